What follows belongs to an exercise in optimizing a design on an open flow for small area; a production flow would make more cautious choices.
RTL that was checked went through simulation tests only; none was proved equivalent to the original.
The runs stand in the order in which they began. Some may have run side by side, so a run need not build on the results above it, and the first need not be the original design.
The series may have gaps, and a smaller design here may also do less where the tests do not look.
Function not checked in run 5: the RTL went through the layout flow alone.
The clock port is modelled as an ideal driver; clocking choices that lean on that would not hold on a real chip.
Power is estimated from default activity; no workload was simulated.

**flow/design.v**
```verilog
`timescale 1ns / 1ps
module CLA (
    input [3:0] a,         
    input [3:0] b,         
    input ci,              
    output [3:0] sum,      
    output co              
);
    wire [3:0] p, g;
    wire [4:0] c;  
    assign c[0] = ci;
    assign g[0] = a[0] & b[0];
    assign g[1] = a[1] & b[1];
    assign g[2] = a[2] & b[2];
    assign g[3] = a[3] & b[3];
    assign p[0] = a[0] ^ b[0];
    assign p[1] = a[1] ^ b[1];
    assign p[2] = a[2] ^ b[2];
    assign p[3] = a[3] ^ b[3];
    assign c[1] = g[0] | (p[0] & c[0]);
    assign c[2] = g[1] | (p[1] & c[1]);
    assign c[3] = g[2] | (p[2] & c[2]);
    assign c[4] = g[3] | (p[3] & c[3]);
    assign sum[0] = p[0] ^ c[0];
    assign sum[1] = p[1] ^ c[1];
    assign sum[2] = p[2] ^ c[2];
    assign sum[3] = p[3] ^ c[3];
    assign co = c[4];
endmodule
`timescale 1ns / 1ps
module Subtraction(a, b, result);
input [3:0] a, b;
output [3:0] result;
wire [3:0] b_complement;
wire co;
assign b_complement = ~b + 1;
CLA minus(a, b_complement, 1'b0, result, co);
endmodule
`timescale 1ns / 1ps
module Combine_Multiplier(
input [3:0] a,
input [3:0] b,
output [7:0] p
);
wire [3:0] m0;
wire [4:0] m1;
wire [5:0] m2;
wire [6:0] m3;
wire [7:0] s1,s2,s3;
assign m0 = a & {4{b[0]}};
    assign m1 = (a & {4{b[1]}}) << 1;
    assign m2 = (a & {4{b[2]}}) << 2;
    assign m3 = (a & {4{b[3]}}) << 3;
    assign s1 = m1 + {4'b0000, m0};
    assign s2 = m2 + s1;
    assign s3 = m3 + s2;
    assign p = s3;
endmodule
`timescale 1ns / 1ps
module Division (
    input [3:0] a,          
    input [3:0] b,          
    output reg [3:0] quotient,  
    output reg [3:0] remainder  
);
    integer i;  
    always @(*) begin
        quotient = 4'b0000;
        remainder = 4'b0000;
        if (b == 0) begin
            quotient = 4'b1111;  
            remainder = 4'b0000;
        end else begin
            for (i = 3; i >= 0; i = i - 1) begin
                remainder = (remainder << 1) | a[i];
                if (remainder >= b) begin
                    remainder = remainder - b;  
                    quotient[i] = 1;            
                end
            end
        end
    end
endmodule
`timescale 1ns / 1ps
module operation(a, b, op, result);
input [3:0] a, b;
input [2:0] op;
output reg [7:0] result;
wire [3:0] add_out;
wire co;
wire [7:0] p;
wire [3:0] sub_out;
wire [3:0] div_out;
CLA add(a, b, 1'b0, add_out, co);
Subtraction sub(a, b, sub_out);
Combine_Multiplier multi(a, b, p);
Division div(a, b, div_out);
always @(*) begin
        case (op)
            3'b000: result <= {3'b0, co, add_out};  
            3'b001: result <= {4'b0, sub_out};   
            3'b010: result <= p;                 
            3'b011: result <= {4'b0, div_out};   
            3'b100: result <= a & b;         
            3'b101: result <= a | b;         
            3'b110: result <= a ^ b;         
            3'b111: result <= ~a;            
            default: result <= 8'b00000000;           
        endcase
    end
endmodule
`timescale 1ns / 1ps
module Bin2BCD_converter(   
    input           clk,
    input           reset,
    input           en,
    input   [11:0]  bin_d_in,
    output  [15:0]  bcd_d_out,
    output          rdy
    );
    parameter IDLE      = 3'b000;
    parameter SETUP     = 3'b001;
    parameter ADD      = 3'b010;
    parameter SHIFT     = 3'b011;
    parameter DONE     = 3'b100;
	reg [11:0]  bin_data;
	reg [27:0] bcd_data;
	reg [2:0] state;
	reg busy;
	reg [3:0]   sh_counter;
    reg [1:0]   add_counter;
    reg result_rdy;
    always @(posedge clk)
        begin
        if(reset)
            begin
            bcd_data    <= 0;
            state       <= IDLE;
            busy        <= 0;
            sh_counter  <= 0;
            add_counter <= 0;
            result_rdy  <= 0;
            end
        else
        begin
        if(en)
            begin
                if(~busy)
                    begin
                    bcd_data    <= {16'b0, bin_d_in};
                    state       <= SETUP;
                    end
            end
        case(state)
            IDLE:
                begin
                    result_rdy  <= 0;
                    busy        <= 0;
                end
            SETUP:
                begin
                busy        <= 1;
                state       <= ADD;
                end
            ADD:
                begin
                case(add_counter)
                0: begin
				if (bcd_data[15:12] > 4)
				    bcd_data[27:12] <= bcd_data[27:12] + 3;
				    add_counter <= add_counter +1;
				end
				1:begin
				if (bcd_data[19:16] > 4)
				    bcd_data[27:16] <= bcd_data[27:16] + 3;
				    add_counter <= add_counter +1;
				end
				2:begin
				 if((add_counter == 2) && (bcd_data[23:20] > 4))
                 begin
				    bcd_data[27:20] <= bcd_data[27:20] + 3;
				 end
				    add_counter <= add_counter +1;
				end
				3:begin
				 if((add_counter == 3) && (bcd_data[27:24] > 4))
                 begin
				    bcd_data[27:24] <= bcd_data[27:24] + 3;
				 end
				    add_counter <= 0;
				    state <= SHIFT;
				end
            endcase
				end 
            SHIFT:
                begin
                sh_counter  <= sh_counter + 1;
                bcd_data    <= bcd_data << 1;
                if(sh_counter == 11)
                    begin
                    sh_counter  <= 0;
                    state       <= DONE;
                    end
                else
                    begin
                    state   <= ADD;
                    end
                end
            DONE:
                begin
                    result_rdy <= 1;
                    state <= IDLE;
                end
            default:
                begin
                state <= IDLE;
                end
            endcase
        end
        end
        assign bcd_d_out = bcd_data[27:12];
        assign rdy = result_rdy;
endmodule
`timescale 1ns / 1ps
module ss_decode(clk, reset, bcd,seg);
    input clk;
    input reset;
    input [3:0] bcd;
    output reg[6:0] seg;
always @(posedge clk)
    if (reset)
        seg <= 7'b1000000;
    else
    begin
        case (bcd)  
            0 : seg <= 7'b1000000;
            1 : seg <= 7'b1111001;
            2 : seg <= 7'b0100100;
            3 : seg <= 7'b0110000;
            4 : seg <= 7'b0011001;
            5 : seg <= 7'b0010010;
            6 : seg <= 7'b0000010;
            7 : seg <= 7'b1111000;
            8 : seg <= 7'b0000000;
            9 : seg <= 7'b0010000;
            default : seg <= 7'b1111111; 
        endcase
        end 
endmodule
`timescale 1ns / 1ps
module multi_seg_drive(
    input clk,
    input reset,
    input [15:0] bcd_in,
    output [3:0] sseg_a_o,
    output [6:0] sseg_c_o);
parameter g_s = 5;
parameter gt = 4;
wire [6:0] sseg_o;
reg [3:0] anode;
reg [3:0] bcd_seg;
reg [g_s-1:0] g_count;
ss_decode ss_dec(clk, reset, bcd_seg,sseg_o);
always @(posedge clk)
    if (reset)
    begin
        g_count = 0;
        anode = 4'b0001;
        bcd_seg <= 4'b0000;
    end
    else
    begin
        g_count =g_count+1;
        if(g_count == 0)
            begin
            if(anode == 4'b0001)
                begin
                anode = 4'b1000;
                end   
            else 
                begin
                anode = anode >>1;
                end
             end
         if(&g_count[g_s-1:gt])
            begin
            case (anode)  
            4'b1000 : bcd_seg <= bcd_in[15:12];
            4'b0100 : bcd_seg <= bcd_in[11:8];
            4'b0010 : bcd_seg <= bcd_in[7:4];
            4'b0001 : bcd_seg <= bcd_in[3:0];
            default : bcd_seg <= 4'b1111; 
            endcase
         end 
         else 
            begin
            bcd_seg <= 4'b1111; 
            end 
          end
assign  sseg_a_o = ~anode;   
assign  sseg_c_o =  sseg_o;    
endmodule
`timescale 1ns / 1ps
module calculator(clk, reset, rst, a, b, op, seg, an);
input clk, reset, rst;
input [3:0] a, b;
input [2:0] op;
output [6:0] seg;
output [3:0] an;
wire [7:0] result;
wire [11:0] bin_d_in;
wire [15:0] bcd_d_out;
wire rdy;
assign bin_d_in = {4'b0, result};
operation ops(a, b, op, result);
Bin2BCD_converter Bin2BCD(clk, reset, rst, bin_d_in, bcd_d_out, rdy);
multi_seg_drive msd(clk, reset, bcd_d_out, an, seg);
endmodule
```
**flow/run.sh**
```bash
#!/bin/bash
# synth_recipe.tcl (not shown) runs the flow's synth.tcl, then flattens the netlist and writes it again
# the make line also repeats each setting of config.mk as NAME=value (left out here)
make -C /OpenROAD-flow-scripts/flow DESIGN_CONFIG=/design/flow/config.mk WORK_HOME=/design/flow/orfs CLKGATE_MAP_FILE= SYNTH_SCRIPT=/design/flow/synth_recipe.tcl finish
```
**flow/config.mk**
```make
export PLATFORM = sky130hd
export DESIGN_NAME = calculator
export DESIGN_NICKNAME = calculator
export VERILOG_FILES = /design/flow/design.v
export SDC_FILE = /design/flow/constraint.sdc
export NUM_CORES = 4
export LEC_CHECK = 0
export CAP_MARGIN = 20
export CORE_MARGIN = 2
export CORE_UTILIZATION = 40
export SLEW_MARGIN = 20
```
**flow/constraint.sdc**
```tcl
create_clock -name core_clock -period 6.0 [get_ports {clk}]
set_input_delay 1.2000 -clock core_clock [delete_from_list [all_inputs] [get_ports {clk}]]
set_output_delay 1.2000 -clock core_clock [all_outputs]
set_load 0.01 [all_outputs]
```
==> summary.txt, run 1 <==
largest family of logic cells by synthesized area=compound AO/OA/AOI/OAI gates; starting density of the core=41.2%; total setup buffers inserted after CTS=0; LEAKAGE=2.43 nW; largest cells by area after synthesis=dfxtp_1 21%, ha_1 12%, a21oi_1 6.3%, nor2_1 4.7%, fa_1 4.4%; status=complete, no violations; RSZ-0062 raised after global routing=false; Synth Area in Compound Gates=27.3%; drt wl/cell=16.5 microns; number of synthesized flops with an enable pin=0; ys flop type=dfxtp_1; clk sinks=58; maximum vdd drop=0.000142 V; post-synthesis mux area share=2.61%; antenna violations before repair=0; Finished Core Util=47.6%; top post-synthesis cells by count=69 x a21oi_1, 69 x nor2_1, 63 x nand2_1, 58 x dfxtp_1, 53 x ha_1; DR vias/cell=5.92; Power Density=203 nW/um^2; I/O pins=25; DP Worst Slack=-0.368 ns; CTS Buffer Depth=2; Clock Pin Slew Worst Setup and Hold Paths=0.06 ns; Synth Area per Inst=7.57 sq um; synth unique cells=77; global-route wire length before repair=25700 microns; f_max=177 MHz; largest fanout on the critical path=4; Cells after Synth=727; area leader, netlist=dfxtp_1; hpwl dp=10800 microns; fin nets=820; Filler cells=1330; CORE AREA=13300 sq um; post-route insts no fill=922; Hold Path Class=reg2reg; Yosys Warn Count=5; setup violators final=0; RD Place Congestion=0.899; Post-Synth Simple-Gate Area=22.2%; DRC viols=0; maxcap violations=0; area delta synth->final=15.3%; antenna viol nets, final=0; Critical Path End Type=flop; Post-synth ARST share=0%; CTS tree=built; slew at the pin with the worst max-slew slack=1.08 ns; gr usage total=21.4%; Tcrit/Tclk final=94.1%; Fin Clk Skew=0.00927 ns; worst rel slew slack=27.8%; max incr delay on CP=0.49 ns; Die W=121 microns; Setup crit start kind=input port; placed cell area=5950 sq um; Total Wirelength=15200 microns; highest routed metal layer=met4; XOR/XNOR Fraction of Synth Area=3.59%; routed length on met2=7100 microns; CTS root buf=clkbuf_16; vias in the first global route=5246; slowest CP cell=clkdlybuf4s50_1; min cycle time layout=5.64 ns; worst-skew pair later-pin latency=0.33 ns; synthesized-area fraction occupied by adder cells=16.4%; Critical Path AT=5.83 ns; WL met1=7090 microns; Buffers on Ports=24; largest net degree at the start of global routing=61; Slew Limit Fails=0; die height=121 microns; post-synthesis sequential area ratio=21.1%; cell area after synthesis=5510 sq um; final hold vios=0; DRT iter0 DRCs=595; fin area=6350 sq um; met3 wire length=773 microns; H-tree depth=3; DRT Pass-1 Iters=6; total CTS buffers=9; FF+latch count, synth=58; crit path kind=in2reg; syn_nets=806; n_diodes=0; via count=5461; Sum Neg Setup Slack=0 ns; setup ws final=0.355 ns; top-area cell type share of the netlist area=21.1%; Congestion Overflow GR=0; Die ar.=14700 sq um; hold slack=0.448 ns; floorplan row count=42; placed cell count=906; Power, Total=1.29 mW; Critical Path RT=6.18 ns; layout cell share with drive strength beyond 1=9.92%
critical path: cells and delay by family:
family                   cells  cell delay [ns]
adder cells (fa/ha/maj)      4             1.09
buffers and inverters        5             1.00
AO/OA/AOI/OAI               13             1.77
multiplexers                 1             0.24
AND/OR/NAND/NOR              4             0.51
worst paths after layout:
kind	start	to	slack, ns	cells after the start
worst max-delay path	a[3]	Bin2BCD.bcd_data[0]$_SDFFE_PP0P_	0.36	27
worst min-delay path	Bin2BCD.bcd_data[3]$_SDFFE_PP0P_	Bin2BCD.bcd_data[4]$_SDFFE_PP0P_	0.45	2
worst max register to register	Bin2BCD.bcd_data[12]$_SDFF_PP0_	Bin2BCD.bcd_data[24]$_SDFF_PP0_	3.15	7
worst min register to register	Bin2BCD.bcd_data[3]$_SDFFE_PP0P_	Bin2BCD.bcd_data[4]$_SDFFE_PP0P_	0.45	2
power breakdown:
group / internal (mW) / switching, mW / total [mW] / leakage, nW
registers: 0.399 / 0.0140 / 0.413 / 0.473
clock network: 0.410 / 0.200 / 0.610 / 0.171
logic: 0.120 / 0.147 / 0.267 / 1.79
cell families (layout without fill, tap and decap cells):
family,Yosys count,after routing
buf+inv,92,111
simple gates,256,256
mux,13,13
xor+xnor,21,21
compound gates,222,222
fa+ha+maj,65,65
flops,58,58
cell type report:
class | instances | area, sq um | area share (%)
timing repair buffer | 48 | 415 | 6.54
clock buffer | 9 | 225 | 3.55
inverter | 47 | 176 | 2.78
tap | 176 | 220 | 3.47
multi-input combinational | 577 | 4030 | 63.4
sequential | 58 | 1160 | 18.3
clock inverter | 7 | 125 | 1.97
per-layer routing:
layer / up-vias / track usage [%]
met5: - / 0
met4: 0 / 6.39
met3: 29 / 2.91
met2: 173 / 34.7
met1: 2597 / 29.5
li1: 2662 / -
layout by cell type, fill, tap and decap left out, types with 6 or more instances in the layout:
cell / n
nand3_1: 40
fa_1: 12
mux2i_1: 8
xor2_1: 7
xnor2_1: 13
or2_2: 7
buf_4: 24
nor2_1: 69
or3_1: 6
a21o_1: 6
clkbuf_16: 9
nor2b_1: 14
a21oi_1: 65
a22oi_1: 6
o211ai_1: 6
a211oi_1: 9
nand2_1: 63
nand2b_1: 11
ha_1: 52
nor3_1: 19
a31oi_1: 13
o21ai_0: 40
inv_1: 46
clkdlybuf4s50_1: 23
dfxtp_1: 58
what timing repair did:
action / 4_1_cts / 5_1_grt
endpoints found under the setup margin: 1 / 1
resized for setup: 1 / 11
cloned: 0 / 0
pin swaps: 0 / 3
hold buffers: 0 / 0
registers in the layout (all words and copies together) (netlist names):
signal and count:
msd.g_count 5, Bin2BCD.add_counter 2, msd.anode 4, Bin2BCD.state 3, Bin2BCD.busy 1, Bin2BCD.sh_counter 4
msd.ss_dec.seg 7, msd.bcd_seg 4, Bin2BCD.bcd_data 28
==> run 2: changes to the inputs <==
==> flow/design.v (replaced) <==
`timescale 1ns / 1ps
module calculator(clk, reset, rst, a, b, op, seg, an);
input clk, reset, rst;
input [3:0] a, b;
input [2:0] op;
output [6:0] seg;
output [3:0] an;
reg [7:0] res;
reg [3:0] quo;
reg [4:0] rem;
integer i;
always @* begin
    rem = 5'd0;
    for (i = 3; i >= 0; i = i - 1) begin
        rem = {rem[3:0], a[i]};
        quo[i] = (rem >= {1'b0, b});
        if (quo[i]) rem = rem - {1'b0, b};
    end
    case (op)
        3'd0: res = a + b;
        3'd1: res = {4'b0, a - b};
        3'd2: res = a * b;
        3'd3: res = {4'b0, quo};
        3'd4: res = {4'b0, a & b};
        3'd5: res = {4'b0, a | b};
        3'd6: res = {4'b0, a ^ b};
        default: res = {4'b1111, ~a};
    endcase
end
reg [5:0] t;
reg [7:0] rr;
reg [3:0] ones, tens;
reg [1:0] hund;
wire free = (t == 6'd0) | (t == 6'd63);
wire load = rst & free;
reg sh, a0, a1, bi;
integer k;
always @* begin
    sh = 1'b0; a0 = 1'b0; a1 = 1'b0; bi = 1'b0;
    for (k = 0; k < 8; k = k + 1) begin
        if (t == 25 + 5 * k) begin sh = 1'b1; bi = rr[7 - k]; end
        if (k < 7 && t == 26 + 5 * k) a0 = 1'b1;
        if (k < 7 && t == 27 + 5 * k) a1 = 1'b1;
    end
end
always @(posedge clk) begin
    if (reset)
        t <= 6'd63;
    else if (rst | (t != 6'd63))
        t <= t + 6'd1;
    if (load)
        rr <= res;
    if (reset | load)
        {hund, tens, ones} <= 10'd0;
    else if (sh)
        {hund, tens, ones} <= {hund[0], tens, ones, bi};
    else if (a0 & (ones > 4'd4))
        ones <= ones + 4'd3;
    else if (a1 & (tens > 4'd4))
        tens <= tens + 4'd3;
end
reg [6:0] cnt;
reg [3:0] dig, dig2;
always @(posedge clk) begin
    if (reset) begin
        cnt  <= 7'd0;
        dig  <= 4'd0;
        dig2 <= 4'd0;
    end else begin
        cnt  <= cnt + 7'd1;
        dig2 <= dig;
        if (cnt[4:0] >= 5'd15 && cnt[4:0] != 5'd31)
            case (cnt[6:5])
                2'd0: dig <= ones;
                2'd1: dig <= 4'd0;
                2'd2: dig <= {2'b00, hund};
                default: dig <= tens;
            endcase
        else
            dig <= 4'd15;
    end
end
assign an = {cnt[6:5] != 2'd1, cnt[6:5] != 2'd2, cnt[6:5] != 2'd3, cnt[6:5] != 2'd0};
reg [6:0] pat;
always @* begin
    case (dig2)
        4'd0: pat = 7'b1000000;
        4'd1: pat = 7'b1111001;
        4'd2: pat = 7'b0100100;
        4'd3: pat = 7'b0110000;
        4'd4: pat = 7'b0011001;
        4'd5: pat = 7'b0010010;
        4'd6: pat = 7'b0000010;
        4'd7: pat = 7'b1111000;
        4'd8: pat = 7'b0000000;
        4'd9: pat = 7'b0010000;
        default: pat = 7'b1111111;
    endcase
end
assign seg = pat;
endmodule
--- a/flow/config.mk
+++ b/flow/config.mk
@@ -5,7 +5,8 @@
 export SDC_FILE = /design/flow/constraint.sdc
 export NUM_CORES = 4
 export LEC_CHECK = 0
+export ABC_AREA = 1
 export CAP_MARGIN = 20
 export CORE_MARGIN = 2
-export CORE_UTILIZATION = 40
+export CORE_UTILIZATION = 60
 export SLEW_MARGIN = 20
==> run 2 against run 1 <==
  * Sequential cell count is 16 lower
  * Global-route usage is 2.1 points higher
  * Synthesized cell count is 29% lower
  * Sequential power is 4.8% lower
  * Synthesized area is 32% lower
  * Clock skew is 0.0027 ns lower
  * First-iteration DRC count is 76% lower
==> summary.txt, run 2 <==
CORE AREA=5990 sq um (was 13300 sq um); post-synthesis mux area share=0% (was 2.61%); Die ar.=6900 sq um (was 14700 sq um); hold buffers post-CTS=0 (unchanged); crit path kind=in2reg (unchanged); Finished Core Util=70.9% (was 47.6%); Largest register FFs=8 (was 28); largest cells by area after synthesis=dfxtp_1 18%, ha_1 18%, nand2_1 10%, inv_1 8.9%, edfxtp_1 6.4% (was dfxtp_1 21%, ha_1 12%, a21oi_1 6.3%, nor2_1 4.7%, fa_1 4.4%); Total Wirelength=8050 microns (was 15200 microns); RSZ-0062 raised after global routing=false (unchanged); largest family of logic cells by synthesized area=simple AND/OR/NAND/NOR gates (was compound AO/OA/AOI/OAI gates); reg-to-reg setup timing slack=3.85 ns (was 3.15 ns); I/O pins=25 (unchanged); drt wl/cell=12.8 microns (was 16.5 microns); routed length on met2=4160 microns (was 7100 microns); Fin Clk Skew=0.00653 ns (was 0.00927 ns); Die W=83.1 microns (was 121 microns); antenna viol nets, final=0 (unchanged); setup violators final=0 (unchanged); Hold Path Class=reg2reg (unchanged); syn_nets=592 (was 806); number of synthesized flops with an enable pin=8 (was 0); worst rel slew slack=59.2% (was 27.8%); Power Density=280 nW/um^2 (was 203 nW/um^2); hold slack=0.450 ns (was 0.448 ns); ys flop type=dfxtp_1 (unchanged); area leader, netlist=dfxtp_1 (unchanged); Slew Limit Fails=0 (unchanged); Post-Synth Simple-Gate Area=24.6% (was 22.2%); layout cell share with drive strength beyond 1=10.1% (was 9.92%); WL met1=3530 microns (was 7090 microns); XOR/XNOR Fraction of Synth Area=2.57% (was 3.59%); placed cell area=4110 sq um (was 5950 sq um); Buffers on Ports=24 (unchanged); min cycle time layout=5.51 ns (was 5.64 ns); synth unique cells=53 (was 77); Critical Path End Type=flop (unchanged); largest fanout on the critical path=7 (was 4); largest net degree at the start of global routing=19 (was 61); Clock Pin Slew Worst Setup and Hold Paths=0.08 ns (was 0.06 ns); synthesized-area fraction occupied by adder cells=22.0% (was 16.4%); Cells after Synth=517 (was 727); FF+latch count, synth=42 (was 58); maxcap violations=0 (unchanged); vias in the first global route=3243 (was 5246); H-tree depth=2 (was 3); clk sinks=42 (was 58); via count=3437 (was 5461); final hold vios=0 (unchanged); global-route wire length before repair=13600 microns (was 25700 microns); status=complete, no violations (unchanged); floorplan row count=28 (was 42); Sum Neg Setup Slack=0 ns (unchanged); post-synthesis sequential area ratio=24.6% (was 21.1%); Synth Area per Inst=7.25 sq um (was 7.57 sq um); most frequent cells in the layout=101 x nand2_1, 89 x inv_1, 53 x ha_1, 42 x nor2_1, 34 x dfxtp_1 (was 69 x nor2_1, 65 x a21oi_1, 63 x nand2_1, 58 x dfxtp_1, 52 x ha_1); fin area=4250 sq um (was 6350 sq um); LEAKAGE=2.06 nW (was 2.43 nW); n_diodes=0 (unchanged); CTS Buffer Depth=2 (unchanged); cell area after synthesis=3750 sq um (was 5510 sq um); maximum vdd drop=0.000230 V (was 0.000142 V); f_max=182 MHz (was 177 MHz); Reg with most FFs=rr (was Bin2BCD.bcd_data); hpwl dp=6610 microns (was 10800 microns); DRC viols=0 (unchanged); CP most frequent cell=nand2_1; Post-synth ARST share=0% (unchanged); Tcrit/Tclk final=91.8% (was 94.1%); top-area cell type share of the netlist area=18.2% (was 21.1%); fin nets=627 (was 820); Synth Area in Compound Gates=15.6% (was 27.3%); highest routed metal layer=met4 (unchanged); slowest CP cell=clkdlybuf4s50_1 (unchanged); area delta synth->final=13.3% (was 15.3%); Congestion Overflow GR=0 (unchanged); Critical Path AT=5.56 ns (was 5.83 ns); worst-skew pair later-pin latency=0.30 ns (was 0.33 ns); gr usage total=23.5% (was 21.4%); DR vias/cell=5.47 (was 5.92); max incr delay on CP=0.47 ns (was 0.49 ns); CTS root buf=clkbuf_8 (was clkbuf_16); DRT Pass-1 Iters=5 (was 6); RD Place Congestion=0.909 (was 0.899); starting density of the core=62.6% (was 41.2%); top post-synthesis cells by count=101 x nand2_1, 89 x inv_1, 53 x ha_1, 42 x nor2_1, 34 x dfxtp_1 (was 69 x a21oi_1, 69 x nor2_1, 63 x nand2_1, 58 x dfxtp_1, 53 x ha_1); count leader, synth=nand2_1; Yosys Warn Count=1 (was 5); Critical Path RT=6.05 ns (was 6.18 ns); antenna violations before repair=0 (unchanged); met3 wire length=241 microns (was 773 microns); CTS tree=built (unchanged); total CTS buffers=5 (was 9); Setup crit start kind=input port (unchanged); DRT iter0 DRCs=145 (was 595); most common cell after layout, fill and taps aside=nand2_1 (was nor2_1); slew at the pin with the worst max-slew slack=0.611 ns (was 1.08 ns); die height=83.1 microns (was 121 microns)
-- run 2: cell count changes after synthesis, sizes merged, moves of 15 or more --
cell | before | now
inv | 46 | 102
nand2 | 65 | 108
a21oi | 69 | 28
clkbuf | 30 | 1
nor2 | 69 | 44
dfxtp | 58 | 34
nand3 | 40 | 20
nor2b | 15 | 0
-- run 2: cells by family after synthesis --
kind of cell | Yosys count
AOI/OAI and AO/OA | 94
xor gates and xnor gates | 11
adders and majority gates | 61
buffers and inverters | 104
DFF | 42
and+or+nand+nor | 205
-- run 2: final timing paths --
kind | depth (start not counted) | end | start
max | 36 | rr[0]$_DFFE_PP_ | a[3]
min | 1 | cnt[0]$_SDFF_PP0_ | cnt[0]$_SDFF_PP0_
max reg2reg | 10 | tens[2]$_SDFFE_PP0P_ | t[0]$_SDFFE_PP1P_
min reg2reg | 1 | cnt[0]$_SDFF_PP0_ | cnt[0]$_SDFF_PP0_
-- run 2: layout make-up --
type                       count  area, sq um
multi-input combinational    371         2450
fill                         520         1740
sequential                    42          921
inverter                     102          385
timing repair buffer          30          285
tap                           75         93.8
clock buffer                   5         68.8
clock inverter                 3         40.0
-- run 2: power breakdown --
| group | internal, mW | leakage (nW) | switching, mW |
|---|---|---|---|
| sequential | 0.345 | 0.355 | 0.0480 |
| combinational | 0.204 | 1.65 | 0.370 |
| clock | 0.123 | 0.0579 | 0.100 |
| total | 0.672 | 2.06 | 0.518 |
-- run 2: stage by stage --
stage / std cells / setup WS (ns) / total power, mW
after global placement: 619 / 0.0342 / 0.942
after CTS: 627 / 0.116 / 1.18
after floorplan: 517 / 0.751 / 0.829
final: 628 / 0.494 / 1.19
after detailed placement: 619 / -0.179 / 0.960
after global routing: 628 / 0.0482 / 1.29
-- run 2: per-layer routing --
layer / up-vias / global-route usage (%)
li1: 1761 / -
met1: 1594 / 26.1
met2: 70 / 45.0
met3: 12 / 3.28
met4: 0 / 8.35
met5: - / 0
-- run 2: repair_timing --
item,in CTS,in global routing
setup buffers,0,1
setup endpoints to repair,0,1
gates resized for setup,0,8
-- run 2: worst max-delay path, delay by kind of cell --
| family | cells | cell delay (ns) |
|---|---|---|
| simple gates | 18 | 1.69 |
| fa+ha+maj | 5 | 1.04 |
| buf+inv | 7 | 0.85 |
| compound gates | 6 | 0.79 |
==> run 3: changes to the inputs <==
==> flow/design.v (replaced) <==
`timescale 1ns / 1ps
module calculator(clk, reset, rst, a, b, op, seg, an);
input clk, reset, rst;
input [3:0] a, b;
input [2:0] op;
output [6:0] seg;
output [3:0] an;
reg [2:0] p;
reg [3:0] r;
wire idle  = (p == 3'd7);
wire setup = (p == 3'd4) & (r == 4'd15);
wire load  = rst & (idle | setup);
wire sh    = (p == 3'd4);
wire a0    = (p == 3'd0);
wire a1    = (p == 3'd1);
wire step  = sh & (r[3:2] == 2'b00);         
wire oshf  = sh & (r[3] ^ r[2]);             
wire last  = (r == 4'd11);
always @(posedge clk) begin
    if (reset) begin
        p <= 3'd7;
        r <= 4'd11;
    end else if (idle) begin
        if (rst) begin
            p <= 3'd4;
            r <= 4'd15;
        end
    end else if (sh & ~last) begin
        p <= 3'd0;
        r <= r + 4'd1;
    end else
        p <= p + 3'd1;
end
reg [3:0] A, P, Q;
reg mmul, mmsk;    
reg mdiv;
wire [4:0] msum = {1'b0, P} + {1'b0, A & {4{Q[0]}}};
wire [4:0] dx   = {P, Q[3]};
wire [5:0] ddif = {1'b0, dx} - {2'b00, A};
wire dge  = ~ddif[5];
always @(posedge clk) begin
    if (load) begin
        mmul <= (op == 3'd0) | (op == 3'd1) | (op == 3'd2);
        mdiv <= (op == 3'd3);
        mmsk <= (op == 3'd1) | (op == 3'd3);
        case (op)
            3'd0: begin A <= a;     Q <= 4'd1;  P <= b;     end
            3'd1: begin A <= 4'd15; Q <= b;     P <= a;     end
            3'd2: begin A <= a;     Q <= b;     P <= 4'd0;  end
            3'd3: begin A <= b;     Q <= a;     P <= 4'd0;  end
            3'd4: begin A <= a;     Q <= a & b; P <= 4'd0;  end
            3'd5: begin A <= a;     Q <= a | b; P <= 4'd0;  end
            3'd6: begin A <= a;     Q <= a ^ b; P <= 4'd0;  end
            default: begin A <= a;  Q <= ~a;    P <= 4'd15; end
        endcase
    end else if (step & mmul) begin
        {P, Q} <= {msum, Q[3:1]};
    end else if (step & mdiv) begin
        P <= dge ? ddif[3:0] : dx[3:0];
        Q <= {Q[2:0], dge};
    end else if (oshf) begin
        {P, Q} <= {P[2:0], Q, 1'b0};
    end
end
wire bi = P[3] & ~(mmsk & ~r[3]) & oshf;
reg [3:0] ones, tens;
reg [1:0] hund;
function [3:0] adj(input [3:0] o);
    adj = (o > 4'd4) ? o + 4'd3 : o;
endfunction
always @(posedge clk) begin
    if (reset | load)
        {hund, tens, ones} <= 10'd0;
    else if (sh)
        {hund, tens, ones} <= {hund[0], tens, ones, bi};
    else if (a0)
        ones <= adj(ones);
    else if (a1)
        tens <= adj(tens);
end
reg [6:0] cnt;
reg [3:0] dig, dig2;
wire show = (cnt[4] | (cnt[3:0] == 4'd15)) & (cnt[4:0] != 5'd31);
always @(posedge clk) begin
    if (reset) begin
        cnt  <= 7'd0;
        dig  <= 4'd0;
        dig2 <= 4'd0;
    end else begin
        cnt  <= cnt + 7'd1;
        dig2 <= dig;
        if (show)
            case (cnt[6:5])
                2'd0: dig <= ones;
                2'd1: dig <= 4'd0;
                2'd2: dig <= {2'b00, hund};
                default: dig <= tens;
            endcase
        else
            dig <= 4'd15;
    end
end
assign an = {cnt[6:5] != 2'd1, cnt[6:5] != 2'd2, cnt[6:5] != 2'd3, cnt[6:5] != 2'd0};
wire [3:0] x = dig2;
wire blank = x[3] & (x[2] | x[1]);
assign seg[0] = (x == 4'd1) | (x == 4'd4) | blank;
assign seg[1] = (x == 4'd5) | (x == 4'd6) | blank;
assign seg[2] = (x == 4'd2) | blank;
assign seg[3] = (x == 4'd1) | (x == 4'd4) | (x == 4'd7) | blank;
assign seg[4] = (x == 4'd1) | (x == 4'd3) | (x == 4'd4) | (x == 4'd5) | (x == 4'd7) | (x == 4'd9) | blank;
assign seg[5] = (x == 4'd1) | (x == 4'd2) | (x == 4'd3) | (x == 4'd7) | blank;
assign seg[6] = (x == 4'd0) | (x == 4'd1) | (x == 4'd7) | blank;
endmodule
==> run 3 against run 2 <==
  * First-iteration DRC count is 1.4% higher
  * Final area is 17% lower
  * Cell count is 16% lower
  * Global-route usage is 0.72 points lower
  * Die area is 16% lower
  * Largest power group unchanged
  * Highest routed layer unchanged
==> summary.txt, run 3 <==
status=complete, no violations (unchanged); drt wl/cell=11.9 microns (was 12.8 microns); area leader, netlist=dfxtp_1 (unchanged); Synth Area per Inst=7.17 sq um (was 7.25 sq um); RD Place Congestion=0.873 (was 0.909); fin nets=500 (was 627); placed cell area=3400 sq um (was 4110 sq um); Critical Path AT=1.73 ns (was 5.56 ns); maximum vdd drop=0.000167 V (was 0.000230 V); total CTS buffers=5 (unchanged); Crit path max-delay family=buffers and inverters (was simple AND/OR/NAND/NOR gates); Congestion Overflow GR=0 (unchanged); ys flop type=dfxtp_1 (unchanged); Fin Clk Skew=0.00723 ns (was 0.00653 ns); CTS resizes=0 (unchanged); H-tree depth=2 (unchanged); Tcrit/Tclk final=48.9% (was 91.8%); CORE AREA=5040 sq um (was 5990 sq um); number of synthesized flops with an enable pin=15 (was 8); f_max=341 MHz (was 182 MHz); largest fanout on the critical path=5 (was 7); maxcap violations=0 (unchanged); via count=2774 (was 3437); layout cell share with drive strength beyond 1=3.49% (was 10.1%); Critical Path End Type=output port (was flop); DRT Pass-1 Iters=5 (unchanged); min cycle time layout=2.93 ns (was 5.51 ns); Reg with most FFs=cnt (was rr); Hold Path Class=reg2reg (unchanged); Buffers on Ports=24 (unchanged); Clock Pin Slew Worst Setup and Hold Paths=0.09 ns (was 0.08 ns); slew at the pin with the worst max-slew slack=0.668 ns (was 0.611 ns); syn_nets=476 (was 592); gr usage total=22.8% (was 23.5%); Cells after Synth=433 (was 517); Setup crit start kind=flop (was input port); area delta synth->final=13.1% (was 13.3%); most frequent cells in the layout=79 x inv_1, 79 x nand2_1, 48 x nor2_1, 33 x nand3_1, 33 x a21oi_1 (was 101 x nand2_1, 89 x inv_1, 53 x ha_1, 42 x nor2_1, 34 x dfxtp_1); setup violators final=0 (unchanged); CTS root buf=clkbuf_8 (unchanged); top post-synthesis cells by count=79 x inv_1, 79 x nand2_1, 48 x nor2_1, 33 x a21oi_1, 33 x nand3_1 (was 101 x nand2_1, 89 x inv_1, 53 x ha_1, 42 x nor2_1, 34 x dfxtp_1); hold buffers post-CTS=0 (unchanged); DRT iter0 DRCs=147 (was 145); n_diodes=0 (unchanged); Critical Path RT=4.80 ns (was 6.05 ns); cell area after synthesis=3110 sq um (was 3750 sq um); WP buf/inv=1 (was 7); Power Density=331 nW/um^2 (was 280 nW/um^2); antenna violations before repair=0 (unchanged); Post-synth ARST share=0% (unchanged); antenna viol nets, final=0 (unchanged); floorplan row count=26 (was 28); Largest register FFs=7 (was 8); Slew Limit Fails=0 (unchanged); LEAKAGE=1.66 nW (was 2.06 nW); CTS tree=built (unchanged); Die ar.=5770 sq um (was 6900 sq um); FF+latch count, synth=47 (was 42); max incr delay on CP=0.53 ns (was 0.47 ns); CTS Buffer Depth=2 (unchanged); largest cells by area after synthesis=dfxtp_1 21%, edfxtp_1 15%, ha_1 11%, inv_1 9.5%, nand2_1 9.5% (was dfxtp_1 18%, ha_1 18%, nand2_1 10%, inv_1 8.9%, edfxtp_1 6.4%); synth unique cells=36 (was 53); RSZ-0062 raised after global routing=false (unchanged); DRC viols=0 (unchanged); DR vias/cell=5.25 (was 5.47); I/O pins=25 (unchanged); hpwl dp=4850 microns (was 6610 microns); top-area cell type share of the netlist area=20.6% (was 18.2%); global-route wire length before repair=11000 microns (was 13600 microns); final hold vios=0 (unchanged); fin area=3510 sq um (was 4250 sq um); starting density of the core=61.6% (was 62.6%); vias in the first global route=2533 (was 3243); largest net degree at the start of global routing=18 (was 19); die height=75.9 microns (was 83.1 microns); reg-to-reg setup timing slack=3.47 ns (was 3.85 ns); Sum Neg Setup Slack=0 ns (unchanged); worst rel slew slack=55.3% (was 59.2%); worst-skew pair later-pin latency=0.29 ns (was 0.30 ns); total setup buffers inserted after CTS=0 (unchanged); Cell Chain, Critical Path=nor2_1, nor3_1, a21oi_1, nand3_1, clkdlybuf4s50_1; clk sinks=47 (was 42); Yosys Warn Count=1 (unchanged); Total Wirelength=6270 microns (was 8050 microns); slowest CP cell=clkdlybuf4s50_1 (unchanged); crit path kind=reg2out (was in2reg); post-synthesis sequential area ratio=35.1% (was 24.6%); Die W=75.9 microns (was 83.1 microns)
## run 3: changes by cell type in the layout (fill, tap and decap cells not counted), moves of 7 or more
| cell | delta |
|---|---|
| nand2_1 | -22 |
| o22ai_1 | +7 |
| o211ai_1 | +7 |
| ha_1 | -26 |
| nand3_1 | +14 |
| edfxtp_1 | +7 |
| inv_2 | -10 |
| inv_1 | -10 |
## run 3: routing by layer
metal  track usage [%]  wire (microns)  vias up
li1                  -               -     1466
met1              33.3            3230     1236
met2              36.3            2740       70
met3              2.98             276        2
met4              4.91              28        0
met5                 0               0        -
## run 3: final timing paths
path / start / end / cells after the start
max: dig2[1]$_SDFF_PP0_ / seg[3] / 5
min: dig[3]$_SDFF_PP0_ / dig2[3]$_SDFF_PP0_ / 2
max reg2reg: p[0]$_SDFFE_PP1P_ / Q[1]$_DFFE_PP_ / 8
min reg2reg: dig[3]$_SDFF_PP0_ / dig2[3]$_SDFF_PP0_ / 2
## run 3: power by group
group          total [mW]  internal [mW]  switching [mW]
sequential          0.460          0.410          0.0506
combinational       0.477          0.180           0.297
clock               0.226          0.120           0.106
total                1.16          0.710           0.453
## run 3: cells by family (layout without fill, tap and decap cells)
logic type	count (synthesis)	count (layout)	share of synthesized area [%]
flip-flops	47	47	35.1
adder cells (fa/ha/maj)	29	29	12.2
XOR/XNOR	5	5	1.41
buffers and inverters	88	113	11.0
AND/OR/NAND/NOR	178	178	24.4
AO/OA/AOI/OAI	86	86	15.9
## run 3: final cells by class
class                   instances  area (sq um)
clock inverters                 1          8.76
flip-flops and latches         47          1090
well taps                      70          87.6
fillers                       447          1530
repair buffers                 24           240
multi-input cells             298          1670
clock buffers                   7           108
inverters                      81           304
## run 3: worst min-delay path: cells and delay by family (launching register included)
family	cells	cell delay [ns]
flip-flops	1	0.31
AND/OR/NAND/NOR	1	0.03
buffers and inverters	1	0.04
## run 3: through the flow
stage | setup WS [ns] | util [%] | power (mW) | hold slack, ns | std cells
finish | 3.07 | 69.7 | 1.16 | 0.408 | 528
CTS | 3.05 | 69.7 | 1.17 | 0.409 | 528
detailed placement | 3.18 | 67.3 | 0.936 | 0.396 | 520
floorplan | 3.84 | - | 0.819 | 0.388 | 433
global route | 2.91 | 69.7 | 1.26 | 0.420 | 528
global placement | 3.20 | 67.3 | 0.923 | 0.398 | 520
==> run 4: changes to the inputs <==
==> flow/flow/run.sh (new file) <==
#!/bin/bash
# Own layout flow: the standard synthesis, then its combinational logic
# re-mapped by ABC (flip-flops untouched, equivalence proven with Yosys
# before the new netlist is used), then the standard layout steps with
# sky130_fd_sc_hd__buf_1 as the port buffers.
set -uo pipefail
HERE=$(pwd)
R=$HERE/orfs/results/sky130hd/calculator/base
LIB=/OpenROAD-flow-scripts/flow/platforms/sky130hd/lib/sky130_fd_sc_hd__tt_025C_1v80.lib

bash standard.sh synth > log_synth.log 2>&1 || { echo "standard synthesis failed"; exit 1; }

mkdir -p remap
cp "$R/1_2_yosys.v" remap/in.v
cp flow/remap.ys flow/eq.ys remap/
# ABC script: area-oriented mapping
echo 'abc -script +strash;&get,-n;&st;&deepsyn,-T,30;&dch;&nf,-R,1000;&put -liberty '"$LIB"' -dont_use *probe* -dont_use *lpflow*' > remap/abc.ys
# blackbox every sequential or tie cell the netlist uses
grep -o 'sky130_fd_sc_hd__[a-z0-9_]*' remap/in.v | sort -u | grep -E '__(df|edf|sdf|sedf|dl|conb)' | sed 's/^/blackbox /' > remap/bb.ys
(cd remap && yosys -q -l ../log_remap.log remap.ys) > /dev/null 2>&1
ok=$?
if [ $ok -eq 0 ]; then
  (cd remap && yosys -l ../log_equiv.log eq.ys) > /dev/null 2>&1
  ok=$?
fi
if [ $ok -eq 0 ]; then
  echo "using the re-mapped netlist"
  cp remap/out.v "$R/1_2_yosys.v"
  rm -f "$R/1_synth.odb" "$R/1_synth.sdc"
else
  echo "re-mapping not used"
fi

bash standard.sh "BUFFER_PORTS_ARGS=-buffer_cell sky130_fd_sc_hd__buf_1" finish > log_finish.log 2>&1 || { echo "layout failed"; exit 1; }
==> flow/flow/eq.ys (new file) <==
read_liberty -ignore_miss_func /OpenROAD-flow-scripts/flow/platforms/sky130hd/lib/sky130_fd_sc_hd__tt_025C_1v80.lib
read_verilog in.v
rename calculator gold
read_verilog out.v
rename calculator gate
hierarchy -check
rename -hide gold/w:_* gold/c:_* gate/w:_* gate/c:_*
flatten gold gate
opt_clean
equiv_make gold gate eq
hierarchy -top eq
equiv_simple -seq 2
equiv_induct
equiv_status -assert
==> flow/flow/remap.ys (new file) <==
# Re-map the combinational logic of the standard synthesis netlist (in.v)
# with a stronger ABC script. The flip-flops (listed in bb.ys as blackboxes)
# and their instance names are kept exactly as the standard synthesis made them.
read_liberty -ignore_miss_func /OpenROAD-flow-scripts/flow/platforms/sky130hd/lib/sky130_fd_sc_hd__tt_025C_1v80.lib
script bb.ys
read_verilog in.v
hierarchy -top calculator
flatten
opt -purge
script abc.ys
opt_clean -purge
hilomap -singleton -hicell sky130_fd_sc_hd__conb_1 HI -locell sky130_fd_sc_hd__conb_1 LO
insbuf -buf sky130_fd_sc_hd__buf_1 A X
check -assert
tee -o stat.txt stat -liberty /OpenROAD-flow-scripts/flow/platforms/sky130hd/lib/sky130_fd_sc_hd__tt_025C_1v80.lib
write_verilog -noattr -noexpr -nohex -nodec out.v
==> flow/standard.sh (new file) <==
#!/bin/bash
# synth_recipe.tcl (not shown) runs the flow's synth.tcl, then flattens the netlist and writes it again
# the make line also repeats each setting of config.mk as NAME=value (left out here)
make -C /OpenROAD-flow-scripts/flow DESIGN_CONFIG=/design/flow/config.mk WORK_HOME=/design/flow/orfs CLKGATE_MAP_FILE= SYNTH_SCRIPT=/design/flow/synth_recipe.tcl "${@:-finish}"
removed: flow/run.sh
==> run 4 against run 3 <==
  * Combinational power decreased by 2%
  * Largest power group unchanged
  * Sequential cell count unchanged
  * Synthesized area unchanged
  * Final area decreased by 4.3%
  * Highest routed layer unchanged
  * Largest cell class unchanged
  * Sequential power about the same
  * Worst hold slack improved by 0.0066 ns
  * Core utilization decreased by 3.0 points
  * Maximum frequency increased by 11%
==> summary.txt, run 4 <==
Power Density=347 nW/um^2 (was 331 nW/um^2); max incr delay on CP=0.36 ns (was 0.53 ns); clk sinks=47 (unchanged); final hold vios=0 (unchanged); I/O pins=25 (unchanged); vias in the first global route=2434 (was 2533); DRT Pass-1 Iters=5 (unchanged); area leader, netlist=dfxtp_1 (unchanged); hpwl dp=5000 microns (was 4850 microns); Synth Area per Inst=7.17 sq um (unchanged); Critical Path End Type=output port (unchanged); CORE AREA=5040 sq um (unchanged); post-synthesis sequential area ratio=35.1% (unchanged); hold slack=0.414 ns (was 0.408 ns); Clock power frac=20.2% (was 19.4%); net load switching power=460 uW (was 453 uW); ys flop type=dfxtp_1 (unchanged); Reg with most FFs=cnt (unchanged); layout cell share with drive strength beyond 1=3.49% (unchanged); hold buffers post-CTS=0 (unchanged); Cell Chain, Critical Path=nor2_1, nor3_1, a21oi_1, nand3_1, buf_1 (was nor2_1, nor3_1, a21oi_1, nand3_1, clkdlybuf4s50_1); total setup buffers inserted after CTS=0 (unchanged); post-route insts no fill=528 (unchanged); Sum Neg Setup Slack=0 ns (unchanged); DRC viols=0 (unchanged); cell area after synthesis=3110 sq um (unchanged); placed cell count=520 (unchanged); Congestion Overflow GR=0 (unchanged); status=complete, no violations (unchanged); largest fanout on the critical path=5 (unchanged); DP Worst Slack=3.52 ns (was 3.18 ns); antenna viol nets, final=0 (unchanged); Critical Path RT=4.80 ns (about the same); number of synthesized flops with an enable pin=15 (unchanged); worst rel slew slack=46.8% (was 55.3%); maximum vdd drop=0.000162 V (was 0.000167 V); top post-synthesis cells by count=79 x inv_1, 79 x nand2_1, 48 x nor2_1, 33 x a21oi_1, 33 x nand3_1 (unchanged); Fin Clk Skew=0.0127 ns (was 0.00723 ns); H-tree depth=2 (unchanged); area delta synth->final=8.18% (was 13.1%); Slew Limit Fails=0 (unchanged); drt wl/cell=12.1 microns (was 11.9 microns); via count=2782 (was 2774); Cells after Synth=433 (unchanged); CTS tree=built (unchanged); die height=75.9 microns (unchanged); Setup crit start kind=flop (unchanged); slew at the pin with the worst max-slew slack=0.799 ns (was 0.668 ns); most frequent cells in the layout=79 x inv_1, 79 x nand2_1, 48 x nor2_1, 33 x nand3_1, 33 x a21oi_1 (unchanged); Largest register FFs=7 (unchanged); Buffers on Ports=24 (unchanged); setup violators final=0 (unchanged); Power, Total=1.17 mW (was 1.16 mW); antenna violations before repair=0 (unchanged); Pint=705 uW (was 710 uW); setup ws final=3.35 ns (was 3.07 ns); Yosys Warn Count=1 (unchanged); RSZ-0062 raised after global routing=false (unchanged); CTS root buf=clkbuf_8 (unchanged); slowest CP cell=dfxtp_1 (was clkdlybuf4s50_1); n_diodes=0 (unchanged); total CTS buffers=5 (unchanged); Finished Core Util=66.6% (was 69.7%); f_max=377 MHz (was 341 MHz); worst-skew pair later-pin latency=0.30 ns (was 0.29 ns); min cycle time layout=2.65 ns (was 2.93 ns); FF+latch count, synth=47 (unchanged); synth unique cells=36 (unchanged); reg-to-reg setup timing slack=3.55 ns (was 3.47 ns); global-route wire length before repair=11100 microns (was 11000 microns); LEAKAGE=1.59 nW (was 1.66 nW); crit path kind=reg2out (unchanged); syn_nets=476 (unchanged); Clock Pin Slew Worst Setup and Hold Paths=0.09 ns (about the same); top-area cell type share of the netlist area=20.6% (unchanged); Critical Path AT=1.45 ns (was 1.73 ns); fin area=3360 sq um (was 3510 sq um); gr usage total=23.3% (was 22.8%); placed cell area=3250 sq um (was 3400 sq um); maxcap violations=0 (unchanged); Tcrit/Tclk final=44.2% (was 48.9%); RD Place Congestion=0.895 (was 0.873); largest cells by area after synthesis=dfxtp_1 21%, edfxtp_1 15%, ha_1 11%, inv_1 9.5%, nand2_1 9.5% (unchanged); Die ar.=5770 sq um (unchanged); Total Wirelength=6400 microns (was 6270 microns); DR vias/cell=5.27 (was 5.25); largest net degree at the start of global routing=18 (unchanged); Die W=75.9 microns (unchanged); DRT iter0 DRCs=156 (was 147); CTS resizes=0 (unchanged); starting density of the core=61.6% (unchanged); Hold Path Class=reg2reg (unchanged); fin nets=500 (unchanged); Comb pwr share=40.1% (was 41.0%); Post-synth ARST share=0% (unchanged); switch share=39.4% (was 39.0%); floorplan row count=26 (unchanged); sequential power share=39.6% (about the same); CTS Buffer Depth=2 (unchanged)
-- run 4: cell counts after synthesis --
No cell type changed its count.
-- run 4: critical path, delay by kind of cell, from the launching register on --
kind	cells	cell delay (ns)
compound gates	1	0.19
buf+inv	1	0.13
flops	1	0.36
simple gates	3	0.46
-- run 4: kinds of logic (layout without fill, tap and decap cells) --
logic type | after synthesis | count (layout) | synth area share, %
and+or+nand+nor | 178 | 178 | 24.4
DFF | 47 | 47 | 35.1
adders and majority gates | 29 | 29 | 12.2
xor gates and xnor gates | 5 | 5 | 1.41
AOI/OAI and AO/OA | 86 | 86 | 15.9
buffers and inverters | 88 | 113 | 11.0
-- run 4: routing by layer --
layer | GRT usage, % | up-vias | share of wire (%)
met1 | 34.2 | 1247 | 51
met3 | 4.05 | 2 | 4.0
met5 | 0 | - | 0
met2 | 34.9 | 68 | 44
met4 | 7.64 | 0 | 0.55
li1 | - | 1465 | -
-- run 4: path summary, 6_finish.rpt --
path / startpoint / to / depth (start not counted)
worst min register to register: dig[3]$_SDFF_PP0_ / dig2[3]$_SDFF_PP0_ / 2
worst max-delay path: dig2[1]$_SDFF_PP0_ / seg[3] / 5
worst max register to register: p[0]$_SDFFE_PP1P_ / Q[3]$_DFFE_PP_ / 8
worst min-delay path: dig[3]$_SDFF_PP0_ / dig2[3]$_SDFF_PP0_ / 2
-- run 4: power by group through the flow --
stage / Clock, mW / Combinational [mW] / Sequential [mW]
floorplan: 0 / 0.370 / 0.449
global placement: 0 / 0.452 / 0.466
detailed placement: 0 / 0.463 / 0.468
CTS: 0.242 / 0.466 / 0.461
global route: 0.256 / 0.540 / 0.470
finish: 0.236 / 0.468 / 0.461
-- run 4: final cells by class --
class / count / area [sq um]
clock buffers: 5 / 68.8
clock inverters: 3 / 45.0
fillers: 488 / 1680
inverters: 81 / 304
multi-input cells: 298 / 1670
flip-flops and latches: 47 / 1090
well taps: 70 / 87.6
repair buffers: 24 / 90.1
==> run 5: changes to the inputs <==
--- a/flow/design.v
+++ b/flow/design.v
@@ -32,34 +32,31 @@
         p <= p + 3'd1;
 end
 reg [3:0] A, P, Q;
-reg mmul, mmsk;    
-reg mdiv;
+reg [1:0] m;       
+wire mmul = m[0];
+wire mdiv = m[1] & ~m[0];
+wire mmsk = m[1];
 wire [4:0] msum = {1'b0, P} + {1'b0, A & {4{Q[0]}}};
 wire [4:0] dx   = {P, Q[3]};
 wire [5:0] ddif = {1'b0, dx} - {2'b00, A};
-wire dge  = ~ddif[5];
+wire dge  = ~ddif[5] & mdiv & step;    
 always @(posedge clk) begin
     if (load) begin
-        mmul <= (op == 3'd0) | (op == 3'd1) | (op == 3'd2);
-        mdiv <= (op == 3'd3);
-        mmsk <= (op == 3'd1) | (op == 3'd3);
         case (op)
-            3'd0: begin A <= a;     Q <= 4'd1;  P <= b;     end
-            3'd1: begin A <= 4'd15; Q <= b;     P <= a;     end
-            3'd2: begin A <= a;     Q <= b;     P <= 4'd0;  end
-            3'd3: begin A <= b;     Q <= a;     P <= 4'd0;  end
-            3'd4: begin A <= a;     Q <= a & b; P <= 4'd0;  end
-            3'd5: begin A <= a;     Q <= a | b; P <= 4'd0;  end
-            3'd6: begin A <= a;     Q <= a ^ b; P <= 4'd0;  end
-            default: begin A <= a;  Q <= ~a;    P <= 4'd15; end
+            3'd0: begin A <= a;     Q <= 4'd1;  P <= b;     m <= 2'b01; end
+            3'd1: begin A <= 4'd15; Q <= b;     P <= a;     m <= 2'b11; end
+            3'd2: begin A <= a;     Q <= b;     P <= 4'd0;  m <= 2'b01; end
+            3'd3: begin A <= b;     Q <= a;     P <= 4'd0;  m <= 2'b10; end
+            3'd4: begin A <= a;     Q <= a & b; P <= 4'd0;  m <= 2'b00; end
+            3'd5: begin A <= a;     Q <= a | b; P <= 4'd0;  m <= 2'b00; end
+            3'd6: begin A <= a;     Q <= a ^ b; P <= 4'd0;  m <= 2'b00; end
+            default: begin A <= a;  Q <= ~a;    P <= 4'd15; m <= 2'b00; end
         endcase
     end else if (step & mmul) begin
         {P, Q} <= {msum, Q[3:1]};
-    end else if (step & mdiv) begin
+    end else if ((step & mdiv) | oshf) begin
         P <= dge ? ddif[3:0] : dx[3:0];
         Q <= {Q[2:0], dge};
-    end else if (oshf) begin
-        {P, Q} <= {P[2:0], Q, 1'b0};
     end
 end
 wire bi = P[3] & ~(mmsk & ~r[3]) & oshf;
--- a/flow/flow/run.sh
+++ b/flow/flow/run.sh
@@ -12,7 +12,7 @@
 
 mkdir -p remap
 cp "$R/1_2_yosys.v" remap/in.v
-cp flow/remap.ys flow/eq.ys remap/
+cp flow/remap.ys flow/eq.ys flow/chk.ys remap/
 # ABC script: area-oriented mapping
 echo 'abc -script +strash;&get,-n;&st;&deepsyn,-T,30;&dch;&nf,-R,1000;&put -liberty '"$LIB"' -dont_use *probe* -dont_use *lpflow*' > remap/abc.ys
 # blackbox every sequential or tie cell the netlist uses
@@ -20,7 +20,7 @@
 (cd remap && yosys -q -l ../log_remap.log remap.ys) > /dev/null 2>&1
 ok=$?
 if [ $ok -eq 0 ]; then
-  (cd remap && yosys -l ../log_equiv.log eq.ys) > /dev/null 2>&1
+  (cd remap && yosys -l ../log_check.log chk.ys && yosys -l ../log_equiv.log eq.ys) > /dev/null 2>&1
   ok=$?
 fi
 if [ $ok -eq 0 ]; then
==> flow/flow/chk.ys (new file) <==
read_liberty -lib /OpenROAD-flow-scripts/flow/platforms/sky130hd/lib/sky130_fd_sc_hd__tt_025C_1v80.lib
read_verilog out.v
hierarchy -check -top calculator
check -assert
--- a/flow/flow/remap.ys
+++ b/flow/flow/remap.ys
@@ -11,6 +11,5 @@
 opt_clean -purge
 hilomap -singleton -hicell sky130_fd_sc_hd__conb_1 HI -locell sky130_fd_sc_hd__conb_1 LO
 insbuf -buf sky130_fd_sc_hd__buf_1 A X
-check -assert
 tee -o stat.txt stat -liberty /OpenROAD-flow-scripts/flow/platforms/sky130hd/lib/sky130_fd_sc_hd__tt_025C_1v80.lib
 write_verilog -noattr -noexpr -nohex -nodec out.v
--- a/flow/config.mk
+++ b/flow/config.mk
@@ -9,4 +9,7 @@
 export CAP_MARGIN = 20
 export CORE_MARGIN = 2
 export CORE_UTILIZATION = 60
+export CTS_BUF_LIST = sky130_fd_sc_hd__clkbuf_8
+export CTS_CLUSTER_DIAMETER = 100
+export CTS_CLUSTER_SIZE = 25
 export SLEW_MARGIN = 20
==> run 5 against run 4 <==
  * Critical path type is now reg2reg
  * Clock skew fell by 0.0095 ns
  * Combinational power fell by 76%
  * Critical path depth rose by 4
  * Worst hold slack improved by 0.026 ns
  * Core utilization rose by 1.3 points
  * Via count fell by 22%
  * Count of clock-buffer cells in the layout did not move
  * Synthesized area fell by 22%
  * Final area fell by 20%
  * Wire length fell by 20%
==> summary.txt, run 5 <==
Fin Clk Skew=0.00319 ns (was 0.0127 ns); crit path kind=reg2reg (was reg2out); max incr delay on CP=0.50 ns (was 0.36 ns); slew at the pin with the worst max-slew slack=0.652 ns (was 0.799 ns); floorplan row count=23 (was 26); LEAKAGE=0.920 nW (was 1.59 nW); die height=67.5 microns (was 75.9 microns); Filler cells=330 (was 488); DRT iter0 DRCs=141 (was 156); most frequent cells in the layout=35 x a21oi_1, 32 x dfxtp_1, 30 x nor2_1, 27 x nand2_1, 24 x buf_1 (was 79 x inv_1, 79 x nand2_1, 48 x nor2_1, 33 x nand3_1, 33 x a21oi_1); global-route wire length before repair=8230 microns (was 11100 microns); antenna violations before repair=0 (unchanged); reg-to-reg setup timing slack=3.08 ns (was 3.55 ns); n_diodes=0 (unchanged); CORE AREA=3940 sq um (was 5040 sq um); syn_nets=299 (was 476); Critical Path RT=6.05 ns (was 4.80 ns); Setup crit start kind=flop (unchanged); DR vias/cell=5.89 (was 5.27); Critical Path End Type=flop (was output port); CP most frequent cell=nand2_1; drt wl/cell=13.8 microns (was 12.1 microns); vias in the first global route=1783 (was 2434); Critical Path AT=2.97 ns (was 1.45 ns); gr usage total=24.0% (was 23.3%); final hold vios=0 (unchanged); Die W=67.5 microns (was 75.9 microns); f_max=342 MHz (was 377 MHz); slowest CP cell=and2_0 (was dfxtp_1); maxcap violations=0 (unchanged); starting density of the core=61.4% (was 61.6%); largest fanout on the critical path=10 (was 5); CTS Buffer Depth=2 (unchanged); Clock Pin Slew Worst Setup and Hold Paths=0.09 ns (about the same); FF/Latch Area=1060 sq um (was 1090 sq um); setup violators final=0 (unchanged); DP Worst Slack=2.95 ns (was 3.52 ns); Synth Area per Inst=8.49 sq um (was 7.17 sq um); Congestion Overflow GR=0 (unchanged); Power, Total=668 uW (was 1.17 mW); Slew Limit Fails=0 (unchanged); Tcrit/Tclk final=48.7% (was 44.2%); largest net degree at the start of global routing=23 (was 18); Power Density=250 nW/um^2 (was 347 nW/um^2); area delta synth->final=10.6% (was 8.18%); Total Wirelength=5100 microns (was 6400 microns); area taken by multi-input logic gates=1320 sq um (was 1670 sq um); Crit path max-delay family=simple AND/OR/NAND/NOR gates (unchanged); Largest register FFs=7 (unchanged); total CTS buffers=5 (unchanged); hold buffers post-CTS=0 (unchanged); Reg with most FFs=cnt (unchanged); Cell Chain, Critical Path=nor2_1, and2_0, and3_1, nand2_1, o21a_1, clkinv_1, nand2_1, a21oi_1, a221oi_1 (was nor2_1, nor3_1, a21oi_1, nand3_1, buf_1); maximum vdd drop=0.000175 V (was 0.000162 V); layout cell share with drive strength beyond 1=3.13% (was 3.49%); CTS resizes=0 (unchanged); CTS tree=built (unchanged); H-tree depth=2 (unchanged); Yosys Warn Count=1 (unchanged); cell area after synthesis=2420 sq um (was 3110 sq um); Sum Neg Setup Slack=0 ns (unchanged); clk sinks=46 (was 47); setup ws final=3.08 ns (was 3.35 ns); fin nets=332 (was 500); RSZ-0062 raised after global routing=false (unchanged); Critical Path Stages=9 (was 5); WHS Path Cells=1 (was 2); min cycle time layout=2.92 ns (was 2.65 ns); Cells after Synth=285 (was 433); WP buf/inv=1 (unchanged); most common cell after layout, fill and taps aside=a21oi_1; Buffers on Ports=24 (unchanged); RD Place Congestion=0.791 (was 0.895); antenna viol nets, final=0 (unchanged); Die ar.=4560 sq um (was 5770 sq um); total setup buffers inserted after CTS=0 (unchanged); worst-skew pair later-pin latency=0.30 ns (about the same); via count=2174 (was 2782); hpwl dp=3790 microns (was 5000 microns); DRC viols=0 (unchanged); worst rel slew slack=56.5% (was 46.8%); R2R depth=9 (was 8); DRT Pass-1 Iters=5 (unchanged); status=complete, no violations (unchanged); Hold Path Class=reg2reg (unchanged); I/O pins=25 (unchanged); CTS root buf=clkbuf_8 (unchanged)
## run 5: worst paths after layout
kind / start / to
setup reg to reg: p[0]$_SDFFE_PP1P_ / P[0]$_DFFE_PP_
hold / removal: dig[2]$_SDFF_PP0_ / dig2[2]$_SDFF_PP0_
hold reg to reg: dig[2]$_SDFF_PP0_ / dig2[2]$_SDFF_PP0_
setup / recovery: p[0]$_SDFFE_PP1P_ / P[0]$_DFFE_PP_
## run 5: area by class of cell
class,instances,share of cell area (%)
clock buffer,5,2.57
sequential,46,39.6
tap,50,2.34
inverter,11,1.54
timing repair buffer,26,3.93
multi-input combinational,228,49.2
clock inverter,3,0.748
## run 5: per-stage QoR
stage | instances | hold WS (ns) | cell area, sq um | util [%]
3_5_place_dp | 361 | 0.420 | 2590 | 65.6
3_3_place_gp | 361 | 0.419 | 2590 | 65.6
5_1_grt | 369 | 0.459 | 2680 | 67.9
4_1_cts | 369 | 0.441 | 2680 | 67.9
2_1_floorplan | 285 | 0.414 | 2420 | -
6_report | 369 | 0.440 | 2680 | 67.9
## run 5: worst reg2reg max path, stage by stage (launching register included)
cell and delay (ns):
dfxtp_1 0.38, nor2_1 0.39, and2_0 0.50, and3_1 0.29
nand2_1 0.10, o21a_1 0.30, clkinv_1 0.22, nand2_1 0.19
a21oi_1 0.22, a221oi_1 0.08
## run 5: layer usage
layer	GRT usage [%]	part of all wire (%)
met2	33.9	42
met5	0	0
met1	37.3	52
met4	6.12	1.1
met3	4.67	5.3
## run 5: power by group
part | total (mW) | switching, mW | internal, mW
clock network | 0.192 | 0.109 | 0.0823
logic | 0.113 | 0.0690 | 0.0438
registers | 0.364 | 0.0193 | 0.344
==> run 6: changes to the inputs <==
--- a/flow/design.v
+++ b/flow/design.v
@@ -31,7 +31,11 @@
     end else
         p <= p + 3'd1;
 end
-reg [3:0] A, P, Q;
+reg [3:0] P, Q;
+reg [3:0] ones, tens;
+reg [1:0] hund;
+wire [3:0] A = tens;
+wire dval = r[3] ^ r[2];                  
 reg [1:0] m;       
 wire mmul = m[0];
 wire mdiv = m[1] & ~m[0];
@@ -43,14 +47,14 @@
 always @(posedge clk) begin
     if (load) begin
         case (op)
-            3'd0: begin A <= a;     Q <= 4'd1;  P <= b;     m <= 2'b01; end
-            3'd1: begin A <= 4'd15; Q <= b;     P <= a;     m <= 2'b11; end
-            3'd2: begin A <= a;     Q <= b;     P <= 4'd0;  m <= 2'b01; end
-            3'd3: begin A <= b;     Q <= a;     P <= 4'd0;  m <= 2'b10; end
-            3'd4: begin A <= a;     Q <= a & b; P <= 4'd0;  m <= 2'b00; end
-            3'd5: begin A <= a;     Q <= a | b; P <= 4'd0;  m <= 2'b00; end
-            3'd6: begin A <= a;     Q <= a ^ b; P <= 4'd0;  m <= 2'b00; end
-            default: begin A <= a;  Q <= ~a;    P <= 4'd15; m <= 2'b00; end
+            3'd0: begin Q <= 4'd1;  P <= b;     m <= 2'b01; end
+            3'd1: begin Q <= b;     P <= a;     m <= 2'b11; end
+            3'd2: begin Q <= b;     P <= 4'd0;  m <= 2'b01; end
+            3'd3: begin Q <= a;     P <= 4'd0;  m <= 2'b10; end
+            3'd4: begin Q <= a & b; P <= 4'd0;  m <= 2'b00; end
+            3'd5: begin Q <= a | b; P <= 4'd0;  m <= 2'b00; end
+            3'd6: begin Q <= a ^ b; P <= 4'd0;  m <= 2'b00; end
+            default: begin Q <= ~a; P <= 4'd15; m <= 2'b00; end
         endcase
     end else if (step & mmul) begin
         {P, Q} <= {msum, Q[3:1]};
@@ -59,20 +63,23 @@
         Q <= {Q[2:0], dge};
     end
 end
-wire bi = P[3] & ~(mmsk & ~r[3]) & oshf;
-reg [3:0] ones, tens;
-reg [1:0] hund;
+wire bi = P[3] & ~(mmsk & ~r[3]);
 function [3:0] adj(input [3:0] o);
     adj = (o > 4'd4) ? o + 4'd3 : o;
 endfunction
 always @(posedge clk) begin
-    if (reset | load)
+    if (reset) begin
         {hund, tens, ones} <= 10'd0;
-    else if (sh)
+    end else if (load) begin
+        {hund, ones} <= 6'd0;
+        tens <= (op == 3'd3) ? b : (op == 3'd1) ? 4'd15 : a;
+    end else if (step & (r[1:0] == 2'd3))
+        tens <= 4'd0;
+    else if (oshf)
         {hund, tens, ones} <= {hund[0], tens, ones, bi};
     else if (a0)
         ones <= adj(ones);
-    else if (a1)
+    else if (a1 & dval)
         tens <= adj(tens);
 end
 reg [6:0] cnt;
@@ -91,7 +98,7 @@
                 2'd0: dig <= ones;
                 2'd1: dig <= 4'd0;
                 2'd2: dig <= {2'b00, hund};
-                default: dig <= tens;
+                default: dig <= dval ? tens : 4'd0;
             endcase
         else
             dig <= 4'd15;
--- a/flow/flow/run.sh
+++ b/flow/flow/run.sh
@@ -31,4 +31,4 @@
   echo "re-mapping not used"
 fi
 
-bash standard.sh "BUFFER_PORTS_ARGS=-buffer_cell sky130_fd_sc_hd__buf_1" finish > log_finish.log 2>&1 || { echo "layout failed"; exit 1; }
+bash standard.sh "BUFFER_PORTS_ARGS=-buffer_cell sky130_fd_sc_hd__buf_1" "CTS_ARGS=-sink_clustering_enable -repair_clock_nets -buf_list sky130_fd_sc_hd__clkbuf_8 -dont_use_dummy_load" finish > log_finish.log 2>&1 || { echo "layout failed"; exit 1; }
--- a/flow/config.mk
+++ b/flow/config.mk
@@ -9,7 +9,4 @@
 export CAP_MARGIN = 20
 export CORE_MARGIN = 2
 export CORE_UTILIZATION = 60
-export CTS_BUF_LIST = sky130_fd_sc_hd__clkbuf_8
-export CTS_CLUSTER_DIAMETER = 100
-export CTS_CLUSTER_SIZE = 25
 export SLEW_MARGIN = 20
==> run 6 against run 5 <==
  * Still clean on timing, DRC and antenna
  * Maximum frequency decreased by 0.77%
  * Cell count shrank 1.9%
  * Combinational power is 9% higher
  * Global-route usage grew 3.8 points
  * Synthesized area shrank 4.9%
  * Clock skew increased by 0.0064 ns
  * Wire length grew 8.7%
  * Register-to-register slack worse by 0.02 ns
  * Power decreased by 5.4%
  * Setup slack got worse by 0.023 ns
  * Core utilization is 0.88 points higher
  * Largest power group unchanged
==> summary.txt, run 6 <==
area delta synth->final=10.2% (was 10.6%); CTS resizes=0 (unchanged); f_max=340 MHz (was 342 MHz); worst rel slew slack=62.4% (was 56.5%); slowest CP cell=nor3_1 (was and2_0); setup violators final=0 (unchanged); Total Wirelength=5550 microns (was 5100 microns); LEAKAGE=0.906 nW (was 0.920 nW); net load switching power=194 uW (was 198 uW); DR vias/cell=6.35 (was 5.89); Hold Path Sink=dig2[1]$_SDFF_PP0_ (was dig2[2]$_SDFF_PP0_); layout cell share with drive strength beyond 1=2.23% (was 3.13%); Die ar.=4350 sq um (was 4560 sq um); Hold Path Class=reg2reg (unchanged); sequential power share=54.5% (was 54.4%); antenna viol nets, final=0 (unchanged); Yosys Warn Count=1 (unchanged); CTS root buf=clkbuf_8 (unchanged); antenna violations before repair=0 (unchanged); area taken by multi-input logic gates=1340 sq um (was 1320 sq um); most frequent cells in the layout=32 x dfxtp_1, 30 x nor2_1, 29 x a21oi_1, 26 x nand2_1, 25 x o21ai_0 (was 35 x a21oi_1, 32 x dfxtp_1, 30 x nor2_1, 27 x nand2_1, 24 x buf_1); DRT Pass-1 Iters=5 (unchanged); Die W=65.9 microns (was 67.5 microns); Sum Neg Setup Slack=0 ns (unchanged); Pint=438 uW (was 470 uW); Comb pwr share=19.4% (was 16.9%); Buffers on Ports=24 (unchanged); Clock Pin Slew Worst Setup and Hold Paths=0.07 ns (was 0.09 ns); DRT iter0 DRCs=184 (was 141); switch share=30.7% (was 29.6%); Setup crit start kind=flop (unchanged); Synth Area per Inst=8.14 sq um (was 8.49 sq um); Slew Limit Fails=0 (unchanged); global-route wire length before repair=9260 microns (was 8230 microns); starting density of the core=62.4% (was 61.4%); Reg with most FFs=cnt (unchanged); fin area=2540 sq um (was 2680 sq um); drt wl/cell=15.3 microns (was 13.8 microns); Filler cells=319 (was 330); total setup buffers inserted after CTS=0 (unchanged); worst-skew pair later-pin latency=0.30 ns (about the same); Clock power frac=26.1% (was 28.7%); syn_nets=297 (was 299); n_diodes=0 (unchanged); setup ws final=3.06 ns (was 3.08 ns); H-tree depth=2 (unchanged); DRC viols=0 (unchanged); reg2reg start=p[2]$_SDFFE_PP1P_ (was p[0]$_SDFFE_PP1P_); maxcap violations=0 (unchanged); hpwl dp=4120 microns (was 3790 microns); maximum vdd drop=0.000112 V (was 0.000175 V); largest fanout on the critical path=11 (was 10); largest net degree at the start of global routing=27 (was 23); DP Worst Slack=2.91 ns (was 2.95 ns); WHS Path Cells=1 (unchanged); Cell Chain, Critical Path=clkinv_1, nor3_1, and3_1, and3_1, o21ai_0, buf_4, clkinv_1, nor2_1, a22oi_1, o21ai_0, o41ai_1 (was nor2_1, and2_0, and3_1, nand2_1, o21a_1, clkinv_1, nand2_1, a21oi_1, a221oi_1); Worst R2R End=Q[1]$_DFFE_PP_ (was P[0]$_DFFE_PP_); R2R depth=11 (was 9); Congestion Overflow GR=0 (unchanged); Cells after Synth=283 (was 285); most common cell after layout, fill and taps aside=dfxtp_1 (was a21oi_1); Critical Path End Type=flop (unchanged); status=complete, no violations (unchanged); placed cell area=2470 sq um (was 2590 sq um); RSZ-0062 raised after global routing=false (unchanged); crit path kind=reg2reg (unchanged); final hold vios=0 (unchanged); hold buffers post-CTS=0 (unchanged); slew at the pin with the worst max-slew slack=0.564 ns (was 0.652 ns); cell area after synthesis=2300 sq um (was 2420 sq um); Critical Path AT=3.05 ns (was 2.97 ns); CTS Buffer Depth=2 (unchanged); min cycle time layout=2.94 ns (was 2.92 ns); RD Place Congestion=0.918 (was 0.791); Power Density=249 nW/um^2 (was 250 nW/um^2); Tcrit/Tclk final=49.0% (was 48.7%); via count=2299 (was 2174); FF/Latch Area=941 sq um (was 1060 sq um); die height=65.9 microns (was 67.5 microns); clk sinks=42 (was 46); reg-to-reg setup timing slack=3.06 ns (was 3.08 ns); gr usage total=27.9% (was 24.0%); CTS tree=built (unchanged); Critical Path RT=6.10 ns (was 6.05 ns); total CTS buffers=5 (unchanged); max incr delay on CP=0.47 ns (was 0.50 ns); Largest register FFs=7 (unchanged); I/O pins=25 (unchanged); Fin Clk Skew=0.00957 ns (was 0.00319 ns); vias in the first global route=2023 (was 1783); fin nets=330 (was 332); CORE AREA=3690 sq um (was 3940 sq um); HP Start=dig[1]$_SDFF_PP0_ (was dig[2]$_SDFF_PP0_); floorplan row count=22 (was 23)
## run 6: worst max path at each step
stage / slack (ns) / endpoint / from / cells after the start
final: 3.06 / Q[1]$_DFFE_PP_ / p[2]$_SDFFE_PP1P_ / 11
after global routing: 2.74 / Q[1]$_DFFE_PP_ / p[2]$_SDFFE_PP1P_ / 11
after CTS: 3.03 / Q[1]$_DFFE_PP_ / p[2]$_SDFFE_PP1P_ / 11
after detailed placement: 2.91 / Q[1]$_DFFE_PP_ / op[0] / 6
after global placement: 3.01 / Q[1]$_DFFE_PP_ / op[0] / 6
after floorplan: 2.96 / P[0]$_DFFE_PP_ / p[0]$_SDFFE_PP1P_ / 7
## run 6: cell type report
cell class / count / area share, %
clock buffer: 5 / 2.71
inverter: 7 / 1.04
multi-input combinational: 234 / 52.6
sequential: 42 / 37.1
tap: 48 / 2.37
timing repair buffer: 26 / 4.14
## run 6: through the flow
stage,util [%],hold slack [ns],instances,power [mW]
final,68.8,0.443,362,0.632
after global routing,68.8,0.468,362,0.662
after CTS,68.8,0.445,362,0.630
after detailed placement,66.9,0.428,357,0.470
after global placement,66.9,0.425,357,0.466
after floorplan,-,0.414,283,0.427
## run 6: layer usage
metal	up-vias	share of wire [%]	GRT usage (%)	wire [microns]
met5	-	0	0	0
met4	0	1.7	8.67	97
met3	12	7.4	6.30	412
met2	101	47	45.5	2600
met1	1057	44	36.8	2440
li1	1129	-	-	-
## run 6: power by group through the flow
stage / Clock, mW / Combinational [mW] / Sequential (mW)
floorplan: 0 / 0.0870 / 0.340
global placement: 0 / 0.117 / 0.349
detailed placement: 0 / 0.120 / 0.350
CTS: 0.166 / 0.121 / 0.343
global route: 0.178 / 0.137 / 0.348
finish: 0.165 / 0.123 / 0.344
## run 6: critical path, delay by kind of cell, from the launching register on
| family | cells | cell delay (ns) |
|---|---|---|
| and+or+nand+nor | 4 | 1.13 |
| buffers and inverters | 3 | 0.44 |
| DFF | 1 | 0.44 |
| AOI/OAI and AO/OA | 4 | 0.74 |
==> run 7: changes to the inputs <==
--- a/flow/design.v
+++ b/flow/design.v
@@ -36,47 +36,56 @@
 reg [1:0] hund;
 wire [3:0] A = tens;
 wire dval = r[3] ^ r[2];                  
-reg [1:0] m;       
-wire mmul = m[0];
-wire mdiv = m[1] & ~m[0];
-wire mmsk = m[1];
-wire [4:0] msum = {1'b0, P} + {1'b0, A & {4{Q[0]}}};
-wire [4:0] dx   = {P, Q[3]};
-wire [5:0] ddif = {1'b0, dx} - {2'b00, A};
-wire dge  = ~ddif[5] & mdiv & step;    
+wire mmul = ones[0];
+wire mdiv = ones[1] & ~ones[0];
+wire mclr = ones[1];
+wire lastst = step & (r[1:0] == 2'd3);    
+wire [3:0] aop1 = mdiv ? {P[2:0], Q[3]} : P;
+wire [3:0] aop2 = A & {4{Q[0] | mdiv}};
+wire [4:0] asum = {1'b0, aop1} + {1'b0, aop2} + {4'b0, mdiv};
+wire dge = (asum[4] | P[3]) & mdiv & step;    
 always @(posedge clk) begin
     if (load) begin
         case (op)
-            3'd0: begin Q <= 4'd1;  P <= b;     m <= 2'b01; end
-            3'd1: begin Q <= b;     P <= a;     m <= 2'b11; end
-            3'd2: begin Q <= b;     P <= 4'd0;  m <= 2'b01; end
-            3'd3: begin Q <= a;     P <= 4'd0;  m <= 2'b10; end
-            3'd4: begin Q <= a & b; P <= 4'd0;  m <= 2'b00; end
-            3'd5: begin Q <= a | b; P <= 4'd0;  m <= 2'b00; end
-            3'd6: begin Q <= a ^ b; P <= 4'd0;  m <= 2'b00; end
-            default: begin Q <= ~a; P <= 4'd15; m <= 2'b00; end
+            3'd0: begin Q <= 4'd1;  P <= b;     end
+            3'd1: begin Q <= b;     P <= a;     end
+            3'd2: begin Q <= b;     P <= 4'd0;  end
+            3'd3: begin Q <= a;     P <= 4'd0;  end
+            3'd4: begin Q <= a & b; P <= 4'd0;  end
+            3'd5: begin Q <= a | b; P <= 4'd0;  end
+            3'd6: begin Q <= a ^ b; P <= 4'd0;  end
+            default: begin Q <= ~a; P <= 4'd15; end
         endcase
     end else if (step & mmul) begin
-        {P, Q} <= {msum, Q[3:1]};
+        P <= (lastst & mclr) ? 4'd0 : asum[4:1];
+        Q <= {asum[0], Q[3:1]};
     end else if ((step & mdiv) | oshf) begin
-        P <= dge ? ddif[3:0] : dx[3:0];
+        P <= (lastst & mclr) ? 4'd0 : dge ? asum[3:0] : {P[2:0], Q[3]};
         Q <= {Q[2:0], dge};
     end
 end
-wire bi = P[3] & ~(mmsk & ~r[3]);
 function [3:0] adj(input [3:0] o);
-    adj = (o > 4'd4) ? o + 4'd3 : o;
+    adj = {o[3] | o[2] & o[0] | o[2] & o[1],
+           o[3] & o[0] | o[2] & ~o[1] & ~o[0],
+           ~o[2] & o[1] | o[1] & o[0] | o[3] & ~o[0],
+           ~o[3] & ~o[2] & o[0] | o[2] & o[1] & ~o[0] | o[3] & ~o[0]};
 endfunction
 always @(posedge clk) begin
     if (reset) begin
         {hund, tens, ones} <= 10'd0;
     end else if (load) begin
-        {hund, ones} <= 6'd0;
-        tens <= (op == 3'd3) ? b : (op == 3'd1) ? 4'd15 : a;
-    end else if (step & (r[1:0] == 2'd3))
-        tens <= 4'd0;
+        hund <= 2'd0;
+        tens <= (op == 3'd3) ? ~b : (op == 3'd1) ? 4'd15 : a;
+        case (op)
+            3'd0, 3'd2: ones <= 4'b0001;
+            3'd1:       ones <= 4'b0011;
+            3'd3:       ones <= 4'b0010;
+            default:    ones <= 4'b0000;
+        endcase
+    end else if (lastst)
+        {tens, ones} <= 8'd0;
     else if (oshf)
-        {hund, tens, ones} <= {hund[0], tens, ones, bi};
+        {hund, tens, ones} <= {hund[0], tens, ones, P[3]};
     else if (a0)
         ones <= adj(ones);
     else if (a1 & dval)
@@ -95,7 +104,7 @@
         dig2 <= dig;
         if (show)
             case (cnt[6:5])
-                2'd0: dig <= ones;
+                2'd0: dig <= dval ? ones : 4'd0;
                 2'd1: dig <= 4'd0;
                 2'd2: dig <= {2'b00, hund};
                 default: dig <= dval ? tens : 4'd0;
--- a/flow/flow/remap.ys
+++ b/flow/flow/remap.ys
@@ -6,6 +6,7 @@
 read_verilog in.v
 hierarchy -top calculator
 flatten
+rename -hide w:*.*
 opt -purge
 script abc.ys
 opt_clean -purge
--- a/flow/config.mk
+++ b/flow/config.mk
@@ -9,4 +9,5 @@
 export CAP_MARGIN = 20
 export CORE_MARGIN = 2
 export CORE_UTILIZATION = 60
+export GPL_TIMING_DRIVEN = 0
 export SLEW_MARGIN = 20
==> run 7 against run 6 <==
  * Synthesized cell count rose by 0.71%
  * Setup slack got worse by 0.22 ns
  * Critical path type unchanged
  * Critical endpoint is now P[3]$_DFFE_PP_
  * Largest cell class unchanged
  * Sequential cell count fell by 2
  * Combinational power fell by 9%
  * Clock power fell by 6%
  * Via count fell by 2.7%
  * Largest power group unchanged
  * Critical path depth fell by 1
  * Wire length fell by 2.9%
==> summary.txt, run 7 <==
hpwl dp=3960 microns (was 4120 microns); LEAKAGE=0.862 nW (was 0.906 nW); n_diodes=0 (unchanged); CTS Buffer Depth=2 (unchanged); Critical Path RT=6.01 ns (was 6.10 ns); crit path kind=reg2reg (unchanged); DRT iter0 DRCs=172 (was 184); Comb pwr share=19.1% (was 19.4%); Critical Path End Type=flop (unchanged); starting density of the core=61.8% (was 62.4%); slew at the pin with the worst max-slew slack=1.05 ns (was 0.564 ns); maxcap violations=0 (unchanged); total CTS buffers=5 (unchanged); DRC viols=0 (unchanged); worst-skew pair later-pin latency=0.28 ns (was 0.30 ns); Sum Neg Setup Slack=0 ns (unchanged); net load switching power=173 uW (was 194 uW); Largest register FFs=7 (unchanged); sequential power share=54.5% (about the same); die height=64.9 microns (was 65.9 microns); Power, Total=588 uW (was 632 uW); Hold Path Class=reg2reg (unchanged); Worst R2R End=P[3]$_DFFE_PP_ (was Q[1]$_DFFE_PP_); global routing usage on met3=5.90% (was 6.30%); f_max=316 MHz (was 340 MHz); vias in the first global route=1963 (was 2023); Yosys Warn Count=1 (unchanged); status=complete, no violations (unchanged); layout cell share with drive strength beyond 1=1.91% (was 2.23%); HP Start=dig[0]$_SDFF_PP0_ (was dig[1]$_SDFF_PP0_); most common cell after layout, fill and taps aside=nand2_1 (was dfxtp_1); Cells after Synth=285 (was 283); setup violators final=0 (unchanged); R2R depth=10 (was 11); Die ar.=4220 sq um (was 4350 sq um); DRT Pass-1 Iters=4 (was 5); fin area=2450 sq um (was 2540 sq um); reg2reg start=ones[0]$_SDFFE_PP0P_ (was p[2]$_SDFFE_PP1P_); antenna violations before repair=0 (unchanged); Tcrit/Tclk final=52.7% (was 49.0%); reg-to-reg setup timing slack=2.84 ns (was 3.06 ns); DR vias/cell=6.18 (was 6.35); largest net degree at the start of global routing=23 (was 27); Clock power frac=26.4% (was 26.1%); CORE AREA=3610 sq um (was 3690 sq um); Congestion Overflow GR=0 (unchanged); WHS Path Cells=1 (unchanged); antenna viol nets, final=0 (unchanged); Critical Path AT=3.17 ns (was 3.05 ns); placed cell count=357 (unchanged); H-tree depth=2 (unchanged); placed cell area=2380 sq um (was 2470 sq um); Fin Clk Skew=0.0124 ns (was 0.00957 ns); final hold vios=0 (unchanged); total setup buffers inserted after CTS=0 (unchanged); gr usage total=27.6% (was 27.9%); Cell Chain, Critical Path=nand2b_1, mux2i_1, clkinv_1, maj3_1, xor2_1, nand2_1, a21oi_1, a311oi_1, a221oi_1, o21ai_0 (was clkinv_1, nor3_1, and3_1, and3_1, o21ai_0, buf_4, clkinv_1, nor2_1, a22oi_1, o21ai_0, o41ai_1); Hold Path Sink=dig2[0]$_SDFF_PP0_ (was dig2[1]$_SDFF_PP0_); Pint=415 uW (was 438 uW); RSZ-0062 raised after global routing=false (unchanged); most frequent cells in the layout=34 x nand2_1, 33 x nor2_1, 32 x dfxtp_1, 28 x a21oi_1, 26 x o21ai_0 (was 32 x dfxtp_1, 30 x nor2_1, 29 x a21oi_1, 26 x nand2_1, 25 x o21ai_0); CTS root buf=clkbuf_8 (unchanged); I/O pins=25 (unchanged); global-route wire length before repair=9030 microns (was 9260 microns); via count=2238 (was 2299); CTS resizes=0 (unchanged); CTS tree=built (unchanged); Synth Area per Inst=7.82 sq um (was 8.14 sq um); slowest CP cell=dfxtp_1 (was nor3_1); Slew Limit Fails=0 (unchanged); Total Wirelength=5390 microns (was 5550 microns); Buffers on Ports=24 (unchanged); Setup crit start kind=flop (unchanged); GRT Max-Usage Layer=met2 (unchanged); Finished Core Util=68.0% (was 68.8%); post-route insts no fill=362 (unchanged); hold buffers post-CTS=0 (unchanged); worst rel slew slack=29.9% (was 62.4%); area delta synth->final=10.1% (was 10.2%); largest fanout on the critical path=11 (unchanged); clk sinks=40 (was 42); fin nets=330 (unchanged); GR Util met1=36.1% (was 36.8%); syn_nets=299 (was 297); Filler cells=334 (was 319); drt wl/cell=14.9 microns (was 15.3 microns); max incr delay on CP=0.58 ns (was 0.47 ns); Clock Pin Slew Worst Setup and Hold Paths=0.07 ns (about the same); maximum vdd drop=0.000133 V (was 0.000112 V); switch share=29.5% (was 30.7%); met2 Use GR=45.5% (about the same); floorplan row count=22 (unchanged); Power Density=240 nW/um^2 (was 249 nW/um^2); Die W=64.9 microns (was 65.9 microns); RD Place Congestion=0.967 (was 0.918); cell area after synthesis=2230 sq um (was 2300 sq um); min cycle time layout=3.16 ns (was 2.94 ns); Reg with most FFs=cnt (unchanged)
## run 7: how the worst max path moves through the flow
| stage | from | depth (start not counted) | slack (ns) | to |
|---|---|---|---|---|
| 6_report | ones[0]$_SDFFE_PP0P_ | 10 | 2.84 | P[3]$_DFFE_PP_ |
| 2_1_floorplan | ones[0]$_SDFFE_PP0P_ | 10 | 3.35 | P[3]$_DFFE_PP_ |
| 4_1_cts | ones[0]$_SDFFE_PP0P_ | 10 | 2.92 | P[3]$_DFFE_PP_ |
| 3_5_place_dp | reset | 6 | 2.68 | tens[1]$_SDFFE_PP0P_ |
| 5_1_grt | ones[0]$_SDFFE_PP0P_ | 10 | 2.56 | P[3]$_DFFE_PP_ |
| 3_3_place_gp | reset | 3 | 2.70 | r[0]$_SDFFE_PP1P_ |
## run 7: per-stage QoR
| step | hold slack, ns | worst slack, ns |
|---|---|---|
| 2_1_floorplan | 0.414 | 3.35 |
| 3_5_place_dp | 0.424 | 2.68 |
| 6_report | 0.440 | 2.84 |
| 5_1_grt | 0.458 | 2.56 |
| 3_3_place_gp | 0.416 | 2.70 |
| 4_1_cts | 0.441 | 2.92 |
## run 7: layout make-up
class                           count  area (sq um)  area share (%)
Multi-Input combinational cell    235          1320            53.6
Sequential cell                    40           881            35.9
Timing Repair Buffer               24          90.1            3.67
Clock buffer                        5          68.8            2.80
Tap cell                           48          60.1            2.45
Inverter                           10          37.5            1.53
## run 7: worst max-delay path: cells and delay by family (launching register included)
family	cells	cell delay [ns]
compound gates	4	0.85
xor+xnor	1	0.28
fa+ha+maj	1	0.42
buf+inv	1	0.11
flops	1	0.58
mux	1	0.32
simple gates	2	0.35
## run 7: metal layers
layer | vias up | routed length, microns
li1 | 1129 | -
met1 | 1025 | 2430
met2 | 76 | 2550
met3 | 8 | 336
met4 | 0 | 68
met5 | - | 0
## run 7: power groups by stage
| stage | logic (mW) | registers (mW) | clock network [mW] |
|---|---|---|---|
| final | 0.112 | 0.320 | 0.155 |
| after global routing | 0.126 | 0.323 | 0.169 |
| after CTS | 0.111 | 0.320 | 0.156 |
| after detailed placement | 0.111 | 0.326 | 0 |
| after global placement | 0.108 | 0.326 | 0 |
| after floorplan | 0.0806 | 0.318 | 0 |
==> run 8: changes to the inputs <==
--- a/flow/flow/run.sh
+++ b/flow/flow/run.sh
@@ -31,4 +31,22 @@
   echo "re-mapping not used"
 fi
 
-bash standard.sh "BUFFER_PORTS_ARGS=-buffer_cell sky130_fd_sc_hd__buf_1" "CTS_ARGS=-sink_clustering_enable -repair_clock_nets -buf_list sky130_fd_sc_hd__clkbuf_8 -dont_use_dummy_load" finish > log_finish.log 2>&1 || { echo "layout failed"; exit 1; }
+ARGS=("BUFFER_PORTS_ARGS=-buffer_cell sky130_fd_sc_hd__buf_1" "CTS_ARGS=-sink_clustering_enable -repair_clock_nets -buf_list sky130_fd_sc_hd__clkbuf_8 -dont_use_dummy_load")
+bash standard.sh "${ARGS[@]}" place > log_place.log 2>&1 || { echo "placement failed"; exit 1; }
+
+# Clock tree: the clock port drives K clkbuf_8 leaf buffers, one per cluster
+# of flip-flops; use the smallest K whose estimated clock-pin slew is low,
+# else leave the clock tree to the standard CTS step.
+export FLOW_HOME RESDIR=$R CTS_BUF=sky130_fd_sc_hd__clkbuf_8
+for K in 3 4; do
+  CTS_K=$K openroad -no_init -exit flow/mycts.tcl > log_cts_try$K.log 2>&1
+  s=$(grep -o 'worst clock pin slew (placement estimate): [0-9.e-]*' log_cts_try$K.log | awk '{print $NF}')
+  echo "K=$K estimated clock-pin slew: $s"
+  if [ -n "$s" ] && awk -v s="$s" 'BEGIN { exit !(s < 0.110) }'; then
+    CTS_K=$K OUTDB=$R/4_1_cts.odb OUTSDC=$R/4_cts.sdc openroad -no_init -exit flow/mycts.tcl > log_cts.log 2>&1 \
+      && echo "clock tree with $K leaf buffers" || rm -f $R/4_1_cts.odb $R/4_cts.sdc
+    break
+  fi
+done
+
+bash standard.sh "${ARGS[@]}" finish > log_finish.log 2>&1 || { echo "layout failed"; exit 1; }
==> flow/flow/mycts.tcl (new file) <==
# Clock tree: the clock port drives K leaf buffers directly, each placed at
# the centre of a cluster of flip-flops (k-means on their positions).
set P $::env(FLOW_HOME)/platforms/sky130hd
set R $::env(RESDIR)
set K $::env(CTS_K)
set BUF $::env(CTS_BUF)
read_liberty $P/lib/sky130_fd_sc_hd__tt_025C_1v80.lib
read_db $R/3_place.odb
read_sdc $R/3_place.sdc
source $P/setRC.tcl
set block [ord::get_db_block]
set pins {}
set xs {}
set ys {}
foreach pin [get_pins -of_objects [get_nets clk]] {
  if {[get_property $pin direction] != "input"} { continue }
  set inst [sta::sta_to_db_inst [get_cells -of_objects $pin]]
  set bb [$inst getBBox]
  lappend pins $pin
  lappend xs [expr {([$bb xMin] + [$bb xMax]) / 2.0}]
  lappend ys [expr {([$bb yMin] + [$bb yMax]) / 2.0}]
}
set n [llength $pins]
puts "clock sinks: $n"
# initial centres: sinks spread along x+y order
set order [lsort -real -indices [lmap x $xs y $ys {expr {$x + $y}}]]
for {set k 0} {$k < $K} {incr k} {
  set i [lindex $order [expr {int(($k + 0.5) * $n / $K)}]]
  set cx($k) [lindex $xs $i]; set cy($k) [lindex $ys $i]
}
for {set it 0} {$it < 50} {incr it} {
  for {set k 0} {$k < $K} {incr k} { set sx($k) 0.0; set sy($k) 0.0; set cnt($k) 0 }
  for {set i 0} {$i < $n} {incr i} {
    set x [lindex $xs $i]; set y [lindex $ys $i]
    set best 0; set bd 1e30
    for {set k 0} {$k < $K} {incr k} {
      set d [expr {abs($x - $cx($k)) + abs($y - $cy($k))}]
      if {$d < $bd} { set bd $d; set best $k }
    }
    set asg($i) $best
    set sx($best) [expr {$sx($best) + $x}]; set sy($best) [expr {$sy($best) + $y}]; incr cnt($best)
  }
  for {set k 0} {$k < $K} {incr k} {
    if {$cnt($k) > 0} { set cx($k) [expr {$sx($k) / $cnt($k)}]; set cy($k) [expr {$sy($k) / $cnt($k)}] }
  }
}
set dbu [$block getDbUnitsPerMicron]
for {set k 0} {$k < $K} {incr k} {
  set pl {}
  for {set i 0} {$i < $n} {incr i} { if {$asg($i) == $k} { lappend pl [lindex $pins $i] } }
  if {[llength $pl] == 0} { continue }
  puts "leaf $k: [llength $pl] sinks at [expr {$cx($k)/$dbu}] [expr {$cy($k)/$dbu}]"
  insert_buffer -buffer_cell $BUF -net clk -load_pins $pl -location [list [expr {$cx($k)/$dbu}] [expr {$cy($k)/$dbu}]] -buffer_name clkleaf_$k -net_name clknet_leaf_$k
}
foreach inst [$block getInsts] { if {[string match clkleaf_* [$inst getName]]} { $inst setSourceType TIMING } }
detailed_placement
check_placement
set_propagated_clock [all_clocks]
estimate_parasitics -placement
set worst 0
foreach pin [get_pins -hierarchical */CLK] {
  set s [get_property $pin slew_max]
  if {$s > $worst} {set worst $s}
}
puts "worst clock pin slew (placement estimate): $worst"
report_checks -path_delay min_max -format end
if {[info exists ::env(OUTDB)]} {
  write_db $::env(OUTDB)
  write_sdc -no_timestamp $::env(OUTSDC)
}
==> run 8 against run 7 <==
  * Still clean
  * Critical path depth shrank 4
  * Setup slack worse by 0.0086 ns
  * Global-route usage fell by 1.5 points
  * Sequential power about the same
  * Critical path type is now in2reg
  * Highest routed layer unchanged
==> summary.txt, run 8 <==
status=complete, no violations (unchanged); area taken by multi-input logic gates=1320 sq um (unchanged); floorplan row count=22 (unchanged); Reg with most FFs=cnt (unchanged); layout cell share with drive strength beyond 1=1.28% (was 1.91%); area delta synth->final=8.87% (was 10.1%); Sum Neg Setup Slack=0 ns (unchanged); DRT iter0 DRCs=180 (was 172); RSZ-0062 raised after global routing=false (unchanged); Total Wirelength=5350 microns (was 5390 microns); Tcrit/Tclk final=52.8% (was 52.7%); Hold Path Class=reg2reg (unchanged); hpwl dp=3960 microns (unchanged); DRC viols=0 (unchanged); Largest register FFs=7 (unchanged); largest fanout on the critical path=22 (was 11); post-route insts no fill=360 (was 362); worst-skew pair later-pin latency=0.15 ns (was 0.28 ns); Synth Area per Inst=7.82 sq um (unchanged); cell area after synthesis=2230 sq um (unchanged); starting density of the core=61.8% (unchanged); n_diodes=0 (unchanged); die height=64.9 microns (unchanged); worst rel slew slack=29.9% (about the same); slew at the pin with the worst max-slew slack=1.05 ns (about the same); antenna violations before repair=0 (unchanged); global-route wire length before repair=8980 microns (was 9030 microns); f_max=316 MHz (about the same); DRT Pass-1 Iters=4 (unchanged); CORE AREA=3610 sq um (unchanged); Die ar.=4220 sq um (unchanged); drt wl/cell=14.9 microns (about the same); Congestion Overflow GR=0 (unchanged); Yosys Warn Count=1 (unchanged); maxcap violations=0 (unchanged); crit path kind=in2reg (was reg2reg); Buffers on Ports=24 (unchanged); Slew Limit Fails=0 (unchanged); syn_nets=299 (unchanged); LEAKAGE=0.848 nW (was 0.862 nW); Setup crit start kind=input port (was flop); Cells after Synth=285 (unchanged); FF/Latch Area=881 sq um (unchanged); DR vias/cell=6.23 (was 6.18); maximum vdd drop=0.000187 V (was 0.000133 V); I/O pins=25 (unchanged); min cycle time layout=3.17 ns (was 3.16 ns); largest net degree at the start of global routing=23 (unchanged); most common cell after layout, fill and taps aside=nand2_1 (unchanged); via count=2243 (was 2238); DP Worst Slack=2.68 ns (unchanged); setup violators final=0 (unchanged); setup ws final=2.83 ns (was 2.84 ns); fin nets=328 (was 330); Critical Path RT=6.01 ns (about the same); Fin Clk Skew=0.0247 ns (was 0.0124 ns); Power Density=224 nW/um^2 (was 240 nW/um^2); Clock Pin Slew Worst Setup and Hold Paths=0.09 ns (was 0.07 ns); final hold vios=0 (unchanged); gr usage total=26.2% (was 27.6%); placed cell count=357 (unchanged); Critical Path AT=3.17 ns (about the same); hold slack=0.447 ns (was 0.440 ns); Critical Path End Type=flop (unchanged); most frequent cells in the layout=34 x nand2_1, 33 x nor2_1, 32 x dfxtp_1, 28 x a21oi_1, 26 x o21ai_0 (unchanged); placed cell area=2380 sq um (unchanged); Filler cells=333 (was 334); vias in the first global route=1962 (was 1963); fin area=2430 sq um (was 2450 sq um); Die W=64.9 microns (unchanged); antenna viol nets, final=0 (unchanged); RD Place Congestion=0.967 (unchanged)
[run 8: metal layers]
metal  up-vias  part of all wire, %  track usage [%]
met3         5                  5.3             1.22
li1       1121                    -                -
met4         0                 0.86             5.05
met2        76                   49             46.1
met1      1041                   45             35.7
met5         -                    0                0
[run 8: final timing paths]
kind / start / end / slack [ns] / depth (start not counted)
max reg2reg: ones[0]$_SDFFE_PP0P_ / P[3]$_DFFE_PP_ / 2.83 / 10
max: reset / tens[1]$_SDFFE_PP0P_ / 2.83 / 6
min reg2reg: dig[0]$_SDFF_PP0_ / dig2[0]$_SDFF_PP0_ / 0.45 / 1
min: dig[0]$_SDFF_PP0_ / dig2[0]$_SDFF_PP0_ / 0.45 / 1
[run 8: cell type report]
class,instances,area share (%)
clock buffers,3,1.70
well taps,48,2.48
multi-input cells,235,54.3
flip-flops and latches,40,36.3
inverters,10,1.55
repair buffers,24,3.71
[run 8: metrics by stage]
| stage | power [mW] | utilization [%] |
|---|---|---|
| 6_report | 0.543 | 67.3 |
| 5_1_grt | 0.570 | 67.3 |
| 3_5_place_dp | 0.437 | 66.1 |
| 3_3_place_gp | 0.433 | 66.0 |
| 2_1_floorplan | 0.399 | - |
[run 8: power by group]
group          leakage [nW]  internal, mW  switching [mW]
Sequential            0.340         0.296          0.0244
Clock                0.0216        0.0460          0.0655
Combinational         0.486        0.0438          0.0681
Total                 0.848         0.386           0.158
[run 8: worst max-delay path: stages]
cell and delay [ns]:
buf_1 0.73, clkinv_1 0.50, nand2_1 0.31, nor2_1 0.15
a21oi_1 0.17, o211ai_1 0.10
==> run 9: changes to the inputs <==
--- a/flow/flow/run.sh
+++ b/flow/flow/run.sh
@@ -12,18 +12,7 @@
 
 mkdir -p remap
 cp "$R/1_2_yosys.v" remap/in.v
-cp flow/remap.ys flow/eq.ys flow/chk.ys remap/
-# ABC script: area-oriented mapping
-echo 'abc -script +strash;&get,-n;&st;&deepsyn,-T,30;&dch;&nf,-R,1000;&put -liberty '"$LIB"' -dont_use *probe* -dont_use *lpflow*' > remap/abc.ys
-# blackbox every sequential or tie cell the netlist uses
-grep -o 'sky130_fd_sc_hd__[a-z0-9_]*' remap/in.v | sort -u | grep -E '__(df|edf|sdf|sedf|dl|conb)' | sed 's/^/blackbox /' > remap/bb.ys
-(cd remap && yosys -q -l ../log_remap.log remap.ys) > /dev/null 2>&1
-ok=$?
-if [ $ok -eq 0 ]; then
-  (cd remap && yosys -l ../log_check.log chk.ys && yosys -l ../log_equiv.log eq.ys) > /dev/null 2>&1
-  ok=$?
-fi
-if [ $ok -eq 0 ]; then
+if bash flow/remap.sh remap > log_remap.log 2>&1; then
   echo "using the re-mapped netlist"
   cp remap/out.v "$R/1_2_yosys.v"
   rm -f "$R/1_synth.odb" "$R/1_synth.sdc"
==> flow/flow/remap.sh (new file) <==
#!/bin/bash
# remap.sh DIR: re-map the combinational logic of DIR/in.v (the standard
# synthesis netlist) several times with ABC, keep the smallest result that
# Yosys proves equivalent to in.v, and write it to DIR/out.v.
# Logs go to DIR/*.log.
set -u
D=$1
F=$(cd "$(dirname "$0")" && pwd)
LIB=/OpenROAD-flow-scripts/flow/platforms/sky130hd/lib/sky130_fd_sc_hd__tt_025C_1v80.lib
cd "$D"
cp in.v best.v
area() { grep 'Chip area' "$1" | awk '{print $NF}'; }
best_area=1e9
for it in 1 2 3; do
  for S in 0 1 2 3; do
    W=it${it}_s$S; mkdir -p $W; cp best.v $W/in.v; cp "$F/remap.ys" $W/
    grep -o 'sky130_fd_sc_hd__[a-z0-9_]*' $W/in.v | sort -u | grep -E '__(df|edf|sdf|sedf|dl|conb)' | sed 's/^/blackbox /' > $W/bb.ys
    echo "abc -script +strash;&get,-n;&st;&deepsyn,-T,30,-S,$S;&dch;&nf,-R,1000,-p;&put -liberty $LIB -dont_use *probe* -dont_use *lpflow*" > $W/abc.ys
    (cd $W && timeout 600 yosys -q -l remap.log remap.ys > /dev/null 2>&1) &
  done
  wait
  for S in 0 1 2 3; do
    W=it${it}_s$S
    [ -f $W/stat.txt ] && [ -f $W/out.v ] || continue
    a=$(area $W/stat.txt)
    echo "iteration $it seed $S: $a"
    if awk -v a="$a" -v b="$best_area" 'BEGIN { exit !(a < b) }'; then best_area=$a; cp $W/out.v best.v; fi
  done
done
echo "best: $best_area"
cp best.v out.v
cp "$F/chk.ys" "$F/eq.ys" .
yosys -q -l check.log chk.ys > /dev/null 2>&1 || { echo "check failed"; exit 1; }
yosys -l equiv.log eq.ys > /dev/null 2>&1 || { echo "equivalence failed"; exit 1; }
echo "equivalence proven"
==> run 9 against run 8 <==
  * Setup slack got worse by 0.19 ns
  * Die area is 1.4% lower
  * Largest cell class unchanged
  * Critical path type is now reg2reg
  * Power grew 0.79%
  * Worst hold slack got worse by 0.015 ns
  * Sequential share of layout area is 0.63 points higher
  * Cell count is 6.1% lower
  * Combinational power increased by 4%
  * Register-to-register slack lost 0.19 ns
  * Still clean on timing, DRC and antenna
  * Sequential power barely moved
  * Largest power group unchanged
  * Wire length shrank 7.3%
  * Non-clock buffer count stayed put
==> summary.txt, run 9 <==
status=complete, no violations (unchanged); Critical Path End Type=flop (unchanged); Hold Path Class=reg2reg (unchanged); CORE AREA=3420 sq um (was 3610 sq um); setup ws final=2.64 ns (was 2.83 ns); largest fanout on the critical path=8 (was 22); syn_nets=279 (was 299); Fin Clk Skew=0.0290 ns (was 0.0247 ns); area taken by multi-input logic gates=1280 sq um (was 1320 sq um); Power, Total=548 uW (was 543 uW); f_max=298 MHz (was 316 MHz); DR vias/cell=6.09 (was 6.23); most frequent cells in the layout=40 x nand2_1, 32 x dfxtp_1, 25 x nor2_1, 23 x buf_1, 17 x a21oi_1 (was 34 x nand2_1, 33 x nor2_1, 32 x dfxtp_1, 28 x a21oi_1, 26 x o21ai_0); Congestion Overflow GR=0 (unchanged); crit path kind=reg2reg (was in2reg); layout cell share with drive strength beyond 1=1.37% (was 1.28%); post-route insts no fill=338 (was 360); RSZ-0062 raised after global routing=false (unchanged); cell area after synthesis=2190 sq um (was 2230 sq um); Die W=64.5 microns (was 64.9 microns); antenna viol nets, final=0 (unchanged); LEAKAGE=0.848 nW (about the same); reg-to-reg setup timing slack=2.64 ns (was 2.83 ns); Synth Area per Inst=8.28 sq um (was 7.82 sq um); Filler cells=312 (was 333); Reg with most FFs=cnt (unchanged); DP Worst Slack=2.68 ns (about the same); Die ar.=4160 sq um (was 4220 sq um); n_diodes=0 (unchanged); Yosys Warn Count=1 (unchanged); worst rel slew slack=59.5% (was 29.9%); hold slack=0.431 ns (was 0.447 ns); maxcap violations=0 (unchanged); Critical Path AT=3.27 ns (was 3.17 ns); vias in the first global route=1880 (was 1962); Power Density=230 nW/um^2 (was 224 nW/um^2); Tcrit/Tclk final=55.9% (was 52.8%); min cycle time layout=3.36 ns (was 3.17 ns); Setup crit start kind=flop (was input port); RD Place Congestion=0.912 (was 0.967); die height=64.5 microns (was 64.9 microns); drt wl/cell=14.7 microns (was 14.9 microns); I/O pins=25 (unchanged); fin nets=308 (was 328); worst-skew pair later-pin latency=0.15 ns (about the same); Cells after Synth=265 (was 285); maximum vdd drop=0.000191 V (was 0.000187 V); hpwl dp=3720 microns (was 3960 microns); gr usage total=25.0% (was 26.2%); Clock Pin Slew Worst Setup and Hold Paths=0.10 ns (was 0.09 ns); via count=2059 (was 2243); Slew Limit Fails=0 (unchanged); DRT iter0 DRCs=115 (was 180); FF/Latch Area=881 sq um (unchanged); DRC viols=0 (unchanged); slew at the pin with the worst max-slew slack=0.607 ns (was 1.05 ns); global-route wire length before repair=8620 microns (was 8980 microns); floorplan row count=21 (was 22); Buffers on Ports=24 (unchanged); starting density of the core=64.2% (was 61.8%); Total Wirelength=4960 microns (was 5350 microns); placed cell count=335 (was 357); largest net degree at the start of global routing=26 (was 23); DRT Pass-1 Iters=4 (unchanged); area delta synth->final=8.67% (was 8.87%); setup violators final=0 (unchanged); most common cell after layout, fill and taps aside=nand2_1 (unchanged); antenna violations before repair=0 (unchanged); Critical Path RT=5.91 ns (was 6.01 ns); Sum Neg Setup Slack=0 ns (unchanged); Largest register FFs=7 (unchanged); final hold vios=0 (unchanged)
==> run 9: routing by layer <==
layer  vias to the layer above  track usage, %  share of wire (%)  wire length (microns)
met5                         -               0                  0                      0
met4                         0            2.93               0.89                     44
met3                         4            1.22                4.1                    205
met2                        46            43.4                 48                   2370
met1                       944            35.7                 47                   2330
li1                       1065               -                  -                      -
==> run 9: layout make-up <==
class	count	share of cell area, %
well taps	46	2.41
flip-flops and latches	40	36.9
clock buffers	3	1.73
inverters	8	1.26
multi-input cells	217	53.8
repair buffers	24	3.83
==> run 9: final timing paths <==
| kind | start | to | cells past startpoint |
|---|---|---|---|
| min reg2reg | dig[3]$_SDFF_PP0_ | dig2[3]$_SDFF_PP0_ | 1 |
| max | tens[1]$_SDFFE_PP0P_ | P[1]$_DFFE_PP_ | 11 |
| min | dig[3]$_SDFF_PP0_ | dig2[3]$_SDFF_PP0_ | 1 |
| max reg2reg | tens[1]$_SDFFE_PP0P_ | P[1]$_DFFE_PP_ | 11 |
==> run 9: power by group <==
part / switching (mW) / total (mW) / internal [mW]
clock: 0.0637 / 0.110 / 0.0459
combinational: 0.0695 / 0.117 / 0.0478
sequential: 0.0250 / 0.321 / 0.296
total: 0.158 / 0.548 / 0.389
==> run 9: through the flow <==
step	cell area [sq um]	utilization, %
after detailed placement	2340	68.6
after global placement	2340	68.6
after global routing	2380	69.8
after floorplan	2190	-
final	2380	69.8
==> run 9: worst max-delay path, cell delays in order, from the launching register on <==
cell	delay [ns]
dfxtp_1	0.52
xnor2_1	0.17
nand3_1	0.14
o211ai_1	0.14
nand2b_1	0.19
a311o_1	0.39
maj3_1	0.38
xnor2_1	0.30
nand2_1	0.11
a21o_1	0.21
nor3b_1	0.19
a221o_1	0.37
==> run 10: changes to the inputs <==
--- a/flow/design.v
+++ b/flow/design.v
@@ -35,33 +35,36 @@
 reg [3:0] ones, tens;
 reg [1:0] hund;
 wire [3:0] A = tens;
+wire [2:0] sop = ones[2:0];
 wire dval = r[3] ^ r[2];                  
-wire mmul = ones[0];
-wire mdiv = ones[1] & ~ones[0];
-wire mclr = ones[1];
+wire mmul = ~sop[2] & ~(sop[1] & sop[0]);                 
+wire mdiv = (sop == 3'd3);
+wire mclr = (sop == 3'd1) | (sop == 3'd3) | (sop == 3'd4) | (sop == 3'd5) | (sop == 3'd6);
 wire lastst = step & (r[1:0] == 2'd3);    
 wire [3:0] aop1 = mdiv ? {P[2:0], Q[3]} : P;
 wire [3:0] aop2 = A & {4{Q[0] | mdiv}};
 wire [4:0] asum = {1'b0, aop1} + {1'b0, aop2} + {4'b0, mdiv};
 wire dge = (asum[4] | P[3]) & mdiv & step;    
+reg nb;
+always @* begin
+    case (sop)
+        3'd3: nb = asum[4] | P[3];
+        3'd4: nb = P[3] & Q[3];
+        3'd5: nb = P[3] | Q[3];
+        3'd6: nb = P[3] ^ Q[3];
+        default: nb = ~P[3];
+    endcase
+end
 always @(posedge clk) begin
     if (load) begin
-        case (op)
-            3'd0: begin Q <= 4'd1;  P <= b;     end
-            3'd1: begin Q <= b;     P <= a;     end
-            3'd2: begin Q <= b;     P <= 4'd0;  end
-            3'd3: begin Q <= a;     P <= 4'd0;  end
-            3'd4: begin Q <= a & b; P <= 4'd0;  end
-            3'd5: begin Q <= a | b; P <= 4'd0;  end
-            3'd6: begin Q <= a ^ b; P <= 4'd0;  end
-            default: begin Q <= ~a; P <= 4'd15; end
-        endcase
+        P <= (op[2:1] == 2'b01) ? 4'd0 : a;
+        Q <= (op == 3'd3) ? a : (op == 3'd7) ? 4'd15 : b;
     end else if (step & mmul) begin
         P <= (lastst & mclr) ? 4'd0 : asum[4:1];
         Q <= {asum[0], Q[3:1]};
-    end else if ((step & mdiv) | oshf) begin
+    end else if (step | oshf) begin
         P <= (lastst & mclr) ? 4'd0 : dge ? asum[3:0] : {P[2:0], Q[3]};
-        Q <= {Q[2:0], dge};
+        Q <= {Q[2:0], nb & step};
     end
 end
 function [3:0] adj(input [3:0] o);
@@ -75,18 +78,18 @@
         {hund, tens, ones} <= 10'd0;
     end else if (load) begin
         hund <= 2'd0;
-        tens <= (op == 3'd3) ? ~b : (op == 3'd1) ? 4'd15 : a;
-        case (op)
-            3'd0, 3'd2: ones <= 4'b0001;
-            3'd1:       ones <= 4'b0011;
-            3'd3:       ones <= 4'b0010;
-            default:    ones <= 4'b0000;
+        case (op[1:0])
+            2'd0: tens <= 4'd1;
+            2'd1: tens <= 4'd15;
+            2'd2: tens <= a;
+            default: tens <= ~b;
         endcase
+        ones <= {1'b0, op};
     end else if (lastst)
         {tens, ones} <= 8'd0;
     else if (oshf)
         {hund, tens, ones} <= {hund[0], tens, ones, P[3]};
-    else if (a0)
+    else if (a0 & dval)
         ones <= adj(ones);
     else if (a1 & dval)
         tens <= adj(tens);
==> run 10 against run 9 <==
  * Clock power is essentially flat
  * Critical endpoint is now P[2]$_DFFE_PP_
  * Worst hold slack gained 0.015 ns
  * Count of clock-buffer cells in the layout is the same
  * Global-route usage grew 0.55 points
  * Register-to-register slack lost 0.44 ns
  * Synthesized area shrank 1.7%
  * Core utilization shrank 0.49 points
  * Still clean
==> summary.txt, run 10 <==
status=complete, no violations (unchanged); DRC viols=0 (unchanged); antenna violations before repair=0 (unchanged); die height=64.0 microns (was 64.5 microns); Tcrit/Tclk final=63.3% (was 55.9%); n_diodes=0 (unchanged); Filler cells=275 (was 312); Yosys Warn Count=1 (unchanged); Buffers on Ports=24 (unchanged); Finished Core Util=69.3% (was 69.8%); Critical Path RT=5.88 ns (was 5.91 ns); most common cell after layout, fill and taps aside=nand2_1 (unchanged); Clock Pin Slew Worst Setup and Hold Paths=0.11 ns (was 0.10 ns); Synth Area per Inst=7.88 sq um (was 8.28 sq um); global-route wire length before repair=8760 microns (was 8620 microns); Fin Clk Skew=0.0364 ns (was 0.0290 ns); drt wl/cell=14.1 microns (was 14.7 microns); Clock power frac=20.6% (was 20.0%); starting density of the core=63.7% (was 64.2%); Total Wirelength=4890 microns (was 4960 microns); net load switching power=155 uW (was 158 uW); Congestion Overflow GR=0 (unchanged); Cell Chain, Critical Path=xor2_1, nand2b_1, nand3_1, and3_1, nor2_1, nand2_1, xor2_1, a21oi_1, nor2_1, o21a_1, nor2_1, nand2_1, a211oi_1, a2111oi_1, a222oi_1, nand2_1 (was xnor2_1, nand3_1, o211ai_1, nand2b_1, a311o_1, maj3_1, xnor2_1, nand2_1, a21o_1, nor3b_1, a221o_1); Sum Neg Setup Slack=0 ns (unchanged); R2R depth=16 (was 11); Worst R2R End=P[2]$_DFFE_PP_ (was P[1]$_DFFE_PP_); DRT Pass-1 Iters=5 (was 4); largest fanout on the critical path=7 (was 8); cell area after synthesis=2160 sq um (was 2190 sq um); I/O pins=25 (unchanged); HP Start=dig[2]$_SDFF_PP0_ (was dig[3]$_SDFF_PP0_); worst rel slew slack=44.1% (was 59.5%); setup violators final=0 (unchanged); Die ar.=4090 sq um (was 4160 sq um); min cycle time layout=3.80 ns (was 3.36 ns); hold slack=0.446 ns (was 0.431 ns); maximum vdd drop=0.000183 V (was 0.000191 V); f_max=263 MHz (was 298 MHz); Power, Total=540 uW (was 548 uW); Critical Path End Type=flop (unchanged); fin nets=317 (was 308); area delta synth->final=8.87% (was 8.67%); LEAKAGE=0.859 nW (was 0.848 nW); post-route insts no fill=347 (was 338); worst-skew pair later-pin latency=0.16 ns (was 0.15 ns); Die W=64.0 microns (was 64.5 microns); maxcap violations=0 (unchanged); reg-to-reg setup timing slack=2.20 ns (was 2.64 ns); switch share=28.7% (was 28.9%); slew at the pin with the worst max-slew slack=0.826 ns (was 0.607 ns); crit path kind=reg2reg (unchanged); Cells after Synth=274 (was 265); CORE AREA=3390 sq um (was 3420 sq um); layout cell share with drive strength beyond 1=1.33% (was 1.37%); Pint=385 uW (was 389 uW); Critical Path AT=3.67 ns (was 3.27 ns); FF/Latch Area=881 sq um (unchanged); final hold vios=0 (unchanged); gr usage total=25.5% (was 25.0%); floorplan row count=21 (unchanged); slowest CP cell=dfxtp_1 (unchanged); hpwl dp=3720 microns (about the same); reg2reg start=tens[1]$_SDFFE_PP0P_ (unchanged); RD Place Congestion=0.922 (was 0.912); DRT iter0 DRCs=304 (was 115); Comb pwr share=20.1% (was 21.4%); sequential power share=59.4% (was 58.6%); WHS Path Cells=1 (unchanged); Power Density=230 nW/um^2 (about the same); DR vias/cell=6.12 (was 6.09); via count=2124 (was 2059); vias in the first global route=1984 (was 1880); placed cell count=344 (was 335); syn_nets=288 (was 279); most frequent cells in the layout=47 x nand2_1, 34 x nor2_1, 32 x dfxtp_1, 23 x buf_1, 21 x a21oi_1 (was 40 x nand2_1, 32 x dfxtp_1, 25 x nor2_1, 23 x buf_1, 17 x a21oi_1); area taken by multi-input logic gates=1270 sq um (was 1280 sq um); largest net degree at the start of global routing=28 (was 26); Setup crit start kind=flop (unchanged); Largest register FFs=7 (unchanged); Slew Limit Fails=0 (unchanged); RSZ-0062 raised after global routing=false (unchanged); Hold Path Class=reg2reg (unchanged); antenna viol nets, final=0 (unchanged); Hold Path Sink=dig2[2]$_SDFF_PP0_ (was dig2[3]$_SDFF_PP0_); max incr delay on CP=0.47 ns (was 0.52 ns); Reg with most FFs=cnt (unchanged)
run 10: stage by stage:
step / setup WS (ns) / cell area, sq um
finish: 2.20 / 2350
global route: 1.73 / 2350
detailed placement: 2.21 / 2310
global placement: 2.21 / 2310
floorplan: 2.74 / 2160
run 10: critical path: cells and delay by family, from the launching register on:
kind                      cells  cell delay, ns
and+or+nand+nor               9            1.23
xor gates and xnor gates      2            0.37
AOI/OAI and AO/OA             5            1.44
DFF                           1            0.47
run 10: metal layers:
metal	global-route usage, %	vias to the layer above	wire length, microns
li1	-	1067	-
met4	5.71	0	97
met2	41.9	92	2170
met3	1.58	10	331
met1	36.9	955	2300
met5	0	-	0
run 10: power groups by stage:
stage               sequential [mW]  clock [mW]  combinational [mW]
finish                        0.321       0.111               0.108
global route                  0.325       0.123               0.123
detailed placement            0.326           0               0.106
global placement              0.326           0               0.105
floorplan                     0.319           0              0.0796
run 10: layout make-up:
| cell class | instances | area share (%) |
|---|---|---|
| inverter | 3 | 0.479 |
| tap | 46 | 2.45 |
| timing repair buffer | 24 | 3.89 |
| sequential | 40 | 37.5 |
| clock buffer | 3 | 1.76 |
| multi-input combinational | 231 | 53.9 |
run 10: how the worst max path moves through the flow:
stage / start / endpoint / slack [ns] / cells past startpoint
2_1_floorplan: P[0]$_DFFE_PP_ / P[1]$_DFFE_PP_ / 2.74 / 16
3_3_place_gp: P[0]$_DFFE_PP_ / P[1]$_DFFE_PP_ / 2.21 / 15
3_5_place_dp: P[0]$_DFFE_PP_ / P[2]$_DFFE_PP_ / 2.21 / 15
5_1_grt: ones[0]$_SDFFE_PP0P_ / P[1]$_DFFE_PP_ / 1.73 / 16
6_report: tens[1]$_SDFFE_PP0P_ / P[2]$_DFFE_PP_ / 2.20 / 16
==> run 11: changes to the inputs <==
--- a/flow/design.v
+++ b/flow/design.v
@@ -8,7 +8,7 @@
 reg [2:0] p;
 reg [3:0] r;
 wire idle  = (p == 3'd7);
-wire setup = (p == 3'd4) & (r == 4'd15);
+wire setup = (p == 3'd4) & r[3] & r[2];       
 wire load  = rst & (idle | setup);
 wire sh    = (p == 3'd4);
 wire a0    = (p == 3'd0);
--- a/flow/flow/run.sh
+++ b/flow/flow/run.sh
@@ -23,17 +23,18 @@
 ARGS=("BUFFER_PORTS_ARGS=-buffer_cell sky130_fd_sc_hd__buf_1" "CTS_ARGS=-sink_clustering_enable -repair_clock_nets -buf_list sky130_fd_sc_hd__clkbuf_8 -dont_use_dummy_load")
 bash standard.sh "${ARGS[@]}" place > log_place.log 2>&1 || { echo "placement failed"; exit 1; }
 
-# Clock tree: the clock port drives K clkbuf_8 leaf buffers, one per cluster
-# of flip-flops; use the smallest K whose estimated clock-pin slew is low,
+# Clock tree: the clock port drives K leaf buffers, one per cluster of
+# flip-flops; use the smallest choice whose estimated clock-pin slew is low,
 # else leave the clock tree to the standard CTS step.
-export FLOW_HOME RESDIR=$R CTS_BUF=sky130_fd_sc_hd__clkbuf_8
-for K in 3 4; do
-  CTS_K=$K openroad -no_init -exit flow/mycts.tcl > log_cts_try$K.log 2>&1
-  s=$(grep -o 'worst clock pin slew (placement estimate): [0-9.e-]*' log_cts_try$K.log | awk '{print $NF}')
-  echo "K=$K estimated clock-pin slew: $s"
-  if [ -n "$s" ] && awk -v s="$s" 'BEGIN { exit !(s < 0.110) }'; then
-    CTS_K=$K OUTDB=$R/4_1_cts.odb OUTSDC=$R/4_cts.sdc openroad -no_init -exit flow/mycts.tcl > log_cts.log 2>&1 \
-      && echo "clock tree with $K leaf buffers" || rm -f $R/4_1_cts.odb $R/4_cts.sdc
+export FLOW_HOME RESDIR=$R
+for choice in 3:sky130_fd_sc_hd__clkbuf_4 4:sky130_fd_sc_hd__clkbuf_4 3:sky130_fd_sc_hd__clkbuf_8 4:sky130_fd_sc_hd__clkbuf_8; do
+  K=${choice%%:*}; B=${choice#*:}
+  CTS_K=$K CTS_BUF=$B openroad -no_init -exit flow/mycts.tcl > log_cts_try_${K}_$B.log 2>&1
+  s=$(grep -o 'worst clock pin slew (placement estimate): [0-9.e-]*' log_cts_try_${K}_$B.log | awk '{print $NF}')
+  echo "K=$K $B estimated clock-pin slew: $s"
+  if [ -n "$s" ] && awk -v s="$s" 'BEGIN { exit !(s < 0.115) }'; then
+    CTS_K=$K CTS_BUF=$B OUTDB=$R/4_1_cts.odb OUTSDC=$R/4_cts.sdc openroad -no_init -exit flow/mycts.tcl > log_cts.log 2>&1 \
+      && echo "clock tree with $K leaf buffers $B" || rm -f $R/4_1_cts.odb $R/4_cts.sdc
     break
   fi
 done
--- a/flow/flow/remap.sh
+++ b/flow/flow/remap.sh
@@ -11,7 +11,7 @@
 cp in.v best.v
 area() { grep 'Chip area' "$1" | awk '{print $NF}'; }
 best_area=1e9
-for it in 1 2 3; do
+for it in 1 2 3 4; do
   for S in 0 1 2 3; do
     W=it${it}_s$S; mkdir -p $W; cp best.v $W/in.v; cp "$F/remap.ys" $W/
     grep -o 'sky130_fd_sc_hd__[a-z0-9_]*' $W/in.v | sort -u | grep -E '__(df|edf|sdf|sedf|dl|conb)' | sed 's/^/blackbox /' > $W/bb.ys
==> run 11 against run 10 <==
  * Count of clock-buffer cells in the layout stayed put
  * Sequential power rose by 1%
  * Global-route usage is essentially flat
  * Clock power is 4% higher
  * Wire length is 4.1% higher
  * Final area fell by 1.2%
  * Die area down 1.1%
  * Clock skew fell by 0.017 ns
  * Register-to-register slack better by 0.41 ns
  * Critical endpoint unchanged
==> summary.txt, run 11 <==
Slew Limit Fails=0 (unchanged); maximum vdd drop=0.000207 V (was 0.000183 V); most frequent cells in the layout=40 x nand2_1, 32 x dfxtp_1, 28 x nor2_1, 28 x o21ai_0, 24 x buf_1 (was 47 x nand2_1, 34 x nor2_1, 32 x dfxtp_1, 23 x buf_1, 21 x a21oi_1); R2R depth=13 (was 16); status=complete, no violations (unchanged); slew at the pin with the worst max-slew slack=0.919 ns (was 0.826 ns); final hold vios=0 (unchanged); fin nets=310 (was 317); n_diodes=0 (unchanged); Tcrit/Tclk final=60.1% (was 63.3%); worst rel slew slack=38.7% (was 44.1%); Setup crit start kind=input port (was flop); area delta synth->final=8.86% (was 8.87%); met2 Use GR=42.2% (was 41.9%); antenna viol nets, final=0 (unchanged); min cycle time layout=3.60 ns (was 3.80 ns); drt wl/cell=15.0 microns (was 14.1 microns); CORE AREA=3360 sq um (was 3390 sq um); largest net degree at the start of global routing=23 (was 28); reg2reg start=ones[0]$_SDFFE_PP0P_ (was tens[1]$_SDFFE_PP0P_); HP Start=dig[0]$_SDFF_PP0_ (was dig[2]$_SDFF_PP0_); syn_nets=281 (was 288); Critical Path RT=5.87 ns (was 5.88 ns); hpwl dp=3790 microns (was 3720 microns); crit path kind=in2reg (was reg2reg); gr usage total=25.5% (about the same); Reg with most FFs=cnt (unchanged); Congestion Overflow GR=0 (unchanged); antenna violations before repair=0 (unchanged); LEAKAGE=0.832 nW (was 0.859 nW); DRT Pass-1 Iters=5 (unchanged); worst-skew pair later-pin latency=0.15 ns (was 0.16 ns); floorplan row count=21 (unchanged); GRT Max-Usage Layer=met2 (unchanged); Synth Area per Inst=7.99 sq um (was 7.88 sq um); setup violators final=0 (unchanged); GR Util met1=36.9% (about the same); I/O pins=25 (unchanged); RSZ-0062 raised after global routing=false (unchanged); Fin Clk Skew=0.0196 ns (was 0.0364 ns); largest fanout on the critical path=9 (was 7); Cells after Synth=267 (was 274); Total Wirelength=5100 microns (was 4890 microns); DR vias/cell=6.23 (was 6.12); f_max=277 MHz (was 263 MHz); Worst R2R End=P[2]$_DFFE_PP_ (unchanged); maxcap violations=0 (unchanged); die height=63.6 microns (was 64.0 microns); starting density of the core=63.4% (was 63.7%); most common cell after layout, fill and taps aside=nand2_1 (unchanged); Die ar.=4050 sq um (was 4090 sq um); Sum Neg Setup Slack=0 ns (unchanged); RD Place Congestion=0.932 (was 0.922); via count=2117 (was 2124); global-route wire length before repair=8440 microns (was 8760 microns); Finished Core Util=69.0% (was 69.3%); WHS Path Cells=1 (unchanged); Filler cells=313 (was 275); Critical Path End Type=flop (unchanged); Hold Path Sink=dig2[0]$_SDFF_PP0_ (was dig2[2]$_SDFF_PP0_); layout cell share with drive strength beyond 1=1.02% (was 1.33%); Clock Pin Slew Worst Setup and Hold Paths=0.09 ns (was 0.11 ns); Critical Path AT=3.48 ns (was 3.67 ns); Hold Path Class=reg2reg (unchanged); Largest register FFs=7 (unchanged); cell area after synthesis=2130 sq um (was 2160 sq um); global routing usage on met3=1.43% (was 1.58%); Buffers on Ports=24 (unchanged); Die W=63.6 microns (was 64.0 microns); DRT iter0 DRCs=168 (was 304); DRC viols=0 (unchanged); Yosys Warn Count=1 (unchanged); Power Density=236 nW/um^2 (was 230 nW/um^2); vias in the first global route=1835 (was 1984); reg-to-reg setup timing slack=2.61 ns (was 2.20 ns)
==> run 11: cell count changes in the layout (fill, tap and decap cells not counted), moves of 4 or more <==
cell,delta
or3_1,-4
nand2_1,-7
nor2_1,-6
a21oi_1,-6
a31oi_1,+4
a221oi_1,+5
o21ai_0,+9
==> run 11: cell type report <==
cell class | instances | area, sq um | area share, %
multi-input cells | 222 | 1230 | 53.1
flip-flops and latches | 40 | 881 | 37.9
repair buffers | 24 | 90.1 | 3.88
well taps | 46 | 57.6 | 2.48
clock buffers | 3 | 41.3 | 1.78
inverters | 5 | 18.8 | 0.808
==> run 11: worst max-delay path by stage <==
stage / to / from / slack, ns
floorplan: P[2]$_DFFE_PP_ / rst / 2.93
global placement: P[2]$_DFFE_PP_ / rst / 2.35
detailed placement: P[2]$_DFFE_PP_ / rst / 2.29
global route: P[2]$_DFFE_PP_ / rst / 2.13
finish: P[2]$_DFFE_PP_ / rst / 2.40
==> run 11: worst max-delay path, stage by stage <==
cell and delay (ns):
buf_1 0.09, clkinv_1 0.08, a31oi_1 0.15, or2_0 0.59
nor2b_1 0.36, o21ai_0 0.31, nor2_1 0.35, a221oi_1 0.17
xor2_1 0.17
==> run 11: where the power goes <==
part           internal [mW]  switching [mW]  leakage, nW
Clock                 0.0461          0.0685       0.0216
Combinational         0.0441          0.0652        0.470
Sequential             0.297          0.0282        0.340
Total                  0.387           0.162        0.832
==> run 11: through the flow <==
step	total power, mW	instance area (sq um)	std cells	setup WS [ns]	hold slack (ns)
2_1_floorplan	0.402	2130	267	2.93	0.414
3_3_place_gp	0.436	2280	337	2.35	0.418
3_5_place_dp	0.438	2280	337	2.29	0.422
5_1_grt	0.575	2320	340	2.13	0.463
6_report	0.549	2320	340	2.40	0.443
==> run 11: per-layer routing <==
| layer | share of wire, % | vias up |
|---|---|---|
| li1 | - | 1049 |
| met1 | 45 | 988 |
| met2 | 46 | 69 |
| met3 | 6.5 | 11 |
| met4 | 2.0 | 0 |
| met5 | 0 | - |
==> run 12: changes to the inputs <==
--- a/flow/config.mk
+++ b/flow/config.mk
@@ -8,6 +8,6 @@
 export ABC_AREA = 1
 export CAP_MARGIN = 20
 export CORE_MARGIN = 2
-export CORE_UTILIZATION = 60
+export CORE_UTILIZATION = 80
 export GPL_TIMING_DRIVEN = 0
 export SLEW_MARGIN = 20
==> run 12 against run 11 <==
  * Synthesized area rose by 0.12%
  * The run now fails in global placement (3_3_place_gp)
  * Synthesized cell count fell by 2.6%
==> summary.txt, run 12 <==
floorplan row count=18 (was 21); I/O pins=25 (unchanged); Buffers on Ports=24 (unchanged); First Err=[ERROR GPL-0301] Utilization 102.707 % exceeds 100%.; die height=55.7 microns (was 63.6 microns); Cells after Synth=260 (was 267); Synth Area per Inst=8.21 sq um (was 7.99 sq um); Yosys Warn Count=1 (unchanged); starting density of the core=85.4% (was 63.4%); Last stage=global placement (3_3_place_gp); cell area after synthesis=2140 sq um (was 2130 sq um); syn_nets=274 (was 281); status=did not finish (was complete, no violations); Die W=55.7 microns (was 63.6 microns)
==> run 13: changes to the inputs <==
--- a/flow/config.mk
+++ b/flow/config.mk
@@ -8,6 +8,7 @@
 export ABC_AREA = 1
 export CAP_MARGIN = 20
 export CORE_MARGIN = 2
-export CORE_UTILIZATION = 80
+export CORE_UTILIZATION = 70
 export GPL_TIMING_DRIVEN = 0
+export PLACE_DENSITY = 0.85
 export SLEW_MARGIN = 20
==> run 13 against run 12 <==
  * The run now finishes clean
  * Synthesized area is 0.12% lower
  * Synthesized cell count is 2.7% higher
==> summary.txt, run 13 <==
n_diodes=0; slew at the pin with the worst max-slew slack=0.888 ns; gr usage total=30.7%; most frequent cells in the layout=40 x nand2_1, 32 x dfxtp_1, 28 x nor2_1, 28 x o21ai_0, 24 x buf_1; global routing usage on met3=1.97%; worst-skew pair later-pin latency=0.16 ns; DRC viols=0; fin nets=310; Crit path max-delay family=simple AND/OR/NAND/NOR gates; area delta synth->final=8.09%; Finished Core Util=77.4%; final hold vios=0; Critical Path End Type=flop; max incr delay on CP=0.57 ns; Hold Path Class=reg2reg; Die W=59.2 microns (was 55.7 microns); Setup crit start kind=input port; LEAKAGE=0.832 nW; Yosys Warn Count=1 (unchanged); WP buf/inv=2; Worst R2R End=P[2]$_DFFE_PP_; met2 Use GR=51.5%; status=complete, no violations (was did not finish); Buffers on Ports=24 (unchanged); maximum vdd drop=0.000147 V; vias in the first global route=1882; fin area=2310 sq um; Synth Area per Inst=7.99 sq um (was 8.21 sq um); worst rel slew slack=40.8%; HP Start=dig[2]$_SDFF_PP0_; slowest CP cell=or2_0; Reg with most FFs=cnt; Critical Path AT=3.47 ns; hpwl dp=3810 microns; placed cell area=2260 sq um; Filler cells=243; min cycle time layout=3.57 ns; syn_nets=281 (was 274); via count=2073; Total Wirelength=5120 microns; RD Place Congestion=0.952; Power Density=237 nW/um^2; f_max=280 MHz; Fin Clk Skew=0.0248 ns; most common cell after layout, fill and taps aside=nand2_1; GRT Max-Usage Layer=met2; GR Util met1=44.2%; WHS Path Cells=1; DR vias/cell=6.34; Hold Path Sink=dig2[2]$_SDFF_PP0_; largest fanout on the critical path=9; drt wl/cell=15.7 microns; cell area after synthesis=2130 sq um (was 2140 sq um); Die ar.=3510 sq um; floorplan row count=20 (was 18); maxcap violations=0; Power, Total=546 uW; DRT iter0 DRCs=235; layout cell share with drive strength beyond 1=1.02%; largest net degree at the start of global routing=23; setup violators final=0; placed cell count=324; Cells after Synth=267 (was 260); reg2reg start=ones[0]$_SDFFE_PP0P_; setup ws final=2.43 ns; R2R depth=13; Slew Limit Fails=0; Largest register FFs=7; die height=59.2 microns (was 55.7 microns); antenna violations before repair=0; starting density of the core=71.6% (was 85.4%); crit path kind=in2reg; reg-to-reg setup timing slack=2.49 ns; post-route insts no fill=327; Cell Chain, Critical Path=buf_1, clkinv_1, a31oi_1, or2_0, nor2b_1, o21ai_0, nor2_1, a221oi_1, xor2_1; DRT Pass-1 Iters=8; Sum Neg Setup Slack=0 ns; hold slack=0.461 ns; DP Worst Slack=2.32 ns; Congestion Overflow GR=0; antenna viol nets, final=0; CORE AREA=2980 sq um; global-route wire length before repair=8510 microns; I/O pins=25 (unchanged); Tcrit/Tclk final=59.4%; RSZ-0062 raised after global routing=false; Clock Pin Slew Worst Setup and Hold Paths=0.10 ns; Critical Path RT=5.90 ns
==> run 13: per-layer routing <==
layer  up-vias  wire length (microns)
li1       1036                      -
met1       924                   2210
met2       104                   2440
met3         9                    402
met4         0                     68
met5         -                      0
==> run 13: worst max-delay path by stage <==
stage / from / end / depth (start not counted)
final: rst / P[2]$_DFFE_PP_ / 9
after global routing: rst / tens[1]$_SDFFE_PP0P_ / 11
after detailed placement: rst / P[2]$_DFFE_PP_ / 9
after global placement: rst / P[2]$_DFFE_PP_ / 9
after floorplan: rst / P[2]$_DFFE_PP_ / 8
==> run 13: cell type report <==
type	count	area, sq um	share of cell area (%)
Sequential cell	40	881	38.2
Clock buffer	3	41.3	1.79
Multi-Input combinational cell	222	1230	53.5
Tap cell	33	41.3	1.79
Timing Repair Buffer	24	90.1	3.91
Inverter	5	18.8	0.814
==> run 13: worst register-to-register path, stage by stage, from the launching register on <==
cell	delay, ns
dfxtp_1	0.62
and2_0	0.43
o21ai_0	0.19
xnor2_1	0.19
nor2_1	0.11
a21oi_1	0.06
or2_0	0.28
and3_1	0.20
nor2_1	0.21
nand2_1	0.09
a21oi_1	0.29
and3_1	0.29
nand3_1	0.11
xor2_1	0.17
==> run 13: where the power goes <==
part | total (mW) | internal, mW | leakage, nW | switching (mW)
clock | 0.111 | 0.0460 | 0.0216 | 0.0647
combinational | 0.110 | 0.0441 | 0.470 | 0.0654
sequential | 0.326 | 0.297 | 0.340 | 0.0288
==> run 14: changes to the inputs <==
--- a/flow/flow/run.sh
+++ b/flow/flow/run.sh
@@ -27,7 +27,7 @@
 # flip-flops; use the smallest choice whose estimated clock-pin slew is low,
 # else leave the clock tree to the standard CTS step.
 export FLOW_HOME RESDIR=$R
-for choice in 3:sky130_fd_sc_hd__clkbuf_4 4:sky130_fd_sc_hd__clkbuf_4 3:sky130_fd_sc_hd__clkbuf_8 4:sky130_fd_sc_hd__clkbuf_8; do
+for choice in 3:sky130_fd_sc_hd__clkbuf_4 4:sky130_fd_sc_hd__clkbuf_4 3:sky130_fd_sc_hd__buf_6 3:sky130_fd_sc_hd__clkbuf_8 4:sky130_fd_sc_hd__clkbuf_8; do
   K=${choice%%:*}; B=${choice#*:}
   CTS_K=$K CTS_BUF=$B openroad -no_init -exit flow/mycts.tcl > log_cts_try_${K}_$B.log 2>&1
   s=$(grep -o 'worst clock pin slew (placement estimate): [0-9.e-]*' log_cts_try_${K}_$B.log | awk '{print $NF}')
--- a/flow/flow/remap.sh
+++ b/flow/flow/remap.sh
@@ -11,7 +11,7 @@
 cp in.v best.v
 area() { grep 'Chip area' "$1" | awk '{print $NF}'; }
 best_area=1e9
-for it in 1 2 3 4; do
+for it in 1 2 3 4 5; do
   for S in 0 1 2 3; do
     W=it${it}_s$S; mkdir -p $W; cp best.v $W/in.v; cp "$F/remap.ys" $W/
     grep -o 'sky130_fd_sc_hd__[a-z0-9_]*' $W/in.v | sort -u | grep -E '__(df|edf|sdf|sedf|dl|conb)' | sed 's/^/blackbox /' > $W/bb.ys
--- a/flow/config.mk
+++ b/flow/config.mk
@@ -8,7 +8,6 @@
 export ABC_AREA = 1
 export CAP_MARGIN = 20
 export CORE_MARGIN = 2
-export CORE_UTILIZATION = 70
+export CORE_UTILIZATION = 60
 export GPL_TIMING_DRIVEN = 0
-export PLACE_DENSITY = 0.85
 export SLEW_MARGIN = 20
==> run 14 against run 13 <==
  * Core utilization down 8.5 points
  * Highest routed layer unchanged
  * Setup slack better by 0.11 ns
  * Final area grew 1.4%
  * Largest cell class unchanged
  * Clock power is 5% lower
  * Critical path type is now reg2reg
==> summary.txt, run 14 <==
DRT iter0 DRCs=202 (was 235); LEAKAGE=0.871 nW (was 0.832 nW); Critical Path RT=5.86 ns (was 5.90 ns); gr usage total=25.2% (was 30.7%); DP Worst Slack=2.62 ns (was 2.32 ns); via count=2116 (was 2073); Cell Chain, Critical Path=a21o_1, nand2_1, nand2_1, o21ai_0, a21oi_1, xor2_1, a21oi_1, maj3_1, xor2_1, nand2_1, nand2_1, nand2_1, nor3_1, nor2b_1, a221oi_1, o21ai_0 (was buf_1, clkinv_1, a31oi_1, or2_0, nor2b_1, o21ai_0, nor2_1, a221oi_1, xor2_1); max incr delay on CP=0.62 ns (was 0.57 ns); fin nets=317 (was 310); layout cell share with drive strength beyond 1=0.997% (was 1.02%); Synth Area per Inst=7.87 sq um (was 7.99 sq um); Tcrit/Tclk final=57.6% (was 59.4%); Clock Pin Slew Worst Setup and Hold Paths=0.09 ns (was 0.10 ns); Power Density=244 nW/um^2 (was 237 nW/um^2); CP most frequent cell=nand2_1; hpwl dp=3740 microns (was 3810 microns); Reg with most FFs=cnt (unchanged); area delta synth->final=8.42% (was 8.09%); setup violators final=0 (unchanged); maximum vdd drop=0.000208 V (was 0.000147 V); WP buf/inv=0 (was 2); fin area=2340 sq um (was 2310 sq um); Congestion Overflow GR=0 (unchanged); min cycle time layout=3.46 ns (was 3.57 ns); Crit path max-delay family=compound AO/OA/AOI/OAI gates (was simple AND/OR/NAND/NOR gates); vias in the first global route=1904 (was 1882); Critical Path End Type=flop (unchanged); Slew Limit Fails=0 (unchanged); antenna viol nets, final=0 (unchanged); Cells after Synth=274 (was 267); syn_nets=288 (was 281); Critical Path AT=3.32 ns (was 3.47 ns); antenna violations before repair=0 (unchanged); die height=63.9 microns (was 59.2 microns); CP startpoint=tens[0]$_SDFFE_PP0P_ (was rst); Die W=63.9 microns (was 59.2 microns); CORE AREA=3390 sq um (was 2980 sq um); WHS Path Cells=1 (unchanged); Hold Path Class=reg2reg (unchanged); Fin Clk Skew=0.00753 ns (was 0.0248 ns); largest fanout on the critical path=14 (was 9); crit path kind=reg2reg (was in2reg); floorplan row count=21 (was 20); worst rel slew slack=43.3% (was 40.8%); DRT Pass-1 Iters=4 (was 8); cell area after synthesis=2160 sq um (was 2130 sq um); global-route wire length before repair=8470 microns (was 8510 microns); Largest register FFs=7 (unchanged); Total Wirelength=5010 microns (was 5120 microns); DRC viols=0 (unchanged); GRT Max-Usage Layer=met2 (unchanged); Setup crit start kind=flop (was input port); Yosys Warn Count=1 (unchanged); final hold vios=0 (unchanged); reg2reg start=tens[0]$_SDFFE_PP0P_ (was ones[0]$_SDFFE_PP0P_); Filler cells=296 (was 243); drt wl/cell=14.4 microns (was 15.7 microns); RD Place Congestion=0.860 (was 0.952); HP Start=dig[3]$_SDFF_PP0_ (was dig[2]$_SDFF_PP0_); most common cell after layout, fill and taps aside=nand2_1 (unchanged); Sum Neg Setup Slack=0 ns (unchanged); maxcap violations=0 (unchanged); R2R depth=16 (was 13); Die ar.=4090 sq um (was 3510 sq um); largest net degree at the start of global routing=18 (was 23); met2 Use GR=44.0% (was 51.5%); hold slack=0.444 ns (was 0.461 ns); DR vias/cell=6.10 (was 6.34); starting density of the core=63.6% (was 71.6%); I/O pins=25 (unchanged); status=complete, no violations (unchanged); n_diodes=0 (unchanged); slew at the pin with the worst max-slew slack=0.839 ns (was 0.888 ns); most frequent cells in the layout=39 x nand2_1, 37 x a21oi_1, 32 x dfxtp_1, 27 x o21ai_0, 24 x buf_1 (was 40 x nand2_1, 32 x dfxtp_1, 28 x nor2_1, 28 x o21ai_0, 24 x buf_1); FF/Latch Area=881 sq um (unchanged); area taken by multi-input logic gates=1250 sq um (was 1230 sq um); slowest CP cell=dfxtp_1 (was or2_0); global routing usage on met3=1.94% (was 1.97%); f_max=289 MHz (was 280 MHz); setup ws final=2.54 ns (was 2.43 ns); RSZ-0062 raised after global routing=false (unchanged); placed cell area=2300 sq um (was 2260 sq um); GR Util met1=34.7% (was 44.2%); Critical Path Stages=16 (was 9); Buffers on Ports=24 (unchanged); worst-skew pair later-pin latency=0.12 ns (was 0.16 ns)
==> run 14: through the flow <==
| stage | power (mW) | util (%) | cells |
|---|---|---|---|
| 2_1_floorplan | 0.427 | - | 274 |
| 3_3_place_gp | 0.465 | 68.0 | 344 |
| 3_5_place_dp | 0.468 | 68.0 | 344 |
| 5_1_grt | 0.602 | 69.0 | 347 |
| 6_report | 0.569 | 69.0 | 347 |
==> run 14: routing by layer <==
layer	share of wire (%)	up-vias
met1	46	967
met4	0.56	0
met3	5.9	3
met5	0	-
met2	47	66
li1	-	1080
==> run 14: path summary, 6_finish.rpt <==
| check | end | slack (ns) |
|---|---|---|
| worst max-delay path | P[3]$_DFFE_PP_ | 2.54 |
| worst min-delay path | dig2[3]$_SDFF_PP0_ | 0.44 |
| worst max register to register | P[3]$_DFFE_PP_ | 2.54 |
| worst min register to register | dig2[3]$_SDFF_PP0_ | 0.44 |
==> run 14: power breakdown <==
part	total (mW)	switching (mW)	internal [mW]	leakage, nW
Clock	0.105	0.0651	0.0401	0.0182
Combinational	0.129	0.0761	0.0524	0.512
Sequential	0.336	0.0347	0.301	0.341
Total	0.569	0.176	0.393	0.871
==> run 14: final cells by class <==
type,count,share of cell area (%)
inverters,7,1.12
flip-flops and latches,40,37.7
multi-input cells,227,53.4
clock buffers,3,1.45
repair buffers,24,3.85
well taps,46,2.46
==> run 15: changes to the inputs <==
--- a/flow/design.v
+++ b/flow/design.v
@@ -6,28 +6,41 @@
 output [6:0] seg;
 output [3:0] an;
 reg [2:0] p;
-reg [3:0] r;
-wire idle  = (p == 3'd7);
-wire setup = (p == 3'd4) & r[3] & r[2];       
+reg [2:0] r;
+wire xst   = p[2] & (p[1] | p[0]);           
+wire idle  = (p == 3'd7) & (r == 3'd7);
+wire setup = (p == 3'd5) & (r == 3'd0);
 wire load  = rst & (idle | setup);
-wire sh    = (p == 3'd4);
+wire oshf  = (p == 3'd4);
 wire a0    = (p == 3'd0);
 wire a1    = (p == 3'd1);
-wire step  = sh & (r[3:2] == 2'b00);         
-wire oshf  = sh & (r[3] ^ r[2]);             
-wire last  = (r == 4'd11);
+wire step  = (p == 3'd7) & ~r[2];            
+wire lastst = (p == 3'd7) & (r == 3'd3);     
+wire dval  = ~(xst & ~r[2]);                 
 always @(posedge clk) begin
     if (reset) begin
         p <= 3'd7;
-        r <= 4'd11;
+        r <= 3'd7;
     end else if (idle) begin
         if (rst) begin
-            p <= 3'd4;
-            r <= 4'd15;
+            p <= 3'd5;
+            r <= 3'd0;
         end
-    end else if (sh & ~last) begin
-        p <= 3'd0;
-        r <= r + 4'd1;
+    end else if (p == 3'd4) begin
+        if (r == 3'd7)
+            p <= 3'd5;
+        else begin
+            p <= 3'd0;
+            r <= r + 3'd1;
+        end
+    end else if (p == 3'd7) begin
+        if (r == 3'd6) begin
+            p <= 3'd0;
+            r <= 3'd0;
+        end else begin
+            p <= 3'd5;
+            r <= r + 3'd1;
+        end
     end else
         p <= p + 3'd1;
 end
@@ -36,11 +49,9 @@
 reg [1:0] hund;
 wire [3:0] A = tens;
 wire [2:0] sop = ones[2:0];
-wire dval = r[3] ^ r[2];                  
 wire mmul = ~sop[2] & ~(sop[1] & sop[0]);                 
 wire mdiv = (sop == 3'd3);
 wire mclr = (sop == 3'd1) | (sop == 3'd3) | (sop == 3'd4) | (sop == 3'd5) | (sop == 3'd6);
-wire lastst = step & (r[1:0] == 2'd3);    
 wire [3:0] aop1 = mdiv ? {P[2:0], Q[3]} : P;
 wire [3:0] aop2 = A & {4{Q[0] | mdiv}};
 wire [4:0] asum = {1'b0, aop1} + {1'b0, aop2} + {4'b0, mdiv};
@@ -89,9 +100,9 @@
         {tens, ones} <= 8'd0;
     else if (oshf)
         {hund, tens, ones} <= {hund[0], tens, ones, P[3]};
-    else if (a0 & dval)
+    else if (a0)
         ones <= adj(ones);
-    else if (a1 & dval)
+    else if (a1)
         tens <= adj(tens);
 end
 reg [6:0] cnt;
--- a/flow/flow/remap.sh
+++ b/flow/flow/remap.sh
@@ -12,14 +12,16 @@
 area() { grep 'Chip area' "$1" | awk '{print $NF}'; }
 best_area=1e9
 for it in 1 2 3 4 5; do
-  for S in 0 1 2 3; do
+ for batch in 0 4; do
+  for S in $batch $((batch + 1)) $((batch + 2)) $((batch + 3)); do
     W=it${it}_s$S; mkdir -p $W; cp best.v $W/in.v; cp "$F/remap.ys" $W/
     grep -o 'sky130_fd_sc_hd__[a-z0-9_]*' $W/in.v | sort -u | grep -E '__(df|edf|sdf|sedf|dl|conb)' | sed 's/^/blackbox /' > $W/bb.ys
     echo "abc -script +strash;&get,-n;&st;&deepsyn,-T,30,-S,$S;&dch;&nf,-R,1000,-p;&put -liberty $LIB -dont_use *probe* -dont_use *lpflow*" > $W/abc.ys
     (cd $W && timeout 600 yosys -q -l remap.log remap.ys > /dev/null 2>&1) &
   done
   wait
-  for S in 0 1 2 3; do
+ done
+  for S in 0 1 2 3 4 5 6 7; do
     W=it${it}_s$S
     [ -f $W/stat.txt ] && [ -f $W/out.v ] || continue
     a=$(area $W/stat.txt)
==> run 15 against run 14 <==
  * Still clean
  * Clock skew grew 0.024 ns
  * First-iteration DRC count is 5.0% lower
  * Power up 65%
  * Sequential power grew 37%
  * Die area fell by 4.2%
  * Final area down 3.6%
  * Critical endpoint unchanged
  * Highest routed layer unchanged
==> summary.txt, run 15 <==
status=complete, no violations (unchanged); floorplan row count=21 (unchanged); Buffers on Ports=24 (unchanged); DRT Pass-1 Iters=4 (unchanged); Sum Neg Setup Slack=0 ns (unchanged); LEAKAGE=0.781 nW (was 0.871 nW); CP most frequent cell=o21ai_0 (was nand2_1); syn_nets=270 (was 288); antenna violations before repair=0 (unchanged); final hold vios=0 (unchanged); HP Start=dig[2]$_SDFF_PP0_ (was dig[3]$_SDFF_PP0_); Setup crit start kind=flop (unchanged); drt wl/cell=14.2 microns (was 14.4 microns); Clock Pin Slew Worst Setup and Hold Paths=0.10 ns (was 0.09 ns); Synth Area per Inst=8.04 sq um (was 7.87 sq um); CORE AREA=3310 sq um (was 3390 sq um); Hold Path Class=reg2reg (unchanged); Filler cells=307 (was 296); Critical Path AT=3.27 ns (was 3.32 ns); fin area=2250 sq um (was 2340 sq um); RSZ-0062 raised after global routing=false (unchanged); Cells after Synth=256 (was 274); Pint=552 uW (was 393 uW); largest fanout on the critical path=10 (was 14); DR vias/cell=6.12 (was 6.10); Comb pwr share=40.0% (was 22.6%); Critical Path RT=5.88 ns (was 5.86 ns); placed cell area=2210 sq um (was 2300 sq um); cell area after synthesis=2060 sq um (was 2160 sq um); DRT iter0 DRCs=192 (was 202); Power Density=417 nW/um^2 (was 244 nW/um^2); via count=2019 (was 2116); I/O pins=25 (unchanged); Fin Clk Skew=0.0314 ns (was 0.00753 ns); reg2reg start=ones[0]$_SDFFE_PP0P_ (was tens[0]$_SDFFE_PP0P_); Clock power frac=11.0% (was 18.5%); most frequent cells in the layout=42 x nand2_1, 31 x dfxtp_1, 24 x buf_1, 22 x o21ai_0, 21 x a21oi_1 (was 39 x nand2_1, 37 x a21oi_1, 32 x dfxtp_1, 27 x o21ai_0, 24 x buf_1); Largest register FFs=7 (unchanged); RD Place Congestion=0.876 (was 0.860); Yosys Warn Count=1 (unchanged); die height=62.6 microns (was 63.9 microns); most common cell after layout, fill and taps aside=nand2_1 (unchanged); setup violators final=0 (unchanged); layout cell share with drive strength beyond 1=1.41% (was 0.997%); CP startpoint=ones[0]$_SDFFE_PP0P_ (was tens[0]$_SDFFE_PP0P_); slowest CP cell=dfxtp_1 (unchanged); n_diodes=0 (unchanged); min cycle time layout=3.39 ns (was 3.46 ns); crit path kind=reg2reg (unchanged); Total Wirelength=4680 microns (was 5010 microns); fin nets=300 (was 317); Reg with most FFs=cnt (unchanged); antenna viol nets, final=0 (unchanged); f_max=295 MHz (was 289 MHz); slew at the pin with the worst max-slew slack=0.891 ns (was 0.839 ns); worst-skew pair later-pin latency=0.13 ns (was 0.12 ns); hpwl dp=3510 microns (was 3740 microns); net load switching power=387 uW (was 176 uW); max incr delay on CP=0.52 ns (was 0.62 ns); sequential power share=49.0% (was 58.9%); area delta synth->final=9.36% (was 8.42%); Tcrit/Tclk final=56.5% (was 57.6%); maximum vdd drop=0.000337 V (was 0.000208 V); largest net degree at the start of global routing=26 (was 18); vias in the first global route=1723 (was 1904); DRC viols=0 (unchanged); starting density of the core=62.2% (was 63.6%); gr usage total=24.1% (was 25.2%); switch share=41.2% (was 30.9%); Die ar.=3920 sq um (was 4090 sq um); worst rel slew slack=40.0% (was 43.3%); Critical Path End Type=flop (unchanged); Congestion Overflow GR=0 (unchanged); Die W=62.6 microns (was 63.9 microns); maxcap violations=0 (unchanged); global-route wire length before repair=7930 microns (was 8470 microns); Cell Chain, Critical Path=and2_0, o21ai_0, nand2_1, nor2_1, o21ai_0, and2_0, o21ai_0, a21oi_1, o211ai_1, nor3b_1, xnor2_1, o21ai_0 (was a21o_1, nand2_1, nand2_1, o21ai_0, a21oi_1, xor2_1, a21oi_1, maj3_1, xor2_1, nand2_1, nand2_1, nand2_1, nor3_1, nor2b_1, a221oi_1, o21ai_0); Slew Limit Fails=0 (unchanged)
-- run 15: changes by cell type in the layout (fill, tap and decap cells not counted), moves of 3 or more --
cell      previous run  this run
o221ai_1             0         5
o21ai_0             27        22
nand2_1             39        42
xor2_1               5         2
a21oi_1             37        21
clkinv_1             7         4
a21o_1               5         1
xnor2_1              3         7
o22ai_1              6         1
a31oi_1              0         7
and2_0               3        10
nor3_1              15        11
-- run 15: path summary, 6_finish.rpt --
path	slack, ns	endpoint	depth (start not counted)
min reg2reg	0.45	dig2[2]$_SDFF_PP0_	1
max reg2reg	2.61	P[3]$_DFFE_PP_	12
min	0.45	dig2[2]$_SDFF_PP0_	1
max	2.61	P[3]$_DFFE_PP_	12
-- run 15: final cells by class --
| cell class | count | area (sq um) | area share, % |
|---|---|---|---|
| Sequential cell | 39 | 861 | 38.2 |
| Timing Repair Buffer | 25 | 101 | 4.50 |
| Inverter | 4 | 15.0 | 0.667 |
| Multi-Input combinational cell | 213 | 1180 | 52.6 |
| Clock buffer | 3 | 33.8 | 1.50 |
| Tap cell | 46 | 57.6 | 2.56 |
-- run 15: per-stage QoR --
| stage | cells | hold slack [ns] | total power, mW | utilization, % | worst slack [ns] |
|---|---|---|---|---|---|
| 2_1_floorplan | 256 | 0.414 | 0.728 | - | 3.38 |
| 3_3_place_gp | 326 | 0.419 | 0.828 | 66.7 | 2.70 |
| 3_5_place_dp | 326 | 0.423 | 0.832 | 66.7 | 2.70 |
| 5_1_grt | 330 | 0.476 | 1.01 | 68.0 | 2.23 |
| 6_report | 330 | 0.448 | 0.939 | 68.0 | 2.61 |
-- run 15: worst max-delay path: cells and delay by family, from the launching register on --
family | cells | cell delay, ns
simple gates | 5 | 1.26
compound gates | 6 | 1.20
flops | 1 | 0.52
xor+xnor | 1 | 0.16
-- run 15: power groups by stage --
stage	registers (mW)	logic [mW]	clock network (mW)
finish	0.461	0.376	0.103
floorplan	0.435	0.293	0
global placement	0.463	0.365	0
detailed placement	0.465	0.367	0
global route	0.473	0.427	0.114
-- run 15: layer usage --
metal | track usage, % | part of all wire, % | vias to the layer above
met5 | 0 | 0 | -
met4 | 2.78 | 1.3 | 0
met2 | 41.8 | 47 | 69
met3 | 1.44 | 8.0 | 4
met1 | 34.3 | 44 | 923
li1 | - | - | 1023
==> run 16: changes to the inputs <==
--- a/flow/flow/remap.sh
+++ b/flow/flow/remap.sh
@@ -11,7 +11,7 @@
 cp in.v best.v
 area() { grep 'Chip area' "$1" | awk '{print $NF}'; }
 best_area=1e9
-for it in 1 2 3 4 5; do
+for it in 1 2 3 4 5 6 7 8 9 10; do
  for batch in 0 4; do
   for S in $batch $((batch + 1)) $((batch + 2)) $((batch + 3)); do
     W=it${it}_s$S; mkdir -p $W; cp best.v $W/in.v; cp "$F/remap.ys" $W/
==> run 16 against run 15 <==
  * Core utilization is 0.42 points lower
  * Clock skew is 0.025 ns lower
  * Synthesized area is 0.12% lower
  * Via count is 3.1% lower
  * Setup slack worse by 0.28 ns
  * Register-to-register slack worse by 0.28 ns
==> summary.txt, run 16 <==
Power, Total=909 uW (was 939 uW); starting density of the core=62.1% (was 62.2%); Power Density=406 nW/um^2 (was 417 nW/um^2); RD Place Congestion=0.853 (was 0.876); vias in the first global route=1644 (was 1723); Crit path max-delay family=simple AND/OR/NAND/NOR gates (unchanged); most frequent cells in the layout=42 x nand2_1, 31 x dfxtp_1, 24 x o21ai_0, 24 x buf_1, 22 x nor2_1 (was 42 x nand2_1, 31 x dfxtp_1, 24 x buf_1, 22 x o21ai_0, 21 x a21oi_1); antenna violations before repair=0 (unchanged); DR vias/cell=6.00 (was 6.12); area delta synth->final=8.82% (was 9.36%); layout cell share with drive strength beyond 1=1.07% (was 1.41%); DRC viols=0 (unchanged); global routing usage on met3=1.08% (was 1.44%); setup violators final=0 (unchanged); slowest CP cell=nor4b_1 (was dfxtp_1); worst rel slew slack=35.6% (was 40.0%); global-route wire length before repair=7840 microns (was 7930 microns); Clock Pin Slew Worst Setup and Hold Paths=0.09 ns (was 0.10 ns); DRT Pass-1 Iters=4 (unchanged); DRT iter0 DRCs=187 (was 192); Die W=62.6 microns (about the same); Largest register FFs=7 (unchanged); met2 Use GR=39.1% (was 41.8%); Fin Clk Skew=0.00677 ns (was 0.0314 ns); Critical Path End Type=flop (unchanged); largest fanout on the critical path=12 (was 10); Filler cells=296 (was 307); WP buf/inv=0 (unchanged); gr usage total=24.0% (was 24.1%); fin area=2240 sq um (was 2250 sq um); net load switching power=367 uW (was 387 uW); Setup crit start kind=flop (unchanged); switch share=40.4% (was 41.2%); slew at the pin with the worst max-slew slack=0.952 ns (was 0.891 ns); worst-skew pair later-pin latency=0.12 ns (was 0.13 ns); post-route insts no fill=326 (was 330); most common cell after layout, fill and taps aside=nand2_1 (unchanged); drt wl/cell=14.3 microns (was 14.2 microns); Cell Chain, Critical Path=and2_0, o21ai_0, nand2_1, a222oi_1, nor2_1, and2_0, o21ai_0, a21oi_1, nor2_1, nor4b_1, nor2b_1, xnor2_1, o21ai_0 (was and2_0, o21ai_0, nand2_1, nor2_1, o21ai_0, and2_0, o21ai_0, a21oi_1, o211ai_1, nor3b_1, xnor2_1, o21ai_0); Pint=542 uW (was 552 uW); GR Util met1=35.9% (was 34.3%); Critical Path RT=5.87 ns (was 5.88 ns); floorplan row count=21 (unchanged); LEAKAGE=0.789 nW (was 0.781 nW); n_diodes=0 (unchanged); min cycle time layout=3.67 ns (was 3.39 ns); CP most frequent cell=o21ai_0 (unchanged); antenna viol nets, final=0 (unchanged); sequential power share=51.0% (was 49.0%); max incr delay on CP=0.78 ns (was 0.52 ns); syn_nets=267 (was 270); placed cell area=2200 sq um (was 2210 sq um); Synth Area per Inst=8.13 sq um (was 8.04 sq um); Tcrit/Tclk final=61.1% (was 56.5%); I/O pins=25 (unchanged); Total Wirelength=4670 microns (was 4680 microns); CORE AREA=3310 sq um (unchanged); cell area after synthesis=2060 sq um (about the same); hpwl dp=3520 microns (was 3510 microns); Critical Path AT=3.53 ns (was 3.27 ns); Reg with most FFs=cnt (unchanged); Yosys Warn Count=1 (unchanged); placed cell count=323 (was 326); maxcap violations=0 (unchanged); Die ar.=3910 sq um (was 3920 sq um); Slew Limit Fails=0 (unchanged); Comb pwr share=37.6% (was 40.0%); Clock power frac=11.4% (was 11.0%); Sum Neg Setup Slack=0 ns (unchanged); maximum vdd drop=0.000310 V (was 0.000337 V); final hold vios=0 (unchanged); status=complete, no violations (unchanged); die height=62.6 microns (about the same); Cells after Synth=253 (was 256); GRT Max-Usage Layer=met2 (unchanged); Buffers on Ports=24 (unchanged); Congestion Overflow GR=0 (unchanged); f_max=273 MHz (was 295 MHz); Hold Path Class=reg2reg (unchanged); fin nets=296 (was 300); via count=1956 (was 2019); largest net degree at the start of global routing=21 (was 26); Finished Core Util=67.6% (was 68.0%); crit path kind=reg2reg (unchanged); RSZ-0062 raised after global routing=false (unchanged)
## run 16: cell count changes in the layout (fill, tap and decap cells not counted), sizes merged, moves of 3 or more
cell	previous run	this run
and2	10	7
a211oi	3	0
a31oi	7	4
a21oi	21	15
xor2	2	5
nor2b	5	11
## run 16: layout make-up
class	instances	area, sq um	area share [%]
timing repair buffer	24	90.1	4.02
inverter	3	11.3	0.503
tap	46	57.6	2.57
sequential	39	861	38.5
multi-input combinational	211	1180	52.9
clock buffer	3	33.8	1.51
## run 16: routing by layer
layer	share of wire, %	vias up
met3	6.1	7
met2	45	68
li1	-	1000
met4	1.4	0
met5	0	-
met1	47	881
## run 16: metrics by stage
stage | setup slack, ns | hold slack, ns
after floorplan | 3.14 | 0.414
after global placement | 2.45 | 0.417
after detailed placement | 2.45 | 0.424
after global routing | 1.99 | 0.472
final | 2.33 | 0.449
## run 16: path summary, 6_finish.rpt
kind | startpoint | end | slack, ns | cells after the start
setup / recovery | ones[0]$_SDFFE_PP0P_ | P[0]$_DFFE_PP_ | 2.33 | 13
setup reg to reg | ones[0]$_SDFFE_PP0P_ | P[0]$_DFFE_PP_ | 2.33 | 13
hold / removal | dig[2]$_SDFF_PP0_ | dig2[2]$_SDFF_PP0_ | 0.45 | 1
hold reg to reg | dig[2]$_SDFF_PP0_ | dig2[2]$_SDFF_PP0_ | 0.45 | 1
## run 16: power by group through the flow
stage / logic [mW] / clock network (mW) / registers, mW
finish: 0.342 / 0.104 / 0.464
global route: 0.390 / 0.116 / 0.476
detailed placement: 0.337 / 0 / 0.468
global placement: 0.335 / 0 / 0.468
floorplan: 0.267 / 0 / 0.438
==> run 17: changes to the inputs <==
--- a/flow/flow/run.sh
+++ b/flow/flow/run.sh
@@ -1,8 +1,10 @@
 #!/bin/bash
-# Own layout flow: the standard synthesis, then its combinational logic
-# re-mapped by ABC (flip-flops untouched, equivalence proven with Yosys
-# before the new netlist is used), then the standard layout steps with
-# sky130_fd_sc_hd__buf_1 as the port buffers.
+# Own layout flow: the standard synthesis (bash standard.sh synth); then its
+# combinational logic re-mapped by ABC with the flip-flops untouched, used
+# only when Yosys proves it equivalent (flow/remap.sh); the standard
+# floorplan and placement with sky130_fd_sc_hd__buf_1 as the port buffers;
+# a clock tree of a few leaf buffers driven by the clock port
+# (flow/mycts.tcl); then the standard routing and finishing steps.
 set -uo pipefail
 HERE=$(pwd)
 R=$HERE/orfs/results/sky130hd/calculator/base
==> run 17 against run 16 <==
  * Critical path depth did not move
  * Count of clock-buffer cells in the layout did not move
  * Worst hold slack did not move
  * Maximum frequency did not move
  * Cell count did not move
  * Largest power group unchanged
==> summary.txt, run 17 <==
LEAKAGE=0.789 nW (unchanged); antenna violations before repair=0 (unchanged); worst rel slew slack=35.6% (unchanged); status=complete, no violations (unchanged); Yosys Warn Count=1 (unchanged); Cells after Synth=253 (unchanged); slew at the pin with the worst max-slew slack=0.952 ns (unchanged); Critical Path AT=3.53 ns (about the same); Fin Clk Skew=0.00677 ns (unchanged); DR vias/cell=6.00 (unchanged); HP Start=dig[2]$_SDFF_PP0_ (unchanged); final hold vios=0 (unchanged); floorplan row count=21 (unchanged); RSZ-0062 raised after global routing=false (unchanged); Die ar.=3910 sq um (unchanged); largest fanout on the critical path=12 (unchanged); fin nets=296 (unchanged); Pint=542 uW (unchanged); syn_nets=267 (unchanged); hpwl dp=3520 microns (unchanged); Critical Path End Type=flop (unchanged); Power, Total=909 uW (unchanged); setup violators final=0 (unchanged); most common cell after layout, fill and taps aside=nand2_1 (unchanged); starting density of the core=62.1% (unchanged); Die W=62.6 microns (unchanged); R2R depth=13 (unchanged); largest net degree at the start of global routing=21 (unchanged); CORE AREA=3310 sq um (unchanged); reg2reg start=ones[0]$_SDFFE_PP0P_ (unchanged); via count=1956 (unchanged); Comb pwr share=37.6% (about the same); Worst R2R End=P[0]$_DFFE_PP_ (unchanged); Total Wirelength=4670 microns (unchanged); switch share=40.4% (unchanged); maximum vdd drop=0.000310 V (unchanged); Clock power frac=11.4% (about the same); Largest register FFs=7 (unchanged); RD Place Congestion=0.853 (unchanged); f_max=273 MHz (unchanged); min cycle time layout=3.67 ns (unchanged); reg-to-reg setup timing slack=2.33 ns (about the same); Sum Neg Setup Slack=0 ns (unchanged); most frequent cells in the layout=42 x nand2_1, 31 x dfxtp_1, 24 x o21ai_0, 24 x buf_1, 22 x nor2_1 (unchanged); net load switching power=367 uW (unchanged); Synth Area per Inst=8.13 sq um (unchanged); Buffers on Ports=24 (unchanged); n_diodes=0 (unchanged); cell area after synthesis=2060 sq um (unchanged); I/O pins=25 (unchanged); DRT Pass-1 Iters=4 (unchanged); sequential power share=51.0% (about the same); Power Density=406 nW/um^2 (unchanged); Slew Limit Fails=0 (unchanged); worst-skew pair later-pin latency=0.12 ns (about the same); area delta synth->final=8.82% (unchanged); Setup crit start kind=flop (unchanged); antenna viol nets, final=0 (unchanged); gr usage total=24.0% (unchanged); drt wl/cell=14.3 microns (unchanged); maxcap violations=0 (unchanged); Hold Path Class=reg2reg (unchanged); crit path kind=reg2reg (unchanged); Congestion Overflow GR=0 (unchanged); DRC viols=0 (unchanged); die height=62.6 microns (unchanged); Hold Path Sink=dig2[2]$_SDFF_PP0_ (unchanged); Critical Path RT=5.87 ns (about the same); vias in the first global route=1644 (unchanged); global-route wire length before repair=7840 microns (unchanged); Tcrit/Tclk final=61.1% (unchanged); Reg with most FFs=cnt (unchanged); Filler cells=296 (unchanged); WHS Path Cells=1 (unchanged); DRT iter0 DRCs=187 (unchanged); layout cell share with drive strength beyond 1=1.07% (unchanged); Clock Pin Slew Worst Setup and Hold Paths=0.09 ns (about the same)
[run 17: cell counts in the layout (fill, tap and decap cells not counted)]
Identical to the previous run, type by type.
[run 17: per-stage QoR]
step                      util, %  instance area [sq um]  hold WS, ns  worst slack, ns  std cells
after detailed placement     66.6                   2200        0.424             2.45        323
after floorplan                 -                   2060        0.414             3.14        253
after global routing         67.6                   2240        0.472             1.99        326
after global placement       66.6                   2200        0.417             2.45        323
final                        67.6                   2240        0.449             2.33        326
[run 17: area by class of cell]
cell class,count,area (sq um),area share (%)
clock buffer,3,33.8,1.51
tap,46,57.6,2.57
multi-input combinational,211,1180,52.9
inverter,3,11.3,0.503
timing repair buffer,24,90.1,4.02
sequential,39,861,38.5
[run 17: power by group through the flow]
stage               Combinational [mW]  Sequential [mW]  Clock [mW]
finish                           0.342            0.464       0.104
global route                     0.390            0.476       0.116
detailed placement               0.337            0.468           0
global placement                 0.335            0.468           0
floorplan                        0.267            0.438           0
[run 17: worst max path at each step]
stage,from,endpoint,slack [ns],cells past startpoint
2_1_floorplan,ones[0]$_SDFFE_PP0P_,P[0]$_DFFE_PP_,3.14,13
3_3_place_gp,ones[0]$_SDFFE_PP0P_,P[0]$_DFFE_PP_,2.45,13
3_5_place_dp,ones[0]$_SDFFE_PP0P_,P[0]$_DFFE_PP_,2.45,13
5_1_grt,ones[0]$_SDFFE_PP0P_,P[0]$_DFFE_PP_,1.99,13
6_report,ones[0]$_SDFFE_PP0P_,P[0]$_DFFE_PP_,2.33,13
[run 17: routing by layer]
layer | global-route usage, % | part of all wire, % | routed length [microns] | vias up
li1 | - | - | - | 1000
met1 | 35.9 | 47 | 2200 | 881
met2 | 39.1 | 45 | 2120 | 68
met3 | 1.08 | 6.1 | 284 | 7
met4 | 4.44 | 1.4 | 64 | 0
met5 | 0 | 0 | 0 | -
[run 17: critical path, stage by stage (launching register included)]
cell	delay [ns]
dfxtp_1	0.55
and2_0	0.43
o21ai_0	0.15
nand2_1	0.14
a222oi_1	0.10
nor2_1	0.16
and2_0	0.20
o21ai_0	0.12
a21oi_1	0.25
nor2_1	0.07
nor4b_1	0.78
nor2b_1	0.25
xnor2_1	0.13
o21ai_0	0.08

==> separate check: timing with driven ports <==
The flow's constraints put no driver on any port. The routed layouts listed below were extracted and timed again, unchanged, in two steps. Step 1 sets driving cells, clkbuf_16 on the clock port and buf_2 on the other inputs (assumed; they add their load-dependent delay and slew). Step 2 times the ports against the registers' clock, not the clock port: input delays grow and output delays shrink by t, the midpoint of the rising clock arrivals with the driver on. Three values: ideal, step 1, step 2; two values: the first two.
run	shift t [ns]	setup WS [ns]	hold slack, ns	slew at the worst register clock pin (ns)
run 1	0.366	0.355 / 0.361 / -0.005	0.448 / 0.448 / 0.448	0.06 / 0.06
run 2	0.325	0.494 / 0.499 / 0.175	0.450 / 0.450 / 0.450	0.08 / 0.08
run 3	0.317	3.067 / 3.037 / 3.175	0.408 / 0.408 / 0.408	0.09 / 0.09
run 4	0.324	3.350 / 3.321 / 3.525	0.414 / 0.414 / 0.414	0.09 / 0.09
run 5	0.326	3.080 / 3.080 / 2.942	0.440 / 0.440 / 0.440	0.09 / 0.09
run 6	0.320	3.057 / 3.057 / 2.902	0.443 / 0.443 / 0.443	0.08 / 0.08
run 7	0.305	2.839 / 2.839 / 2.659	0.440 / 0.440 / 0.440	0.07 / 0.07
run 8	0.188	2.830 / 2.831 / 2.662	0.447 / 0.447 / 0.447	0.09 / 0.09
run 9	0.189	2.645 / 2.645 / 2.645	0.431 / 0.431 / 0.431	0.10 / 0.10
run 10	0.194	2.202 / 2.202 / 2.202	0.446 / 0.446 / 0.446	0.11 / 0.10
run 11	0.192	2.396 / 2.424 / 2.232	0.443 / 0.443 / 0.443	0.09 / 0.09
run 13	0.193	2.434 / 2.461 / 2.268	0.461 / 0.461 / 0.461	0.10 / 0.10
run 14	0.169	2.544 / 2.544 / 2.544	0.444 / 0.444 / 0.444	0.09 / 0.09
run 15	0.162	2.612 / 2.612 / 2.612	0.448 / 0.448 / 0.448	0.10 / 0.10
run 16	0.166	2.334 / 2.334 / 2.334	0.449 / 0.449 / 0.449	0.09 / 0.09
run 17	0.166	2.334 / 2.334 / 2.334	0.449 / 0.449 / 0.449	0.09 / 0.09
With both steps, setup timing fails in run 1, where it was met with ideal ports. The setup slack of run 1, which loses most, moves by +0.006 ns with the drivers and by -0.360 ns with both steps.
